What follows belongs to an exercise in optimizing a design on an open flow for small area and a short achievable clock period; a production flow would make more cautious choices. Where RTL was checked, it was by simulation tests only, not by an equivalence proof against the original. The runs stand in the order in which they began. Some may have run side by side, so a run need not build on the results above it, and the first need not be the original design. Not every run is shown, and edits may drop behaviour that the tests do not exercise. Function not checked in run 7: the RTL went through the layout flow alone.

## flow/run.sh

```bash
#!/bin/bash
# synth_recipe.tcl (not shown) runs the flow's synth.tcl, then flattens the netlist and writes it again
# the make line also repeats each setting of config.mk as NAME=value (left out here)
make -C /OpenROAD-flow-scripts/flow DESIGN_CONFIG=/design/flow/config.mk WORK_HOME=/design/flow/orfs CLKGATE_MAP_FILE= SYNTH_SCRIPT=/design/flow/synth_recipe.tcl finish
```

## flow/config.mk

```make
export PLATFORM = sky130hd
export DESIGN_NAME = top_moduleAlu
export DESIGN_NICKNAME = top_moduleAlu
export VERILOG_FILES = /design/flow/design.v
export SDC_FILE = /design/flow/constraint.sdc
export NUM_CORES = 4
export LEC_CHECK = 0
export CAP_MARGIN = 20
export CORE_MARGIN = 2
export CORE_UTILIZATION = 40
export SLEW_MARGIN = 20
```

## flow/constraint.sdc

```tcl
create_clock -name core_clock -period 20.0 [get_ports {clk_top}]
set_input_delay 4.0000 -clock core_clock [delete_from_list [all_inputs] [get_ports {clk_top}]]
set_output_delay 4.0000 -clock core_clock [all_outputs]
set_load 0.01 [all_outputs]
```

## flow/design.v

```verilog
module sum #(parameter DATA_WIDTH = 8)(
	input signed [(DATA_WIDTH-1) : 0] port_A,
	input signed [(DATA_WIDTH-1) : 0] port_B,
	output signed [(DATA_WIDTH) : 0] result,
	output carry_flag,
	output zero_flag
);
assign result = port_A + port_B;
assign carry_flag = (port_A[(DATA_WIDTH-1)]==1'b1 && port_B[(DATA_WIDTH-1)]==1'b1)? 1'b1 : 1'b0;
assign zero_flag = (result==0)? 1'b1 : 1'b0;
endmodule 
module rest #(parameter DATA_WIDTH = 8)(
	input signed [(DATA_WIDTH-1) : 0] port_A,
	input signed [(DATA_WIDTH-1) : 0] port_B,
	output signed [(DATA_WIDTH) : 0] result,
	output zero_flag
);
assign result = port_A - port_B; 
assign zero_flag = (result==0)? 1'b1 : 1'b0;
endmodule 
module prod #(parameter DATA_WIDTH = 8)(
	input signed [(DATA_WIDTH-1) : 0] port_A,
	input signed [(DATA_WIDTH-1) : 0] port_B,
	output signed [(DATA_WIDTH*2)-1 : 0] result,
	output zero_flag
);
assign result = port_A * port_B;
assign zero_flag = (result==0)? 1'b1 : 1'b0;
endmodule
module and_oper #(parameter DATA_WIDTH = 8)(
	input [(DATA_WIDTH-1) : 0] port_A,
	input [(DATA_WIDTH-1) : 0] port_B,
	output [(DATA_WIDTH-1) : 0] result,
	output zero_flag
);
assign result = port_A & port_B;
assign zero_flag = (result==0)? 1'b1 : 1'b0;
endmodule
module or_oper #(parameter DATA_WIDTH = 8)(
	input [(DATA_WIDTH-1) : 0] port_A,
	input [(DATA_WIDTH-1) : 0] port_B,
	output [(DATA_WIDTH-1) : 0] result,
	output zero_flag
);
assign result = port_A | port_B;
assign zero_flag = (result==0)? 1'b1 : 1'b0;
endmodule
module nand_oper #(parameter DATA_WIDTH = 8)(
	input [(DATA_WIDTH-1) : 0] port_A,
	input [(DATA_WIDTH-1) : 0] port_B,
	output [(DATA_WIDTH-1) : 0] result,
	output zero_flag
);
assign result = ~(port_A & port_B);
assign zero_flag = (result==0)? 1'b1 : 1'b0;
endmodule
module nor_oper #(parameter DATA_WIDTH = 8)(
	input [(DATA_WIDTH-1) : 0] port_A,
	input [(DATA_WIDTH-1) : 0] port_B,
	output [(DATA_WIDTH-1) : 0] result,
	output zero_flag
);
assign result = ~(port_A | port_B);
assign zero_flag = (result==0)? 1'b1 : 1'b0;
endmodule
module xor_oper #(parameter DATA_WIDTH = 8)(
	input [(DATA_WIDTH-1) : 0] port_A,
	input [(DATA_WIDTH-1) : 0] port_B,
	output [(DATA_WIDTH-1) : 0] result,
	output zero_flag
);
assign result = port_A ^ port_B;
assign zero_flag = (result==0)? 1'b1 : 1'b0;
endmodule
module controlador#(parameter DATA_WIDTH = 8)(
	input clk,
	input [2:0] opcode,
	input [(DATA_WIDTH) 		: 0] result_sum,
	input [(DATA_WIDTH) 		: 0] result_res,
	input [(DATA_WIDTH*2)-1 : 0] result_pro,
	input [(DATA_WIDTH-1) 	: 0] result_and,
	input [(DATA_WIDTH-1) 	: 0] result_or,
	input [(DATA_WIDTH-1) 	: 0] result_nand,
	input [(DATA_WIDTH-1) 	: 0] result_nor,
	input [(DATA_WIDTH-1) 	: 0] result_xor,
	output reg [(DATA_WIDTH*2)-1 : 0] data
);
parameter SUM=3'b000,RES=3'b001,PRO=3'b010,ANDS=3'b011,ORS=3'b100,NANDS=3'b101,NORS=3'b110,XORS=3'b111;
always@(posedge clk) begin
	case (opcode)
		SUM:
			begin
				data <= {{(DATA_WIDTH-1){result_sum[DATA_WIDTH]}},result_sum};
			end
		RES:
			begin
				data <= {{(DATA_WIDTH-1){result_res[DATA_WIDTH]}},result_res};
			end
		PRO:
			begin
				data <= result_pro;
			end
		ANDS:
			begin
				data <= {{(DATA_WIDTH){1'b0}},result_and};
			end
		ORS:
			begin
				data <= {{(DATA_WIDTH){1'b0}},result_or};
			end
		NANDS:
			begin
				data <= {{(DATA_WIDTH){1'b0}},result_nand};
			end
		NORS:
			begin
				data <= {{(DATA_WIDTH){1'b0}},result_nor};
			end
		XORS:
			begin
				data <= {{(DATA_WIDTH){1'b0}},result_xor};
			end
		default:
			data <= {(DATA_WIDTH*2){1'b0}};
	endcase
end
endmodule
module flags(
	input clk,
	input [2:0] opcode,
	input carry_flag_sum,
	input zero_flag_sum,
	input zero_flag_res,
	input zero_flag_pro,
	input zero_flag_and,
	input zero_flag_or,
	input zero_flag_nand,
	input zero_flag_nor,
	input zero_flag_xor,
	output reg carry_flag,
	output reg zero_flag
);
parameter SUM=3'b000,RES=3'b001,PRO=3'b010,ANDS=3'b011,ORS=3'b100,NANDS=3'b101,NORS=3'b110,XORS=3'b111;
always@(posedge clk) begin
	case(opcode)
		SUM:
			begin
				carry_flag <= carry_flag_sum;
				zero_flag <= zero_flag_sum;
			end
		RES:
			begin
				carry_flag <= 0;
				zero_flag <= zero_flag_res;
			end
		PRO:
			begin
				carry_flag <= 0;
				zero_flag <= zero_flag_pro;
			end
		ANDS:
			begin
				carry_flag <= 0;
				zero_flag <= zero_flag_and;
			end
		ORS:
			begin
				carry_flag <= 0;
				zero_flag <= zero_flag_or;
			end
		NANDS:
			begin
				carry_flag <= 0;
				zero_flag <= zero_flag_nand;
			end
		NORS:
			begin
				carry_flag <= 0;
				zero_flag <= zero_flag_nor;
			end
		XORS:
			begin
				carry_flag <= 0;
				zero_flag <= zero_flag_xor;
			end
		default:
			begin
				carry_flag <= 0;
				zero_flag <= 0;
			end
		endcase
end
endmodule
module top_moduleAlu#(parameter DATA_WIDTH = 32)(
	input clk_top,
	input [2:0] opcode_top,
	input [(DATA_WIDTH-1) : 0] portA_top,
	input [(DATA_WIDTH-1) : 0] portB_top,
	output [(DATA_WIDTH*2)-1 : 0] out_top,
	output [(DATA_WIDTH) : 0] result_sum_top,
	output [(DATA_WIDTH) : 0] result_res_top,
	output [(DATA_WIDTH*2)-1 : 0] result_pro_top,
	output [(DATA_WIDTH-1) : 0] result_and_top,
	output [(DATA_WIDTH-1) : 0] result_or_top,
	output [(DATA_WIDTH-1) : 0] result_nand_top,
	output [(DATA_WIDTH-1) : 0] result_nor_top,
	output [(DATA_WIDTH-1) : 0] result_xor_top,
	output carry_flag_sum_top,
	output zero_flag_sum_top,
	output zero_flag_res_top,
	output zero_flag_pro_top,
	output zero_flag_and_top,
	output zero_flag_or_top,
	output zero_flag_nand_top,
	output zero_flag_nor_top,
	output zero_flag_xor_top,
	output carry_flag_top,
	output zero_flag_top
);
sum #( .DATA_WIDTH(DATA_WIDTH)) sum_dut( 
	.port_A	(portA_top),
	.port_B	(portB_top),
	.result	(result_sum_top),
	.carry_flag(carry_flag_sum_top),
	.zero_flag (zero_flag_sum_top)
);
rest #( .DATA_WIDTH(DATA_WIDTH)) rest_dut(
	.port_A	(portA_top),
	.port_B	(portB_top),
	.result	(result_res_top),
	.zero_flag (zero_flag_res_top)
);
prod #( .DATA_WIDTH(DATA_WIDTH)) prod_dut(
	.port_A	(portA_top),
	.port_B	(portB_top),
	.result	(result_pro_top),
	.zero_flag (zero_flag_pro_top)
);
and_oper #( .DATA_WIDTH(DATA_WIDTH)) and_dut(
	.port_A	(portA_top),
	.port_B	(portB_top),
	.result	(result_and_top),
	.zero_flag (zero_flag_and_top)
);
or_oper #( .DATA_WIDTH(DATA_WIDTH)) or_dut(
	.port_A	(portA_top),
	.port_B	(portB_top),
	.result	(result_or_top),
	.zero_flag (zero_flag_or_top)
);
nand_oper #( .DATA_WIDTH(DATA_WIDTH)) nand_dut(
	.port_A	(portA_top),
	.port_B	(portB_top),
	.result	(result_nand_top),
	.zero_flag (zero_flag_nand_top)
);
nor_oper #(	.DATA_WIDTH(DATA_WIDTH)) nor_dut(
	.port_A	(portA_top),
	.port_B	(portB_top),
	.result	(result_nor_top),
	.zero_flag (zero_flag_nor_top)
);
xor_oper #( .DATA_WIDTH(DATA_WIDTH)) xor_dut(
	.port_A	(portA_top),
	.port_B	(portB_top),
	.result	(result_xor_top),
	.zero_flag (zero_flag_xor_top)
);
controlador#( .DATA_WIDTH(DATA_WIDTH)) cont_dut(
	.clk				(clk_top),
	.opcode			(opcode_top),
	.result_sum		(result_sum_top),
	.result_res		(result_res_top),
	.result_pro		(result_pro_top),
	.result_and		(result_and_top),
	.result_or		(result_or_top),
	.result_nand	(result_nand_top),
	.result_nor		(result_nor_top),
	.result_xor		(result_xor_top),
	.data				(out_top)
);
flags flag_dut(
	.clk					(clk_top),
	.opcode				(opcode_top),
	.carry_flag_sum	(carry_flag_sum_top),
	.zero_flag_sum		(zero_flag_sum_top),
	.zero_flag_res		(zero_flag_res_top),
	.zero_flag_pro		(zero_flag_pro_top),
	.zero_flag_and		(zero_flag_and_top),
	.zero_flag_or		(zero_flag_or_top),
	.zero_flag_nand	(zero_flag_nand_top),
	.zero_flag_nor		(zero_flag_nor_top),
	.zero_flag_xor		(zero_flag_xor_top),
	.carry_flag			(carry_flag_top),
	.zero_flag			(zero_flag_top)
);
endmodule
```

==> results of run 1 <==
## sequential cells by signal, indices dropped and copies added, names as in the netlist
| register | cells |
|---|---|
| cont_dut.data | 64 |
| flag_dut.carry_flag | 1 |
| flag_dut.zero_flag | 1 |
## placed cells by master, fill, tap and decap left out, types with 34 or more instances in the layout
cell type / instances
o21ai_0: 148
nand2_1: 668
buf_4: 173
nand4_1: 44
ha_1: 281
nor3_1: 38
fa_1: 1084
a21oi_1: 147
nor4_1: 41
nor2_1: 653
nand3_1: 34
o211ai_1: 39
xnor2_1: 97
xor2_1: 46
dfxtp_1: 66
clkdlybuf4s50_1: 428
inv_1: 1137
## routing by layer
metal	global-route usage (%)	up-vias	wire length [um]
met5	0	-	13
met4	16.7	2	11700
met3	10.0	581	23300
met2	54.4	2544	87700
met1	45.8	20800	74600
li1	-	16300	-
## cells by family (layout without fill, tap and decap cells)
kind of cell	count (synthesis)	count (layout)
and+or+nand+nor	1601	1601
buffers and inverters	1458	1784
adders and majority gates	1365	1365
AOI/OAI and AO/OA	555	555
xor gates and xnor gates	143	143
DFF	66	66
muxes	27	27
other	0	10
## path summary, 6_finish.rpt
path | from | endpoint | cells after the start
setup / recovery | portA_top[14] | zero_flag_pro_top | 30
hold / removal | opcode_top[1] | cont_dut.data[1]$_DFF_P_ | 3
## metrics by stage
stage	utilization, %	hold slack [ns]	instance area, um2
3_5_place_dp	46.0	4.52	50200
3_3_place_gp	46.0	4.51	50200
5_1_grt	46.3	4.16	50500
4_1_cts	46.3	4.15	50500
6_report	46.4	4.17	50500
2_1_floorplan	-	4.30	44000
## final cells by class
| class | instances | area (um2) |
|---|---|---|
| Fill cell | 10800 | 58500 |
| Multi-Input combinational cell | 3691 | 37100 |
| Timing Repair Buffer | 605 | 5620 |
| Inverter | 1163 | 4370 |
| Tap cell | 1414 | 1770 |
| Sequential cell | 66 | 1320 |
| Clock buffer | 9 | 225 |
| Clock inverter | 7 | 100 |
| Antenna cell | 10 | 25.0 |
## critical path, delay by kind of cell
family	cells	cell delay [ns]
AO/OA/AOI/OAI	4	1.33
buffers and inverters	8	2.77
XOR/XNOR	1	0.67
AND/OR/NAND/NOR	8	2.08
adder cells (fa/ha/maj)	9	4.38
==> summary.txt, run 1 <==
Synthesis
  • Synth area leader: fa_1
  • Adder-cell area share of the yosys netlist: 57.3%
  • Number of synthesized flops with an enable pin: 0
  • Yosys reg bits: 66
  • Synthesized instance count: 5,215
  • Async S/R FF share, synth: 0%
  • Synth top area cells: fa_1, inv_1, ha_1
  • Synth warnings: 2
  • Synthesized area per cell: 8.44 um2
  • Cell Area, Synth: 0.0440 mm2
  • Synth Area in Compound Gates: 8.19%
  • Mux cell area share after synthesis: 0.645%
  • Simple-gate portion of the synthesized area: 15.3%
  • Count leader, synth: inv_1
  • Top_reg_cell synth: dfxtp_1
  • Sequential area share after synthesis: 3.00%
  • Synth top area share: 49.3%
  • Distinct cells, synth: 89
  • Combinational family with the most area after synthesis: adder cells
  • Xor-xnor portion of the synthesized cell area: 2.84%
  • Synth top cells by count: inv_1, fa_1, nand2_1

Die
  • Die W: 336 um
  • Die height: 336 um
  • Initial Util: 40.4%
  • DIE AREA: 0.113 mm2
  • I/O pin total: 433
  • Core area: 0.109 mm2
  • Row count: 121

Global route
  • Global-route wire length before repair: 286,000 um
  • Initial antenna violation count: 9
  • Vias in the first global route: 41,200
  • GRT Util Overall: 35.3%
  • GRT overflow: 0
  • Largest net degree at the start of global routing: 80

Timing
  • Ratio of final minimum period to clock period: 96.2%
  • Least-Margin Pin Slew: 1.19 ns
  • Setup TNS: 0 ns
  • Highest clock rate: 0.0520 GHz
  • Slew Viols, Final: 0
  • RSZ-0062 raised after global routing: false
  • Setup WS post-layout: 0.751 ns
  • Fin crit period: 19.25 ns
  • Final setup fails: 0
  • Slew headroom: 20.5%
  • Fin. Hold Viols: 0

CTS
  • Clock root cell: clkbuf_16
  • CTS tree: yes
  • Sink Count: 66
  • Clock buffer count from CTS: 9
  • Resized cells post-CTS: 0
  • Clock buffer depth: 2
  • CTS clk-pin slew, worst paths: 0.07 ns
  • Post-CTS Setup Inserts: 0
  • Hold_buf cts: 0
  • H-tree levels: 3

Placed design
  • Inst Count DP: 6,938
  • Worst slack at placement: 0.861 ns
  • GP Congestion: 1.03
  • Port buffer count: 432
  • HPWL after DPL: 165,000 um

Job
  • Max-Cap Viols: 0

Critical path
  • Worst path slowest cell: clkdlybuf4s50_1
  • Kind of critical path: in2out
  • Crit path launch type: primary input
  • Crit path DAT: 15.25 ns
  • CP max FO: 13
  • Worst stage delay on the critical path: 1.07 ns
  • Worst EP required: 16.00 ns
  • Crit. End Element: output port
  • Crit path top cell by count: fa_1

Cells and area
  • Layout area overhead: 14.8%
  • # nets final: 6,969
  • Cell Count, Final, Fillers Out: 6,965
  • Layout cells sized above 1: 4.22%

Drt
  • Drt first pass iters: 6
  • Total Wirelength: 197,000 um
  • Average wire per standard cell: 28.3 um
  • DR vias: 40,300
  • Antenna Nets Post-Route: 0
  • DRC violations left: 0
  • Initial DRC count: 4,218
  • Vias/cell: 5.78

Worst hold path
  • Worst hold path type: in2reg

Status
  • Status: no timing/DRC/antenna violations
Power of run 1 is left out: the tool's default activity adds up to more than one toggle a clock period on the data nets, which glitch-free logic cannot reach.
## Run 2: large edit since run 1, in outline
flow/design.v: 297 -> 1932 lines; modules unchanged: 0
  addsub: new, 319 lines
  prod: edited, 9 -> 1543 lines, shown in part
  fa: new, 4 lines
  top_moduleAlu: edited, 104 -> 66 lines
  removed: sum, rest, and_oper, or_oper, nand_oper, nor_oper, xor_oper, controlador, flags
==> module addsub as of run 2 <==
module addsub (
  input [31:0] A,
  input [31:0] B,
  output [32:0] S,
  output [32:0] D
);
wire G1, P2, G3, P4, G5, P6, G7, P8, G9, P10, G11, P12, G13, P14, G15, P16;
wire G17, P18, G19, P20, G21, P22, G23, P24, G25, P26, G27, P28, G29, P30, G31, P32;
wire G33, P34, G35, P36, G37, P38, G39, P40, G41, P42, G43, P44, G45, P46, G47, P48;
wire G49, P50, G51, P52, G53, P54, G55, P56, G57, P58, G59, P60, G61, P62, G63, P64;
wire G65, P66, G67, P68, G69, P70, G71, P72, G73, P74, G75, P76, G77, P78, G79, P80;
wire G81, P82, G83, P84, G85, P86, G87, P88, G89, P90, G91, P92, G93, P94, G95, P96;
wire G97, P98, G99, P100, G101, P102, G103, P104, G105, P106, G107, P108, G109, P110, G111, P112;
wire G113, P114, G115, P116, G117, P118, G119, P120, G121, P122, G123, P124, G125, P126, G127, P128;
wire G129, P130, G131, P132, G133, P134, G135, P136, G137, P138, G139, P140, G141, P142, G143, P144;
wire G145, P146, G147, P148, G149, P150, G151, P152, G153, P154, G155, P156, G157, P158, G159, P160;
wire G161, P162, G163, P164, G165, P166, G167, P168, G169, P170, G171, P172, G173, P174, G175, P176;
wire G177, P178, G179, P180, G181, P182, G183, P184, G185, P186, G187, P188, G189, P190, G191, P192;
wire G193, P194, G195, P196, G197, P198, G199, P200, G201, P202, G203, P204, G205, P206, G207, P208;
wire G209, P210, G211, P212, G213, P214, G215, P216, G217, P218, G219, P220, G221, P222, G223, P224;
wire G225, P226, G227, P228;
wire [31:0] p = A ^ B;
wire [31:0] g = A & B;
wire [31:0] gd = A & ~B;
assign G1 = g[1] | (p[1] & g[0]);
assign P2 = p[1] & p[0];
assign G3 = g[3] | (p[3] & g[2]);
assign P4 = p[3] & p[2];
assign G5 = g[5] | (p[5] & g[4]);
assign P6 = p[5] & p[4];
assign G7 = g[7] | (p[7] & g[6]);
assign P8 = p[7] & p[6];
assign G9 = g[9] | (p[9] & g[8]);
assign P10 = p[9] & p[8];
assign G11 = g[11] | (p[11] & g[10]);
assign P12 = p[11] & p[10];
assign G13 = g[13] | (p[13] & g[12]);
assign P14 = p[13] & p[12];
assign G15 = g[15] | (p[15] & g[14]);
assign P16 = p[15] & p[14];
assign G17 = g[17] | (p[17] & g[16]);
assign P18 = p[17] & p[16];
assign G19 = g[19] | (p[19] & g[18]);
assign P20 = p[19] & p[18];
assign G21 = g[21] | (p[21] & g[20]);
assign P22 = p[21] & p[20];
assign G23 = g[23] | (p[23] & g[22]);
assign P24 = p[23] & p[22];
assign G25 = g[25] | (p[25] & g[24]);
assign P26 = p[25] & p[24];
assign G27 = g[27] | (p[27] & g[26]);
assign P28 = p[27] & p[26];
assign G29 = g[29] | (p[29] & g[28]);
assign P30 = p[29] & p[28];
assign G31 = g[31] | (p[31] & g[30]);
assign P32 = p[31] & p[30];
assign G33 = G3 | (P4 & G1);
assign P34 = P4 & P2;
assign G35 = G7 | (P8 & G5);
assign P36 = P8 & P6;
assign G37 = G11 | (P12 & G9);
assign P38 = P12 & P10;
assign G39 = G15 | (P16 & G13);
assign P40 = P16 & P14;
assign G41 = G19 | (P20 & G17);
assign P42 = P20 & P18;
assign G43 = G23 | (P24 & G21);
assign P44 = P24 & P22;
assign G45 = G27 | (P28 & G25);
assign P46 = P28 & P26;
assign G47 = G31 | (P32 & G29);
assign P48 = P32 & P30;
assign G49 = G35 | (P36 & G33);
assign P50 = P36 & P34;
assign G51 = G39 | (P40 & G37);
assign P52 = P40 & P38;
assign G53 = G43 | (P44 & G41);
assign P54 = P44 & P42;
assign G55 = G47 | (P48 & G45);
assign P56 = P48 & P46;
assign G57 = G51 | (P52 & G49);
assign P58 = P52 & P50;
assign G59 = G55 | (P56 & G53);
assign P60 = P56 & P54;
assign G61 = G59 | (P60 & G57);
assign P62 = P60 & P58;
assign G63 = G53 | (P54 & G57);
assign P64 = P54 & P58;
assign G65 = G37 | (P38 & G49);
assign P66 = P38 & P50;
assign G67 = G41 | (P42 & G57);
assign P68 = P42 & P58;
assign G69 = G45 | (P46 & G63);
assign P70 = P46 & P64;
assign G71 = G5 | (P6 & G33);
assign P72 = P6 & P34;
assign G73 = G9 | (P10 & G49);
assign P74 = P10 & P50;
assign G75 = G13 | (P14 & G65);
assign P76 = P14 & P66;
assign G77 = G17 | (P18 & G57);
assign P78 = P18 & P58;
assign G79 = G21 | (P22 & G67);
assign P80 = P22 & P68;
assign G81 = G25 | (P26 & G63);
assign P82 = P26 & P64;
assign G83 = G29 | (P30 & G69);
assign P84 = P30 & P70;
assign G85 = g[2] | (p[2] & G1);
assign P86 = p[2] & P2;
assign G87 = g[4] | (p[4] & G33);
assign P88 = p[4] & P34;
assign G89 = g[6] | (p[6] & G71);
assign P90 = p[6] & P72;
assign G91 = g[8] | (p[8] & G49);
assign P92 = p[8] & P50;
assign G93 = g[10] | (p[10] & G73);
assign P94 = p[10] & P74;
assign G95 = g[12] | (p[12] & G65);
assign P96 = p[12] & P66;
assign G97 = g[14] | (p[14] & G75);
assign P98 = p[14] & P76;
assign G99 = g[16] | (p[16] & G57);
assign P100 = p[16] & P58;
assign G101 = g[18] | (p[18] & G77);
assign P102 = p[18] & P78;
assign G103 = g[20] | (p[20] & G67);
assign P104 = p[20] & P68;
assign G105 = g[22] | (p[22] & G79);
assign P106 = p[22] & P80;
assign G107 = g[24] | (p[24] & G63);
assign P108 = p[24] & P64;
assign G109 = g[26] | (p[26] & G81);
assign P110 = p[26] & P82;
assign G111 = g[28] | (p[28] & G69);
assign P112 = p[28] & P70;
assign G113 = g[30] | (p[30] & G83);
assign P114 = p[30] & P84;
assign G115 = gd[1] | (~p[1] & (A[0] | ~B[0]));
assign P116 = ~p[1] & ~p[0];
assign G117 = gd[3] | (~p[3] & gd[2]);
assign P118 = ~p[3] & ~p[2];
assign G119 = gd[5] | (~p[5] & gd[4]);
assign P120 = ~p[5] & ~p[4];
assign G121 = gd[7] | (~p[7] & gd[6]);
assign P122 = ~p[7] & ~p[6];
assign G123 = gd[9] | (~p[9] & gd[8]);
assign P124 = ~p[9] & ~p[8];
assign G125 = gd[11] | (~p[11] & gd[10]);
assign P126 = ~p[11] & ~p[10];
assign G127 = gd[13] | (~p[13] & gd[12]);
assign P128 = ~p[13] & ~p[12];
assign G129 = gd[15] | (~p[15] & gd[14]);
assign P130 = ~p[15] & ~p[14];
assign G131 = gd[17] | (~p[17] & gd[16]);
assign P132 = ~p[17] & ~p[16];
assign G133 = gd[19] | (~p[19] & gd[18]);
assign P134 = ~p[19] & ~p[18];
assign G135 = gd[21] | (~p[21] & gd[20]);
assign P136 = ~p[21] & ~p[20];
assign G137 = gd[23] | (~p[23] & gd[22]);
assign P138 = ~p[23] & ~p[22];
assign G139 = gd[25] | (~p[25] & gd[24]);
assign P140 = ~p[25] & ~p[24];
assign G141 = gd[27] | (~p[27] & gd[26]);
assign P142 = ~p[27] & ~p[26];
assign G143 = gd[29] | (~p[29] & gd[28]);
assign P144 = ~p[29] & ~p[28];
assign G145 = gd[31] | (~p[31] & gd[30]);
assign P146 = ~p[31] & ~p[30];
assign G147 = G117 | (P118 & G115);
assign P148 = P118 & P116;
assign G149 = G121 | (P122 & G119);
assign P150 = P122 & P120;
assign G151 = G125 | (P126 & G123);
assign P152 = P126 & P124;
assign G153 = G129 | (P130 & G127);
assign P154 = P130 & P128;
assign G155 = G133 | (P134 & G131);
assign P156 = P134 & P132;
assign G157 = G137 | (P138 & G135);
assign P158 = P138 & P136;
assign G159 = G141 | (P142 & G139);
assign P160 = P142 & P140;
assign G161 = G145 | (P146 & G143);
assign P162 = P146 & P144;
assign G163 = G149 | (P150 & G147);
assign P164 = P150 & P148;
assign G165 = G153 | (P154 & G151);
assign P166 = P154 & P152;
assign G167 = G157 | (P158 & G155);
assign P168 = P158 & P156;
assign G169 = G161 | (P162 & G159);
assign P170 = P162 & P160;
assign G171 = G165 | (P166 & G163);
assign P172 = P166 & P164;
assign G173 = G169 | (P170 & G167);
assign P174 = P170 & P168;
assign G175 = G173 | (P174 & G171);
assign P176 = P174 & P172;
assign G177 = G167 | (P168 & G171);
assign P178 = P168 & P172;
assign G179 = G151 | (P152 & G163);
assign P180 = P152 & P164;
assign G181 = G155 | (P156 & G171);
assign P182 = P156 & P172;
assign G183 = G159 | (P160 & G177);
assign P184 = P160 & P178;
assign G185 = G119 | (P120 & G147);
assign P186 = P120 & P148;
assign G187 = G123 | (P124 & G163);
assign P188 = P124 & P164;
assign G189 = G127 | (P128 & G179);
assign P190 = P128 & P180;
assign G191 = G131 | (P132 & G171);
assign P192 = P132 & P172;
assign G193 = G135 | (P136 & G181);
assign P194 = P136 & P182;
assign G195 = G139 | (P140 & G177);
assign P196 = P140 & P178;
assign G197 = G143 | (P144 & G183);
assign P198 = P144 & P184;
assign G199 = gd[2] | (~p[2] & G115);
assign P200 = ~p[2] & P116;
assign G201 = gd[4] | (~p[4] & G147);
assign P202 = ~p[4] & P148;
assign G203 = gd[6] | (~p[6] & G185);
assign P204 = ~p[6] & P186;
assign G205 = gd[8] | (~p[8] & G163);
assign P206 = ~p[8] & P164;
assign G207 = gd[10] | (~p[10] & G187);
assign P208 = ~p[10] & P188;
assign G209 = gd[12] | (~p[12] & G179);
assign P210 = ~p[12] & P180;
assign G211 = gd[14] | (~p[14] & G189);
assign P212 = ~p[14] & P190;
assign G213 = gd[16] | (~p[16] & G171);
assign P214 = ~p[16] & P172;
assign G215 = gd[18] | (~p[18] & G191);
assign P216 = ~p[18] & P192;
assign G217 = gd[20] | (~p[20] & G181);
assign P218 = ~p[20] & P182;
assign G219 = gd[22] | (~p[22] & G193);
assign P220 = ~p[22] & P194;
assign G221 = gd[24] | (~p[24] & G177);
assign P222 = ~p[24] & P178;
assign G223 = gd[26] | (~p[26] & G195);
assign P224 = ~p[26] & P196;
assign G225 = gd[28] | (~p[28] & G183);
assign P226 = ~p[28] & P184;
assign G227 = gd[30] | (~p[30] & G197);
assign P228 = ~p[30] & P198;
assign S[0] = p[0];
assign D[0] = p[0];
assign S[1] = p[1] ^ g[0];
assign D[1] = ~(p[1] ^ (A[0] | ~B[0]));
assign S[2] = p[2] ^ G1;
assign D[2] = ~(p[2] ^ G115);
assign S[3] = p[3] ^ G85;
assign D[3] = ~(p[3] ^ G199);
assign S[4] = p[4] ^ G33;
assign D[4] = ~(p[4] ^ G147);
assign S[5] = p[5] ^ G87;
assign D[5] = ~(p[5] ^ G201);
assign S[6] = p[6] ^ G71;
assign D[6] = ~(p[6] ^ G185);
assign S[7] = p[7] ^ G89;
assign D[7] = ~(p[7] ^ G203);
assign S[8] = p[8] ^ G49;
assign D[8] = ~(p[8] ^ G163);
assign S[9] = p[9] ^ G91;
assign D[9] = ~(p[9] ^ G205);
assign S[10] = p[10] ^ G73;
assign D[10] = ~(p[10] ^ G187);
assign S[11] = p[11] ^ G93;
assign D[11] = ~(p[11] ^ G207);
assign S[12] = p[12] ^ G65;
assign D[12] = ~(p[12] ^ G179);
assign S[13] = p[13] ^ G95;
assign D[13] = ~(p[13] ^ G209);
assign S[14] = p[14] ^ G75;
assign D[14] = ~(p[14] ^ G189);
assign S[15] = p[15] ^ G97;
assign D[15] = ~(p[15] ^ G211);
assign S[16] = p[16] ^ G57;
assign D[16] = ~(p[16] ^ G171);
assign S[17] = p[17] ^ G99;
assign D[17] = ~(p[17] ^ G213);
assign S[18] = p[18] ^ G77;
assign D[18] = ~(p[18] ^ G191);
assign S[19] = p[19] ^ G101;
assign D[19] = ~(p[19] ^ G215);
assign S[20] = p[20] ^ G67;
assign D[20] = ~(p[20] ^ G181);
assign S[21] = p[21] ^ G103;
assign D[21] = ~(p[21] ^ G217);
assign S[22] = p[22] ^ G79;
assign D[22] = ~(p[22] ^ G193);
assign S[23] = p[23] ^ G105;
assign D[23] = ~(p[23] ^ G219);
assign S[24] = p[24] ^ G63;
assign D[24] = ~(p[24] ^ G177);
assign S[25] = p[25] ^ G107;
assign D[25] = ~(p[25] ^ G221);
assign S[26] = p[26] ^ G81;
assign D[26] = ~(p[26] ^ G195);
assign S[27] = p[27] ^ G109;
assign D[27] = ~(p[27] ^ G223);
assign S[28] = p[28] ^ G69;
assign D[28] = ~(p[28] ^ G183);
assign S[29] = p[29] ^ G111;
assign D[29] = ~(p[29] ^ G225);
assign S[30] = p[30] ^ G83;
assign D[30] = ~(p[30] ^ G197);
assign S[31] = p[31] ^ G113;
assign D[31] = ~(p[31] ^ G227);
assign S[32] = p[31] ^ G61;
assign D[32] = ~(p[31] ^ G175);
endmodule
==> module prod, changes in run 2, first 26 of 1551 lines <==
@@ -1,9 +1,1543 @@
-module prod #(parameter DATA_WIDTH = 8)(
-	input signed [(DATA_WIDTH-1) : 0] port_A,
-	input signed [(DATA_WIDTH-1) : 0] port_B,
-	output signed [(DATA_WIDTH*2)-1 : 0] result,
-	output zero_flag
+module prod (
+  input [31:0] A,
+  input [31:0] B,
+  output [63:0] result
 );
-assign result = port_A * port_B;
-assign zero_flag = (result==0)? 1'b1 : 1'b0;
+wire neg0, one0, two0, pp1, pp2, pp3, pp4, pp5, pp6, pp7, pp8, pp9, pp10, pp11, pp12, pp13;
+wire pp14, pp15, pp16, pp17, pp18, pp19, pp20, pp21, pp22, pp23, pp24, pp25, pp26, pp27, pp28, pp29;
+wire pp30, pp31, pp32, pp33, ppn34, neg1, one1, two1, pp35, pp36, pp37, pp38, pp39, pp40, pp41, pp42;
+wire pp43, pp44, pp45, pp46, pp47, pp48, pp49, pp50, pp51, pp52, pp53, pp54, pp55, pp56, pp57, pp58;
+wire pp59, pp60, pp61, pp62, pp63, pp64, pp65, pp66, pp67, ppn68, neg2, one2, two2, pp69, pp70, pp71;
+wire pp72, pp73, pp74, pp75, pp76, pp77, pp78, pp79, pp80, pp81, pp82, pp83, pp84, pp85, pp86, pp87;
+wire pp88, pp89, pp90, pp91, pp92, pp93, pp94, pp95, pp96, pp97, pp98, pp99, pp100, pp101, ppn102, neg3;
+wire one3, two3, pp103, pp104, pp105, pp106, pp107, pp108, pp109, pp110, pp111, pp112, pp113, pp114, pp115, pp116;
+wire pp117, pp118, pp119, pp120, pp121, pp122, pp123, pp124, pp125, pp126, pp127, pp128, pp129, pp130, pp131, pp132;
+wire pp133, pp134, pp135, ppn136, neg4, one4, two4, pp137, pp138, pp139, pp140, pp141, pp142, pp143, pp144, pp145;
+wire pp146, pp147, pp148, pp149, pp150, pp151, pp152, pp153, pp154, pp155, pp156, pp157, pp158, pp159, pp160, pp161;
+wire pp162, pp163, pp164, pp165, pp166, pp167, pp168, pp169, ppn170, neg5, one5, two5, pp171, pp172, pp173, pp174;
+wire pp175, pp176, pp177, pp178, pp179, pp180, pp181, pp182, pp183, pp184, pp185, pp186, pp187, pp188, pp189, pp190;
==> module fa as of run 2 <==
module fa (input a, input b, input c, output s, output co);
assign s = a ^ b ^ c;
assign co = (a & b) | (c & (a ^ b));
endmodule
==> module top_moduleAlu as of run 2 <==
module top_moduleAlu #(parameter DATA_WIDTH = 32)(
	input clk_top,
	input [2:0] opcode_top,
	input [31:0] portA_top,
	input [31:0] portB_top,
	output reg [63:0] out_top,
	output [32:0] result_sum_top,
	output [32:0] result_res_top,
	output [63:0] result_pro_top,
	output [31:0] result_and_top,
	output [31:0] result_or_top,
	output [31:0] result_nand_top,
	output [31:0] result_nor_top,
	output [31:0] result_xor_top,
	output carry_flag_sum_top,
	output zero_flag_sum_top,
	output zero_flag_res_top,
	output zero_flag_pro_top,
	output zero_flag_and_top,
	output zero_flag_or_top,
	output zero_flag_nand_top,
	output zero_flag_nor_top,
	output zero_flag_xor_top,
	output reg carry_flag_top,
	output reg zero_flag_top
);
wire [31:0] a = portA_top;
wire [31:0] b = portB_top;
addsub addsub_dut (.A(a), .B(b), .S(result_sum_top), .D(result_res_top));
prod prod_dut (.A(a), .B(b), .result(result_pro_top));
assign result_and_top  = a & b;
assign result_or_top   = a | b;
assign result_nand_top = ~(a & b);
assign result_nor_top  = ~(a | b);
assign result_xor_top  = a ^ b;
wire a_zero = ~|a;
wire b_zero = ~|b;
assign carry_flag_sum_top = a[31] & b[31];
assign zero_flag_sum_top  = ~|result_sum_top;
assign zero_flag_res_top  = ~|result_xor_top;
assign zero_flag_pro_top  = a_zero | b_zero;
assign zero_flag_and_top  = ~|result_and_top;
assign zero_flag_or_top   = a_zero & b_zero;
assign zero_flag_nand_top = &result_and_top;
assign zero_flag_nor_top  = &result_or_top;
assign zero_flag_xor_top  = zero_flag_res_top;
reg [63:0] out_d;
reg        zero_d;
always @(*) begin
	case (opcode_top)
		3'd0: begin out_d = {{31{result_sum_top[32]}}, result_sum_top}; zero_d = zero_flag_sum_top; end
		3'd1: begin out_d = {{31{result_res_top[32]}}, result_res_top}; zero_d = zero_flag_res_top; end
		3'd2: begin out_d = result_pro_top;                  zero_d = zero_flag_pro_top;  end
		3'd3: begin out_d = {32'd0, result_and_top};         zero_d = zero_flag_and_top;  end
		3'd4: begin out_d = {32'd0, result_or_top};          zero_d = zero_flag_or_top;   end
		3'd5: begin out_d = {32'd0, result_nand_top};        zero_d = zero_flag_nand_top; end
		3'd6: begin out_d = {32'd0, result_nor_top};         zero_d = zero_flag_nor_top;  end
		default: begin out_d = {32'd0, result_xor_top};      zero_d = zero_flag_xor_top;  end
	endcase
end
always @(posedge clk_top) begin
	out_top        <= out_d;
	carry_flag_top <= (opcode_top == 3'd0) & carry_flag_sum_top;
	zero_flag_top  <= zero_d;
end
endmodule
--- a/flow/config.mk
+++ b/flow/config.mk
@@ -5,7 +5,10 @@
 export SDC_FILE = /design/flow/constraint.sdc
 export NUM_CORES = 4
 export LEC_CHECK = 0
+export ABC_AREA = 1
 export CAP_MARGIN = 20
 export CORE_MARGIN = 2
 export CORE_UTILIZATION = 40
 export SLEW_MARGIN = 20
+export SYNTH_HIERARCHICAL = 1
+export SYNTH_MINIMUM_KEEP_SIZE = 0
==> run 2 against run 1 <==
Effect of this change: still clean on timing, DRC and antenna; critical path depth decreased by 4; via count shrank 26%; cell count decreased by 31%; flip-flop and latch count unchanged; area after synthesis is 31% lower; wire length shrank 28%; non-clock buffer count shrank 68; setup slack gained 3.0 ns; global-route usage up 0.88 points; clock-buffer cell count is 1 higher; die area decreased by 31%; largest cell class unchanged; highest routed layer unchanged.
==> summary.txt, run 2 <==
Status
  • Status: no timing/DRC/antenna violations

Critical path
  • CP max FO: 27 (+14)
  • Crit path DAT: 12.25 ns (-3.00 ns)
  • Kind of critical path: in2out
  • Crit. End Element: output port
  • Worst EP required: 16.00 ns (about the same)
  • Crit path launch type: primary input
  • Worst Setup SP: portB_top[13]

Worst hold path
  • WHS Endpoint: out_top[11]$_DFF_P_
  • Hold Path Origin: portB_top[11]
  • Hold Path Depth: 5 (+2)
  • Worst hold path type: in2reg

Cells and area
  • Largest Register: out_top
  • Commonest non-fill, non-tap cell in the layout: o22ai_1
  • Fill cells: 7,353 (-32%)
  • Design Area, Final: 0.0356 mm2 (-30%)
  • Number of flip-flops in the largest register: 64 (unchanged)
  • Commonest non-fill, non-tap cells in the layout: o22ai_1, xor2_1, fa_1
  • # nets final: 4,629 (-34%)
  • Layout cells sized above 1: 6.22% (+2.0 points)
  • Utilization after layout: 47.7% (+1.3 points)
  • Layout area overhead: 17.7%
  • Largest regs: out_top: 64 flops, carry_flag_top: 1 flops, zero_flag_top: 1 flops

CTS
  • Resized cells post-CTS: 0 (unchanged)
  • Clock buffer depth: 2 (unchanged)
  • CTS tree: yes
  • H-tree levels: 3 (unchanged)
  • Clock root cell: clkbuf_16
  • Post-CTS Setup Inserts: 0 (unchanged)
  • Hold_buf cts: 0 (unchanged)
  • CTS clk-pin slew, worst paths: 0.10 ns (+0.03 ns)
  • Clock buffer count from CTS: 9 (unchanged)
  • Sink Count: 66 (unchanged)

Global route
  • Largest net degree at the start of global routing: 66 (-18%)
  • GRT overflow: 0 (unchanged)
  • GRT Util Overall: 36.2% (+0.88 points)
  • Vias in the first global route: 29,200 (-29%)
  • Initial antenna violation count: 7 (-2)
  • Global-route wire length before repair: 206,000 um (-28%)

Die
  • DIE AREA: 0.0778 mm2 (-31%)
  • Die height: 279 um (-17%)
  • Core area: 0.0747 mm2 (-31%)
  • Die W: 279 um (-17%)
  • Initial Util: 40.5% (+0.10 points)
  • Row count: 100 (-17%)
  • I/O pin total: 433 (unchanged)

Synthesis
  • Synthesized area per cell: 8.52 um2 (+0.90%)
  • Distinct cells, synth: 46 (-48%)
  • Combinational family with the most area after synthesis: adder cells
  • Simple-gate portion of the synthesized area: 9.57% (-5.7 points)
  • Synth top area cells: fa_1, xor2_1, o22ai_1
  • Count leader, synth: o22ai_1
  • Cell Area, Synth: 0.0303 mm2 (-31%)
  • Synth top area share: 33.0% (-16 points)
  • Mux cell area share after synthesis: 0% (-0.65 points)
  • Sequential area share after synthesis: 4.37% (+1.4 points)
  • Yosys reg bits: 66 (unchanged)
  • Top_reg_cell synth: dfxtp_1
  • Async S/R FF share, synth: 0% (unchanged)
  • Synthesized instance count: 3,551 (-32%)
  • Synth top cells by count: o22ai_1, xor2_1, fa_1
  • Synth area leader: fa_1
  • Number of synthesized flops with an enable pin: 0 (unchanged)
  • Adder-cell area share of the yosys netlist: 43.7% (-14 points)
  • Synth Area in Compound Gates: 16.3% (+8.2 points)
  • Synth warnings: 7 (+5)
  • Xor-xnor portion of the synthesized cell area: 16.5% (+14 points)

Timing
  • Ratio of final minimum period to clock period: 81.3% (-15 points)
  • Highest clock rate: 0.0615 GHz (+18%)
  • Fin crit period: 16.25 ns (-3.00 ns)
  • Least-Margin Pin Slew: 1.22 ns (+0.0326 ns)
  • Slew headroom: 18.3% (-2.2 points)
  • Setup TNS: 0 ns (unchanged)
  • Fin. Hold Viols: 0 (unchanged)
  • Final setup fails: 0 (unchanged)
  • RSZ-0062 raised after global routing: false
  • Setup WS post-layout: 3.75 ns (+3.00 ns)
  • Slew Viols, Final: 0 (unchanged)

Placed design
  • Area after DPL: 0.0353 mm2 (-30%)
  • HPWL after DPL: 104,000 um (-37%)
  • Port buffer count: 432 (unchanged)
  • GP Congestion: 1.05 (+0.99%)
  • Worst slack at placement: 3.87 ns (+3.01 ns)

Drt
  • Drt first pass iters: 7 (+1)
  • DR vias: 30,000 (-26%)
  • Average wire per standard cell: 29.9 um (+5.6%)
  • Initial DRC count: 3,749 (-11%)
  • DRC violations left: 0 (unchanged)
  • Vias/cell: 6.27 (+8.4%)
  • Antenna Nets Post-Route: 0 (unchanged)
  • Total Wirelength: 143,000 um (-28%)

Job
  • Max-Cap Viols: 0 (unchanged)
run 2: cells by family after synthesis:
| family | Yosys count |
|---|---|
| AO/OA/AOI/OAI | 765 |
| XOR/XNOR | 571 |
| adder cells (fa/ha/maj) | 757 |
| buffers and inverters | 713 |
| flip-flops | 66 |
| other | 1 |
| AND/OR/NAND/NOR | 678 |
run 2: per-module statistics from Yosys, one instance, submodules excluded:
| module | copies in the design | flip-flops and latches |
|---|---|---|
| addsub | 1 | 0 |
| prod | 1 | 0 |
| fa | 435 | 0 |
| top_moduleAlu | 1 | 66 |
run 2: routing by layer:
metal	vias to the layer above	global-route usage, %	share of wire, %
li1	12300	-	-
met1	14900	48.9	39
met2	2269	53.8	43
met3	453	10.3	13
met4	8	15.8	5.0
met5	-	0	0.034
run 2: metrics by stage:
step / hold WS [ns] / instances
6_report: 4.40 / 4780
5_1_grt: 4.46 / 4779
4_1_cts: 4.36 / 4778
3_5_place_dp: 4.74 / 4762
3_3_place_gp: 4.74 / 4762
2_1_floorplan: 4.28 / 3560
run 2: area by class of cell:
class	count	area (um2)	area share, %
Multi-Input combinational cell	2781	26200	73.5
Timing Repair Buffer	537	5030	14.1
Inverter	409	1540	4.31
Sequential cell	66	1320	3.71
Tap cell	969	1210	3.40
Clock buffer	10	229	0.643
Clock inverter	6	90.1	0.253
Antenna cell	2	5.00	0.0141
run 2: worst max path at each step:
stage	slack [ns]	end
4_1_cts	3.86	result_pro_top[62]
6_report	3.75	result_pro_top[62]
3_3_place_gp	3.94	result_pro_top[62]
3_5_place_dp	3.87	result_pro_top[62]
2_1_floorplan	6.36	result_pro_top[47]
5_1_grt	3.41	result_pro_top[62]
run 2: critical path: stages:
cell	delay (ns)
buf_2	0.50
buf_4	0.55
nor2_1	0.12
a21oi_2	0.70
buf_4	0.38
o22ai_1	0.11
xor2_1	0.19
fa_1	0.47
fa_1	0.59
fa_1	0.43
fa_1	0.43
fa_1	0.51
fa_1	0.41
ha_1	0.36
nand4_1	0.24
nor4_1	0.38
nand2_2	0.10
nand2_2	0.16
nand2_1	0.08
nand2_1	0.11
nand2_1	0.08
nand2_2	0.12
a21oi_2	0.08
fa_1	0.46
inv_1	0.08
clkdlybuf4s50_1	0.54
Power of run 2 is left out for the same reason.
==> inputs of run 3 (changes only) <==
==> flow/flow/run.sh (new file) <==
#!/bin/bash
# Standard ORFS layout; the only change is the cell used to buffer the ports
# (buf_1 instead of the default choice, clkdlybuf4s50_1).
set -euo pipefail
bash standard.sh "BUFFER_PORTS_ARGS=-buffer_cell sky130_fd_sc_hd__buf_1" finish > make_finish.log 2>&1
==> flow/standard.sh (new file) <==
#!/bin/bash
# synth_recipe.tcl (not shown) runs the flow's synth.tcl, then flattens the netlist and writes it again
# the make line also repeats each setting of config.mk as NAME=value (left out here)
make -C /OpenROAD-flow-scripts/flow DESIGN_CONFIG=/design/flow/config.mk WORK_HOME=/design/flow/orfs CLKGATE_MAP_FILE= SYNTH_SCRIPT=/design/flow/synth_recipe.tcl "${@:-finish}"
removed: flow/run.sh
==> run 3 against run 2 <==
Effect of this change: sequential share of layout area increased by 0.28 points; final area is 7.1% lower; flip-flop and latch count did not move; maximum frequency increased by 6.3%; clock-buffer cell count did not move; worst hold slack got worse by 0.25 ns; critical endpoint unchanged; critical path depth rose by 1; still clean on timing, DRC and antenna; global-route usage rose by 0.26 points; utilization down 3.4 points; cell count increased by 0.33%.
==> summary.txt, run 3 <==
Drt
  • DRC violations left: 0 (unchanged)
  • Average wire per standard cell: 30.1 um (+0.67%)
  • Antenna Nets Post-Route: 0 (unchanged)
  • Vias/cell: 6.28 (+0.20%)
  • DR vias: 30,100 (+0.54%)
  • Initial DRC count: 3,956 (+5.5%)
  • Drt first pass iters: 8 (+1)
  • Total Wirelength: 144,000 um (+1.0%)

Cells and area
  • # nets final: 4,642 (+0.28%)
  • Largest regs: out_top: 64 flops, carry_flag_top: 1 flops, zero_flag_top: 1 flops
  • Layout area overhead: 9.41%
  • Commonest non-fill, non-tap cells in the layout: o22ai_1, xor2_1, fa_1
  • Layout cells sized above 1: 6.62% (+0.40 points)
  • Commonest non-fill, non-tap cell in the layout: o22ai_1
  • Number of flip-flops in the largest register: 64 (unchanged)
  • Fill cells: 7,582 (+3.1%)
  • Largest Register: out_top

Die
  • Core area: 0.0747 mm2 (unchanged)
  • Row count: 100 (unchanged)
  • Die W: 279 um (unchanged)
  • DIE AREA: 0.0778 mm2 (unchanged)
  • I/O pin total: 433 (unchanged)
  • Initial Util: 40.5% (unchanged)
  • Die height: 279 um (unchanged)

CTS
  • Resized cells post-CTS: 0 (unchanged)
  • CTS clk-pin slew, worst paths: 0.08 ns (-0.02 ns)
  • CTS tree: yes
  • H-tree levels: 3 (unchanged)
  • Sink Count: 66 (unchanged)
  • Post-CTS Setup Inserts: 0 (unchanged)
  • Clock buffer depth: 2 (unchanged)
  • Clock root cell: clkbuf_16
  • Hold_buf cts: 0 (unchanged)
  • Clock buffer count from CTS: 9 (unchanged)

Global route
  • Most Crowded Layer GR: met2
  • Met2 usage: 54.3% (+0.52 points)
  • Largest net degree at the start of global routing: 44 (-33%)
  • Met3 usage: 9.53% (-0.76 points)
  • GRT overflow: 0 (unchanged)
  • Initial antenna violation count: 11 (+4)
  • Vias in the first global route: 29,000 (-0.53%)
  • GRT Util Overall: 36.4% (+0.26 points)
  • Global-route wire length before repair: 208,000 um (+0.72%)
  • Met1 GRT Util: 49.6% (+0.71 points)

Critical path
  • CP max FO: 31 (+15%)
  • Crit. End Element: output port
  • Worst EP required: 16.00 ns (about the same)
  • Crit path DAT: 11.29 ns (-0.96 ns)
  • Kind of critical path: in2out
  • Crit path launch type: primary input

Timing
  • Least-Margin Pin Slew: 1.11 ns (-0.111 ns)
  • Fin. Hold Viols: 0 (unchanged)
  • RSZ-0062 raised after global routing: false
  • Slew Viols, Final: 0 (unchanged)
  • Final setup fails: 0 (unchanged)
  • Highest clock rate: 0.0654 GHz (+6.3%)
  • Slew headroom: 25.7% (+7.4 points)
  • Setup TNS: 0 ns (unchanged)
  • Fin crit period: 15.29 ns (-0.957 ns)
  • Ratio of final minimum period to clock period: 76.5% (-4.8 points)

Status
  • Status: no timing/DRC/antenna violations

Placed design
  • Port buffer count: 432 (unchanged)
  • HPWL after DPL: 105,000 um (+1.6%)
  • GP Congestion: 1.04 (-0.55%)

Synthesis
  • Number of synthesized flops with an enable pin: 0 (unchanged)
  • Synthesized area per cell: 8.52 um2 (unchanged)
  • Cell Area, Synth: 0.0303 mm2 (unchanged)
  • Distinct cells, synth: 46 (unchanged)
  • Yosys reg bits: 66 (unchanged)
  • Sequential area share after synthesis: 4.37% (unchanged)
  • Synth warnings: 7 (unchanged)
  • Synth top area cells: fa_1, xor2_1, o22ai_1
  • Synth top cells by count: o22ai_1, xor2_1, fa_1
  • Synth top area share: 33.0% (unchanged)
  • Top_reg_cell synth: dfxtp_1
  • Synth area leader: fa_1
  • Count leader, synth: o22ai_1
  • Async S/R FF share, synth: 0% (unchanged)
  • Synthesized instance count: 3,551 (unchanged)

Worst hold path
  • Worst hold path type: in2reg
  • Hold Path Depth: 4 (-1)

Job
  • Max-Cap Viols: 0 (unchanged)
[run 3: Yosys stat by module, one instance, submodules excluded]
module,cells,flops+latches,copies in the design,area [um2]
prod,1833,0,1,12700
addsub,417,0,1,3080
fa,1,0,435,20.0
top_moduleAlu,866,66,1,5780
[run 3: per-stage QoR]
stage	std cells	hold slack [ns]	setup slack, ns	instance area, um2	util, %
6_report	4796	4.16	4.71	33100	44.3
5_1_grt	4792	4.17	4.41	33100	44.3
4_1_cts	4791	4.13	4.83	33100	44.3
3_5_place_dp	4775	4.39	4.83	32800	43.9
3_3_place_gp	4775	4.39	4.85	32800	43.9
2_1_floorplan	3560	4.28	6.36	30300	-
[run 3: layout make-up]
cell class | count | area [um2] | share of cell area, %
multi-input combinational | 2781 | 26200 | 79.1
timing repair buffer | 550 | 2530 | 7.64
inverter | 409 | 1540 | 4.64
sequential | 66 | 1320 | 3.99
tap | 969 | 1210 | 3.66
clock buffer | 10 | 239 | 0.722
clock inverter | 6 | 65.1 | 0.197
antenna | 5 | 12.5 | 0.0378
[run 3: per-layer routing]
metal  up-vias  share of wire, %
met5         -             0.066
met4        10               5.3
met3       462                12
met2      2290                43
met1     15000                39
li1      12300                 -
[run 3: worst paths after layout]
path                                   to     startpoint  slack (ns)
worst max-delay path   result_pro_top[62]  portB_top[17]        4.71
worst min-delay path  out_top[27]$_DFF_P_  opcode_top[0]        4.16
[run 3: cell families (layout without fill, tap and decap cells)]
| logic type | Yosys count | in the layout | share of synthesized area [%] |
|---|---|---|---|
| compound gates | 765 | 765 | 16.3 |
| simple gates | 678 | 678 | 9.57 |
| fa+ha+maj | 757 | 757 | 43.7 |
| other cells | 1 | 15 | 0.0124 |
| xor+xnor | 571 | 571 | 16.5 |
| flops | 66 | 66 | 4.37 |
| buf+inv | 713 | 975 | 9.51 |
[run 3: worst max-delay path, stage by stage]
cell and delay (ns):
clkbuf_2 0.10, buf_4 0.34, buf_4 0.51, inv_1 0.18, o21ai_2 0.16, buf_4 0.42, o22ai_1 0.14, xor2_1 0.21
fa_1 0.47, fa_1 0.58, fa_1 0.43, fa_1 0.40, fa_1 0.53, fa_1 0.47, ha_1 0.32, nand4_1 0.20
nor4_1 0.37, nand2_2 0.09, nand2_2 0.16, nand2_1 0.08, nand2_1 0.11, nand2_1 0.08, nand2_2 0.10, a21oi_2 0.07
fa_1 0.46, inv_1 0.08, buf_1 0.16
Power of run 3 is left out for the same reason.
==> inputs of run 4 (changes only) <==
--- a/flow/config.mk
+++ b/flow/config.mk
@@ -9,6 +9,7 @@
 export CAP_MARGIN = 20
 export CORE_MARGIN = 2
 export CORE_UTILIZATION = 40
+export SETUP_SLACK_MARGIN = 5
 export SLEW_MARGIN = 20
 export SYNTH_HIERARCHICAL = 1
 export SYNTH_MINIMUM_KEEP_SIZE = 0
==> run 4 against run 3 <==
Effect of this change: worst hold slack got worse by 0.0086 ns; largest cell class unchanged; still clean on timing, DRC and antenna; area after synthesis did not move; critical path type unchanged; maximum frequency rose by 3.3%; final area rose by 0.99%; clock-buffer cell count stayed put; first-iteration DRC count is 6.0% higher; setup slack better by 0.49 ns; cell count rose by 0.21%; utilization is 0.44 points higher; sequential share of layout area hardly changed; wire length increased by 0.65%.
==> summary.txt, run 4 <==
Timing
  • Slew Viols, Final: 0 (unchanged)
  • Fin. Hold Viols: 0 (unchanged)
  • Setup TNS: 0 ns (unchanged)
  • Fin crit period: 14.81 ns (-0.486 ns)
  • Highest clock rate: 0.0675 GHz (+3.3%)
  • Final hold slack: 4.15 ns (-0.00862 ns)
  • Final setup fails: 0 (unchanged)
  • Least-Margin Pin Slew: 1.02 ns (-0.0859 ns)
  • Ratio of final minimum period to clock period: 74.0% (-2.4 points)
  • RSZ-0062 raised after global routing: false
  • Slew headroom: 31.7% (+6.0 points)
  • Setup WS post-layout: 5.19 ns (+0.486 ns)

Critical path
  • Crit path buf inv count: 5 (-2)
  • Cell family with most CP delay: adder cells
  • Levels on crit path: 22 (-19%)
  • Crit path launch type: primary input
  • Crit path top cell by count: fa_1
  • Worst EP required: 16.00 ns (about the same)
  • CP max FO: 32 (+3.2%)
  • Worst stage delay on the critical path: 0.74 ns (+0.16 ns)
  • Kind of critical path: in2out
  • Worst path slowest cell: buf_1
  • Crit path DAT: 10.81 ns (-0.48 ns)
  • CP Cell Sequence: buf_1 -> clkinv_1 -> buf_4 -> o22ai_1 -> xor2_1 -> fa_1 -> fa_1 -> fa_1 -> fa_1 -> fa_1 -> ha_1 -> nand2_1 -> inv_1 -> a21oi_1 -> nand2_1 -> a31oi_1 -> o21bai_1 -> nand3_1 -> nand2_1 -> fa_1 -> xor2_1 -> buf_1
  • Crit. End Element: output port

Synthesis
  • Async S/R FF share, synth: 0% (unchanged)
  • Synthesized area per cell: 8.52 um2 (unchanged)
  • Number of synthesized flops with an enable pin: 0 (unchanged)
  • Synth top area share: 33.0% (unchanged)
  • Yosys reg bits: 66 (unchanged)
  • Synthesized instance count: 3,551 (unchanged)
  • Top_reg_cell synth: dfxtp_1
  • Synth area leader: fa_1
  • Sequential area share after synthesis: 4.37% (unchanged)
  • Cell Area, Synth: 0.0303 mm2 (unchanged)
  • Synth top area cells: fa_1, xor2_1, o22ai_1
  • Distinct cells, synth: 46 (unchanged)
  • Synth top cells by count: o22ai_1, xor2_1, fa_1
  • Synth warnings: 7 (unchanged)
  • Count leader, synth: o22ai_1

Drt
  • Vias/cell: 6.28 (about the same)
  • Antenna Nets Post-Route: 0 (unchanged)
  • DR vias: 30,200 (+0.18%)
  • Drt first pass iters: 6 (-2)
  • Total Wirelength: 145,000 um (+0.65%)
  • Initial DRC count: 4,192 (+6.0%)
  • DRC violations left: 0 (unchanged)
  • Average wire per standard cell: 30.2 um (+0.44%)

Die
  • Initial Util: 40.5% (unchanged)
  • Core area: 0.0747 mm2 (unchanged)
  • DIE AREA: 0.0778 mm2 (unchanged)
  • Row count: 100 (unchanged)
  • Die height: 279 um (unchanged)
  • Die W: 279 um (unchanged)
  • I/O pin total: 433 (unchanged)

Worst hold path
  • Worst hold path type: in2reg
  • Hold Path Depth: 4 (unchanged)

Global route
  • Largest net degree at the start of global routing: 44 (unchanged)
  • GRT overflow: 0 (unchanged)
  • GRT Util Overall: 36.6% (+0.14 points)
  • Initial antenna violation count: 9 (-2)
  • Vias in the first global route: 29,000 (-0.069%)
  • Global-route wire length before repair: 208,000 um (+0.31%)

Cells and area
  • Layout area overhead: 10.5%
  • Number of flip-flops in the largest register: 64 (unchanged)
  • Layout cells sized above 1: 7.27% (+0.65 points)
  • # nets final: 4,656 (+0.30%)
  • Largest regs: out_top: 64 flops, carry_flag_top: 1 flops, zero_flag_top: 1 flops
  • Commonest non-fill, non-tap cell in the layout: o22ai_1
  • Fill cells: 7,549 (-0.44%)
  • Register Area: 0.00132 mm2 (unchanged)
  • Multi-input gate area: 0.0263 mm2 (+0.27%)
  • Largest Register: out_top
  • Cell Count, Final, Fillers Out: 4,806 (+0.21%)
  • Commonest non-fill, non-tap cells in the layout: o22ai_1, xor2_1, fa_1

CTS
  • Sink Count: 66 (unchanged)
  • Clock buffer depth: 2 (unchanged)
  • CTS tree: yes
  • CTS clk-pin slew, worst paths: 0.08 ns (about the same)
  • Hold_buf cts: 0 (unchanged)
  • Clock buffer count from CTS: 9 (unchanged)
  • H-tree levels: 3 (unchanged)
  • Clock root cell: clkbuf_16

Placed design
  • GP Congestion: 1.04 (unchanged)
  • Worst slack at placement: 4.83 ns (unchanged)
  • Port buffer count: 432 (unchanged)
  • Inst Count DP: 4,775 (unchanged)
  • HPWL after DPL: 105,000 um (unchanged)

Status
  • Status: no timing/DRC/antenna violations

Job
  • Max-Cap Viols: 0 (unchanged)
-- run 4: repair_timing --
item                                    4_1_cts  5_1_grt
setup buffers                                 0       13
hold endpoints to repair                      0        0
gates resized for setup                       8       61
pin swaps                                     1        2
cloned                                        1        0
endpoints found under the setup margin        9       27
-- run 4: per-stage QoR --
stage          instance area, um2  util [%]
3_3_place_gp                32800      43.9
2_1_floorplan               30300         -
3_5_place_dp                32800      43.9
5_1_grt                     33400      44.8
4_1_cts                     33100      44.3
6_report                    33400      44.8
-- run 4: metal layers --
metal / vias to the layer above / global-route usage [%] / wire length [um] / part of all wire, %
li1: 12400 / - / - / -
met1: 15000 / 50.0 / 56700 / 39
met2: 2343 / 54.6 / 63200 / 43
met3: 464 / 9.43 / 17900 / 12
met4: 10 / 15.4 / 7420 / 5.1
met5: - / 0 / 56 / 0.039
-- run 4: tightest hold or removal path, delay by kind of cell --
kind,cells,cell delay [ns]
buffers and inverters,2,0.32
AND/OR/NAND/NOR,2,0.19
-- run 4: kinds of logic after synthesis --
group           count (synthesis)  share of synthesized area (%)
compound gates                765                           16.3
buf+inv                       713                           9.51
simple gates                  678                           9.57
fa+ha+maj                     757                           43.7
other cells                     1                         0.0124
xor+xnor                      571                           16.5
flops                          66                           4.37
-- run 4: final cells by class --
type	instances	share of cell area, %
multi-input cells	2782	78.5
repair buffers	563	8.34
inverters	409	4.62
flip-flops and latches	66	3.95
well taps	969	3.63
clock buffers	10	0.715
clock inverters	6	0.195
diodes	1	0.00749
-- run 4: worst paths after layout --
| check | start | end | slack (ns) |
|---|---|---|---|
| max | portA_top[10] | result_pro_top[31] | 5.19 |
| min | opcode_top[0] | out_top[27]$_DFF_P_ | 4.15 |
-- run 4: modules after synthesis, one instance, submodules excluded --
| module | cell area [um2] | times used | cells | flops+latches |
|---|---|---|---|---|
| prod | 12700 | 1 | 1833 | 0 |
| top_moduleAlu | 5780 | 1 | 866 | 66 |
| addsub | 3080 | 1 | 417 | 0 |
| fa | 20.0 | 435 | 1 | 0 |
Power of run 4 is left out for the same reason.
==> inputs of run 5 (changes only) <==
--- a/flow/config.mk
+++ b/flow/config.mk
@@ -8,7 +8,7 @@
 export ABC_AREA = 1
 export CAP_MARGIN = 20
 export CORE_MARGIN = 2
-export CORE_UTILIZATION = 40
+export CORE_UTILIZATION = 60
 export SETUP_SLACK_MARGIN = 5
 export SLEW_MARGIN = 20
 export SYNTH_HIERARCHICAL = 1
==> run 5 against run 4 <==
Effect of this change: still clean; final area shrank 0.62%; maximum frequency fell by 0.98%; critical path type unchanged; critical endpoint is now result_pro_top[62]; setup slack got worse by 0.15 ns; wire length increased by 0.12%; synthesized cell count stayed put; utilization rose by 22 points; first-iteration DRC count up 21%; global-route usage increased by 18 points; die area decreased by 33%.
==> summary.txt, run 5 <==
Critical path
  • Worst path slowest cell: fa_1
  • Worst Setup SP: portB_top[15]
  • Crit path DAT: 10.95 ns (+0.14 ns)
  • Crit. End Element: output port
  • CP max FO: 32 (unchanged)
  • Worst stage delay on the critical path: 0.57 ns (-0.17 ns)
  • Worst EP required: 16.00 ns (about the same)
  • Cell family with most CP delay: adder cells
  • Kind of critical path: in2out
  • Crit path top cell by count: fa_1
  • Crit path launch type: primary input
  • Crit path buf inv count: 6 (+1)

Timing
  • RSZ-0062 raised after global routing: false
  • Highest clock rate: 0.0669 GHz (-0.98%)
  • Setup TNS: 0 ns (unchanged)
  • Setup WS post-layout: 5.05 ns (-0.146 ns)
  • Least-Margin Pin Slew: 1.41 ns (+0.386 ns)
  • Fin crit period: 14.95 ns (+0.146 ns)
  • Final setup fails: 0 (unchanged)
  • Fin. Hold Viols: 0 (unchanged)
  • Slew Viols, Final: 0 (unchanged)
  • Ratio of final minimum period to clock period: 74.8% (+0.73 points)
  • Slew headroom: 5.99% (-26 points)
  • Final hold slack: 4.17 ns (+0.0189 ns)

Global route
  • Vias in the first global route: 31,800 (+9.6%)
  • Initial antenna violation count: 8 (-1)
  • GRT Util Overall: 54.1% (+18 points)
  • Largest net degree at the start of global routing: 48 (+9.1%)
  • Global-route wire length before repair: 210,000 um (+0.65%)
  • GRT overflow: 0 (unchanged)

Drt
  • Metal2 WL: 61,000 um (-3.4%)
  • Antenna Nets Post-Route: 0 (unchanged)
  • Drt first pass iters: 8 (+2)
  • DRC violations left: 0 (unchanged)
  • Vias/cell: 7.10 (+13%)
  • Wire length on met3: 21,800 um (+22%)
  • Met1 WL: 47,900 um (-15%)
  • Top sig layer: met5
  • Total Wirelength: 145,000 um (+0.12%)
  • Initial DRC count: 5,083 (+21%)
  • DR vias: 32,100 (+6.4%)
  • Average wire per standard cell: 32.2 um (+6.5%)

Cells and area
  • Number of flip-flops in the largest register: 64 (unchanged)
  • Commonest non-fill, non-tap cell in the layout: o22ai_1
  • Utilization after layout: 66.5% (+22 points)
  • Commonest non-fill, non-tap cells in the layout: o22ai_1, xor2_1, fa_1
  • Layout cells sized above 1: 7.03% (-0.24 points)
  • # nets final: 4,658 (+0.043%)
  • Layout area overhead: 9.81%
  • Largest regs: out_top: 64 flops, carry_flag_top: 1 flops, zero_flag_top: 1 flops
  • Largest Register: out_top

CTS
  • Clock root cell: clkbuf_16
  • Clock buffer count from CTS: 9 (unchanged)
  • CTS clk-pin slew, worst paths: 0.06 ns (-0.02 ns)
  • CTS tree: yes
  • Clock buffer depth: 2 (unchanged)
  • Hold_buf cts: 0 (unchanged)
  • H-tree levels: 3 (unchanged)
  • Sink Count: 66 (unchanged)

Die
  • Die height: 229 um (-18%)
  • Row count: 82 (-18%)
  • DIE AREA: 0.0522 mm2 (-33%)
  • I/O pin total: 433 (unchanged)
  • Die W: 229 um (-18%)
  • Core area: 0.0500 mm2 (-33%)
  • Initial Util: 60.5% (+20 points)

Synthesis
  • Distinct cells, synth: 46 (unchanged)
  • Synth area leader: fa_1
  • Yosys reg bits: 66 (unchanged)
  • Synth top cells by count: o22ai_1, xor2_1, fa_1
  • Synthesized instance count: 3,551 (unchanged)
  • Synthesized area per cell: 8.52 um2 (unchanged)
  • Top_reg_cell synth: dfxtp_1
  • Number of synthesized flops with an enable pin: 0 (unchanged)
  • Synth warnings: 7 (unchanged)
  • Count leader, synth: o22ai_1
  • Synth top area share: 33.0% (unchanged)
  • Synth top area cells: fa_1, xor2_1, o22ai_1
  • Async S/R FF share, synth: 0% (unchanged)
  • Sequential area share after synthesis: 4.37% (unchanged)
  • Cell Area, Synth: 0.0303 mm2 (unchanged)

Job
  • Max-Cap Viols: 0 (unchanged)

Placed design
  • Worst slack at placement: 4.13 ns (-0.705 ns)
  • GP Congestion: 1.12 (+7.8%)
  • HPWL after DPL: 104,000 um (-0.99%)
  • Port buffer count: 432 (unchanged)

Worst hold path
  • Worst hold path type: in2reg
  • Hold Path Origin: opcode_top[0]

Status
  • Status: no timing/DRC/antenna violations
## run 5: layout make-up
type                            instances  area (um2)
Antenna cell                            9        22.5
Sequential cell                        66        1320
Fill cell                            4283       16700
Clock buffer                            9         225
Tap cell                              672         841
Inverter                              409        1550
Multi-Input combinational cell       2781       26200
Timing Repair inverter                  1        5.00
Timing Repair Buffer                  565        2970
Clock inverter                          7        77.6
## run 5: final timing paths
check	to	depth (start not counted)	slack, ns
setup / recovery	result_pro_top[62]	27	5.05
hold / removal	out_top[30]$_DFF_P_	4	4.17
## run 5: cells by family after synthesis
kind of cell    count (synthesis)  share of synthesized area (%)
flops                          66                           4.37
xor+xnor                      571                           16.5
fa+ha+maj                     757                           43.7
buf+inv                       713                           9.51
other cells                     1                         0.0124
compound gates                765                           16.3
simple gates                  678                           9.57
## run 5: metal layers
layer	global-route usage [%]	vias to the layer above
li1	-	12400
met1	63.8	15400
met2	80.7	3334
met3	20.1	1007
met4	39.7	6
met5	2.76	-
## run 5: tightest hold or removal path: stages
cell     delay, ns
buf_1         0.08
buf_4         0.23
nand4_1       0.11
nand3_1       0.07
## run 5: per-stage QoR
step,instance area [um2],instances
after detailed placement,32400,4480
after CTS,32700,4497
after global placement,32400,4479
after global routing,33200,4516
final,33200,4519
after floorplan,30300,3560
## run 5: per-module statistics from Yosys, one instance, submodules excluded
module / flip-flops and latches / cell area [um2] / cells inside / times used
prod: 0 / 12700 / 1833 / 1
top_moduleAlu: 66 / 5780 / 866 / 1
addsub: 0 / 3080 / 417 / 1
fa: 0 / 20.0 / 1 / 435
## run 5: what timing repair did
| item | in CTS | in global routing |
|---|---|---|
| resized for setup | 14 | 79 |
| pin swaps | 0 | 1 |
| cloned | 1 | 6 |
| endpoints found under the hold margin | 0 | 0 |
| setup endpoints to repair | 42 | 23 |
| buffers inserted | 0 | 7 |
Power of run 5 is left out for the same reason.
==> inputs of run 6 (changes only) <==
==> flow/flow/run.sh (replaced) <==
#!/bin/bash
# Standard ORFS layout with two changes: the ports are buffered with buf_1 (instead of
# the default clkdlybuf4s50_1), and timing repair aims for a larger setup slack.
set -euo pipefail
bash standard.sh "BUFFER_PORTS_ARGS=-buffer_cell sky130_fd_sc_hd__buf_1" "SETUP_SLACK_MARGIN=7" finish > make_finish.log 2>&1
--- a/flow/config.mk
+++ b/flow/config.mk
@@ -8,8 +8,7 @@
 export ABC_AREA = 1
 export CAP_MARGIN = 20
 export CORE_MARGIN = 2
-export CORE_UTILIZATION = 60
-export SETUP_SLACK_MARGIN = 5
+export CORE_UTILIZATION = 40
 export SLEW_MARGIN = 20
 export SYNTH_HIERARCHICAL = 1
 export SYNTH_MINIMUM_KEEP_SIZE = 0
==> run 6 against run 5 <==
Effect of this change: still clean on timing, DRC and antenna; non-clock buffer count up 149; clock-buffer cell count up 1; global-route usage fell by 15 points; cell count is 9.9% higher; wire length is 5.7% higher; critical path depth grew 2; final area up 13%; worst hold slack worse by 0.021 ns; sequential share of layout area down 0.46 points; maximum frequency increased by 5.3%; area after synthesis unchanged.
==> summary.txt, run 6 <==
Timing
  • Slew headroom: 26.4% (+20 points)
  • Least-Margin Pin Slew: 1.10 ns (-0.310 ns)
  • Fin. Hold Viols: 0 (unchanged)
  • Slew Viols, Final: 0 (unchanged)
  • Fin crit period: 14.20 ns (-0.756 ns)
  • Setup TNS: 0 ns (unchanged)
  • Highest clock rate: 0.0704 GHz (+5.3%)
  • Ratio of final minimum period to clock period: 71.0% (-3.8 points)
  • Final setup fails: 0 (unchanged)
  • RSZ-0062 raised after global routing: true

Synthesis
  • Async S/R FF share, synth: 0% (unchanged)
  • Count leader, synth: o22ai_1
  • Number of synthesized flops with an enable pin: 0 (unchanged)
  • Synth warnings: 7 (unchanged)
  • Synthesized area per cell: 8.52 um2 (unchanged)
  • Sequential area share after synthesis: 4.37% (unchanged)
  • Top_reg_cell synth: dfxtp_1
  • Synth top cells by count: o22ai_1, xor2_1, fa_1
  • Synthesized instance count: 3,551 (unchanged)
  • Synth top area share: 33.0% (unchanged)
  • Yosys reg bits: 66 (unchanged)
  • Distinct cells, synth: 46 (unchanged)
  • Synth area leader: fa_1
  • Cell Area, Synth: 0.0303 mm2 (unchanged)
  • Synth top area cells: fa_1, xor2_1, o22ai_1

Die
  • Core area: 0.0747 mm2 (+49%)
  • I/O pin total: 433 (unchanged)
  • Row count: 100 (+22%)
  • Initial Util: 40.5% (-20 points)
  • Die W: 279 um (+22%)
  • DIE AREA: 0.0778 mm2 (+49%)
  • Die height: 279 um (+22%)

Critical path
  • Worst stage delay on the critical path: 0.55 ns (-0.02 ns)
  • Levels on crit path: 29 (+7.4%)
  • Crit path launch type: primary input
  • Worst EP required: 16.00 ns (about the same)
  • CP max FO: 32 (unchanged)
  • Crit path top cell by count: fa_1
  • Kind of critical path: in2out
  • Worst Setup SP: portA_top[19]
  • Critical path capture point: result_pro_top[62]
  • Worst path slowest cell: fa_1
  • Crit path DAT: 10.20 ns (-0.75 ns)
  • Crit. End Element: output port
  • Crit path buf inv count: 7 (+1)
  • Cell family with most CP delay: adder cells

CTS
  • CTS tree: yes
  • H-tree levels: 3 (unchanged)
  • Sink Count: 66 (unchanged)
  • Hold_buf cts: 0 (unchanged)
  • Clock root cell: clkbuf_16
  • CTS clk-pin slew, worst paths: 0.07 ns (about the same)
  • Clock buffer depth: 2 (unchanged)
  • Clock buffer count from CTS: 9 (unchanged)

Global route
  • GRT Util Overall: 38.8% (-15 points)
  • Vias in the first global route: 31,300 (-1.6%)
  • Initial antenna violation count: 9 (+1)
  • Largest net degree at the start of global routing: 48 (unchanged)
  • Global-route wire length before repair: 220,000 um (+4.7%)
  • GRT overflow: 0 (unchanged)

Cells and area
  • Commonest non-fill, non-tap cell in the layout: o22ai_1
  • Number of flip-flops in the largest register: 64 (unchanged)
  • Cell Count, Final, Fillers Out: 4,966 (+9.9%)
  • Layout cells sized above 1: 17.7% (+11 points)
  • Largest regs: out_top: 64 flops, carry_flag_top: 1 flops, zero_flag_top: 1 flops
  • Layout area overhead: 24.3%
  • # nets final: 4,813 (+3.3%)
  • Commonest non-fill, non-tap cells in the layout: o22ai_1, xor2_1, fa_1
  • Largest Register: out_top

Drt
  • Vias/cell: 6.39 (-10%)
  • Total Wirelength: 154,000 um (+5.7%)
  • DR vias: 31,700 (-1.1%)
  • Average wire per standard cell: 31.0 um (-3.8%)
  • DRC violations left: 0 (unchanged)
  • Antenna Nets Post-Route: 0 (unchanged)
  • Drt first pass iters: 8 (unchanged)
  • Initial DRC count: 4,662 (-8.3%)

Placed design
  • Inst Count DP: 4,775 (+6.6%)
  • Port buffer count: 432 (unchanged)
  • GP Congestion: 1.04 (-7.2%)
  • HPWL after DPL: 103,000 um (-0.75%)

Job
  • Max-Cap Viols: 0 (unchanged)

Status
  • Status: no timing/DRC/antenna violations

Worst hold path
  • Worst hold path type: in2reg
[run 6: cell counts after synthesis]
Identical to the previous run, type by type.
[run 6: logic make-up (layout without fill, tap and decap cells)]
logic type / count (synthesis) / in the layout / synth area share, %
compound gates: 765 / 765 / 16.3
fa+ha+maj: 757 / 757 / 43.7
buf+inv: 713 / 1139 / 9.51
simple gates: 678 / 685 / 9.57
xor+xnor: 571 / 571 / 16.5
flops: 66 / 66 / 4.37
other cells: 1 / 14 / 0.0124
[run 6: final cells by class]
cell class                 instances  area (um2)
fill                            7030       37100
sequential                        66        1320
tap                              969        1210
clock inverter                     6        73.8
timing repair buffer             714        5360
inverter                         409        1580
multi-input combinational       2788       27800
antenna                            4        10.0
clock buffer                      10         239
[run 6: worst min path at each step]
stage | start | to | cells past startpoint | slack (ns)
finish | opcode_top[1] | out_top[19]$_DFF_P_ | 4 | 4.15
detailed placement | out_top[55]$_DFF_P_ | out_top[55] | 1 | 4.38
floorplan | opcode_top[0] | zero_flag_top$_DFF_P_ | 4 | 4.28
CTS | opcode_top[0] | out_top[17]$_DFF_P_ | 4 | 4.11
global placement | out_top[45]$_DFF_P_ | out_top[45] | 1 | 4.39
global route | opcode_top[0] | out_top[23]$_DFF_P_ | 4 | 4.16
[run 6: per-stage QoR]
stage	utilization, %	setup slack (ns)	hold slack, ns	cell area, um2
floorplan	-	6.60	4.28	30800
global placement	44.3	4.76	4.39	33100
detailed placement	44.3	4.73	4.38	33100
CTS	49.4	5.88	4.11	36900
global route	50.3	5.64	4.16	37600
finish	50.3	5.80	4.15	37600
[run 6: modules after synthesis, one instance, submodules excluded]
module         flops+latches  times used  cell area, um2  cells inside
addsub                     0           1            3080           417
fa                         0         435            20.0             1
prod                       0           1           12700          1833
top_moduleAlu             66           1            5780           866
[run 6: repair_timing]
item | in CTS | in global routing
pin swaps | 88 | 86
resized for setup | 410 | 106
endpoints found under the hold margin | 0 | 0
endpoints found under the setup margin | 53 | 49
buffers inserted | 106 | 34
cloned | 31 | 0
[run 6: per-layer routing]
| layer | track usage, % | vias to the layer above | share of wire, % |
|---|---|---|---|
| met1 | 49.0 | 15600 | 36 |
| met4 | 21.0 | 10 | 7.1 |
| met5 | 0.313 | - | 0.041 |
| li1 | - | 12700 | - |
| met3 | 16.4 | 702 | 15 |
| met2 | 55.8 | 2678 | 41 |
Power of run 6 is left out for the same reason.
==> inputs of run 7 (changes only) <==
--- a/flow/design.v
+++ b/flow/design.v
@@ -1,322 +1,3 @@
-module addsub (
-  input [31:0] A,
-  input [31:0] B,
-  output [32:0] S,
-  output [32:0] D
-);
-wire G1, P2, G3, P4, G5, P6, G7, P8, G9, P10, G11, P12, G13, P14, G15, P16;
-wire G17, P18, G19, P20, G21, P22, G23, P24, G25, P26, G27, P28, G29, P30, G31, P32;
-wire G33, P34, G35, P36, G37, P38, G39, P40, G41, P42, G43, P44, G45, P46, G47, P48;
-wire G49, P50, G51, P52, G53, P54, G55, P56, G57, P58, G59, P60, G61, P62, G63, P64;
-wire G65, P66, G67, P68, G69, P70, G71, P72, G73, P74, G75, P76, G77, P78, G79, P80;
-wire G81, P82, G83, P84, G85, P86, G87, P88, G89, P90, G91, P92, G93, P94, G95, P96;
-wire G97, P98, G99, P100, G101, P102, G103, P104, G105, P106, G107, P108, G109, P110, G111, P112;
-wire G113, P114, G115, P116, G117, P118, G119, P120, G121, P122, G123, P124, G125, P126, G127, P128;
-wire G129, P130, G131, P132, G133, P134, G135, P136, G137, P138, G139, P140, G141, P142, G143, P144;
-wire G145, P146, G147, P148, G149, P150, G151, P152, G153, P154, G155, P156, G157, P158, G159, P160;
-wire G161, P162, G163, P164, G165, P166, G167, P168, G169, P170, G171, P172, G173, P174, G175, P176;
-wire G177, P178, G179, P180, G181, P182, G183, P184, G185, P186, G187, P188, G189, P190, G191, P192;
-wire G193, P194, G195, P196, G197, P198, G199, P200, G201, P202, G203, P204, G205, P206, G207, P208;
-wire G209, P210, G211, P212, G213, P214, G215, P216, G217, P218, G219, P220, G221, P222, G223, P224;
-wire G225, P226, G227, P228;
-wire [31:0] p = A ^ B;
-wire [31:0] g = A & B;
-wire [31:0] gd = A & ~B;
-assign G1 = g[1] | (p[1] & g[0]);
-assign P2 = p[1] & p[0];
-assign G3 = g[3] | (p[3] & g[2]);
-assign P4 = p[3] & p[2];
-assign G5 = g[5] | (p[5] & g[4]);
-assign P6 = p[5] & p[4];
-assign G7 = g[7] | (p[7] & g[6]);
-assign P8 = p[7] & p[6];
-assign G9 = g[9] | (p[9] & g[8]);
-assign P10 = p[9] & p[8];
-assign G11 = g[11] | (p[11] & g[10]);
-assign P12 = p[11] & p[10];
-assign G13 = g[13] | (p[13] & g[12]);
-assign P14 = p[13] & p[12];
-assign G15 = g[15] | (p[15] & g[14]);
-assign P16 = p[15] & p[14];
-assign G17 = g[17] | (p[17] & g[16]);
-assign P18 = p[17] & p[16];
-assign G19 = g[19] | (p[19] & g[18]);
-assign P20 = p[19] & p[18];
-assign G21 = g[21] | (p[21] & g[20]);
-assign P22 = p[21] & p[20];
-assign G23 = g[23] | (p[23] & g[22]);
-assign P24 = p[23] & p[22];
-assign G25 = g[25] | (p[25] & g[24]);
-assign P26 = p[25] & p[24];
-assign G27 = g[27] | (p[27] & g[26]);
-assign P28 = p[27] & p[26];
-assign G29 = g[29] | (p[29] & g[28]);
-assign P30 = p[29] & p[28];
-assign G31 = g[31] | (p[31] & g[30]);
-assign P32 = p[31] & p[30];
-assign G33 = G3 | (P4 & G1);
-assign P34 = P4 & P2;
-assign G35 = G7 | (P8 & G5);
-assign P36 = P8 & P6;
-assign G37 = G11 | (P12 & G9);
-assign P38 = P12 & P10;
-assign G39 = G15 | (P16 & G13);
-assign P40 = P16 & P14;
-assign G41 = G19 | (P20 & G17);
-assign P42 = P20 & P18;
-assign G43 = G23 | (P24 & G21);
-assign P44 = P24 & P22;
-assign G45 = G27 | (P28 & G25);
-assign P46 = P28 & P26;
-assign G47 = G31 | (P32 & G29);
-assign P48 = P32 & P30;
-assign G49 = G35 | (P36 & G33);
-assign P50 = P36 & P34;
-assign G51 = G39 | (P40 & G37);
-assign P52 = P40 & P38;
-assign G53 = G43 | (P44 & G41);
-assign P54 = P44 & P42;
-assign G55 = G47 | (P48 & G45);
-assign P56 = P48 & P46;
-assign G57 = G51 | (P52 & G49);
-assign P58 = P52 & P50;
-assign G59 = G55 | (P56 & G53);
-assign P60 = P56 & P54;
-assign G61 = G59 | (P60 & G57);
-assign P62 = P60 & P58;
-assign G63 = G53 | (P54 & G57);
-assign P64 = P54 & P58;
-assign G65 = G37 | (P38 & G49);
-assign P66 = P38 & P50;
-assign G67 = G41 | (P42 & G57);
-assign P68 = P42 & P58;
-assign G69 = G45 | (P46 & G63);
-assign P70 = P46 & P64;
-assign G71 = G5 | (P6 & G33);
-assign P72 = P6 & P34;
-assign G73 = G9 | (P10 & G49);
-assign P74 = P10 & P50;
-assign G75 = G13 | (P14 & G65);
-assign P76 = P14 & P66;
-assign G77 = G17 | (P18 & G57);
-assign P78 = P18 & P58;
-assign G79 = G21 | (P22 & G67);
-assign P80 = P22 & P68;
-assign G81 = G25 | (P26 & G63);
-assign P82 = P26 & P64;
-assign G83 = G29 | (P30 & G69);
-assign P84 = P30 & P70;
-assign G85 = g[2] | (p[2] & G1);
-assign P86 = p[2] & P2;
-assign G87 = g[4] | (p[4] & G33);
-assign P88 = p[4] & P34;
-assign G89 = g[6] | (p[6] & G71);
-assign P90 = p[6] & P72;
-assign G91 = g[8] | (p[8] & G49);
-assign P92 = p[8] & P50;
-assign G93 = g[10] | (p[10] & G73);
-assign P94 = p[10] & P74;
-assign G95 = g[12] | (p[12] & G65);
-assign P96 = p[12] & P66;
-assign G97 = g[14] | (p[14] & G75);
-assign P98 = p[14] & P76;
-assign G99 = g[16] | (p[16] & G57);
-assign P100 = p[16] & P58;
-assign G101 = g[18] | (p[18] & G77);
-assign P102 = p[18] & P78;
-assign G103 = g[20] | (p[20] & G67);
-assign P104 = p[20] & P68;
-assign G105 = g[22] | (p[22] & G79);
-assign P106 = p[22] & P80;
-assign G107 = g[24] | (p[24] & G63);
-assign P108 = p[24] & P64;
-assign G109 = g[26] | (p[26] & G81);
-assign P110 = p[26] & P82;
-assign G111 = g[28] | (p[28] & G69);
-assign P112 = p[28] & P70;
-assign G113 = g[30] | (p[30] & G83);
-assign P114 = p[30] & P84;
-assign G115 = gd[1] | (~p[1] & (A[0] | ~B[0]));
-assign P116 = ~p[1] & ~p[0];
-assign G117 = gd[3] | (~p[3] & gd[2]);
-assign P118 = ~p[3] & ~p[2];
-assign G119 = gd[5] | (~p[5] & gd[4]);
-assign P120 = ~p[5] & ~p[4];
-assign G121 = gd[7] | (~p[7] & gd[6]);
-assign P122 = ~p[7] & ~p[6];
-assign G123 = gd[9] | (~p[9] & gd[8]);
-assign P124 = ~p[9] & ~p[8];
-assign G125 = gd[11] | (~p[11] & gd[10]);
-assign P126 = ~p[11] & ~p[10];
-assign G127 = gd[13] | (~p[13] & gd[12]);
-assign P128 = ~p[13] & ~p[12];
-assign G129 = gd[15] | (~p[15] & gd[14]);
-assign P130 = ~p[15] & ~p[14];
-assign G131 = gd[17] | (~p[17] & gd[16]);
-assign P132 = ~p[17] & ~p[16];
-assign G133 = gd[19] | (~p[19] & gd[18]);
-assign P134 = ~p[19] & ~p[18];
-assign G135 = gd[21] | (~p[21] & gd[20]);
-assign P136 = ~p[21] & ~p[20];
-assign G137 = gd[23] | (~p[23] & gd[22]);
-assign P138 = ~p[23] & ~p[22];
-assign G139 = gd[25] | (~p[25] & gd[24]);
-assign P140 = ~p[25] & ~p[24];
-assign G141 = gd[27] | (~p[27] & gd[26]);
-assign P142 = ~p[27] & ~p[26];
-assign G143 = gd[29] | (~p[29] & gd[28]);
-assign P144 = ~p[29] & ~p[28];
-assign G145 = gd[31] | (~p[31] & gd[30]);
-assign P146 = ~p[31] & ~p[30];
-assign G147 = G117 | (P118 & G115);
-assign P148 = P118 & P116;
-assign G149 = G121 | (P122 & G119);
-assign P150 = P122 & P120;
-assign G151 = G125 | (P126 & G123);
-assign P152 = P126 & P124;
-assign G153 = G129 | (P130 & G127);
-assign P154 = P130 & P128;
-assign G155 = G133 | (P134 & G131);
-assign P156 = P134 & P132;
-assign G157 = G137 | (P138 & G135);
-assign P158 = P138 & P136;
-assign G159 = G141 | (P142 & G139);
-assign P160 = P142 & P140;
-assign G161 = G145 | (P146 & G143);
-assign P162 = P146 & P144;
-assign G163 = G149 | (P150 & G147);
-assign P164 = P150 & P148;
-assign G165 = G153 | (P154 & G151);
-assign P166 = P154 & P152;
-assign G167 = G157 | (P158 & G155);
-assign P168 = P158 & P156;
-assign G169 = G161 | (P162 & G159);
-assign P170 = P162 & P160;
-assign G171 = G165 | (P166 & G163);
-assign P172 = P166 & P164;
-assign G173 = G169 | (P170 & G167);
-assign P174 = P170 & P168;
-assign G175 = G173 | (P174 & G171);
-assign P176 = P174 & P172;
-assign G177 = G167 | (P168 & G171);
-assign P178 = P168 & P172;
-assign G179 = G151 | (P152 & G163);
-assign P180 = P152 & P164;
-assign G181 = G155 | (P156 & G171);
-assign P182 = P156 & P172;
-assign G183 = G159 | (P160 & G177);
-assign P184 = P160 & P178;
-assign G185 = G119 | (P120 & G147);
-assign P186 = P120 & P148;
-assign G187 = G123 | (P124 & G163);
-assign P188 = P124 & P164;
-assign G189 = G127 | (P128 & G179);
-assign P190 = P128 & P180;
-assign G191 = G131 | (P132 & G171);
-assign P192 = P132 & P172;
-assign G193 = G135 | (P136 & G181);
-assign P194 = P136 & P182;
-assign G195 = G139 | (P140 & G177);
-assign P196 = P140 & P178;
-assign G197 = G143 | (P144 & G183);
-assign P198 = P144 & P184;
-assign G199 = gd[2] | (~p[2] & G115);
-assign P200 = ~p[2] & P116;
-assign G201 = gd[4] | (~p[4] & G147);
-assign P202 = ~p[4] & P148;
-assign G203 = gd[6] | (~p[6] & G185);
-assign P204 = ~p[6] & P186;
-assign G205 = gd[8] | (~p[8] & G163);
-assign P206 = ~p[8] & P164;
-assign G207 = gd[10] | (~p[10] & G187);
-assign P208 = ~p[10] & P188;
-assign G209 = gd[12] | (~p[12] & G179);
-assign P210 = ~p[12] & P180;
-assign G211 = gd[14] | (~p[14] & G189);
-assign P212 = ~p[14] & P190;
-assign G213 = gd[16] | (~p[16] & G171);
-assign P214 = ~p[16] & P172;
-assign G215 = gd[18] | (~p[18] & G191);
-assign P216 = ~p[18] & P192;
-assign G217 = gd[20] | (~p[20] & G181);
-assign P218 = ~p[20] & P182;
-assign G219 = gd[22] | (~p[22] & G193);
-assign P220 = ~p[22] & P194;
-assign G221 = gd[24] | (~p[24] & G177);
-assign P222 = ~p[24] & P178;
-assign G223 = gd[26] | (~p[26] & G195);
-assign P224 = ~p[26] & P196;
-assign G225 = gd[28] | (~p[28] & G183);
-assign P226 = ~p[28] & P184;
-assign G227 = gd[30] | (~p[30] & G197);
-assign P228 = ~p[30] & P198;
-assign S[0] = p[0];
-assign D[0] = p[0];
-assign S[1] = p[1] ^ g[0];
-assign D[1] = ~(p[1] ^ (A[0] | ~B[0]));
-assign S[2] = p[2] ^ G1;
-assign D[2] = ~(p[2] ^ G115);
-assign S[3] = p[3] ^ G85;
-assign D[3] = ~(p[3] ^ G199);
-assign S[4] = p[4] ^ G33;
-assign D[4] = ~(p[4] ^ G147);
-assign S[5] = p[5] ^ G87;
-assign D[5] = ~(p[5] ^ G201);
-assign S[6] = p[6] ^ G71;
-assign D[6] = ~(p[6] ^ G185);
-assign S[7] = p[7] ^ G89;
-assign D[7] = ~(p[7] ^ G203);
-assign S[8] = p[8] ^ G49;
-assign D[8] = ~(p[8] ^ G163);
-assign S[9] = p[9] ^ G91;
-assign D[9] = ~(p[9] ^ G205);
-assign S[10] = p[10] ^ G73;
-assign D[10] = ~(p[10] ^ G187);
-assign S[11] = p[11] ^ G93;
-assign D[11] = ~(p[11] ^ G207);
-assign S[12] = p[12] ^ G65;
-assign D[12] = ~(p[12] ^ G179);
-assign S[13] = p[13] ^ G95;
-assign D[13] = ~(p[13] ^ G209);
-assign S[14] = p[14] ^ G75;
-assign D[14] = ~(p[14] ^ G189);
-assign S[15] = p[15] ^ G97;
-assign D[15] = ~(p[15] ^ G211);
-assign S[16] = p[16] ^ G57;
-assign D[16] = ~(p[16] ^ G171);
-assign S[17] = p[17] ^ G99;
-assign D[17] = ~(p[17] ^ G213);
-assign S[18] = p[18] ^ G77;
-assign D[18] = ~(p[18] ^ G191);
-assign S[19] = p[19] ^ G101;
-assign D[19] = ~(p[19] ^ G215);
-assign S[20] = p[20] ^ G67;
-assign D[20] = ~(p[20] ^ G181);
-assign S[21] = p[21] ^ G103;
-assign D[21] = ~(p[21] ^ G217);
-assign S[22] = p[22] ^ G79;
-assign D[22] = ~(p[22] ^ G193);
-assign S[23] = p[23] ^ G105;
-assign D[23] = ~(p[23] ^ G219);
-assign S[24] = p[24] ^ G63;
-assign D[24] = ~(p[24] ^ G177);
-assign S[25] = p[25] ^ G107;
-assign D[25] = ~(p[25] ^ G221);
-assign S[26] = p[26] ^ G81;
-assign D[26] = ~(p[26] ^ G195);
-assign S[27] = p[27] ^ G109;
-assign D[27] = ~(p[27] ^ G223);
-assign S[28] = p[28] ^ G69;
-assign D[28] = ~(p[28] ^ G183);
-assign S[29] = p[29] ^ G111;
-assign D[29] = ~(p[29] ^ G225);
-assign S[30] = p[30] ^ G83;
-assign D[30] = ~(p[30] ^ G197);
-assign S[31] = p[31] ^ G113;
-assign D[31] = ~(p[31] ^ G227);
-assign S[32] = p[31] ^ G61;
-assign D[32] = ~(p[31] ^ G175);
-endmodule
 module prod (
   input [31:0] A,
   input [31:0] B,
@@ -1892,7 +1573,318 @@
 );
 wire [31:0] a = portA_top;
 wire [31:0] b = portB_top;
-addsub addsub_dut (.A(a), .B(b), .S(result_sum_top), .D(result_res_top));
+wire as_G1, as_P2, as_G3, as_P4, as_G5, as_P6, as_G7, as_P8, as_G9, as_P10, as_G11, as_P12, as_G13, as_P14, as_G15, as_P16;
+wire as_G17, as_P18, as_G19, as_P20, as_G21, as_P22, as_G23, as_P24, as_G25, as_P26, as_G27, as_P28, as_G29, as_P30, as_G31, as_P32;
+wire as_G33, as_P34, as_G35, as_P36, as_G37, as_P38, as_G39, as_P40, as_G41, as_P42, as_G43, as_P44, as_G45, as_P46, as_G47, as_P48;
+wire as_G49, as_P50, as_G51, as_P52, as_G53, as_P54, as_G55, as_P56, as_G57, as_P58, as_G59, as_P60, as_G61, as_P62, as_G63, as_P64;
+wire as_G65, as_P66, as_G67, as_P68, as_G69, as_P70, as_G71, as_P72, as_G73, as_P74, as_G75, as_P76, as_G77, as_P78, as_G79, as_P80;
+wire as_G81, as_P82, as_G83, as_P84, as_G85, as_P86, as_G87, as_P88, as_G89, as_P90, as_G91, as_P92, as_G93, as_P94, as_G95, as_P96;
+wire as_G97, as_P98, as_G99, as_P100, as_G101, as_P102, as_G103, as_P104, as_G105, as_P106, as_G107, as_P108, as_G109, as_P110, as_G111, as_P112;
+wire as_G113, as_P114, as_G115, as_P116, as_G117, as_P118, as_G119, as_P120, as_G121, as_P122, as_G123, as_P124, as_G125, as_P126, as_G127, as_P128;
+wire as_G129, as_P130, as_G131, as_P132, as_G133, as_P134, as_G135, as_P136, as_G137, as_P138, as_G139, as_P140, as_G141, as_P142, as_G143, as_P144;
+wire as_G145, as_P146, as_G147, as_P148, as_G149, as_P150, as_G151, as_P152, as_G153, as_P154, as_G155, as_P156, as_G157, as_P158, as_G159, as_P160;
+wire as_G161, as_P162, as_G163, as_P164, as_G165, as_P166, as_G167, as_P168, as_G169, as_P170, as_G171, as_P172, as_G173, as_P174, as_G175, as_P176;
+wire as_G177, as_P178, as_G179, as_P180, as_G181, as_P182, as_G183, as_P184, as_G185, as_P186, as_G187, as_P188, as_G189, as_P190, as_G191, as_P192;
+wire as_G193, as_P194, as_G195, as_P196, as_G197, as_P198, as_G199, as_P200, as_G201, as_P202, as_G203, as_P204, as_G205, as_P206, as_G207, as_P208;
+wire as_G209, as_P210, as_G211, as_P212, as_G213, as_P214, as_G215, as_P216, as_G217, as_P218, as_G219, as_P220, as_G221, as_P222, as_G223, as_P224;
+wire as_G225, as_P226, as_G227, as_P228;
+wire [31:0] as_p = a ^ b;
+wire [31:0] as_g = a & b;
+wire [31:0] as_gd = a & ~b;
+assign as_G1 = as_g[1] | (as_p[1] & as_g[0]);
+assign as_P2 = as_p[1] & as_p[0];
+assign as_G3 = as_g[3] | (as_p[3] & as_g[2]);
+assign as_P4 = as_p[3] & as_p[2];
+assign as_G5 = as_g[5] | (as_p[5] & as_g[4]);
+assign as_P6 = as_p[5] & as_p[4];
+assign as_G7 = as_g[7] | (as_p[7] & as_g[6]);
+assign as_P8 = as_p[7] & as_p[6];
+assign as_G9 = as_g[9] | (as_p[9] & as_g[8]);
+assign as_P10 = as_p[9] & as_p[8];
+assign as_G11 = as_g[11] | (as_p[11] & as_g[10]);
+assign as_P12 = as_p[11] & as_p[10];
+assign as_G13 = as_g[13] | (as_p[13] & as_g[12]);
+assign as_P14 = as_p[13] & as_p[12];
+assign as_G15 = as_g[15] | (as_p[15] & as_g[14]);
+assign as_P16 = as_p[15] & as_p[14];
+assign as_G17 = as_g[17] | (as_p[17] & as_g[16]);
+assign as_P18 = as_p[17] & as_p[16];
+assign as_G19 = as_g[19] | (as_p[19] & as_g[18]);
+assign as_P20 = as_p[19] & as_p[18];
+assign as_G21 = as_g[21] | (as_p[21] & as_g[20]);
+assign as_P22 = as_p[21] & as_p[20];
+assign as_G23 = as_g[23] | (as_p[23] & as_g[22]);
+assign as_P24 = as_p[23] & as_p[22];
+assign as_G25 = as_g[25] | (as_p[25] & as_g[24]);
+assign as_P26 = as_p[25] & as_p[24];
+assign as_G27 = as_g[27] | (as_p[27] & as_g[26]);
+assign as_P28 = as_p[27] & as_p[26];
+assign as_G29 = as_g[29] | (as_p[29] & as_g[28]);
+assign as_P30 = as_p[29] & as_p[28];
+assign as_G31 = as_g[31] | (as_p[31] & as_g[30]);
+assign as_P32 = as_p[31] & as_p[30];
+assign as_G33 = as_G3 | (as_P4 & as_G1);
+assign as_P34 = as_P4 & as_P2;
+assign as_G35 = as_G7 | (as_P8 & as_G5);
+assign as_P36 = as_P8 & as_P6;
+assign as_G37 = as_G11 | (as_P12 & as_G9);
+assign as_P38 = as_P12 & as_P10;
+assign as_G39 = as_G15 | (as_P16 & as_G13);
+assign as_P40 = as_P16 & as_P14;
+assign as_G41 = as_G19 | (as_P20 & as_G17);
+assign as_P42 = as_P20 & as_P18;
+assign as_G43 = as_G23 | (as_P24 & as_G21);
+assign as_P44 = as_P24 & as_P22;
+assign as_G45 = as_G27 | (as_P28 & as_G25);
+assign as_P46 = as_P28 & as_P26;
+assign as_G47 = as_G31 | (as_P32 & as_G29);
+assign as_P48 = as_P32 & as_P30;
+assign as_G49 = as_G35 | (as_P36 & as_G33);
+assign as_P50 = as_P36 & as_P34;
+assign as_G51 = as_G39 | (as_P40 & as_G37);
+assign as_P52 = as_P40 & as_P38;
+assign as_G53 = as_G43 | (as_P44 & as_G41);
+assign as_P54 = as_P44 & as_P42;
+assign as_G55 = as_G47 | (as_P48 & as_G45);
+assign as_P56 = as_P48 & as_P46;
+assign as_G57 = as_G51 | (as_P52 & as_G49);
+assign as_P58 = as_P52 & as_P50;
+assign as_G59 = as_G55 | (as_P56 & as_G53);
+assign as_P60 = as_P56 & as_P54;
+assign as_G61 = as_G59 | (as_P60 & as_G57);
+assign as_P62 = as_P60 & as_P58;
+assign as_G63 = as_G53 | (as_P54 & as_G57);
+assign as_P64 = as_P54 & as_P58;
+assign as_G65 = as_G37 | (as_P38 & as_G49);
+assign as_P66 = as_P38 & as_P50;
+assign as_G67 = as_G41 | (as_P42 & as_G57);
+assign as_P68 = as_P42 & as_P58;
+assign as_G69 = as_G45 | (as_P46 & as_G63);
+assign as_P70 = as_P46 & as_P64;
+assign as_G71 = as_G5 | (as_P6 & as_G33);
+assign as_P72 = as_P6 & as_P34;
+assign as_G73 = as_G9 | (as_P10 & as_G49);
+assign as_P74 = as_P10 & as_P50;
+assign as_G75 = as_G13 | (as_P14 & as_G65);
+assign as_P76 = as_P14 & as_P66;
+assign as_G77 = as_G17 | (as_P18 & as_G57);
+assign as_P78 = as_P18 & as_P58;
+assign as_G79 = as_G21 | (as_P22 & as_G67);
+assign as_P80 = as_P22 & as_P68;
+assign as_G81 = as_G25 | (as_P26 & as_G63);
+assign as_P82 = as_P26 & as_P64;
+assign as_G83 = as_G29 | (as_P30 & as_G69);
+assign as_P84 = as_P30 & as_P70;
+assign as_G85 = as_g[2] | (as_p[2] & as_G1);
+assign as_P86 = as_p[2] & as_P2;
+assign as_G87 = as_g[4] | (as_p[4] & as_G33);
+assign as_P88 = as_p[4] & as_P34;
+assign as_G89 = as_g[6] | (as_p[6] & as_G71);
+assign as_P90 = as_p[6] & as_P72;
+assign as_G91 = as_g[8] | (as_p[8] & as_G49);
+assign as_P92 = as_p[8] & as_P50;
+assign as_G93 = as_g[10] | (as_p[10] & as_G73);
+assign as_P94 = as_p[10] & as_P74;
+assign as_G95 = as_g[12] | (as_p[12] & as_G65);
+assign as_P96 = as_p[12] & as_P66;
+assign as_G97 = as_g[14] | (as_p[14] & as_G75);
+assign as_P98 = as_p[14] & as_P76;
+assign as_G99 = as_g[16] | (as_p[16] & as_G57);
+assign as_P100 = as_p[16] & as_P58;
+assign as_G101 = as_g[18] | (as_p[18] & as_G77);
+assign as_P102 = as_p[18] & as_P78;
+assign as_G103 = as_g[20] | (as_p[20] & as_G67);
+assign as_P104 = as_p[20] & as_P68;
+assign as_G105 = as_g[22] | (as_p[22] & as_G79);
+assign as_P106 = as_p[22] & as_P80;
+assign as_G107 = as_g[24] | (as_p[24] & as_G63);
+assign as_P108 = as_p[24] & as_P64;
+assign as_G109 = as_g[26] | (as_p[26] & as_G81);
+assign as_P110 = as_p[26] & as_P82;
+assign as_G111 = as_g[28] | (as_p[28] & as_G69);
+assign as_P112 = as_p[28] & as_P70;
+assign as_G113 = as_g[30] | (as_p[30] & as_G83);
+assign as_P114 = as_p[30] & as_P84;
+assign as_G115 = as_gd[1] | (~as_p[1] & (a[0] | ~b[0]));
+assign as_P116 = ~as_p[1] & ~as_p[0];
+assign as_G117 = as_gd[3] | (~as_p[3] & as_gd[2]);
+assign as_P118 = ~as_p[3] & ~as_p[2];
+assign as_G119 = as_gd[5] | (~as_p[5] & as_gd[4]);
+assign as_P120 = ~as_p[5] & ~as_p[4];
+assign as_G121 = as_gd[7] | (~as_p[7] & as_gd[6]);
+assign as_P122 = ~as_p[7] & ~as_p[6];
+assign as_G123 = as_gd[9] | (~as_p[9] & as_gd[8]);
+assign as_P124 = ~as_p[9] & ~as_p[8];
+assign as_G125 = as_gd[11] | (~as_p[11] & as_gd[10]);
+assign as_P126 = ~as_p[11] & ~as_p[10];
+assign as_G127 = as_gd[13] | (~as_p[13] & as_gd[12]);
+assign as_P128 = ~as_p[13] & ~as_p[12];
+assign as_G129 = as_gd[15] | (~as_p[15] & as_gd[14]);
+assign as_P130 = ~as_p[15] & ~as_p[14];
+assign as_G131 = as_gd[17] | (~as_p[17] & as_gd[16]);
+assign as_P132 = ~as_p[17] & ~as_p[16];
+assign as_G133 = as_gd[19] | (~as_p[19] & as_gd[18]);
+assign as_P134 = ~as_p[19] & ~as_p[18];
+assign as_G135 = as_gd[21] | (~as_p[21] & as_gd[20]);
+assign as_P136 = ~as_p[21] & ~as_p[20];
+assign as_G137 = as_gd[23] | (~as_p[23] & as_gd[22]);
+assign as_P138 = ~as_p[23] & ~as_p[22];
+assign as_G139 = as_gd[25] | (~as_p[25] & as_gd[24]);
+assign as_P140 = ~as_p[25] & ~as_p[24];
+assign as_G141 = as_gd[27] | (~as_p[27] & as_gd[26]);
+assign as_P142 = ~as_p[27] & ~as_p[26];
+assign as_G143 = as_gd[29] | (~as_p[29] & as_gd[28]);
+assign as_P144 = ~as_p[29] & ~as_p[28];
+assign as_G145 = as_gd[31] | (~as_p[31] & as_gd[30]);
+assign as_P146 = ~as_p[31] & ~as_p[30];
+assign as_G147 = as_G117 | (as_P118 & as_G115);
+assign as_P148 = as_P118 & as_P116;
+assign as_G149 = as_G121 | (as_P122 & as_G119);
+assign as_P150 = as_P122 & as_P120;
+assign as_G151 = as_G125 | (as_P126 & as_G123);
+assign as_P152 = as_P126 & as_P124;
+assign as_G153 = as_G129 | (as_P130 & as_G127);
+assign as_P154 = as_P130 & as_P128;
+assign as_G155 = as_G133 | (as_P134 & as_G131);
+assign as_P156 = as_P134 & as_P132;
+assign as_G157 = as_G137 | (as_P138 & as_G135);
+assign as_P158 = as_P138 & as_P136;
+assign as_G159 = as_G141 | (as_P142 & as_G139);
+assign as_P160 = as_P142 & as_P140;
+assign as_G161 = as_G145 | (as_P146 & as_G143);
+assign as_P162 = as_P146 & as_P144;
+assign as_G163 = as_G149 | (as_P150 & as_G147);
+assign as_P164 = as_P150 & as_P148;
+assign as_G165 = as_G153 | (as_P154 & as_G151);
+assign as_P166 = as_P154 & as_P152;
+assign as_G167 = as_G157 | (as_P158 & as_G155);
+assign as_P168 = as_P158 & as_P156;
+assign as_G169 = as_G161 | (as_P162 & as_G159);
+assign as_P170 = as_P162 & as_P160;
+assign as_G171 = as_G165 | (as_P166 & as_G163);
+assign as_P172 = as_P166 & as_P164;
+assign as_G173 = as_G169 | (as_P170 & as_G167);
+assign as_P174 = as_P170 & as_P168;
+assign as_G175 = as_G173 | (as_P174 & as_G171);
+assign as_P176 = as_P174 & as_P172;
+assign as_G177 = as_G167 | (as_P168 & as_G171);
+assign as_P178 = as_P168 & as_P172;
+assign as_G179 = as_G151 | (as_P152 & as_G163);
+assign as_P180 = as_P152 & as_P164;
+assign as_G181 = as_G155 | (as_P156 & as_G171);
+assign as_P182 = as_P156 & as_P172;
+assign as_G183 = as_G159 | (as_P160 & as_G177);
+assign as_P184 = as_P160 & as_P178;
+assign as_G185 = as_G119 | (as_P120 & as_G147);
+assign as_P186 = as_P120 & as_P148;
+assign as_G187 = as_G123 | (as_P124 & as_G163);
+assign as_P188 = as_P124 & as_P164;
+assign as_G189 = as_G127 | (as_P128 & as_G179);
+assign as_P190 = as_P128 & as_P180;
+assign as_G191 = as_G131 | (as_P132 & as_G171);
+assign as_P192 = as_P132 & as_P172;
+assign as_G193 = as_G135 | (as_P136 & as_G181);
+assign as_P194 = as_P136 & as_P182;
+assign as_G195 = as_G139 | (as_P140 & as_G177);
+assign as_P196 = as_P140 & as_P178;
+assign as_G197 = as_G143 | (as_P144 & as_G183);
+assign as_P198 = as_P144 & as_P184;
+assign as_G199 = as_gd[2] | (~as_p[2] & as_G115);
+assign as_P200 = ~as_p[2] & as_P116;
+assign as_G201 = as_gd[4] | (~as_p[4] & as_G147);
+assign as_P202 = ~as_p[4] & as_P148;
+assign as_G203 = as_gd[6] | (~as_p[6] & as_G185);
+assign as_P204 = ~as_p[6] & as_P186;
+assign as_G205 = as_gd[8] | (~as_p[8] & as_G163);
+assign as_P206 = ~as_p[8] & as_P164;
+assign as_G207 = as_gd[10] | (~as_p[10] & as_G187);
+assign as_P208 = ~as_p[10] & as_P188;
+assign as_G209 = as_gd[12] | (~as_p[12] & as_G179);
+assign as_P210 = ~as_p[12] & as_P180;
+assign as_G211 = as_gd[14] | (~as_p[14] & as_G189);
+assign as_P212 = ~as_p[14] & as_P190;
+assign as_G213 = as_gd[16] | (~as_p[16] & as_G171);
+assign as_P214 = ~as_p[16] & as_P172;
+assign as_G215 = as_gd[18] | (~as_p[18] & as_G191);
+assign as_P216 = ~as_p[18] & as_P192;
+assign as_G217 = as_gd[20] | (~as_p[20] & as_G181);
+assign as_P218 = ~as_p[20] & as_P182;
+assign as_G219 = as_gd[22] | (~as_p[22] & as_G193);
+assign as_P220 = ~as_p[22] & as_P194;
+assign as_G221 = as_gd[24] | (~as_p[24] & as_G177);
+assign as_P222 = ~as_p[24] & as_P178;
+assign as_G223 = as_gd[26] | (~as_p[26] & as_G195);
+assign as_P224 = ~as_p[26] & as_P196;
+assign as_G225 = as_gd[28] | (~as_p[28] & as_G183);
+assign as_P226 = ~as_p[28] & as_P184;
+assign as_G227 = as_gd[30] | (~as_p[30] & as_G197);
+assign as_P228 = ~as_p[30] & as_P198;
+assign result_sum_top[0] = as_p[0];
+assign result_res_top[0] = as_p[0];
+assign result_sum_top[1] = as_p[1] ^ as_g[0];
+assign result_res_top[1] = ~(as_p[1] ^ (a[0] | ~b[0]));
+assign result_sum_top[2] = as_p[2] ^ as_G1;
+assign result_res_top[2] = ~(as_p[2] ^ as_G115);
+assign result_sum_top[3] = as_p[3] ^ as_G85;
+assign result_res_top[3] = ~(as_p[3] ^ as_G199);
+assign result_sum_top[4] = as_p[4] ^ as_G33;
+assign result_res_top[4] = ~(as_p[4] ^ as_G147);
+assign result_sum_top[5] = as_p[5] ^ as_G87;
+assign result_res_top[5] = ~(as_p[5] ^ as_G201);
+assign result_sum_top[6] = as_p[6] ^ as_G71;
+assign result_res_top[6] = ~(as_p[6] ^ as_G185);
+assign result_sum_top[7] = as_p[7] ^ as_G89;
+assign result_res_top[7] = ~(as_p[7] ^ as_G203);
+assign result_sum_top[8] = as_p[8] ^ as_G49;
+assign result_res_top[8] = ~(as_p[8] ^ as_G163);
+assign result_sum_top[9] = as_p[9] ^ as_G91;
+assign result_res_top[9] = ~(as_p[9] ^ as_G205);
+assign result_sum_top[10] = as_p[10] ^ as_G73;
+assign result_res_top[10] = ~(as_p[10] ^ as_G187);
+assign result_sum_top[11] = as_p[11] ^ as_G93;
+assign result_res_top[11] = ~(as_p[11] ^ as_G207);
+assign result_sum_top[12] = as_p[12] ^ as_G65;
+assign result_res_top[12] = ~(as_p[12] ^ as_G179);
+assign result_sum_top[13] = as_p[13] ^ as_G95;
+assign result_res_top[13] = ~(as_p[13] ^ as_G209);
+assign result_sum_top[14] = as_p[14] ^ as_G75;
+assign result_res_top[14] = ~(as_p[14] ^ as_G189);
+assign result_sum_top[15] = as_p[15] ^ as_G97;
+assign result_res_top[15] = ~(as_p[15] ^ as_G211);
+assign result_sum_top[16] = as_p[16] ^ as_G57;
+assign result_res_top[16] = ~(as_p[16] ^ as_G171);
+assign result_sum_top[17] = as_p[17] ^ as_G99;
+assign result_res_top[17] = ~(as_p[17] ^ as_G213);
+assign result_sum_top[18] = as_p[18] ^ as_G77;
+assign result_res_top[18] = ~(as_p[18] ^ as_G191);
+assign result_sum_top[19] = as_p[19] ^ as_G101;
+assign result_res_top[19] = ~(as_p[19] ^ as_G215);
+assign result_sum_top[20] = as_p[20] ^ as_G67;
+assign result_res_top[20] = ~(as_p[20] ^ as_G181);
+assign result_sum_top[21] = as_p[21] ^ as_G103;
+assign result_res_top[21] = ~(as_p[21] ^ as_G217);
+assign result_sum_top[22] = as_p[22] ^ as_G79;
+assign result_res_top[22] = ~(as_p[22] ^ as_G193);
+assign result_sum_top[23] = as_p[23] ^ as_G105;
+assign result_res_top[23] = ~(as_p[23] ^ as_G219);
+assign result_sum_top[24] = as_p[24] ^ as_G63;
+assign result_res_top[24] = ~(as_p[24] ^ as_G177);
+assign result_sum_top[25] = as_p[25] ^ as_G107;
+assign result_res_top[25] = ~(as_p[25] ^ as_G221);
+assign result_sum_top[26] = as_p[26] ^ as_G81;
+assign result_res_top[26] = ~(as_p[26] ^ as_G195);
+assign result_sum_top[27] = as_p[27] ^ as_G109;
+assign result_res_top[27] = ~(as_p[27] ^ as_G223);
+assign result_sum_top[28] = as_p[28] ^ as_G69;
+assign result_res_top[28] = ~(as_p[28] ^ as_G183);
+assign result_sum_top[29] = as_p[29] ^ as_G111;
+assign result_res_top[29] = ~(as_p[29] ^ as_G225);
+assign result_sum_top[30] = as_p[30] ^ as_G83;
+assign result_res_top[30] = ~(as_p[30] ^ as_G197);
+assign result_sum_top[31] = as_p[31] ^ as_G113;
+assign result_res_top[31] = ~(as_p[31] ^ as_G227);
+assign result_sum_top[32] = as_p[31] ^ as_G61;
+assign result_res_top[32] = ~(as_p[31] ^ as_G175);
 prod prod_dut (.A(a), .B(b), .result(result_pro_top));
 assign result_and_top  = a & b;
 assign result_or_top   = a | b;
==> flow/flow/run.sh (replaced) <==
#!/bin/bash
# Standard ORFS layout; the only change is the cell used to buffer the ports
# (buf_1 instead of the default choice, clkdlybuf4s50_1).
set -euo pipefail
bash standard.sh "BUFFER_PORTS_ARGS=-buffer_cell sky130_fd_sc_hd__buf_1" finish > make_finish.log 2>&1
--- a/flow/config.mk
+++ b/flow/config.mk
@@ -9,6 +9,7 @@
 export CAP_MARGIN = 20
 export CORE_MARGIN = 2
 export CORE_UTILIZATION = 40
+export SETUP_SLACK_MARGIN = 5
 export SLEW_MARGIN = 20
 export SYNTH_HIERARCHICAL = 1
 export SYNTH_MINIMUM_KEEP_SIZE = 0
==> run 7 against run 6 <==
Effect of this change: critical path depth decreased by 3; utilization decreased by 5.6 points; wire length decreased by 13%; still clean on timing, DRC and antenna; via count decreased by 11%; area after synthesis decreased by 4.1%; die area decreased by 4.1%; first-iteration DRC count decreased by 28%; worst hold slack got worse by 0.065 ns; global-route usage decreased by 3.8 points; final area decreased by 15%; cell count decreased by 9.2%; highest routed layer unchanged.
==> summary.txt, run 7 <==
CTS
  • Clock root cell: clkbuf_16
  • CTS tree: yes
  • Hold_buf cts: 0 (unchanged)
  • Clock buffer depth: 2 (unchanged)
  • CTS clk-pin slew, worst paths: 0.07 ns (about the same)
  • H-tree levels: 3 (unchanged)
  • Sink Count: 66 (unchanged)
  • Clock buffer count from CTS: 9 (unchanged)

Cells and area
  • # nets final: 4,311 (-10%)
  • Fill cells: 7,186 (+2.2%)
  • Layout area overhead: 10.4%
  • Layout cells sized above 1: 7.82% (-9.9 points)
  • Commonest non-fill, non-tap cell in the layout: xor2_1
  • Largest Register: out_top
  • Utilization after layout: 44.7% (-5.6 points)
  • Commonest non-fill, non-tap cells in the layout: xor2_1, o22ai_1, fa_1
  • Register Area: 0.00132 mm2 (unchanged)
  • Largest regs: out_top: 64 flops, carry_flag_top: 1 flops, zero_flag_top: 1 flops
  • Multi-input gate area: 0.0252 mm2 (-9.3%)
  • Number of flip-flops in the largest register: 64 (unchanged)

Drt
  • Initial DRC count: 3,373 (-28%)
  • Drt first pass iters: 6 (-2)
  • DRC violations left: 0 (unchanged)
  • Antenna Nets Post-Route: 0 (unchanged)
  • Vias/cell: 6.28 (-1.7%)
  • Average wire per standard cell: 29.6 um (-4.3%)
  • Total Wirelength: 134,000 um (-13%)
  • DR vias: 28,300 (-11%)

Die
  • Core area: 0.0716 mm2 (-4.1%)
  • Initial Util: 40.5% (about the same)
  • DIE AREA: 0.0747 mm2 (-4.1%)
  • I/O pin total: 433 (unchanged)
  • Die W: 273 um (-2.1%)
  • Row count: 98 (-2.0%)
  • Die height: 273 um (-2.1%)

Timing
  • Slew headroom: 29.2% (+2.8 points)
  • Highest clock rate: 0.0680 GHz (-3.5%)
  • Ratio of final minimum period to clock period: 73.5% (+2.6 points)
  • Least-Margin Pin Slew: 1.06 ns (-0.0433 ns)
  • Slew Viols, Final: 0 (unchanged)
  • Setup TNS: 0 ns (unchanged)
  • RSZ-0062 raised after global routing: false
  • Fin crit period: 14.71 ns (+0.511 ns)
  • Final setup fails: 0 (unchanged)
  • Fin. Hold Viols: 0 (unchanged)
  • Final hold slack: 4.08 ns (-0.0651 ns)

Synthesis
  • Synthesized instance count: 3,295 (-7.2%)
  • Yosys reg bits: 66 (unchanged)
  • Top_reg_cell synth: dfxtp_1
  • Number of synthesized flops with an enable pin: 0 (unchanged)
  • Cell Area, Synth: 0.0290 mm2 (-4.1%)
  • Count leader, synth: xor2_1
  • Synth top cells by count: xor2_1, o22ai_1, fa_1
  • Synth top area cells: fa_1, xor2_1, o22ai_1
  • Synthesized area per cell: 8.80 um2 (+3.3%)
  • Synth top area share: 34.4% (+1.4 points)
  • Async S/R FF share, synth: 0% (unchanged)
  • Synth area leader: fa_1
  • Distinct cells, synth: 54 (+17%)
  • Sequential area share after synthesis: 4.56% (+0.19 points)
  • Synth warnings: 7 (unchanged)

Critical path
  • Worst Setup SP: portB_top[9]
  • Crit path DAT: 10.71 ns (+0.51 ns)
  • CP max FO: 39 (+22%)
  • Crit. End Element: output port
  • Crit path launch type: primary input
  • Worst EP required: 16.00 ns (about the same)
  • Kind of critical path: in2out

Worst hold path
  • WHS Endpoint: carry_flag_top$_DFF_P_
  • Hold Path Depth: 4 (unchanged)
  • Worst hold path type: in2reg
  • Hold Path Origin: opcode_top[0]

Global route
  • Vias in the first global route: 27,500 (-12%)
  • GRT overflow: 0 (unchanged)
  • Largest net degree at the start of global routing: 45 (-6.3%)
  • GRT Util Overall: 35.0% (-3.8 points)
  • Global-route wire length before repair: 193,000 um (-12%)
  • Initial antenna violation count: 9 (unchanged)

Placed design
  • GP Congestion: 0.992 (-4.5%)
  • HPWL after DPL: 96,300 um (-6.9%)
  • Port buffer count: 432 (unchanged)

Job
  • Max-Cap Viols: 0 (unchanged)

Status
  • Status: no timing/DRC/antenna violations
[run 7: layout make-up]
class | count | share of cell area [%]
antenna | 7 | 0.0547
clock buffer | 9 | 0.703
clock inverter | 7 | 0.242
inverter | 356 | 4.22
multi-input combinational | 2583 | 78.7
sequential | 66 | 4.13
tap | 950 | 3.71
timing repair buffer | 532 | 8.18
timing repair inverter | 1 | 0.0156
[run 7: critical path, stage by stage]
cell and delay (ns):
clkbuf_2 0.11, buf_12 0.28, nor2_1 0.15, a21oi_2 0.17
buf_6 0.32, o22ai_1 0.13, xor2_1 0.18, fa_1 0.50
fa_1 0.48, fa_1 0.61, fa_1 0.50, fa_1 0.54
fa_1 0.43, ha_1 0.35, a21o_1 0.21, a31oi_1 0.12
nand2_1 0.11, a21oi_1 0.16, nand2_2 0.12, nand2_1 0.08
nand2_1 0.10, nand2_1 0.10, nand2_2 0.07, fa_1 0.38
xor2_1 0.26, buf_1 0.19
[run 7: metrics by stage]
step	std cells	worst slack, ns	area [um2]
after CTS	4494	5.02	31700
after global routing	4509	4.99	32000
after global placement	4474	4.43	31300
final	4511	5.29	32000
after detailed placement	4474	4.27	31300
after floorplan	3304	6.35	29000
[run 7: modules after synthesis, one instance, submodules excluded]
module         flip-flops and latches  cells inside  times used
prod                                0          1831           1
top_moduleAlu                      66          1029           1
fa                                  0             1         435
[run 7: metal layers]
layer	vias up	GRT usage [%]	part of all wire (%)	routed length, um
met5	-	0	0.0097	13
met4	2	23.4	8.3	11000
met3	448	8.61	11	15200
met2	2216	53.5	44	58800
met1	14000	43.9	36	48700
li1	11600	-	-	-
[run 7: how the worst max path moves through the flow]
stage	slack (ns)	end	cells after the start
after CTS	5.02	result_pro_top[62]	29
final	5.29	result_pro_top[61]	26
after floorplan	6.35	result_pro_top[55]	27
after detailed placement	4.27	result_pro_top[62]	28
after global routing	4.99	result_pro_top[62]	30
after global placement	4.43	result_pro_top[62]	28
[run 7: what timing repair did]
item,in CTS,in global routing
setup endpoints to repair,40,23
gates resized for setup,15,57
setup buffers,3,7
pin swaps,1,1
gates cloned,1,3
[run 7: logic make-up after synthesis]
| group | synth area share, % |
|---|---|
| AOI/OAI and AO/OA | 17.0 |
| adders and majority gates | 42.8 |
| buffers and inverters | 9.24 |
| xor gates and xnor gates | 17.2 |
| and+or+nand+nor | 9.10 |
| DFF | 4.56 |
| other | 0.0129 |
Power of run 7 is left out for the same reason.
==> inputs of run 8 (changes only) <==
--- a/flow/design.v
+++ b/flow/design.v
@@ -1588,9 +1588,9 @@
 wire as_G193, as_P194, as_G195, as_P196, as_G197, as_P198, as_G199, as_P200, as_G201, as_P202, as_G203, as_P204, as_G205, as_P206, as_G207, as_P208;
 wire as_G209, as_P210, as_G211, as_P212, as_G213, as_P214, as_G215, as_P216, as_G217, as_P218, as_G219, as_P220, as_G221, as_P222, as_G223, as_P224;
 wire as_G225, as_P226, as_G227, as_P228;
-wire [31:0] as_p = a ^ b;
-wire [31:0] as_g = a & b;
-wire [31:0] as_gd = a & ~b;
+wire [31:0] as_p = hx;
+wire [31:0] as_g = hn;
+wire [31:0] as_gd = a & hx;
 assign as_G1 = as_g[1] | (as_p[1] & as_g[0]);
 assign as_P2 = as_p[1] & as_p[0];
 assign as_G3 = as_g[3] | (as_p[3] & as_g[2]);
@@ -1886,11 +1886,16 @@
 assign result_sum_top[32] = as_p[31] ^ as_G61;
 assign result_res_top[32] = ~(as_p[31] ^ as_G175);
 prod prod_dut (.A(a), .B(b), .result(result_pro_top));
-assign result_and_top  = a & b;
-assign result_or_top   = a | b;
-assign result_nand_top = ~(a & b);
-assign result_nor_top  = ~(a | b);
-assign result_xor_top  = a ^ b;
+wire [31:0] hx, hn;
+genvar gi;
+generate for (gi = 0; gi < 32; gi = gi + 1) begin : hslice
+	ha_s u_ha (.a(a[gi]), .b(b[gi]), .s(hx[gi]), .c(hn[gi]));
+end endgenerate
+assign result_and_top  = hn;
+assign result_or_top   = hx | hn;
+assign result_nand_top = ~hn;
+assign result_nor_top  = ~(hx | hn);
+assign result_xor_top  = hx;
 wire a_zero = ~|a;
 wire b_zero = ~|b;
 assign carry_flag_sum_top = a[31] & b[31];
@@ -1922,3 +1927,7 @@
 	zero_flag_top  <= zero_d;
 end
 endmodule
+module ha_s (input a, input b, output s, output c);
+assign s = a ^ b;
+assign c = a & b;
+endmodule
==> run 8 against run 7 <==
Effect of this change: first-iteration DRC count grew 7.0%; worst hold slack gained 0.021 ns; still clean on timing, DRC and antenna; largest cell class unchanged; critical path depth grew 4; wire length grew 0.40%; die area shrank 3.1%; synthesized cell count shrank 0.15%; critical endpoint is now result_pro_top[62]; area after synthesis shrank 3.2%; cell count shrank 0.44%.
==> summary.txt, run 8 <==
Status
  • Status: no timing/DRC/antenna violations

Cells and area
  • Commonest non-fill, non-tap cells in the layout: xor2_1, o22ai_1, fa_1
  • Number of flip-flops in the largest register: 64 (unchanged)
  • Layout cells sized above 1: 7.67% (-0.15 points)
  • Utilization after layout: 44.5% (-0.18 points)
  • Largest regs: out_top: 64 flops, carry_flag_top: 1 flops, zero_flag_top: 1 flops
  • Commonest non-fill, non-tap cell in the layout: xor2_1
  • Largest Register: out_top
  • Design Area, Final: 0.0311 mm2 (-2.9%)
  • Layout area overhead: 10.7%
  • # nets final: 4,224 (-2.0%)

Timing
  • Least-Margin Pin Slew: 1.22 ns (+0.164 ns)
  • Final setup fails: 0 (unchanged)
  • Fin crit period: 14.75 ns (+0.0434 ns)
  • RSZ-0062 raised after global routing: false
  • Slew headroom: 18.3% (-11 points)
  • Slew Viols, Final: 0 (unchanged)
  • Fin. Hold Viols: 0 (unchanged)
  • Highest clock rate: 0.0678 GHz (-0.29%)
  • Setup TNS: 0 ns (unchanged)
  • Ratio of final minimum period to clock period: 73.8% (+0.22 points)

Worst hold path
  • WHS Endpoint: carry_flag_top$_DFF_P_
  • Worst hold path type: in2reg
  • Hold Path Depth: 4 (unchanged)
  • Hold Path Origin: portA_top[31]

Placed design
  • HPWL after DPL: 97,600 um (+1.3%)
  • Area after DPL: 0.0304 mm2 (-2.8%)
  • GP Congestion: 1.03 (+3.4%)
  • Port buffer count: 432 (unchanged)

Critical path
  • Worst EP required: 16.00 ns (about the same)
  • Crit path top cell by count: fa_1
  • Worst path slowest cell: fa_1
  • Crit path DAT: 10.75 ns (+0.04 ns)
  • Crit path launch type: primary input
  • Worst stage delay on the critical path: 0.52 ns (-0.09 ns)
  • Crit. End Element: output port
  • Kind of critical path: in2out
  • CP max FO: 41 (+5.1%)

Die
  • Core area: 0.0698 mm2 (-2.5%)
  • I/O pin total: 433 (unchanged)
  • Row count: 97 (-1.0%)
  • Die height: 269 um (-1.6%)
  • Initial Util: 40.2% (-0.26 points)
  • Die W: 269 um (-1.6%)
  • DIE AREA: 0.0723 mm2 (-3.1%)

Global route
  • Global-route wire length before repair: 191,000 um (-0.94%)
  • Vias in the first global route: 27,300 (-0.75%)
  • GRT overflow: 0 (unchanged)
  • Initial antenna violation count: 4 (-5)
  • GRT Util Overall: 36.3% (+1.2 points)
  • Largest net degree at the start of global routing: 47 (+4.4%)

Drt
  • Wire length on met3: 15,500 um (+1.9%)
  • Top sig layer: met4
  • Average wire per standard cell: 29.9 um (+0.85%)
  • Total Wirelength: 134,000 um (+0.40%)
  • DRC violations left: 0 (unchanged)
  • Antenna Nets Post-Route: 0 (unchanged)
  • Vias/cell: 6.31 (+0.46%)
  • Drt first pass iters: 7 (+1)
  • Initial DRC count: 3,609 (+7.0%)
  • Metal2 WL: 58,200 um (-1.1%)
  • DR vias: 28,300 (+0.011%)
  • Met1 WL: 50,000 um (+2.6%)

Synthesis
  • Sequential area share after synthesis: 4.71% (+0.15 points)
  • Distinct cells, synth: 65 (+20%)
  • Cell Area, Synth: 0.0281 mm2 (-3.2%)
  • Synth area leader: fa_1
  • Simple-gate portion of the synthesized area: 11.9% (+2.8 points)
  • Synth top area cells: fa_1, xor2_1, o22ai_1
  • Synth Area in Compound Gates: 17.6% (+0.55 points)
  • Top_reg_cell synth: dfxtp_1
  • Count leader, synth: xor2_1
  • Mux cell area share after synthesis: 0% (unchanged)
  • Synthesized area per cell: 8.53 um2 (-3.0%)
  • Synth warnings: 7 (unchanged)
  • Synth top area share: 33.2% (-1.2 points)
  • Xor-xnor portion of the synthesized cell area: 17.8% (+0.60 points)
  • Synth top cells by count: xor2_1, o22ai_1, fa_1
  • Synthesized instance count: 3,290 (-0.15%)
  • Async S/R FF share, synth: 0% (unchanged)
  • Number of synthesized flops with an enable pin: 0 (unchanged)
  • Combinational family with the most area after synthesis: adder cells
  • Adder-cell area share of the yosys netlist: 39.9% (-3.0 points)
  • Yosys reg bits: 66 (unchanged)

CTS
  • H-tree levels: 3 (unchanged)
  • Clock buffer depth: 2 (unchanged)
  • Clock buffer count from CTS: 9 (unchanged)
  • Sink Count: 66 (unchanged)
  • CTS clk-pin slew, worst paths: 0.06 ns (about the same)
  • Clock root cell: clkbuf_16
  • CTS tree: yes

Job
  • Max-Cap Viols: 0 (unchanged)
-- run 8: changes by cell type after synthesis, moves of 12 or more --
cell      before  now
nor4_1         4   48
inv_2         19    7
a221oi_1      61   20
fa_1         498  466
nand4_1       42   29
o21ai_0        6   54
nand2_1      257  321
o211ai_1      29    8
ha_1         196  149
nand3_1       38   55
nor2_1       121  156
inv_1        333  247
-- run 8: per-stage QoR --
step | instances | setup slack, ns | hold slack, ns
after floorplan | 3299 | 6.36 | 4.14
after global placement | 4463 | 4.72 | 4.39
after detailed placement | 4463 | 4.68 | 4.38
after CTS | 4479 | 4.98 | 4.08
after global routing | 4489 | 4.99 | 4.11
final | 4491 | 5.25 | 4.10
-- run 8: logic make-up (layout without fill, tap and decap cells) --
kind of cell	Yosys count	in the layout
compound gates	777	777
simple gates	700	700
fa+ha+maj	615	615
xor+xnor	571	571
buf+inv	560	807
flops	66	66
other cells	1	15
-- run 8: timing repair --
item | 4_1_cts | 5_1_grt
pin swaps | 0 | 1
gates resized for setup | 12 | 71
endpoints found under the setup margin | 21 | 30
cloned | 0 | 2
hold buffers | 0 | 0
setup buffers | 0 | 5
-- run 8: layout make-up --
| class | count | area (um2) |
|---|---|---|
| Inverter | 259 | 980 |
| Antenna cell | 5 | 12.5 |
| Sequential cell | 66 | 1320 |
| Clock buffer | 11 | 253 |
| Multi-Input combinational cell | 2673 | 24700 |
| Timing Repair Buffer | 532 | 2600 |
| Clock inverter | 5 | 37.5 |
| Fill cell | 7011 | 38700 |
| Tap cell | 940 | 1180 |
-- run 8: worst max-delay path: cells and delay by family --
| family | cells | cell delay [ns] |
|---|---|---|
| fa+ha+maj | 8 | 3.67 |
| simple gates | 13 | 1.45 |
| buf+inv | 5 | 0.98 |
| compound gates | 3 | 0.32 |
| xor+xnor | 1 | 0.26 |
-- run 8: how the worst max path moves through the flow --
stage                        startpoint            endpoint  slack [ns]  depth (start not counted)
after floorplan            portB_top[1]  result_pro_top[55]        6.36                         27
after global placement     portB_top[7]  result_pro_top[62]        4.72                         30
after detailed placement   portB_top[7]  result_pro_top[62]        4.68                         30
after CTS                 portA_top[31]  result_pro_top[62]        4.98                         25
after global routing       portB_top[3]  result_pro_top[62]        4.99                         30
final                      portB_top[3]  result_pro_top[62]        5.25                         30
-- run 8: metal layers --
metal  track usage [%]  up-vias
met5                 0        -
met4              24.1        0
li1                  -    11800
met3              10.1      482
met2              54.1     2169
met1              45.8    13900
-- run 8: modules after synthesis, one instance, submodules excluded --
module | cells inside | area, um2 | flip-flops and latches
prod | 1831 | 12700 | 0
top_moduleAlu | 992 | 6310 | 66
fa | 1 | 20.0 | 0
ha_s | 1 | 12.5 | 0
Power of run 8 is left out for the same reason.
==> inputs of run 9 (changes only) <==
--- a/flow/design.v
+++ b/flow/design.v
@@ -1907,18 +1907,29 @@
 assign zero_flag_nand_top = &result_and_top;
 assign zero_flag_nor_top  = &result_or_top;
 assign zero_flag_xor_top  = zero_flag_res_top;
-reg [63:0] out_d;
-reg        zero_d;
+wire sel_s = (opcode_top == 3'd0);
+wire sel_d = (opcode_top == 3'd1);
+wire sel_p = (opcode_top == 3'd2);
+wire t11 = (opcode_top == 3'd3) | (opcode_top == 3'd4);
+wire tx  = (opcode_top == 3'd4) | (opcode_top == 3'd5) | (opcode_top == 3'd7);
+wire t00 = (opcode_top == 3'd5) | (opcode_top == 3'd6);
+wire [31:0] logic_r = (hn & {32{t11}}) | (hx & {32{tx}}) | (result_nor_top & {32{t00}});
+wire ext = (result_sum_top[32] & sel_s) | (result_res_top[32] & sel_d);
+wire [63:0] out_d;
+assign out_d[31:0] = logic_r | (result_sum_top[31:0] & {32{sel_s}}) | (result_res_top[31:0] & {32{sel_d}}) | (result_pro_top[31:0] & {32{sel_p}});
+assign out_d[32] = ext | (result_pro_top[32] & sel_p);
+assign out_d[63:33] = {31{ext}} | (result_pro_top[63:33] & {31{sel_p}});
+reg zero_d;
 always @(*) begin
 	case (opcode_top)
-		3'd0: begin out_d = {{31{result_sum_top[32]}}, result_sum_top}; zero_d = zero_flag_sum_top; end
-		3'd1: begin out_d = {{31{result_res_top[32]}}, result_res_top}; zero_d = zero_flag_res_top; end
-		3'd2: begin out_d = result_pro_top;                  zero_d = zero_flag_pro_top;  end
-		3'd3: begin out_d = {32'd0, result_and_top};         zero_d = zero_flag_and_top;  end
-		3'd4: begin out_d = {32'd0, result_or_top};          zero_d = zero_flag_or_top;   end
-		3'd5: begin out_d = {32'd0, result_nand_top};        zero_d = zero_flag_nand_top; end
-		3'd6: begin out_d = {32'd0, result_nor_top};         zero_d = zero_flag_nor_top;  end
-		default: begin out_d = {32'd0, result_xor_top};      zero_d = zero_flag_xor_top;  end
+		3'd0: zero_d = zero_flag_sum_top;
+		3'd1: zero_d = zero_flag_res_top;
+		3'd2: zero_d = zero_flag_pro_top;
+		3'd3: zero_d = zero_flag_and_top;
+		3'd4: zero_d = zero_flag_or_top;
+		3'd5: zero_d = zero_flag_nand_top;
+		3'd6: zero_d = zero_flag_nor_top;
+		default: zero_d = zero_flag_xor_top;
 	endcase
 end
 always @(posedge clk_top) begin
==> run 9 against run 8 <==
Effect of this change: utilization increased by 0.12 points; die area decreased by 1.2%; global-route usage fell by 0.62 points; area after synthesis decreased by 1.3%; wire length decreased by 3.4%; maximum frequency down 0.26%; non-clock buffer count down 7; synthesized cell count is 2.0% lower; setup slack worse by 0.038 ns; largest cell class unchanged.
==> summary.txt, run 9 <==
Global route
  • GRT Util Overall: 35.7% (-0.62 points)
  • Met2 usage: 54.1% (about the same)
  • Largest net degree at the start of global routing: 50 (+6.4%)
  • Met1 GRT Util: 43.6% (-2.2 points)
  • Global-route wire length before repair: 187,000 um (-2.4%)
  • Vias in the first global route: 27,000 (-1.0%)
  • GRT overflow: 0 (unchanged)
  • Most Crowded Layer GR: met2
  • Met3 usage: 9.85% (-0.24 points)
  • Initial antenna violation count: 11 (+7)

Synthesis
  • Count leader, synth: xor2_1
  • Async S/R FF share, synth: 0% (unchanged)
  • Synthesized area per cell: 8.60 um2 (+0.79%)
  • Distinct cells, synth: 59 (-9.2%)
  • Synth warnings: 7 (unchanged)
  • Cell Area, Synth: 0.0277 mm2 (-1.3%)
  • Yosys reg bits: 66 (unchanged)
  • Number of synthesized flops with an enable pin: 0 (unchanged)
  • Top_reg_cell synth: dfxtp_1
  • Synth area leader: fa_1
  • Synth top area share: 33.7% (+0.42 points)
  • Sequential area share after synthesis: 4.77% (+0.060 points)
  • Synthesized instance count: 3,223 (-2.0%)
  • Synth top cells by count: xor2_1, o22ai_1, fa_1
  • Synth top area cells: fa_1, xor2_1, o22ai_1

Cells and area
  • Layout cells sized above 1: 7.54% (-0.13 points)
  • Largest regs: out_top: 64 flops, carry_flag_top: 1 flops, zero_flag_top: 1 flops
  • Layout area overhead: 10.5%
  • Commonest non-fill, non-tap cells in the layout: xor2_1, o22ai_1, fa_1
  • Utilization after layout: 44.6% (+0.12 points)
  • # nets final: 4,154 (-1.7%)
  • Largest Register: out_top
  • Number of flip-flops in the largest register: 64 (unchanged)
  • Commonest non-fill, non-tap cell in the layout: xor2_1

Drt
  • Vias/cell: 6.29 (-0.29%)
  • Total Wirelength: 130,000 um (-3.4%)
  • Initial DRC count: 3,406 (-5.6%)
  • DRC violations left: 0 (unchanged)
  • Drt first pass iters: 6 (-1)
  • Average wire per standard cell: 29.4 um (-1.7%)
  • DR vias: 27,800 (-2.0%)
  • Antenna Nets Post-Route: 0 (unchanged)

CTS
  • Clock buffer count from CTS: 9 (unchanged)
  • Clock root cell: clkbuf_16
  • CTS tree: yes
  • Sink Count: 66 (unchanged)
  • CTS clk-pin slew, worst paths: 0.08 ns (+0.02 ns)
  • H-tree levels: 3 (unchanged)
  • Clock buffer depth: 2 (unchanged)
  • Hold_buf cts: 0 (unchanged)

Critical path
  • Worst EP required: 16.00 ns (about the same)
  • Kind of critical path: in2out
  • Crit path DAT: 10.79 ns (+0.04 ns)
  • CP max FO: 41 (unchanged)
  • Crit. End Element: output port
  • Crit path launch type: primary input

Die
  • Initial Util: 40.4% (+0.19 points)
  • Die W: 267 um (-0.62%)
  • Row count: 96 (-1.0%)
  • I/O pin total: 433 (unchanged)
  • Core area: 0.0686 mm2 (-1.7%)
  • Die height: 267 um (-0.62%)
  • DIE AREA: 0.0714 mm2 (-1.2%)

Timing
  • Slew Viols, Final: 0 (unchanged)
  • Fin. Hold Viols: 0 (unchanged)
  • Setup TNS: 0 ns (unchanged)
  • Slew headroom: 29.6% (+11 points)
  • Least-Margin Pin Slew: 1.05 ns (-0.168 ns)
  • RSZ-0062 raised after global routing: false
  • Highest clock rate: 0.0676 GHz (-0.26%)
  • Fin crit period: 14.79 ns (+0.0379 ns)
  • Ratio of final minimum period to clock period: 74.0% (+0.19 points)
  • Final setup fails: 0 (unchanged)

Placed design
  • HPWL after DPL: 91,700 um (-6.1%)
  • Port buffer count: 432 (unchanged)
  • GP Congestion: 1.04 (+0.84%)

Job
  • Max-Cap Viols: 0 (unchanged)

Status
  • Status: no timing/DRC/antenna violations

Worst hold path
  • Worst hold path type: in2reg
==> run 9: per-module statistics from Yosys (local to each module, per instance) <==
module / cells inside / flops+latches / times used / cell area, um2
prod: 1831 / 0 / 1 / 12700
ha_s: 1 / 0 / 32 / 12.5
fa: 1 / 0 / 435 / 20.0
top_moduleAlu: 925 / 66 / 1 / 5960
==> run 9: cell type report <==
class | instances | area, um2
well taps | 931 | 1160
clock buffers | 10 | 239
repair buffers | 525 | 2530
fillers | 6860 | 38000
multi-input cells | 2612 | 24300
clock inverters | 6 | 65.1
inverters | 257 | 968
diodes | 5 | 12.5
flip-flops and latches | 66 | 1320
==> run 9: worst paths after layout <==
path                                      to  depth (start not counted)          start
worst max-delay path      result_pro_top[31]                         24   portB_top[3]
worst min-delay path  carry_flag_top$_DFF_P_                          4  portA_top[31]
==> run 9: logic make-up after synthesis <==
logic type / synth area share, %
AOI/OAI and AO/OA: 16.9
xor gates and xnor gates: 18.3
adders and majority gates: 40.4
buffers and inverters: 8.22
DFF: 4.77
other: 0.0135
and+or+nand+nor: 11.5
==> run 9: worst max-delay path: stages <==
cell and delay (ns):
clkbuf_2 0.10, buf_8 0.35, nor2_1 0.16, a21oi_2 0.17
buf_6 0.28, o22ai_1 0.14, xor2_1 0.20, fa_1 0.58
fa_1 0.43, fa_1 0.40, fa_1 0.52, fa_1 0.45
ha_1 0.36, nand2_1 0.09, nand2_1 0.06, a21oi_1 0.17
nand2_1 0.20, a31oi_1 0.44, o21bai_1 0.17, nand3_1 0.10
nand2_1 0.06, fa_1 0.38, xor2_1 0.69, buf_1 0.23
==> run 9: layer usage <==
metal	share of wire, %	vias up
li1	-	11500
met1	36	13700
met2	44	2116
met3	11	500
met4	8.8	12
met5	0.069	-
==> run 9: repair_timing <==
action	in CTS	in global routing
buffers inserted	1	6
endpoints found under the setup margin	25	25
pin swaps	1	1
endpoints found under the hold margin	0	0
resized for setup	8	54
cloned	0	1
==> run 9: stage by stage <==
stage	worst slack, ns	hold slack, ns	cells	cell area [um2]
2_1_floorplan	6.36	4.14	3232	27800
3_3_place_gp	4.68	4.39	4383	30000
3_5_place_dp	4.59	4.39	4383	30000
4_1_cts	5.01	4.04	4400	30300
5_1_grt	4.98	4.08	4410	30600
6_report	5.21	4.06	4412	30600
Power of run 9 is left out for the same reason.
==> inputs of run 10 (changes only) <==
--- a/flow/config.mk
+++ b/flow/config.mk
@@ -9,6 +9,7 @@
 export CAP_MARGIN = 20
 export CORE_MARGIN = 2
 export CORE_UTILIZATION = 40
+export PLACE_DENSITY = 0.75
 export SETUP_SLACK_MARGIN = 5
 export SLEW_MARGIN = 20
 export SYNTH_HIERARCHICAL = 1
==> run 10 against run 9 <==
Effect of this change: still clean; wire length is 1.3% higher; maximum frequency is 0.29% lower; worst hold slack better by 0.031 ns; non-clock buffer count is 8 higher; critical path depth is 3 higher; critical path type unchanged.
==> summary.txt, run 10 <==
Status
  • Status: no timing/DRC/antenna violations

Timing
  • Slew Viols, Final: 0 (unchanged)
  • Fin. Hold Viols: 0 (unchanged)
  • Setup WS post-layout: 5.17 ns (-0.0434 ns)
  • Ratio of final minimum period to clock period: 74.2% (+0.22 points)
  • Setup TNS: 0 ns (unchanged)
  • Final setup fails: 0 (unchanged)
  • Highest clock rate: 0.0674 GHz (-0.29%)
  • Least-Margin Pin Slew: 1.22 ns (+0.164 ns)
  • Slew headroom: 18.6% (-11 points)
  • RSZ-0062 raised after global routing: true
  • Fin crit period: 14.83 ns (+0.0434 ns)

Cells and area
  • Layout cells sized above 1: 8.00% (+0.46 points)
  • Largest Register: out_top
  • Layout area overhead: 11.4%
  • Number of flip-flops in the largest register: 64 (unchanged)
  • Commonest non-fill, non-tap cells in the layout: xor2_1, o22ai_1, fa_1
  • # nets final: 4,166 (+0.29%)
  • Register Area: 0.00132 mm2 (unchanged)
  • Commonest non-fill, non-tap cell in the layout: xor2_1
  • Multi-input gate area: 0.0245 mm2 (+0.69%)
  • Largest regs: out_top: 64 flops, carry_flag_top: 1 flops, zero_flag_top: 1 flops
  • Fill cells: 6,682 (-2.6%)

Drt
  • DR vias: 29,000 (+4.5%)
  • Average wire per standard cell: 29.7 um (+1.0%)
  • Drt first pass iters: 9 (+3)
  • Vias/cell: 6.56 (+4.2%)
  • Initial DRC count: 4,620 (+36%)
  • Total Wirelength: 131,000 um (+1.3%)
  • DRC violations left: 0 (unchanged)
  • Antenna Nets Post-Route: 0 (unchanged)

Die
  • Die height: 267 um (unchanged)
  • Row count: 96 (unchanged)
  • I/O pin total: 433 (unchanged)
  • DIE AREA: 0.0714 mm2 (unchanged)
  • Die W: 267 um (unchanged)
  • Initial Util: 40.4% (unchanged)
  • Core area: 0.0686 mm2 (unchanged)

CTS
  • Clock buffer depth: 2 (unchanged)
  • Sink Count: 66 (unchanged)
  • Clock root cell: clkbuf_16
  • H-tree levels: 3 (unchanged)
  • Hold_buf cts: 0 (unchanged)
  • CTS tree: yes
  • Clock buffer count from CTS: 9 (unchanged)
  • CTS clk-pin slew, worst paths: 0.07 ns (about the same)

Critical path
  • Crit. End Element: output port
  • CP max FO: 41 (unchanged)
  • Worst path slowest cell: fa_1
  • Cell family with most CP delay: adder cells
  • Crit path launch type: primary input
  • Crit path DAT: 10.83 ns (+0.04 ns)
  • Kind of critical path: in2out
  • Worst stage delay on the critical path: 0.56 ns (-0.13 ns)
  • Worst EP required: 16.00 ns (about the same)
  • Levels on crit path: 27 (+13%)
  • Crit path buf inv count: 5 (+1)
  • Crit path top cell by count: fa_1

Global route
  • GRT Util Overall: 35.9% (+0.20 points)
  • Vias in the first global route: 27,900 (+3.5%)
  • GRT overflow: 0 (unchanged)
  • Largest net degree at the start of global routing: 67 (+34%)
  • Initial antenna violation count: 9 (-2)
  • Global-route wire length before repair: 189,000 um (+1.2%)

Synthesis
  • Synth area leader: fa_1
  • Number of synthesized flops with an enable pin: 0 (unchanged)
  • Adder-cell area share of the yosys netlist: 40.4% (unchanged)
  • Async S/R FF share, synth: 0% (unchanged)
  • Synth top area share: 33.7% (unchanged)
  • Synth top cells by count: xor2_1, o22ai_1, fa_1
  • Synthesized area per cell: 8.60 um2 (unchanged)
  • Top_reg_cell synth: dfxtp_1
  • Synth top area cells: fa_1, xor2_1, o22ai_1
  • Distinct cells, synth: 59 (unchanged)
  • Combinational family with the most area after synthesis: adder cells
  • Count leader, synth: xor2_1
  • Synthesized instance count: 3,223 (unchanged)
  • Xor-xnor portion of the synthesized cell area: 18.3% (unchanged)
  • Mux cell area share after synthesis: 0% (unchanged)
  • Yosys reg bits: 66 (unchanged)
  • Synth warnings: 7 (unchanged)
  • Cell Area, Synth: 0.0277 mm2 (unchanged)
  • Simple-gate portion of the synthesized area: 11.5% (unchanged)
  • Synth Area in Compound Gates: 16.9% (unchanged)
  • Sequential area share after synthesis: 4.77% (unchanged)

Placed design
  • GP Congestion: 1.06 (+2.0%)
  • Worst slack at placement: 4.06 ns (-0.532 ns)
  • HPWL after DPL: 91,500 um (-0.22%)
  • Port buffer count: 432 (unchanged)

Worst hold path
  • Worst hold path type: in2reg
  • Hold Path Depth: 4 (unchanged)

Job
  • Max-Cap Viols: 0 (unchanged)
==> run 10: worst min-delay path, delay by kind of cell <==
| kind | cells | cell delay (ns) |
|---|---|---|
| buffers and inverters | 2 | 0.29 |
| and+or+nand+nor | 2 | 0.15 |
==> run 10: timing repair <==
item,in CTS,in global routing
resized for setup,28,61
pin swaps,2,6
gates cloned,4,1
setup buffers,5,16
setup endpoints to repair,43,32
==> run 10: final cells by class <==
cell class | instances | area share, %
sequential | 66 | 4.28
clock inverter | 7 | 0.223
multi-input combinational | 2615 | 79.3
tap | 931 | 3.77
inverter | 257 | 3.14
antenna | 6 | 0.0486
timing repair inverter | 1 | 0.0162
timing repair buffer | 533 | 8.52
clock buffer | 9 | 0.729
==> run 10: path summary, 6_finish.rpt <==
check / end / startpoint
setup / recovery: result_pro_top[47] / portB_top[7]
hold / removal: carry_flag_top$_DFF_P_ / portA_top[31]
==> run 10: cell families after synthesis <==
| family | Yosys count |
|---|---|
| compound gates | 732 |
| xor+xnor | 576 |
| fa+ha+maj | 615 |
| buf+inv | 554 |
| flops | 66 |
| other cells | 1 |
| simple gates | 679 |
==> run 10: metal layers <==
| metal | routed length, um | track usage, % |
|---|---|---|
| met1 | 44000 | 42.1 |
| met2 | 54000 | 51.8 |
| met3 | 19300 | 13.7 |
| met4 | 14000 | 29.5 |
| met5 | 24 | 0.347 |
==> run 10: Yosys stat by module (local to each module, per instance) <==
module / copies in the design / cells
fa: 435 / 1
ha_s: 32 / 1
prod: 1 / 1831
top_moduleAlu: 1 / 925
==> run 10: per-stage QoR <==
step | area [um2] | util, % | hold WS (ns) | instances
after global placement | 30000 | 43.7 | 4.39 | 4376
after detailed placement | 30000 | 43.7 | 4.39 | 4376
final | 30900 | 45.0 | 4.09 | 4425
after floorplan | 27800 | - | 4.14 | 3232
after global routing | 30900 | 45.0 | 4.11 | 4423
after CTS | 30500 | 44.4 | 4.04 | 4401
Power of run 10 is left out for the same reason.
==> inputs of run 11 (changes only) <==
--- a/flow/config.mk
+++ b/flow/config.mk
@@ -9,7 +9,7 @@
 export CAP_MARGIN = 20
 export CORE_MARGIN = 2
 export CORE_UTILIZATION = 40
-export PLACE_DENSITY = 0.75
+export CTS_BUF_LIST = sky130_fd_sc_hd__clkbuf_8
 export SETUP_SLACK_MARGIN = 5
 export SLEW_MARGIN = 20
 export SYNTH_HIERARCHICAL = 1
==> run 11 against run 10 <==
Effect of this change: worst hold slack worse by 0.11 ns; via count down 4.2%; global-route usage is 0.25 points lower; flip-flop and latch count unchanged; critical path type unchanged; critical endpoint is now result_pro_top[31]; highest routed layer unchanged.
==> summary.txt, run 11 <==
Cells and area
  • Number of flip-flops in the largest register: 64 (unchanged)
  • # nets final: 4,154 (-0.29%)
  • Commonest non-fill, non-tap cells in the layout: xor2_1, o22ai_1, fa_1
  • Largest Register: out_top
  • Layout area overhead: 10.1%
  • Largest regs: out_top: 64 flops, carry_flag_top: 1 flops, zero_flag_top: 1 flops
  • Layout cells sized above 1: 7.54% (-0.46 points)
  • Design Area, Final: 0.0305 mm2 (-1.2%)
  • Commonest non-fill, non-tap cell in the layout: xor2_1

Drt
  • Vias/cell: 6.30 (-4.0%)
  • Average wire per standard cell: 29.3 um (-1.2%)
  • Antenna Nets Post-Route: 0 (unchanged)
  • Drt first pass iters: 6 (-3)
  • DR vias: 27,800 (-4.2%)
  • Initial DRC count: 3,136 (-32%)
  • DRC violations left: 0 (unchanged)
  • Total Wirelength: 129,000 um (-1.4%)

Status
  • Status: no timing/DRC/antenna violations

CTS
  • Clock buffer count from CTS: 9 (unchanged)
  • Clock root cell: clkbuf_8
  • Sink Count: 66 (unchanged)
  • Clock buffer depth: 2 (unchanged)
  • CTS clk-pin slew, worst paths: 0.11 ns (+0.04 ns)
  • CTS tree: yes
  • H-tree levels: 3 (unchanged)

Die
  • I/O pin total: 433 (unchanged)
  • Core area: 0.0686 mm2 (unchanged)
  • Initial Util: 40.4% (unchanged)
  • Die W: 267 um (unchanged)
  • Die height: 267 um (unchanged)
  • Row count: 96 (unchanged)
  • DIE AREA: 0.0714 mm2 (unchanged)

Critical path
  • Crit path DAT: 10.74 ns (-0.09 ns)
  • Crit path buf inv count: 5 (unchanged)
  • Crit. End Element: output port
  • Worst stage delay on the critical path: 0.66 ns (+0.10 ns)
  • Worst EP required: 16.00 ns (about the same)
  • Cell family with most CP delay: adder cells
  • Crit path launch type: primary input
  • CP max FO: 31 (-24%)
  • Worst path slowest cell: xor2_1
  • CP Cell Sequence: clkbuf_2 -> buf_6 -> nor2_1 -> a21oi_2 -> buf_4 -> o22ai_1 -> xor2_1 -> ha_1 -> fa_1 -> fa_1 -> fa_1 -> fa_1 -> ha_1 -> nand2_1 -> inv_1 -> a21oi_1 -> nand2_1 -> a31oi_1 -> o21bai_1 -> nand3_1 -> nand2_1 -> fa_1 -> xor2_1 -> buf_1
  • Crit path top cell by count: fa_1
  • Kind of critical path: in2out

Synthesis
  • Distinct cells, synth: 59 (unchanged)
  • Synth top area cells: fa_1, xor2_1, o22ai_1
  • Synth top area share: 33.7% (unchanged)
  • Synth top cells by count: xor2_1, o22ai_1, fa_1
  • Number of synthesized flops with an enable pin: 0 (unchanged)
  • Yosys reg bits: 66 (unchanged)
  • Synth warnings: 7 (unchanged)
  • Cell Area, Synth: 0.0277 mm2 (unchanged)
  • Sequential area share after synthesis: 4.77% (unchanged)
  • Synthesized instance count: 3,223 (unchanged)
  • Synth area leader: fa_1
  • Async S/R FF share, synth: 0% (unchanged)
  • Top_reg_cell synth: dfxtp_1
  • Synthesized area per cell: 8.60 um2 (unchanged)
  • Count leader, synth: xor2_1

Global route
  • Largest net degree at the start of global routing: 50 (-25%)
  • Initial antenna violation count: 8 (-1)
  • GRT overflow: 0 (unchanged)
  • Global-route wire length before repair: 187,000 um (-1.3%)
  • Vias in the first global route: 26,900 (-3.7%)
  • GRT Util Overall: 35.6% (-0.25 points)

Placed design
  • GP Congestion: 1.04 (-2.0%)
  • Port buffer count: 432 (unchanged)
  • Area after DPL: 0.0300 mm2 (about the same)
  • HPWL after DPL: 91,700 um (+0.22%)
  • Worst slack at placement: 4.59 ns (+0.532 ns)

Timing
  • Setup WS post-layout: 5.26 ns (+0.0970 ns)
  • Ratio of final minimum period to clock period: 73.7% (-0.48 points)
  • Setup TNS: 0 ns (unchanged)
  • Slew Viols, Final: 0 (unchanged)
  • RSZ-0062 raised after global routing: false
  • Least-Margin Pin Slew: 1.14 ns (-0.0769 ns)
  • Highest clock rate: 0.0679 GHz (+0.66%)
  • Final setup fails: 0 (unchanged)
  • Fin. Hold Viols: 0 (unchanged)
  • Fin crit period: 14.74 ns (-0.0970 ns)
  • Slew headroom: 23.8% (+5.1 points)

Job
  • Max-Cap Viols: 0 (unchanged)

Worst hold path
  • Worst hold path type: in2reg
[run 11: cell counts after synthesis]
No cell type changed its count.
[run 11: Yosys stat by module (local to each module, per instance)]
module / flip-flops and latches / area, um2 / cells
top_moduleAlu: 66 / 5960 / 925
fa: 0 / 20.0 / 1
ha_s: 0 / 12.5 / 1
prod: 0 / 12700 / 1831
[run 11: final timing paths]
kind     startpoint                endpoint  slack, ns  cells after the start
max   portB_top[19]      result_pro_top[31]       5.26                     24
min   portA_top[31]  carry_flag_top$_DFF_P_       3.98                      4
[run 11: cell type report]
cell class / count / area [um2]
fillers: 6867 / 38100
multi-input cells: 2612 / 24300
clock buffers: 10 / 138
inverters: 257 / 968
well taps: 931 / 1160
flip-flops and latches: 66 / 1320
clock inverters: 6 / 65.1
repair buffers: 525 / 2540
diodes: 6 / 15.0
[run 11: timing repair]
action / 4_1_cts / 5_1_grt
hold buffers: 0 / 0
buffers inserted: 1 / 6
gates resized for setup: 8 / 56
hold endpoints to repair: 0 / 0
endpoints found under the setup margin: 25 / 25
cloned: 0 / 1
pin swaps: 1 / 1
[run 11: worst min-delay path, stage by stage]
cell     delay [ns]
buf_1          0.07
buf_4          0.20
nand2_1        0.10
nor2_1         0.04
[run 11: metal layers]
layer / vias to the layer above / GRT usage (%) / wire, um
met5: - / 0 / 27
met1: 13800 / 43.3 / 47000
met3: 508 / 9.98 / 14400
met2: 2053 / 54.4 / 57200
met4: 4 / 25.1 / 10900
li1: 11500 / - / -
[run 11: cell families after synthesis]
group / after synthesis / synth area share (%)
AOI/OAI and AO/OA: 732 / 16.9
xor gates and xnor gates: 576 / 18.3
adders and majority gates: 615 / 40.4
buffers and inverters: 554 / 8.22
DFF: 66 / 4.77
other: 1 / 0.0135
and+or+nand+nor: 679 / 11.5
[run 11: through the flow]
stage          hold slack, ns  instances  util, %
2_1_floorplan            4.14       3232        -
3_3_place_gp             4.39       4383     43.7
3_5_place_dp             4.39       4383     43.7
4_1_cts                  3.95       4400     44.1
5_1_grt                  4.00       4411     44.5
6_report                 3.98       4413     44.5
Power of run 11 is left out for the same reason.
==> inputs of run 12 (changes only) <==
==> flow/flow/run.sh (replaced) <==
#!/bin/bash
# Standard ORFS layout with two changes: the ports are buffered with buf_1 (instead of
# the default clkdlybuf4s50_1), and timing repair aims for 6 ns of setup slack.
set -euo pipefail
bash standard.sh "BUFFER_PORTS_ARGS=-buffer_cell sky130_fd_sc_hd__buf_1" "SETUP_SLACK_MARGIN=6" finish > make_finish.log 2>&1
--- a/flow/config.mk
+++ b/flow/config.mk
@@ -10,7 +10,6 @@
 export CORE_MARGIN = 2
 export CORE_UTILIZATION = 40
 export CTS_BUF_LIST = sky130_fd_sc_hd__clkbuf_8
-export SETUP_SLACK_MARGIN = 5
 export SLEW_MARGIN = 20
 export SYNTH_HIERARCHICAL = 1
 export SYNTH_MINIMUM_KEEP_SIZE = 0
==> run 12 against run 11 <==
Effect of this change: still clean; setup slack gained 0.39 ns; critical path depth up 5; synthesized cell count unchanged; via count is 3.8% higher; die area stayed put; critical path type unchanged; critical endpoint is now result_pro_top[60].
==> summary.txt, run 12 <==
Cells and area
  • Layout cells sized above 1: 17.0% (+9.5 points)
  • Number of flip-flops in the largest register: 64 (unchanged)
  • Largest regs: out_top: 64 flops, carry_flag_top: 1 flops, zero_flag_top: 1 flops
  • Largest Register: out_top
  • Fill cells: 6,459 (-5.9%)
  • Commonest non-fill, non-tap cells in the layout: xor2_1, o22ai_1, fa_1
  • Commonest non-fill, non-tap cell in the layout: xor2_1
  • # nets final: 4,266 (+2.7%)
  • Layout area overhead: 22.8%

Critical path
  • Worst stage delay on the critical path: 0.60 ns (-0.06 ns)
  • Crit. End Element: output port
  • Worst EP required: 16.00 ns (about the same)
  • Kind of critical path: in2out
  • Crit path DAT: 10.35 ns (-0.39 ns)
  • Worst path slowest cell: fa_2
  • Crit path launch type: primary input
  • CP max FO: 16 (-48%)

Timing
  • Setup TNS: 0 ns (unchanged)
  • Ratio of final minimum period to clock period: 71.7% (-1.9 points)
  • RSZ-0062 raised after global routing: true
  • Slew Viols, Final: 0 (unchanged)
  • Fin crit period: 14.35 ns (-0.388 ns)
  • Fin. Hold Viols: 0 (unchanged)
  • Slew headroom: 26.8% (+3.1 points)
  • Least-Margin Pin Slew: 1.09 ns (-0.0459 ns)
  • Final setup fails: 0 (unchanged)
  • Highest clock rate: 0.0697 GHz (+2.7%)

Synthesis
  • Synth Area in Compound Gates: 16.9% (unchanged)
  • Yosys reg bits: 66 (unchanged)
  • Distinct cells, synth: 59 (unchanged)
  • Synthesized area per cell: 8.60 um2 (unchanged)
  • Adder-cell area share of the yosys netlist: 40.4% (unchanged)
  • Synth area leader: fa_1
  • Async S/R FF share, synth: 0% (unchanged)
  • Synth warnings: 7 (unchanged)
  • Simple-gate portion of the synthesized area: 11.5% (unchanged)
  • Synthesized instance count: 3,223 (unchanged)
  • Combinational family with the most area after synthesis: adder cells
  • Cell Area, Synth: 0.0277 mm2 (unchanged)
  • Synth top cells by count: xor2_1, o22ai_1, fa_1
  • Top_reg_cell synth: dfxtp_1
  • Synth top area cells: fa_1, xor2_1, o22ai_1
  • Synth top area share: 33.7% (unchanged)
  • Xor-xnor portion of the synthesized cell area: 18.3% (unchanged)
  • Mux cell area share after synthesis: 0% (unchanged)
  • Count leader, synth: xor2_1
  • Sequential area share after synthesis: 4.77% (unchanged)
  • Number of synthesized flops with an enable pin: 0 (unchanged)

CTS
  • Clock root cell: clkbuf_8
  • Clock buffer depth: 2 (unchanged)
  • H-tree levels: 3 (unchanged)
  • Clock buffer count from CTS: 9 (unchanged)
  • CTS clk-pin slew, worst paths: 0.11 ns (about the same)
  • CTS tree: yes
  • Sink Count: 66 (unchanged)

Drt
  • DRC violations left: 0 (unchanged)
  • DR vias: 28,900 (+3.8%)
  • Antenna Nets Post-Route: 0 (unchanged)
  • Total Wirelength: 139,000 um (+7.6%)
  • Average wire per standard cell: 30.8 um (+4.8%)
  • Initial DRC count: 3,832 (+22%)
  • Vias/cell: 6.37 (+1.2%)
  • Drt first pass iters: 8 (+2)

Placed design
  • HPWL after DPL: 91,700 um (unchanged)
  • Port buffer count: 432 (unchanged)
  • GP Congestion: 1.04 (unchanged)

Die
  • I/O pin total: 433 (unchanged)
  • DIE AREA: 0.0714 mm2 (unchanged)
  • Die height: 267 um (unchanged)
  • Die W: 267 um (unchanged)
  • Row count: 96 (unchanged)
  • Core area: 0.0686 mm2 (unchanged)
  • Initial Util: 40.4% (unchanged)

Global route
  • GRT Util Overall: 37.9% (+2.2 points)
  • Initial antenna violation count: 10 (+2)
  • GRT overflow: 0 (unchanged)
  • Largest net degree at the start of global routing: 50 (unchanged)
  • Global-route wire length before repair: 197,000 um (+5.5%)
  • Vias in the first global route: 28,300 (+5.2%)

Status
  • Status: no timing/DRC/antenna violations

Worst hold path
  • Worst hold path type: in2reg

Job
  • Max-Cap Viols: 0 (unchanged)
[run 12: cell counts after synthesis]
Identical to the previous run, type by type.
[run 12: worst max-delay path: cells and delay by family]
family | cells | cell delay, ns
compound gates | 3 | 0.50
xor+xnor | 1 | 0.36
fa+ha+maj | 8 | 3.69
buf+inv | 6 | 0.87
simple gates | 11 | 0.86
[run 12: final timing paths]
kind	depth (start not counted)	end	slack, ns	from
worst max-delay path	29	result_pro_top[60]	5.65	portB_top[0]
worst min-delay path	4	carry_flag_top$_DFF_P_	3.95	portA_top[31]
[run 12: cells by family (layout without fill, tap and decap cells)]
| logic type | count (synthesis) | in the layout |
|---|---|---|
| flip-flops | 66 | 66 |
| XOR/XNOR | 576 | 576 |
| AND/OR/NAND/NOR | 679 | 679 |
| other | 1 | 19 |
| buffers and inverters | 554 | 910 |
| adder cells (fa/ha/maj) | 615 | 615 |
| AO/OA/AOI/OAI | 732 | 732 |
[run 12: layout make-up]
cell class / count / area [um2] / area share [%]
multi-input combinational: 2612 / 25600 / 75.2
timing repair buffer: 637 / 4740 / 13.9
sequential: 66 / 1320 / 3.88
tap: 931 / 1160 / 3.42
inverter: 257 / 997 / 2.93
clock buffer: 10 / 138 / 0.404
clock inverter: 6 / 65.1 / 0.191
antenna: 9 / 22.5 / 0.0662
[run 12: per-module statistics from Yosys, one instance, submodules excluded]
module	cells	cell area (um2)
top_moduleAlu	925	5960
fa	1	20.0
prod	1831	12700
ha_s	1	12.5
[run 12: timing repair]
item                       4_1_cts  5_1_grt
setup endpoints to repair       47       42
gates cloned                    21        9
gates resized for setup        305      217
hold buffers                     0        0
buffers inserted                53       37
pin swaps                       56       86
[run 12: per-stage QoR]
stage	std cells	worst slack [ns]	utilization [%]	area, um2	hold slack [ns]
after detailed placement	4383	4.59	43.7	30000	4.39
after global placement	4383	4.68	43.7	30000	4.39
after global routing	4523	5.51	49.6	34000	3.97
final	4528	5.65	49.6	34000	3.95
after floorplan	3232	6.36	-	27800	4.14
after CTS	4473	5.77	47.5	32600	3.97
[run 12: layer usage]
metal	part of all wire, %	vias to the layer above	GRT usage (%)
li1	-	11700	-
met1	35	14100	44.1
met2	43	2312	55.3
met3	13	674	14.3
met4	9.8	6	31.1
met5	0.029	-	0
Power of run 12 is left out for the same reason.
==> inputs of run 13 (changes only) <==
==> flow/flow/run.sh (replaced) <==
#!/bin/bash
# Standard ORFS layout; the only change is the cell used to buffer the ports
# (buf_1 instead of the default choice, clkdlybuf4s50_1).
set -euo pipefail
bash standard.sh "BUFFER_PORTS_ARGS=-buffer_cell sky130_fd_sc_hd__buf_1" finish > make_finish.log 2>&1
--- a/flow/config.mk
+++ b/flow/config.mk
@@ -10,6 +10,7 @@
 export CORE_MARGIN = 2
 export CORE_UTILIZATION = 40
 export CTS_BUF_LIST = sky130_fd_sc_hd__clkbuf_8
+export SETUP_SLACK_MARGIN = 4.5
 export SLEW_MARGIN = 20
 export SYNTH_HIERARCHICAL = 1
 export SYNTH_MINIMUM_KEEP_SIZE = 0
==> run 13 against run 12 <==
Effect of this change: die area unchanged; still clean; first-iteration DRC count fell by 13%; setup slack got worse by 0.83 ns.
==> summary.txt, run 13 <==
Status
  • Status: no timing/DRC/antenna violations

Critical path
  • Crit. End Element: output port
  • CP max FO: 24 (+8)
  • Crit path DAT: 11.18 ns (+0.83 ns)
  • Crit path launch type: primary input
  • Worst EP required: 16.00 ns (about the same)
  • Kind of critical path: in2out

Drt
  • Average wire per standard cell: 29.3 um (-4.8%)
  • Total Wirelength: 129,000 um (-7.4%)
  • Vias/cell: 6.25 (-1.8%)
  • Antenna Nets Post-Route: 0 (unchanged)
  • Drt first pass iters: 5 (-3)
  • Initial DRC count: 3,319 (-13%)
  • DR vias: 27,600 (-4.5%)
  • DRC violations left: 0 (unchanged)

Die
  • Die W: 267 um (unchanged)
  • Initial Util: 40.4% (unchanged)
  • Die height: 267 um (unchanged)
  • I/O pin total: 433 (unchanged)
  • Core area: 0.0686 mm2 (unchanged)
  • Row count: 96 (unchanged)
  • DIE AREA: 0.0714 mm2 (unchanged)

CTS
  • Hold_buf cts: 0 (unchanged)
  • H-tree levels: 3 (unchanged)
  • Post-CTS Setup Inserts: 0 (-100%)
  • Clock root cell: clkbuf_8
  • Clock buffer depth: 2 (unchanged)
  • CTS clk-pin slew, worst paths: 0.11 ns (about the same)
  • Resized cells post-CTS: 0 (-100%)
  • CTS tree: yes
  • Clock buffer count from CTS: 9 (unchanged)
  • Sink Count: 66 (unchanged)

Synthesis
  • Distinct cells, synth: 59 (unchanged)
  • Combinational family with the most area after synthesis: adder cells
  • Mux cell area share after synthesis: 0% (unchanged)
  • Synth top area share: 33.7% (unchanged)
  • Count leader, synth: xor2_1
  • Synth Area in Compound Gates: 16.9% (unchanged)
  • Adder-cell area share of the yosys netlist: 40.4% (unchanged)
  • Synth area leader: fa_1
  • Cell Area, Synth: 0.0277 mm2 (unchanged)
  • Async S/R FF share, synth: 0% (unchanged)
  • Synth warnings: 7 (unchanged)
  • Top_reg_cell synth: dfxtp_1
  • Synth top cells by count: xor2_1, o22ai_1, fa_1
  • Yosys reg bits: 66 (unchanged)
  • Simple-gate portion of the synthesized area: 11.5% (unchanged)
  • Xor-xnor portion of the synthesized cell area: 18.3% (unchanged)
  • Synthesized area per cell: 8.60 um2 (unchanged)
  • Number of synthesized flops with an enable pin: 0 (unchanged)
  • Synth top area cells: fa_1, xor2_1, o22ai_1
  • Sequential area share after synthesis: 4.77% (unchanged)
  • Synthesized instance count: 3,223 (unchanged)

Global route
  • Global-route wire length before repair: 187,000 um (-5.1%)
  • Initial antenna violation count: 10 (unchanged)
  • Largest net degree at the start of global routing: 50 (unchanged)
  • Vias in the first global route: 27,000 (-4.8%)
  • GRT Util Overall: 35.7% (-2.1 points)
  • GRT overflow: 0 (unchanged)

Cells and area
  • # nets final: 4,146 (-2.8%)
  • Number of flip-flops in the largest register: 64 (unchanged)
  • Commonest non-fill, non-tap cell in the layout: xor2_1
  • Layout cells sized above 1: 7.15% (-9.9 points)
  • Register Area: 0.00132 mm2 (unchanged)
  • Commonest non-fill, non-tap cells in the layout: xor2_1, o22ai_1, fa_1
  • Largest Register: out_top
  • Layout area overhead: 9.13%
  • Multi-input gate area: 0.0243 mm2 (-5.0%)
  • Fill cells: 6,887 (+6.6%)
  • Largest regs: out_top: 64 flops, carry_flag_top: 1 flops, zero_flag_top: 1 flops

Timing
  • RSZ-0062 raised after global routing: false
  • Fin. Hold Viols: 0 (unchanged)
  • Slew Viols, Final: 0 (unchanged)
  • Setup TNS: 0 ns (unchanged)
  • Ratio of final minimum period to clock period: 75.9% (+4.2 points)
  • Highest clock rate: 0.0659 GHz (-5.5%)
  • Least-Margin Pin Slew: 1.19 ns (+0.0930 ns)
  • Fin crit period: 15.18 ns (+0.833 ns)
  • Slew headroom: 20.6% (-6.2 points)
  • Final setup fails: 0 (unchanged)

Placed design
  • GP Congestion: 1.04 (unchanged)
  • Port buffer count: 432 (unchanged)
  • HPWL after DPL: 91,700 um (unchanged)

Job
  • Max-Cap Viols: 0 (unchanged)

Worst hold path
  • Worst hold path type: in2reg
==> run 13: logic make-up (layout without fill, tap and decap cells) <==
group	count (synthesis)	after routing
AO/OA/AOI/OAI	732	732
XOR/XNOR	576	576
adder cells (fa/ha/maj)	615	615
buffers and inverters	554	790
flip-flops	66	66
other	1	17
AND/OR/NAND/NOR	679	679
==> run 13: stage by stage <==
stage | cell area (um2) | setup slack, ns | hold slack, ns | utilization [%] | instances
after floorplan | 27800 | 6.36 | 4.14 | - | 3232
after global placement | 30000 | 4.68 | 4.39 | 43.7 | 4383
after detailed placement | 30000 | 4.59 | 4.39 | 43.7 | 4383
after CTS | 30200 | 4.57 | 3.95 | 44.0 | 4399
after global routing | 30200 | 4.54 | 3.99 | 44.1 | 4404
final | 30300 | 4.82 | 3.96 | 44.1 | 4406
==> run 13: worst paths after layout <==
kind                 startpoint                endpoint  slack [ns]  depth (start not counted)
hold / removal    portA_top[31]  carry_flag_top$_DFF_P_        3.96                          4
setup / recovery  portB_top[21]      result_pro_top[62]        4.82                         26
==> run 13: cell type report <==
type	instances	share of cell area [%]
inverter	257	3.19
timing repair buffer	517	7.56
antenna	7	0.0579
multi-input combinational	2612	80.3
clock inverter	6	0.215
tap	931	3.85
clock buffer	10	0.455
sequential	66	4.37
==> run 13: Yosys stat by module (local to each module, per instance) <==
module         cells inside  cell area [um2]
prod                   1831            12700
fa                        1             20.0
top_moduleAlu           925             5960
ha_s                      1             12.5
==> run 13: metal layers <==
metal | part of all wire (%) | track usage, % | up-vias
met5 | 0.042 | 0 | -
met4 | 8.3 | 25.6 | 8
met3 | 11 | 10.3 | 476
met2 | 44 | 54.2 | 2014
met1 | 37 | 43.3 | 13600
li1 | - | - | 11500
==> run 13: worst max-delay path, cell delays in order <==
cell      delay [ns]
clkbuf_2        0.07
buf_4           0.36
buf_4           0.49
nor2_1          0.19
o21ai_4         0.44
buf_4           0.41
o22ai_1         0.13
xor2_1          0.21
fa_1            0.49
fa_1            0.60
fa_1            0.45
fa_1            0.54
fa_1            0.47
ha_1            0.34
nand4_1         0.21
nor4_1          0.40
nand2_2         0.09
nand2_2         0.14
nand2_1         0.07
nand2_1         0.11
nand2_1         0.08
nand2_2         0.08
a21oi_2         0.06
fa_1            0.53
inv_1           0.05
buf_1           0.12
Power of run 13 is left out for the same reason.
==> inputs of run 14 (changes only) <==
==> flow/flow/run.sh (replaced) <==
#!/bin/bash
# Standard ORFS layout with two changes: the ports are buffered with buf_1 (instead of
# the default clkdlybuf4s50_1), and timing repair aims for 6 ns of setup slack.
set -euo pipefail
bash standard.sh "BUFFER_PORTS_ARGS=-buffer_cell sky130_fd_sc_hd__buf_1" "SETUP_SLACK_MARGIN=6" finish > make_finish.log 2>&1
--- a/flow/config.mk
+++ b/flow/config.mk
@@ -10,7 +10,7 @@
 export CORE_MARGIN = 2
 export CORE_UTILIZATION = 40
 export CTS_BUF_LIST = sky130_fd_sc_hd__clkbuf_8
-export SETUP_SLACK_MARGIN = 4.5
 export SLEW_MARGIN = 20
 export SYNTH_HIERARCHICAL = 1
 export SYNTH_MINIMUM_KEEP_SIZE = 0
+export TNS_END_PERCENT = 0
==> run 14 against run 13 <==
Effect of this change: still clean on timing, DRC and antenna; area after synthesis unchanged; non-clock buffer count increased by 87; utilization up 3.5 points; critical path depth down 7; clock-buffer cell count unchanged; maximum frequency is 5.2% higher; via count up 3.8%; global-route usage rose by 0.82 points; critical endpoint is now result_pro_top[29].
==> summary.txt, run 14 <==
Status
  • Status: no timing/DRC/antenna violations

Critical path
  • Crit path top cell by count: fa_1
  • CP Cell Sequence: buf_1 -> inv_2 -> o22ai_1 -> xor2_1 -> fa_1 -> fa_1 -> fa_1 -> fa_1 -> fa_1 -> ha_1 -> nand2_1 -> inv_1 -> a21oi_1 -> nand2_1 -> a31oi_2 -> o21bai_1 -> fa_1 -> xor2_2 -> buf_1
  • Crit path DAT: 10.43 ns (-0.75 ns)
  • CP max FO: 32 (+33%)
  • Worst EP required: 16.00 ns (about the same)
  • Worst stage delay on the critical path: 0.75 ns (+0.15 ns)
  • Kind of critical path: in2out
  • Crit path launch type: primary input
  • Worst path slowest cell: inv_2
  • Crit. End Element: output port

CTS
  • Sink Count: 66 (unchanged)
  • CTS clk-pin slew, worst paths: 0.11 ns (about the same)
  • Clock buffer depth: 2 (unchanged)
  • CTS tree: yes
  • Clock buffer count from CTS: 9 (unchanged)
  • H-tree levels: 3 (unchanged)
  • Clock root cell: clkbuf_8

Timing
  • Least-Margin Pin Slew: 1.21 ns (+0.0261 ns)
  • Fin. Hold Viols: 0 (unchanged)
  • Slew Viols, Final: 0 (unchanged)
  • Highest clock rate: 0.0693 GHz (+5.2%)
  • Fin crit period: 14.43 ns (-0.756 ns)
  • Slew headroom: 18.9% (-1.7 points)
  • Final setup fails: 0 (unchanged)
  • RSZ-0062 raised after global routing: true
  • Setup WS post-layout: 5.57 ns (+0.756 ns)
  • Ratio of final minimum period to clock period: 72.1% (-3.8 points)
  • Setup TNS: 0 ns (unchanged)

Drt
  • DRC violations left: 0 (unchanged)
  • Initial DRC count: 3,803 (+15%)
  • Vias/cell: 6.37 (+1.9%)
  • Total Wirelength: 137,000 um (+5.8%)
  • Average wire per standard cell: 30.4 um (+3.8%)
  • DR vias: 28,600 (+3.8%)
  • Drt first pass iters: 8 (+3)
  • Antenna Nets Post-Route: 0 (unchanged)

Die
  • Die height: 267 um (unchanged)
  • Core area: 0.0686 mm2 (unchanged)
  • Initial Util: 40.4% (unchanged)
  • I/O pin total: 433 (unchanged)
  • DIE AREA: 0.0714 mm2 (unchanged)
  • Row count: 96 (unchanged)
  • Die W: 267 um (unchanged)

Synthesis
  • Synth area leader: fa_1
  • Cell Area, Synth: 0.0277 mm2 (unchanged)
  • Top_reg_cell synth: dfxtp_1
  • Synth top area cells: fa_1, xor2_1, o22ai_1
  • Sequential area share after synthesis: 4.77% (unchanged)
  • Synthesized instance count: 3,223 (unchanged)
  • Distinct cells, synth: 59 (unchanged)
  • Yosys reg bits: 66 (unchanged)
  • Async S/R FF share, synth: 0% (unchanged)
  • Synth warnings: 7 (unchanged)
  • Synthesized area per cell: 8.60 um2 (unchanged)
  • Synth top area share: 33.7% (unchanged)
  • Synth top cells by count: xor2_1, o22ai_1, fa_1
  • Count leader, synth: xor2_1
  • Number of synthesized flops with an enable pin: 0 (unchanged)

Global route
  • Largest net degree at the start of global routing: 50 (unchanged)
  • Initial antenna violation count: 8 (-2)
  • Global-route wire length before repair: 191,000 um (+2.0%)
  • GRT Util Overall: 36.5% (+0.82 points)
  • Vias in the first global route: 27,500 (+1.9%)
  • GRT overflow: 0 (unchanged)

Worst hold path
  • WHS Endpoint: carry_flag_top$_DFF_P_
  • Worst hold path type: in2reg
  • Hold Path Origin: portA_top[31]
  • Hold Path Depth: 4 (unchanged)

Cells and area
  • Layout area overhead: 17.7%
  • Number of flip-flops in the largest register: 64 (unchanged)
  • Fill cells: 6,629 (-3.7%)
  • Largest regs: out_top: 64 flops, carry_flag_top: 1 flops, zero_flag_top: 1 flops
  • Largest Register: out_top
  • Design Area, Final: 0.0326 mm2 (+7.9%)
  • Register Area: 0.00132 mm2 (unchanged)
  • Commonest non-fill, non-tap cells in the layout: xor2_1, o22ai_1, fa_1
  • Commonest non-fill, non-tap cell in the layout: xor2_1
  • Layout cells sized above 1: 12.5% (+5.3 points)
  • Multi-input gate area: 0.0249 mm2 (+2.5%)
  • # nets final: 4,233 (+2.1%)

Placed design
  • GP Congestion: 1.04 (unchanged)
  • Worst slack at placement: 4.59 ns (unchanged)
  • Port buffer count: 432 (unchanged)
  • Area after DPL: 0.0300 mm2 (unchanged)
  • HPWL after DPL: 91,700 um (unchanged)

Job
  • Max-Cap Viols: 0 (unchanged)
-- run 14: logic make-up (layout without fill, tap and decap cells) --
family	after synthesis	count (layout)	synth area share, %
flops	66	66	4.77
fa+ha+maj	615	615	40.4
buf+inv	554	877	8.22
simple gates	679	679	11.5
xor+xnor	576	576	18.3
other cells	1	15	0.0135
compound gates	732	732	16.9
-- run 14: stage by stage --
step	util, %	hold WS (ns)	cells
final	47.6	4.00	4491
after CTS	45.9	3.96	4435
after global placement	43.7	4.39	4383
after global routing	47.6	4.01	4490
after detailed placement	43.7	4.39	4383
after floorplan	-	4.14	3232
-- run 14: modules after synthesis (local to each module, per instance) --
module,flip-flops and latches,cell area [um2],times used
top_moduleAlu,66,5960,1
prod,0,12700,1
ha_s,0,12.5,32
fa,0,20.0,435
-- run 14: cell type report --
class	count	area share [%]
flip-flops and latches	66	4.05
clock buffers	10	0.422
clock inverters	6	0.199
well taps	931	3.57
inverters	257	3.01
repair buffers	604	12.4
diodes	5	0.0383
multi-input cells	2612	76.3
-- run 14: worst max-delay path: cells and delay by family --
kind | cells | cell delay (ns)
AO/OA/AOI/OAI | 4 | 0.94
XOR/XNOR | 2 | 0.75
adder cells (fa/ha/maj) | 7 | 3.09
buffers and inverters | 4 | 1.17
AND/OR/NAND/NOR | 2 | 0.41
-- run 14: layer usage --
layer | part of all wire (%) | wire [um] | vias to the layer above | global-route usage (%)
li1 | - | - | 11600 | -
met3 | 13 | 17100 | 573 | 11.7
met1 | 35 | 48400 | 14100 | 43.6
met5 | 0.028 | 38 | - | 0
met4 | 9.1 | 12400 | 6 | 27.5
met2 | 43 | 58600 | 2235 | 54.9
-- run 14: worst max-delay path by stage --
stage / startpoint / endpoint / slack [ns] / depth (start not counted)
after global routing: portB_top[7] / result_pro_top[31] / 5.46 / 27
after floorplan: portB_top[1] / result_pro_top[55] / 6.36 / 27
after global placement: portB_top[1] / result_pro_top[62] / 4.68 / 26
after CTS: portB_top[1] / result_pro_top[62] / 5.69 / 27
final: portA_top[10] / result_pro_top[29] / 5.57 / 19
after detailed placement: portB_top[1] / result_pro_top[62] / 4.59 / 26
-- run 14: what timing repair did --
item,4_1_cts,5_1_grt
gates cloned,12,12
resized for setup,163,153
hold buffers,0,0
setup endpoints to repair,47,42
pin swaps,24,62
buffers inserted,24,39
Power of run 14 is left out for the same reason.
==> inputs of run 15 (changes only) <==
==> flow/flow/run.sh (replaced) <==
#!/bin/bash
# Standard ORFS layout with two changes: the ports are buffered with buf_1 (instead of
# the default clkdlybuf4s50_1), and timing repair aims for 5.4 ns of setup slack.
set -euo pipefail
bash standard.sh "BUFFER_PORTS_ARGS=-buffer_cell sky130_fd_sc_hd__buf_1" "SETUP_SLACK_MARGIN=5.4" finish > make_finish.log 2>&1
--- a/flow/config.mk
+++ b/flow/config.mk
@@ -13,4 +13,3 @@
 export SLEW_MARGIN = 20
 export SYNTH_HIERARCHICAL = 1
 export SYNTH_MINIMUM_KEEP_SIZE = 0
-export TNS_END_PERCENT = 0
==> run 15 against run 14 <==
Effect of this change: worst hold slack worse by 0.013 ns; maximum frequency about the same; wire length decreased by 3.9%; via count shrank 2.4%; cell count fell by 1.3%; first-iteration DRC count decreased by 5.9%; highest routed layer unchanged; still clean on timing, DRC and antenna; global-route usage is 0.72 points lower; die area stayed put; final area shrank 4.0%; utilization decreased by 1.9 points; flip-flop and latch count did not move.
==> summary.txt, run 15 <==
CTS
  • Clock buffer depth: 2 (unchanged)
  • CTS clk-pin slew, worst paths: 0.11 ns (about the same)
  • Sink Count: 66 (unchanged)
  • H-tree levels: 3 (unchanged)
  • Clock root cell: clkbuf_8
  • CTS tree: yes
  • Hold_buf cts: 0 (unchanged)
  • Clock buffer count from CTS: 9 (unchanged)

Critical path
  • Kind of critical path: in2out
  • Crit path launch type: primary input
  • CP max FO: 16 (-50%)
  • Worst EP required: 16.00 ns (about the same)
  • Crit path DAT: 10.42 ns (about the same)
  • Crit. End Element: output port

Synthesis
  • Synthesized instance count: 3,223 (unchanged)
  • Sequential area share after synthesis: 4.77% (unchanged)
  • Synthesized area per cell: 8.60 um2 (unchanged)
  • Top_reg_cell synth: dfxtp_1
  • Synth top cells by count: xor2_1, o22ai_1, fa_1
  • Async S/R FF share, synth: 0% (unchanged)
  • Synth top area cells: fa_1, xor2_1, o22ai_1
  • Synth top area share: 33.7% (unchanged)
  • Cell Area, Synth: 0.0277 mm2 (unchanged)
  • Synth area leader: fa_1
  • Synth warnings: 7 (unchanged)
  • Count leader, synth: xor2_1
  • Yosys reg bits: 66 (unchanged)
  • Distinct cells, synth: 59 (unchanged)
  • Number of synthesized flops with an enable pin: 0 (unchanged)

Global route
  • Largest net degree at the start of global routing: 50 (unchanged)
  • GRT overflow: 0 (unchanged)
  • GRT Util Overall: 35.8% (-0.72 points)
  • Vias in the first global route: 27,000 (-1.6%)
  • Global-route wire length before repair: 187,000 um (-1.8%)
  • Initial antenna violation count: 10 (+2)

Cells and area
  • Layout area overhead: 13.1%
  • Cell Count, Final, Fillers Out: 4,433 (-1.3%)
  • Design Area, Final: 0.0313 mm2 (-4.0%)
  • Commonest non-fill, non-tap cell in the layout: xor2_1
  • Number of flip-flops in the largest register: 64 (unchanged)
  • # nets final: 4,174 (-1.4%)
  • Largest Register: out_top
  • Commonest non-fill, non-tap cells in the layout: xor2_1, o22ai_1, fa_1
  • Largest regs: out_top: 64 flops, carry_flag_top: 1 flops, zero_flag_top: 1 flops
  • Fill cells: 6,775 (+2.2%)
  • Layout cells sized above 1: 9.15% (-3.3 points)

Timing
  • Final setup fails: 0 (unchanged)
  • Ratio of final minimum period to clock period: 72.1% (about the same)
  • Slew headroom: 23.0% (+4.1 points)
  • Fin crit period: 14.42 ns (-0.0100 ns)
  • Setup TNS: 0 ns (unchanged)
  • Fin. Hold Viols: 0 (unchanged)
  • Setup WS post-layout: 5.58 ns (+0.0100 ns)
  • Slew Viols, Final: 0 (unchanged)
  • Least-Margin Pin Slew: 1.15 ns (-0.0621 ns)
  • RSZ-0062 raised after global routing: true
  • Highest clock rate: 0.0694 GHz (about the same)

Placed design
  • Area after DPL: 0.0300 mm2 (unchanged)
  • Port buffer count: 432 (unchanged)
  • GP Congestion: 1.04 (unchanged)
  • HPWL after DPL: 91,700 um (unchanged)
  • Inst Count DP: 4,383 (unchanged)
  • Worst slack at placement: 4.59 ns (unchanged)

Drt
  • Drt first pass iters: 6 (-2)
  • Total Wirelength: 131,000 um (-3.9%)
  • DRC violations left: 0 (unchanged)
  • Vias/cell: 6.30 (-1.1%)
  • DR vias: 27,900 (-2.4%)
  • Initial DRC count: 3,580 (-5.9%)
  • Average wire per standard cell: 29.6 um (-2.6%)
  • Antenna Nets Post-Route: 0 (unchanged)

Die
  • Core area: 0.0686 mm2 (unchanged)
  • Row count: 96 (unchanged)
  • I/O pin total: 433 (unchanged)
  • Initial Util: 40.4% (unchanged)
  • Die height: 267 um (unchanged)
  • DIE AREA: 0.0714 mm2 (unchanged)
  • Die W: 267 um (unchanged)

Status
  • Status: no timing/DRC/antenna violations

Job
  • Max-Cap Viols: 0 (unchanged)

Worst hold path
  • Worst hold path type: in2reg
-- run 15: cell counts after synthesis --
No cell type changed its count.
-- run 15: per-stage QoR --
stage               hold WS [ns]  util (%)
finish                      3.99      45.7
global route                4.01      45.7
CTS                         3.95      44.5
detailed placement          4.39      43.7
global placement            4.39      43.7
floorplan                   4.14         -
-- run 15: logic make-up (layout without fill, tap and decap cells) --
kind of cell	after synthesis	in the layout	share of synthesized area [%]
AND/OR/NAND/NOR	679	679	11.5
XOR/XNOR	576	576	18.3
adder cells (fa/ha/maj)	615	615	40.4
AO/OA/AOI/OAI	732	732	16.9
buffers and inverters	554	818	8.22
flip-flops	66	66	4.77
other	1	16	0.0135
-- run 15: layer usage --
layer,vias up,part of all wire (%),global-route usage (%)
li1,11500,-,-
met1,13700,36,43.7
met2,2151,44,54.0
met3,541,11,9.94
met4,8,8.8,26.5
met5,-,0.047,0
-- run 15: critical path, cell delays in order --
cell and delay [ns]:
clkbuf_4 0.20, buf_12 0.20, nand2_1 0.14, nor2_2 0.17
a21oi_4 0.06, buf_12 0.17, o22ai_1 0.14, xor2_1 0.26
fa_1 0.48, fa_1 0.51, fa_1 0.44, fa_1 0.39
fa_1 0.46, fa_1 0.58, ha_4 0.23, nand2_1 0.10
nor2_2 0.05, nand4_2 0.10, clkinv_1 0.09, a21oi_2 0.18
nand2_4 0.12, a21oi_2 0.25, o21bai_2 0.11, nand3_1 0.08
nand2_1 0.07, fa_1 0.41, xor2_2 0.23, buf_1 0.17
-- run 15: modules after synthesis (local to each module, per instance) --
module | cells inside | flops+latches | area (um2)
fa | 1 | 0 | 20.0
prod | 1831 | 0 | 12700
top_moduleAlu | 925 | 66 | 5960
ha_s | 1 | 0 | 12.5
-- run 15: area by class of cell --
cell class | instances | area [um2] | share of cell area (%)
multi-input combinational | 2612 | 24500 | 78.3
timing repair buffer | 545 | 3130 | 9.98
sequential | 66 | 1320 | 4.22
tap | 931 | 1160 | 3.72
inverter | 257 | 967 | 3.09
clock buffer | 10 | 138 | 0.439
clock inverter | 6 | 65.1 | 0.208
antenna | 6 | 15.0 | 0.0479
-- run 15: what timing repair did --
item                                    in CTS  in global routing
pin swaps                                    2                 21
gates cloned                                 1                 10
endpoints found under the setup margin      40                 27
resized for setup                           54                124
buffers inserted                             5                 12
-- run 15: worst paths after layout --
check	slack (ns)	endpoint	from	cells past startpoint
worst max-delay path	5.58	result_pro_top[47]	portB_top[3]	28
worst min-delay path	3.99	carry_flag_top$_DFF_P_	portA_top[31]	4
Power of run 15 is left out for the same reason.
==> inputs of run 16 (changes only) <==
==> flow/flow/run.sh (replaced) <==
#!/bin/bash
# Standard ORFS layout; the only change is the cell used to buffer the ports
# (buf_1 instead of the default choice, clkdlybuf4s50_1).
set -euo pipefail
bash standard.sh "BUFFER_PORTS_ARGS=-buffer_cell sky130_fd_sc_hd__buf_1" finish > make_finish.log 2>&1
--- a/flow/config.mk
+++ b/flow/config.mk
@@ -10,6 +10,8 @@
 export CORE_MARGIN = 2
 export CORE_UTILIZATION = 40
 export CTS_BUF_LIST = sky130_fd_sc_hd__clkbuf_8
+export SETUP_SLACK_MARGIN = 5
 export SLEW_MARGIN = 20
 export SYNTH_HIERARCHICAL = 1
 export SYNTH_MINIMUM_KEEP_SIZE = 0
+export TNS_END_PERCENT = 0
==> run 16 against run 15 <==
Effect of this change: sequential share of layout area grew 0.11 points; flip-flop and latch count is the same; worst hold slack lost 0.014 ns; critical path type unchanged.
==> summary.txt, run 16 <==
Timing
  • Final setup fails: 0 (unchanged)
  • Ratio of final minimum period to clock period: 73.8% (+1.7 points)
  • Least-Margin Pin Slew: 1.16 ns (+0.0124 ns)
  • Slew headroom: 22.2% (-0.81 points)
  • Fin. Hold Viols: 0 (unchanged)
  • Fin crit period: 14.76 ns (+0.345 ns)
  • Setup TNS: 0 ns (unchanged)
  • RSZ-0062 raised after global routing: true
  • Slew Viols, Final: 0 (unchanged)
  • Highest clock rate: 0.0677 GHz (-2.3%)

Drt
  • Total Wirelength: 129,000 um (-1.5%)
  • DRC violations left: 0 (unchanged)
  • Antenna Nets Post-Route: 0 (unchanged)
  • Average wire per standard cell: 29.3 um (-1.0%)
  • Vias/cell: 6.28 (-0.37%)
  • Initial DRC count: 3,136 (-12%)
  • Drt first pass iters: 6 (unchanged)
  • DR vias: 27,700 (-0.82%)

Cells and area
  • Cell Count, Final, Fillers Out: 4,413 (-0.45%)
  • # nets final: 4,154 (-0.48%)
  • Commonest non-fill, non-tap cell in the layout: xor2_1
  • Largest Register: out_top
  • Commonest non-fill, non-tap cells in the layout: xor2_1, o22ai_1, fa_1
  • Multi-input gate area: 0.0243 mm2 (-0.95%)
  • Register Area: 0.00132 mm2 (unchanged)
  • Number of flip-flops in the largest register: 64 (unchanged)
  • Layout area overhead: 10.1%
  • Largest regs: out_top: 64 flops, carry_flag_top: 1 flops, zero_flag_top: 1 flops
  • Fill cells: 6,868 (+1.4%)
  • Layout cells sized above 1: 7.54% (-1.6 points)

CTS
  • Sink Count: 66 (unchanged)
  • CTS tree: yes
  • H-tree levels: 3 (unchanged)
  • Clock buffer count from CTS: 9 (unchanged)
  • Clock root cell: clkbuf_8
  • Clock buffer depth: 2 (unchanged)
  • CTS clk-pin slew, worst paths: 0.11 ns (about the same)
  • Hold_buf cts: 0 (unchanged)

Critical path
  • Crit path launch type: primary input
  • Crit. End Element: output port
  • CP max FO: 41 (+25)
  • Crit path DAT: 10.76 ns (+0.34 ns)
  • Crit path buf inv count: 4 (-1)
  • Levels on crit path: 24 (-14%)
  • Worst EP required: 16.00 ns (about the same)
  • Worst path slowest cell: xor2_1
  • CP Cell Sequence: clkbuf_2 -> buf_8 -> nor2_1 -> a21oi_2 -> buf_6 -> o22ai_1 -> xor2_1 -> fa_1 -> fa_1 -> fa_1 -> fa_1 -> fa_1 -> ha_1 -> nand2_1 -> nand2_1 -> a21oi_1 -> nand2_1 -> a31oi_1 -> o21bai_1 -> nand3_1 -> nand2_1 -> fa_1 -> xor2_1 -> buf_1
  • Worst stage delay on the critical path: 0.66 ns (+0.08 ns)
  • Cell family with most CP delay: adder cells
  • Kind of critical path: in2out
  • Crit path top cell by count: fa_1

Synthesis
  • Synth area leader: fa_1
  • Synth top area share: 33.7% (unchanged)
  • Async S/R FF share, synth: 0% (unchanged)
  • Synth warnings: 7 (unchanged)
  • Distinct cells, synth: 59 (unchanged)
  • Top_reg_cell synth: dfxtp_1
  • Synthesized instance count: 3,223 (unchanged)
  • Yosys reg bits: 66 (unchanged)
  • Sequential area share after synthesis: 4.77% (unchanged)
  • Number of synthesized flops with an enable pin: 0 (unchanged)
  • Cell Area, Synth: 0.0277 mm2 (unchanged)
  • Synth top area cells: fa_1, xor2_1, o22ai_1
  • Synth top cells by count: xor2_1, o22ai_1, fa_1
  • Synthesized area per cell: 8.60 um2 (unchanged)
  • Count leader, synth: xor2_1

Placed design
  • HPWL after DPL: 91,700 um (unchanged)
  • Inst Count DP: 4,383 (unchanged)
  • Port buffer count: 432 (unchanged)
  • GP Congestion: 1.04 (unchanged)

Global route
  • Initial antenna violation count: 8 (-2)
  • GRT overflow: 0 (unchanged)
  • Global-route wire length before repair: 187,000 um (-0.40%)
  • Largest net degree at the start of global routing: 50 (unchanged)
  • Vias in the first global route: 26,900 (-0.45%)
  • GRT Util Overall: 35.6% (-0.20 points)

Worst hold path
  • Worst hold path type: in2reg
  • Hold Path Depth: 4 (unchanged)

Die
  • Initial Util: 40.4% (unchanged)
  • DIE AREA: 0.0714 mm2 (unchanged)
  • I/O pin total: 433 (unchanged)
  • Core area: 0.0686 mm2 (unchanged)
  • Die W: 267 um (unchanged)
  • Row count: 96 (unchanged)
  • Die height: 267 um (unchanged)

Job
  • Max-Cap Viols: 0 (unchanged)

Status
  • Status: no timing/DRC/antenna violations
## run 16: per-module statistics from Yosys, one instance, submodules excluded
module | cells inside | area (um2)
fa | 1 | 20.0
prod | 1831 | 12700
ha_s | 1 | 12.5
top_moduleAlu | 925 | 5960
## run 16: what timing repair did
action                     in CTS  in global routing
resized for setup               8                 55
setup buffers                   1                  6
pin swaps                       1                  1
setup endpoints to repair      25                 25
gates cloned                    0                  1
## run 16: metrics by stage
stage / hold slack, ns / utilization, % / cell area [um2] / worst slack [ns]
3_5_place_dp: 4.39 / 43.7 / 30000 / 4.59
5_1_grt: 4.00 / 44.5 / 30500 / 4.98
4_1_cts: 3.95 / 44.1 / 30200 / 5.01
3_3_place_gp: 4.39 / 43.7 / 30000 / 4.68
2_1_floorplan: 4.14 / - / 27800 / 6.36
6_report: 3.98 / 44.5 / 30500 / 5.24
## run 16: routing by layer
metal | track usage (%) | up-vias | share of wire [%]
met1 | 43.3 | 13700 | 36
met4 | 25.1 | 4 | 8.5
li1 | - | 11500 | -
met3 | 9.98 | 487 | 11
met2 | 54.4 | 2019 | 44
met5 | 0 | - | 0.021
## run 16: layout make-up
type | count | area share [%]
Timing Repair Buffer | 525 | 8.31
Clock inverter | 6 | 0.213
Inverter | 257 | 3.17
Sequential cell | 66 | 4.33
Antenna cell | 6 | 0.0492
Tap cell | 931 | 3.82
Clock buffer | 10 | 0.451
Multi-Input combinational cell | 2612 | 79.7
## run 16: cell families (layout without fill, tap and decap cells)
kind of cell | after synthesis | after routing | share of synthesized area (%)
simple gates | 679 | 679 | 11.5
buf+inv | 554 | 798 | 8.22
flops | 66 | 66 | 4.77
fa+ha+maj | 615 | 615 | 40.4
compound gates | 732 | 732 | 16.9
other cells | 1 | 16 | 0.0135
xor+xnor | 576 | 576 | 18.3
## run 16: final timing paths
path                 startpoint                     end
setup / recovery   portB_top[3]      result_pro_top[31]
hold / removal    portA_top[31]  carry_flag_top$_DFF_P_
Power of run 16 is left out for the same reason.

==> re-timing with driven ports <==
The results above use ideal ports. As a check the final layouts listed here were re-extracted and re-timed, cells and wires unchanged. Step 1 assumes that a clkbuf_16 drives the clock port and a buf_2 every other input. Step 2 adds t to the input delays and takes it off the output delays; t is the mean of the earliest and latest rising clock arrival at the registers after step 1. Input paths then give back, and output paths get back, about the clock's delay inside the block. Slacks: ideal / step 1 / step 2; pairs: ideal / step 1.
run | shift t [ns] | setup WS [ns] | hold WS [ns] | worst setup path after step 2 | slew at the worst register clock pin (ns)
run 1 | 0.405 | 0.751 / 0.728 / 0.728 | 4.166 / 4.144 / 4.549 | input to output | 0.07 / 0.07
run 2 | 0.467 | 3.748 / 3.679 / 3.679 | 4.402 / 4.356 / 4.744 | input to output | 0.10 / 0.10
run 3 | 0.469 | 4.706 / 4.669 / 4.669 | 4.156 / 4.109 / 4.402 | input to output | 0.08 / 0.08
run 4 | 0.466 | 5.191 / 5.152 / 5.152 | 4.148 / 4.105 / 4.400 | input to output | 0.08 / 0.08
run 5 | 0.452 | 5.045 / 5.023 / 5.023 | 4.167 / 4.128 / 4.402 | input to output | 0.08 / 0.08
run 6 | 0.479 | 5.801 / 5.722 / 5.722 | 4.146 / 4.094 / 4.397 | input to output | 0.09 / 0.09
run 7 | 0.450 | 5.290 / 5.263 / 5.263 | 4.081 / 4.045 / 4.403 | input to output | 0.08 / 0.08
run 8 | 0.443 | 5.247 / 5.186 / 5.186 | 4.102 / 4.071 / 4.401 | input to output | 0.07 / 0.07
run 9 | 0.451 | 5.209 / 5.145 / 5.145 | 4.058 / 4.018 / 4.401 | input to output | 0.08 / 0.08
run 10 | 0.442 | 5.165 / 5.139 / 5.139 | 4.088 / 4.051 / 4.403 | input to output | 0.07 / 0.07
run 11 | 0.508 | 5.262 / 5.187 / 5.187 | 3.976 / 3.943 / 4.402 | input to output | 0.11 / 0.11
run 12 | 0.505 | 5.650 / 5.625 / 5.625 | 3.951 / 3.919 / 4.405 | input to output | 0.11 / 0.11
run 13 | 0.522 | 4.817 / 4.786 / 4.786 | 3.961 / 3.927 / 4.404 | input to output | 0.11 / 0.11
run 14 | 0.499 | 5.573 / 5.545 / 5.545 | 4.004 / 3.971 / 4.405 | input to output | 0.11 / 0.11
run 15 | 0.498 | 5.583 / 5.555 / 5.555 | 3.991 / 3.958 / 4.402 | input to output | 0.11 / 0.11
run 16 | 0.508 | 5.238 / 5.195 / 5.195 | 3.977 / 3.943 / 4.402 | input to output | 0.11 / 0.11
After both steps every run listed still meets setup and hold. The setup slack of run 6, which loses most, moves by -0.079 ns with the drivers and by -0.079 ns with both steps.
